Background: an optimization exercise with open tools, aiming at small area, a short achievable clock period and few clock cycles. Do not read the settings as production practice. Where RTL was checked, it was by simulation tests only, not by an equivalence proof against the original. The runs stand in the order in which they began. Some may have run side by side, so a run need not build on the results above it, and the first need not be the original design. Some runs may be left out. An edit can pass the tests and still lose a function that they never use. Only the layout flow was run in run 2; the RTL was not checked for function there. Power is estimated from default activity; no workload was simulated.

### design/flow/run.sh
#!/bin/bash
# synth_recipe.tcl (not shown) runs the flow's synth.tcl, then flattens the netlist and writes it again
# the make line also repeats each setting of config.mk as NAME=value (left out here)
make -C /OpenROAD-flow-scripts/flow DESIGN_CONFIG=/design/flow/config.mk WORK_HOME=/design/flow/orfs CLKGATE_MAP_FILE= SYNTH_SCRIPT=/design/flow/synth_recipe.tcl finish
### design/flow/constraint.sdc
create_clock -name core_clock -period 17.0 [get_ports {clk_i}]
set_input_delay 3.4000 -clock core_clock [delete_from_list [all_inputs] [get_ports {clk_i}]]
set_output_delay 3.4000 -clock core_clock [all_outputs]
set_load 0.01 [all_outputs]
### design/flow/config.mk
export PLATFORM = sky130hd
export DESIGN_NAME = core_ahb
export DESIGN_NICKNAME = core_ahb
export VERILOG_FILES = /design/flow/design.v
export SDC_FILE = /design/flow/constraint.sdc
export NUM_CORES = 8
export LEC_CHECK = 0
export CAP_MARGIN = 20
export CORE_MARGIN = 2
export CORE_UTILIZATION = 40
export SLEW_MARGIN = 20
### design/flow/design.v
module core_ahb #(
    parameter DATA_WIDTH = 32
)(
    input clk_i,
    input reset_i,
    input   [DATA_WIDTH-1:0]    hrdata_i,
    output  reg [DATA_WIDTH-1:0]    hwdata_o,
    input                       hready_i,
    input                       hresp_i,
    output  reg [DATA_WIDTH-1:0]    haddr_o,
    output  reg                     hwrite_o,
    output                          htrans_o
);
reg                      instr_ready;
reg  [DATA_WIDTH-1:0]    instr_rdata;
wire    [DATA_WIDTH-1:0]    instr_addr;
wire                        instr_req;
reg                      data_ready;
reg   [DATA_WIDTH-1:0]    data_rdata;
wire    [DATA_WIDTH-1:0]    data_wdata; 
wire    [DATA_WIDTH-1:0]    data_addr;
wire                        data_req;
wire                        data_write;    
logic							  icache_req_pending;
logic icache_ready;
logic [DATA_WIDTH-1:0] icache_rdata;
logic cache_hit;
logic icache_req;
enum logic [2:0] {IDLE, I_ADDR, I_DATA, D_ADDR, D_DATA} arbiterThisState, arbiterNextState;
assign htrans_o = (arbiterThisState == I_ADDR) || (arbiterThisState == D_ADDR);
Svarog1_Core core(
.clk_i(clk_i),
.reset_i(reset_i),
.instr_ready_i(icache_ready),
.instr_rdata_i(icache_rdata),
.instr_addr_o(instr_addr),
.instr_req_o(instr_req),
.data_ready_i(data_ready),
.data_rdata_i(data_rdata),
.data_wdata_o(data_wdata),
.data_addr_o(data_addr),
.data_req_o(data_req),
.data_write_o(data_write)   
);
ICACHE # (
    .DATA_WIDTH(DATA_WIDTH),
    .CACHE_SIZE_BITS(5)  
    ) I1 (
    .clk_i(clk_i),
    .reset_i(reset_i),
    .core_addr_i(instr_addr),
    .core_req_i(instr_req),
    .core_ready_o(icache_ready),
    .core_rdata_o(icache_rdata),
    .cache_req_o(icache_req),
    .hrdata_i(hrdata_i),
    .hready_i(hready_i && (arbiterThisState == I_DATA))
);
always_comb begin : arbiterStateLogic
    unique case(arbiterThisState)
        IDLE : begin
            if(data_req  ) arbiterNextState = D_ADDR;
            else if((icache_req  )  ) arbiterNextState = I_ADDR;
            else arbiterNextState = IDLE;
        end
        I_ADDR : begin
            arbiterNextState = I_DATA;
        end
        I_DATA : begin  
            arbiterNextState = hready_i ? (data_req ? D_ADDR : IDLE) : I_DATA;
        end
        D_ADDR : begin
            arbiterNextState = D_DATA;
        end
        D_DATA : begin  
            arbiterNextState = hready_i ? (icache_req ? I_ADDR : IDLE) : D_DATA;
        end
		default arbiterNextState = IDLE;
    endcase
end
always_ff @(posedge clk_i or negedge reset_i) begin : arbiterStateFSM
    if(!reset_i) begin
        arbiterThisState <= IDLE;
    end
    else begin
        arbiterThisState <= arbiterNextState;
    end
end
always_comb begin : arbiterBusLogic
    unique case (arbiterThisState)
        IDLE : begin
            hwdata_o = 32'h0;
            haddr_o = 32'hFFFFFFFF;
            hwrite_o = 1'b0;
            instr_rdata = 32'h0;
            instr_ready = 1'b0;
            data_rdata = 32'h0;
            data_ready = 1'h0;
        end 
        I_ADDR : begin
            hwdata_o = 32'h0;
            haddr_o = instr_addr;
            hwrite_o = 1'b0;
            instr_rdata = 32'h0;
            instr_ready = 1'b0;
            data_rdata = 32'h0;
            data_ready = 1'h0;
        end
        I_DATA : begin
            hwdata_o = 32'h0;
            haddr_o = instr_addr;
            hwrite_o = 1'b0;
            instr_rdata = hrdata_i;
            instr_ready = hready_i;
            data_rdata = 32'h0;
            data_ready = 1'h0;         
        end
        D_ADDR : begin
            hwdata_o = 32'h0;
            haddr_o = data_addr;
            hwrite_o = data_write;
            instr_rdata = 32'h0;
            instr_ready = 1'b0;
            data_rdata = 32'h0;
            data_ready = 1'h0;
        end
        D_DATA : begin
            hwdata_o = data_write ? data_wdata : 32'h0;
            haddr_o = data_addr;
            hwrite_o = data_write;
            instr_rdata = 32'h0;
            instr_ready = 1'b0;
            data_rdata = hrdata_i;
            data_ready = hready_i;  
        end
		default : begin
            hwdata_o = 32'h0;
            haddr_o = 32'h0;
            hwrite_o = 1'b0;
            instr_rdata = 32'h0;
            instr_ready = 1'b0;
            data_rdata = 32'h0;
            data_ready = 1'h0;			
		end
    endcase
end
endmodule
module Svarog1_Core #(
parameter DATA_WIDTH=32,
parameter REGISTERS_NUMBER=32
)(
input clk_i,
input reset_i,
input                   instr_ready_i,
input  [DATA_WIDTH-1:0] instr_rdata_i,
output [DATA_WIDTH-1:0] instr_addr_o,
output                  instr_req_o,
input                   data_ready_i,
input  [DATA_WIDTH-1:0] data_rdata_i,
output reg [DATA_WIDTH-1:0] data_wdata_o,
output [DATA_WIDTH-1:0] data_addr_o,
output                  data_req_o,
output                  data_write_o
);
wire pc_branch_en;
wire [DATA_WIDTH-1:0] pc_instr_addr;
wire [DATA_WIDTH-1:0] pc_branch_addr;
wire rf_write_en;
wire [4:0] rf_write_addr;
wire [4:0] rf_read_1_addr;
wire [4:0] rf_read_2_addr;
wire [DATA_WIDTH-1:0] rf_write_data;
wire [DATA_WIDTH-1:0] rf_read_1_data;
wire [DATA_WIDTH-1:0] rf_read_2_data;
wire [DATA_WIDTH-1:0] alu_A;
wire [DATA_WIDTH-1:0] alu_B;
wire [9:0] alu_op_sel;
wire [DATA_WIDTH-1:0] alu_res;
wire alu_zero;
wire alu_neg;
wire alu_ovf;
wire alu_carry;
wire dec_br_sel;
wire [DATA_WIDTH-1:0] dec_imm_branch_addr;
wire [DATA_WIDTH-1:0] branch_link_addr;
wire [2:0] ls_extend;
wire [DATA_WIDTH-1:0] dec_a_imm;
wire [DATA_WIDTH-1:0] dec_b_imm;
wire dec_a_sel;
wire dec_b_sel;
wire dec_rf_wr_sel;
wire [DATA_WIDTH-1:0] dec_fetch_addr;
wire [DATA_WIDTH-1:0] branch_imm_with_offset;
wire data_wr_en;
wire data_rd_en;
reg [DATA_WIDTH-1:0] data_rdata_extended;
pc Program_Counter(
.clk_i(clk_i),
.reset_i(reset_i),
.pc_en_i(instr_ready_i),
.branch_en_i(pc_branch_en),
.branch_addr_i(pc_branch_addr),
.instr_addr_o(pc_instr_addr)
);
registers Register_File(
.clk_i(clk_i),
.reset_i(reset_i),
.write_en_i(rf_write_en),
.write_addr_i(rf_write_addr),
.read_1_addr_i(rf_read_1_addr),
.read_2_addr_i(rf_read_2_addr),
.write_data_i(rf_write_data),
.read_1_data_o(rf_read_1_data),
.read_2_data_o(rf_read_2_data)
);
alu ALU(
.clk_i(clk_i),
.reset_i(reset_i),
.A_i(alu_A),
.B_i(alu_B),
.Op_Sel_i(alu_op_sel),
.Res_o(alu_res),
.zero_o(alu_zero),
.carry_o(alu_carry),
.neg_o(alu_neg),
.ovf_o(alu_ovf)
);
newDecoder Decoder(
.clk_i(clk_i),
.reset_i(reset_i),
.imem_data_i(instr_rdata_i),
.imem_ready_i(instr_ready_i),
.instr_fetched_addr_o(dec_fetch_addr),
.instr_fetch_en_o(instr_req_o),
.flag_carry_i(alu_carry),
.flag_neg_i(alu_neg),
.flag_zero_i(alu_zero),
.flag_ovf_i(alu_ovf),
.br_sel_o(dec_br_sel),
.pc_addr_i(pc_instr_addr),
.pc_br_en_o(pc_branch_en),
.alu_b_imm_o(dec_b_imm),
.alu_a_sel_o(dec_a_sel),
.alu_b_sel_o(dec_b_sel),
.alu_op_sel_o(alu_op_sel),
.ls_data_extend_o(ls_extend),
.rf_wr_sel_o(dec_rf_wr_sel),
.rf_wr_en_o(rf_write_en),
.rf_rd_a_addr_o(rf_read_1_addr),
.rf_rd_b_addr_o(rf_read_2_addr),
.rf_wr_addr_o(rf_write_addr),
.dmem_ready_i(data_ready_i),
.dmem_wr_en_o(data_wr_en),
.dmem_rd_en_o(data_rd_en)	
);
Mux_2_to_1 Mux_A(
.data0_i(rf_read_1_data),
.data1_i(dec_fetch_addr),
.select_i(dec_a_sel),
.data_o(alu_A)
);
Mux_2_to_1 Mux_B(
.data0_i(rf_read_2_data),
.data1_i(dec_b_imm),
.select_i(dec_b_sel),
.data_o(alu_B)
);
Mux_4_to_1 Mux_Writeback(
.data0_i(alu_res),
.data1_i(data_rdata_extended),
.data2_i(branch_link_addr),
.data3_i(0),
.select_i({pc_branch_en, dec_rf_wr_sel}),
.data_o(rf_write_data)
);
Mux_2_to_1 Mux_Branch(
.data0_i(alu_res),
.data1_i(branch_imm_with_offset),
.select_i(dec_br_sel),
.data_o(pc_branch_addr)
);
always_comb begin : lsExtend
        unique case(ls_extend)
                3'b000 : begin  
                  data_wdata_o = { {24{rf_read_2_data[7]}},rf_read_2_data[7:0]};  
                  data_rdata_extended = { {24{data_rdata_i[7]}} ,data_rdata_i[7:0]};
                end
                3'b001 : begin  
                  data_wdata_o = { {16{rf_read_2_data[15]}}, rf_read_2_data[15:0]};
                  data_rdata_extended = { {16{data_rdata_i[15]}}, data_rdata_i[15:0]};        
                end
                3'b010 : begin  
                  data_wdata_o = rf_read_2_data[31:0];
                  data_rdata_extended = data_rdata_i[31:0];
                end
                3'b100 : begin  
                  data_wdata_o = { {24{1'b0}} , rf_read_2_data[7:0]};
                  data_rdata_extended = { {24{1'b0}}, data_rdata_i[7:0]};
                end 
                3'b101 : begin  
                  data_wdata_o = { {16{1'b0}}, rf_read_2_data[15:0]};
                  data_rdata_extended = {{16{1'b0}}, data_rdata_i[15:0]};
                end
                default : begin
                  data_wdata_o = rf_read_2_data[31:0];
                  data_rdata_extended = data_rdata_i[31:0];                        
                end
        endcase
end
assign dec_imm_branch_addr = dec_b_imm;
assign branch_imm_with_offset = dec_imm_branch_addr + dec_fetch_addr;
assign branch_link_addr = dec_fetch_addr + 4;  
assign instr_addr_o = pc_instr_addr;
assign data_write_o = (!data_rd_en && data_wr_en); 
assign data_req_o = data_rd_en || data_wr_en; 
assign data_addr_o = alu_res;
endmodule
module ICACHE #(
    parameter DATA_WIDTH = 32,
    parameter CACHE_SIZE_BITS = 4,
    parameter CACHE_LENGTH = 2 ** CACHE_SIZE_BITS,
    parameter TAG_SIZE_BITS = DATA_WIDTH - CACHE_SIZE_BITS - 2,  
    parameter BYTE_OFFSET = 2
)(
    input                       clk_i,
    input                       reset_i,
    input   [DATA_WIDTH-1:0]    core_addr_i,
    input                       core_req_i,
    output                      core_ready_o,
    output  [DATA_WIDTH-1:0]    core_rdata_o,
    output reg                  cache_hit_o,
    output reg                  cache_req_o, 
    input   [DATA_WIDTH-1:0]        hrdata_i,
    input                       hready_i,
    input                       hresp_i
);
logic                   valid_bit [0:CACHE_LENGTH-1];
logic [TAG_SIZE_BITS-1:0] cache_tag [0:CACHE_LENGTH-1];
logic [TAG_SIZE_BITS-1:0] req_tag;
logic [DATA_WIDTH-1:0]  cache_data [0:CACHE_LENGTH-1];
logic [CACHE_SIZE_BITS-1:0] cache_index;
logic cache_is_hit;
logic cache_is_miss; 
logic tag_match;
logic sram_ready;
logic sram_wr_en;
integer cnt;
enum {CACHE_IDLE, CACHE_COMPARE, CACHE_WB, CACHE_ALLOCATE} cacheThisState, cacheNextState;
assign cache_index = core_addr_i[(CACHE_SIZE_BITS+BYTE_OFFSET-1):(BYTE_OFFSET)];  
assign cache_hit_o = cache_is_hit;
assign req_tag = core_addr_i[(DATA_WIDTH-1):(CACHE_SIZE_BITS+BYTE_OFFSET)];
assign tag_match = (cache_tag[cache_index] == req_tag);
assign cache_is_hit = (tag_match && valid_bit[cache_index] && (cacheThisState == CACHE_COMPARE));  
assign cache_is_miss = ((!tag_match || !(valid_bit[cache_index])) && (cacheThisState == CACHE_COMPARE));
assign sram_ready = (cacheThisState == CACHE_COMPARE);  
assign sram_wr_en = (cacheThisState == CACHE_ALLOCATE);
assign core_rdata_o = cache_data[cache_index];
assign core_ready_o = cache_is_hit;
assign cache_req_o = (cacheThisState == CACHE_ALLOCATE);
always_ff @(posedge clk_i or negedge reset_i) begin : dataAllocate
    if(~reset_i) begin
        for(cnt=0; cnt<2 ** CACHE_SIZE_BITS; cnt++) begin
        cache_data[cnt] <= 32'h00000000;
        cache_tag[cnt] <= 22'b0;
        valid_bit[cnt] <= 1'b0;
    end
    end
    else if(sram_wr_en && hready_i) begin
        cache_data[cache_index] <= hrdata_i;
        cache_tag[cache_index] <= req_tag;
        valid_bit[cache_index] <= 1'b1;
    end
end
always_comb begin : cacheStateLogic
    unique case(cacheThisState)
        CACHE_IDLE : cacheNextState = core_req_i ? CACHE_COMPARE : CACHE_IDLE;
        CACHE_COMPARE : begin   
            cacheNextState = sram_ready ? (cache_is_hit ?  CACHE_IDLE : CACHE_ALLOCATE) : CACHE_COMPARE;
        end
        CACHE_ALLOCATE : cacheNextState = hready_i ? CACHE_COMPARE : CACHE_ALLOCATE;
        default : cacheNextState = CACHE_IDLE;
    endcase
end
always_ff @(posedge clk_i or negedge reset_i) begin : cacheStateFSM
    if(!reset_i) cacheThisState <= CACHE_IDLE; 
    else cacheThisState <= cacheNextState;
end
endmodule
module newDecoder #(
    parameter DATA_WIDTH = 32
)(
    input                       clk_i,
    input                       reset_i,
    input   [DATA_WIDTH-1:0]    imem_data_i,
    input                       imem_ready_i,
    output reg [DATA_WIDTH-1:0] instr_fetched_addr_o,
    output reg                  instr_fetch_en_o,
    input                       flag_carry_i,
    input                       flag_neg_i,
    input                       flag_zero_i,
    input                       flag_ovf_i,
    output reg                  br_sel_o, 
    input      [DATA_WIDTH-1:0] pc_addr_i,
    output reg                  pc_br_en_o,
    output reg [DATA_WIDTH-1:0] alu_b_imm_o,
    output reg                  alu_a_sel_o,
    output reg                  alu_b_sel_o,
    output reg [9:0]            alu_op_sel_o,
    output reg [2:0]            ls_data_extend_o,
    output reg                  rf_wr_sel_o,
    output reg                  rf_wr_en_o,
    output reg [4:0]            rf_rd_a_addr_o,
    output reg [4:0]            rf_rd_b_addr_o,
    output reg [4:0]            rf_wr_addr_o,
    input                       dmem_ready_i,
    output reg                  dmem_wr_en_o,
    output reg                  dmem_rd_en_o    
);
enum {ARG_REGFILE, ARG_IMM_PC} alu_arg_select;
enum {WB_ALU_PC, WB_DMEM} wb_select;
enum {PC_ALU, PC_IMM} pc_br_select;
enum {DEC_FETCH, DEC_EXEC, DEC_DMEM} decThisState, decNextState;
localparam I_LUI    =   7'b0110111;
localparam I_AUIPC  =   7'b0010111;
localparam I_JAL    =   7'b1101111;
localparam I_JALR   =   7'b1100111;
localparam I_BR     =   7'b1100011;
localparam I_LD     =   7'b0000011;
localparam I_ST     =   7'b0100011;
localparam I_IMM    =   7'b0010011;
localparam I_REG    =   7'b0110011;
localparam I_FENCE  =   7'b0001111;
localparam I_ECABR  =   7'b1110011; 
localparam BR_TYPE_BEQ  =   3'b000;
localparam BR_TYPE_BNE  =   3'b001;
localparam BR_TYPE_BLT  =   3'b100;
localparam BR_TYPE_BLTU =   3'b110;
localparam BR_TYPE_BGE  =   3'b101;
localparam BR_TYPE_BGEU =   3'b111;
localparam LD_TYPE_LB   =   3'b000;
localparam LD_TYPE_LH   =   3'b001;
localparam LD_TYPE_LW   =   3'b010;
localparam LD_TYPE_LD   =   3'b011;
localparam LD_TYPE_LBU  =   3'b100;
localparam LD_TYPE_LHU  =   3'b101;
localparam LD_TYPE_LWU  =   3'b110;
localparam ST_TYPE_SB   =   3'b000;
localparam ST_TYPE_SH   =   3'b001;
localparam ST_TYPE_SW   =   3'b010;
localparam ST_TYPE_SD   =   3'b011;
logic [DATA_WIDTH-1:0]  instr_fetch_reg;
logic [DATA_WIDTH-1:0]  instr_current_addr;
logic                   instr_is_dmem_access;
logic                   instr_is_jump;
logic                   instr_dmem_nrw;
logic                   br_addr_done;
assign instr_fetched_addr_o = instr_current_addr;
always_comb begin : dataPathLogic
    unique case(instr_fetch_reg[6:0])
            I_LUI : begin
                alu_b_imm_o = {instr_fetch_reg[31:12], 12'h000};
                alu_a_sel_o = ARG_REGFILE;
                alu_b_sel_o = ARG_IMM_PC;
                alu_op_sel_o = 10'b0;
                rf_rd_a_addr_o = 5'b0;  
                rf_rd_b_addr_o = 5'b0;  
                rf_wr_addr_o = instr_fetch_reg[11:7];
                rf_wr_sel_o = WB_ALU_PC;
                br_sel_o = PC_ALU;
                instr_is_jump = 1'b0;
                instr_is_dmem_access = 1'b0;
                instr_dmem_nrw = 1'b0;
                ls_data_extend_o = 3'b000;
            end
            I_AUIPC : begin
                alu_b_imm_o = {instr_fetch_reg[31:12], 12'h000};
                alu_a_sel_o = ARG_IMM_PC;
                alu_b_sel_o = ARG_IMM_PC;
                alu_op_sel_o = 10'b0;
                rf_rd_a_addr_o = 5'b0;  
                rf_rd_b_addr_o = 5'b0;  
                rf_wr_addr_o = instr_fetch_reg[11:7];
                rf_wr_sel_o = WB_ALU_PC;
                br_sel_o = PC_ALU;
                instr_is_jump = 1'b0;
                instr_is_dmem_access = 1'b0;
                instr_dmem_nrw = 1'b0;
                ls_data_extend_o = 3'b000;
            end
            I_JAL : begin
                alu_b_imm_o = { {11{instr_fetch_reg[31]}}, instr_fetch_reg[31], instr_fetch_reg[19:12], instr_fetch_reg[20], instr_fetch_reg[30:21], 1'b0};
                alu_a_sel_o = ARG_IMM_PC; 
                alu_b_sel_o = ARG_IMM_PC;
                alu_op_sel_o = 10'b0000000000;  
                rf_rd_a_addr_o = 5'b0;  
                rf_rd_b_addr_o = 5'b0;  
                rf_wr_addr_o = instr_fetch_reg[11:7];
                rf_wr_sel_o = WB_ALU_PC;  
                br_sel_o = PC_ALU;   
                instr_is_jump = 1'b1;
                instr_is_dmem_access = 1'b0;
                instr_dmem_nrw = 1'b0;
                ls_data_extend_o = 3'b000;
            end
            I_JALR : begin
                alu_b_imm_o = { {20{instr_fetch_reg[31]}}, instr_fetch_reg[31:20]};
                alu_a_sel_o = ARG_REGFILE;
                alu_b_sel_o = ARG_IMM_PC;
                alu_op_sel_o = 10'b0000000000;  
                rf_rd_a_addr_o = instr_fetch_reg[19:15]; 
                rf_rd_b_addr_o = 5'b0;  
                rf_wr_addr_o = instr_fetch_reg[11:7];
                rf_wr_sel_o = WB_ALU_PC;  
                br_sel_o = PC_ALU;  
                instr_is_jump = 1'b1;
                instr_is_dmem_access = 1'b0;    
                instr_dmem_nrw = 1'b0;
                ls_data_extend_o = 3'b000;
            end
            I_BR : begin
                alu_b_imm_o = { {19{instr_fetch_reg[31]}}, instr_fetch_reg[31],instr_fetch_reg[7], instr_fetch_reg[30:25], instr_fetch_reg[11:8], 1'b0};
                alu_a_sel_o = ARG_REGFILE;
                alu_b_sel_o = ARG_REGFILE;
                rf_rd_a_addr_o = instr_fetch_reg[19:15];
                rf_rd_b_addr_o = instr_fetch_reg[24:20];
                rf_wr_addr_o = 5'b0;
                rf_wr_sel_o = WB_ALU_PC; 
                br_sel_o = PC_IMM;  
                instr_is_dmem_access = 1'b0; 
                instr_dmem_nrw = 1'b0;
                ls_data_extend_o = 3'b000;
                unique case(instr_fetch_reg[14:12])
                    BR_TYPE_BEQ : begin
                        alu_op_sel_o = 10'b0100000000;  
                        instr_is_jump = flag_zero_i;
                    end
                    BR_TYPE_BNE : begin
                        alu_op_sel_o = 10'b0100000000;  
                        instr_is_jump = !flag_zero_i;
                    end 
                    BR_TYPE_BLT : begin
                        alu_op_sel_o = 10'b0000000010;  
                        instr_is_jump = !flag_zero_i;
                    end 
                    BR_TYPE_BLTU : begin 
                        alu_op_sel_o = 10'b0000000011;  
                        instr_is_jump = !flag_zero_i;
                    end
                    BR_TYPE_BGE : begin
                        alu_op_sel_o = 10'b0000000010;  
                        instr_is_jump = flag_zero_i;
                    end 
                    BR_TYPE_BGEU : begin 
                        alu_op_sel_o = 10'b0000000011;  
                        instr_is_jump = flag_zero_i;
                    end
                    default : begin
                        alu_op_sel_o = 10'b0100000000;
                        instr_is_jump = 1'b0;
                    end
                endcase
            end
            I_LD : begin
                alu_b_imm_o = { {20{instr_fetch_reg[31]}}, instr_fetch_reg[31:20]};
                alu_a_sel_o = ARG_REGFILE;
                alu_b_sel_o = ARG_IMM_PC;
                alu_op_sel_o = 10'b0000000000;  
                rf_rd_a_addr_o = instr_fetch_reg[19:15]; 
                rf_rd_b_addr_o = 5'b0;  
                rf_wr_addr_o = instr_fetch_reg[11:7];
                rf_wr_sel_o = WB_DMEM;
                br_sel_o = PC_ALU;
                instr_is_jump = 1'b0;
                instr_is_dmem_access = 1'b1;
                instr_dmem_nrw = 1'b0;
                ls_data_extend_o = instr_fetch_reg[14:12];  
            end
            I_ST : begin
                alu_b_imm_o = { {20{instr_fetch_reg[31]}}, instr_fetch_reg[31:25], instr_fetch_reg[11:7]};
                alu_a_sel_o = ARG_REGFILE;
                alu_b_sel_o = ARG_IMM_PC;           
                alu_op_sel_o = 10'b0000000000;  
                rf_rd_a_addr_o = instr_fetch_reg[19:15]; 
                rf_rd_b_addr_o = instr_fetch_reg[24:20];
                rf_wr_addr_o = 5'b00000;
                rf_wr_sel_o = WB_ALU_PC;
                br_sel_o = PC_ALU;
                instr_is_jump = 1'b0;
                instr_is_dmem_access = 1'b1;
                instr_dmem_nrw = 1'b1;
                ls_data_extend_o = instr_fetch_reg[14:12];  
            end
            I_IMM : begin
                alu_b_imm_o = { {20{instr_fetch_reg[31]}}, instr_fetch_reg[31:20]};
                alu_a_sel_o = ARG_REGFILE;
                alu_b_sel_o = ARG_IMM_PC;
                alu_op_sel_o = (instr_fetch_reg[14:12] == 3'b101) ? {1'b0, instr_fetch_reg[30], 5'b0, instr_fetch_reg[14:12]} : {7'b0, instr_fetch_reg[14:12]};  
                rf_rd_a_addr_o = instr_fetch_reg[19:15]; 
                rf_rd_b_addr_o = 5'b0;  
                rf_wr_addr_o = instr_fetch_reg[11:7];
                rf_wr_sel_o = WB_ALU_PC;
                br_sel_o = PC_ALU;
                instr_is_jump = 1'b0;
                instr_is_dmem_access = 1'b0;
                instr_dmem_nrw = 1'b0;
                ls_data_extend_o = 3'b000;   
            end
            I_REG : begin
                alu_b_imm_o = 32'b0;
                alu_a_sel_o = ARG_REGFILE;
                alu_b_sel_o = ARG_REGFILE;
                alu_op_sel_o = {instr_fetch_reg[31:25], instr_fetch_reg[14:12]};
                rf_rd_a_addr_o = instr_fetch_reg[19:15]; 
                rf_rd_b_addr_o = instr_fetch_reg[24:20];  
                rf_wr_addr_o = instr_fetch_reg[11:7];
                rf_wr_sel_o = WB_ALU_PC;
                br_sel_o = PC_ALU;
                instr_is_jump = 1'b0;
                instr_is_dmem_access = 1'b0;
                instr_dmem_nrw = 1'b0;
                ls_data_extend_o = 3'b000;                 
            end
            I_FENCE : begin
                alu_b_imm_o = 32'b0;
                alu_a_sel_o = ARG_REGFILE;
                alu_b_sel_o = ARG_REGFILE;
                alu_op_sel_o = 0;
                rf_rd_a_addr_o = 0; 
                rf_rd_b_addr_o = 0; 
                rf_wr_addr_o = 0;
                rf_wr_sel_o = WB_ALU_PC;
                br_sel_o = PC_ALU;
                instr_is_jump = 1'b0;
                instr_is_dmem_access = 1'b0;   
                instr_dmem_nrw = 1'b0;
                ls_data_extend_o = 3'b000;
            end
            I_ECABR : begin
                alu_b_imm_o = 32'b0;
                alu_a_sel_o = ARG_REGFILE;
                alu_b_sel_o = ARG_REGFILE;
                alu_op_sel_o = 0;
                rf_rd_a_addr_o = 0; 
                rf_rd_b_addr_o = 0;  
                rf_wr_addr_o = 0;
                rf_wr_sel_o = WB_ALU_PC;
                br_sel_o = PC_ALU;
                instr_is_jump = 1'b0;
                instr_is_dmem_access = 1'b0;              
                instr_dmem_nrw = 1'b0;
                ls_data_extend_o = 3'b000;
            end
            default : begin
                alu_b_imm_o = 32'b0;
                alu_a_sel_o = ARG_REGFILE;
                alu_b_sel_o = ARG_REGFILE;
                alu_op_sel_o = 0;
                rf_rd_a_addr_o = 0; 
                rf_rd_b_addr_o = 0;  
                rf_wr_addr_o = 0;
                rf_wr_sel_o = WB_ALU_PC;
                br_sel_o = PC_ALU;
                instr_is_jump = 1'b0;
                instr_is_dmem_access = 1'b0;              
                instr_dmem_nrw = 1'b0;
                ls_data_extend_o = 3'b000;
            end
    endcase
end
always_comb begin : stateLogic
        unique case(decThisState)
            DEC_FETCH   :   begin
                decNextState = imem_ready_i ? DEC_EXEC : DEC_FETCH;
                instr_fetch_en_o = 1'b0; ;  
                rf_wr_en_o = 1'b0;
                pc_br_en_o = 1'b0;
                dmem_wr_en_o = 1'b0;
                dmem_rd_en_o = 1'b0;
            end
            DEC_EXEC    :   begin
                decNextState = instr_is_dmem_access ? DEC_DMEM : (instr_is_jump ? (br_addr_done ? DEC_FETCH : DEC_EXEC) : DEC_FETCH);  
                instr_fetch_en_o = instr_is_jump ? br_addr_done : ~instr_is_dmem_access;  
                rf_wr_en_o = ~instr_is_dmem_access & ~br_addr_done;  
                pc_br_en_o = instr_is_jump & ~br_addr_done;  
                dmem_wr_en_o = (instr_dmem_nrw & instr_is_dmem_access);
                dmem_rd_en_o = (~instr_dmem_nrw & instr_is_dmem_access);
            end
            DEC_DMEM    :   begin
                decNextState = dmem_ready_i ? DEC_FETCH : DEC_DMEM;
                instr_fetch_en_o =   dmem_ready_i;  
                rf_wr_en_o = ~instr_dmem_nrw & dmem_ready_i;  
                pc_br_en_o = 1'b0;
                dmem_wr_en_o = instr_dmem_nrw;
                dmem_rd_en_o = ~instr_dmem_nrw;
            end
            default     :   begin
                decNextState = DEC_FETCH;
                instr_fetch_en_o = 1'b1;
                rf_wr_en_o = 1'b0;
                pc_br_en_o = 1'b0;
                dmem_wr_en_o = 1'b0;
                dmem_rd_en_o = 1'b0;
            end
        endcase
end
always_ff @(posedge clk_i or negedge reset_i) begin : stateFSM
    if(!reset_i)    decThisState <= DEC_EXEC;
    else            decThisState <= decNextState;
end
always_ff @( posedge clk_i or negedge reset_i ) begin : isAddrDone
    if(~reset_i) br_addr_done <= 1'b0;
    else if((decThisState == DEC_EXEC) && instr_is_jump) br_addr_done <= 1'b1;
    else br_addr_done <= 1'b0;
end
always_ff @(posedge clk_i or negedge reset_i) begin : instrFetch
    if(!reset_i) begin
        instr_fetch_reg <= 32'h0;
        instr_current_addr <= 32'h0;
    end
    else if((decThisState == DEC_FETCH) && imem_ready_i) begin
        instr_fetch_reg <= imem_data_i;
        instr_current_addr <= pc_addr_i;
    end
end
endmodule
module alu #(
parameter DATA_WIDTH=32,
parameter ADDR_BUS_WIDTH=5,
parameter OP_WIDTH=10
)(
input clk_i,
input reset_i,
input [DATA_WIDTH-1:0] A_i,
input [DATA_WIDTH-1:0] B_i,
input [OP_WIDTH-1:0] Op_Sel_i,
output reg [DATA_WIDTH-1:0] Res_o,
output reg zero_o,
output reg carry_o,
output reg neg_o,
output reg ovf_o
);
always_comb
begin
	case(Op_Sel_i)
		10'b0000000000: {carry_o, Res_o} = A_i + B_i;  
		10'b0100000000: {carry_o, Res_o} = A_i - B_i;  
		10'b0000000001: {carry_o, Res_o} = A_i << B_i[4:0];  
		10'b0000000010:  
			begin
				if($signed(A_i) < $signed(B_i)) {carry_o, Res_o} = {1'b0, 32'h00000001};
				else {carry_o, Res_o} = {1'b0, 32'h0};
			end 
		10'b0000000011:  
			begin
				if(A_i < B_i) {carry_o, Res_o} = {1'b0, 32'h00000001};
				else {carry_o, Res_o} = {1'b0, 32'h0};
			end
		10'b0000000100: {carry_o, Res_o} = A_i ^ B_i;  
		10'b0000000101: {carry_o, Res_o} = A_i >> B_i[4:0]; 
		10'b0100000101: {carry_o, Res_o} = {1'b0, $signed(A_i) >>> B_i[4:0]};  
		10'b0000000110: {carry_o, Res_o} = A_i | B_i;  
		10'b0000000111: {carry_o, Res_o} = A_i & B_i;  
		default: 		{carry_o, Res_o} = {1'b0, 32'h0};
	endcase
end
	assign zero_o = ~(|Res_o);
	assign ovf_o = ({carry_o, Res_o[31]} == 2'b01);
	assign neg_o = Res_o[31];
endmodule
module pc #(
parameter DATA_WIDTH=32,
parameter RESET_VECTOR = 32'h00000000
)
(
input	clk_i,
input	reset_i,
input pc_en_i,
input	branch_en_i,			 
input	[31:0]	branch_addr_i,
output reg [31:0] instr_addr_o
);
always_ff @(posedge clk_i or negedge reset_i)
begin
	if(~reset_i)
	begin
		instr_addr_o <= RESET_VECTOR;
	end
	else if(branch_en_i == 1'b1) instr_addr_o <= branch_addr_i;
	else if(pc_en_i == 1'b1) instr_addr_o <= instr_addr_o + 4;
	else instr_addr_o <= instr_addr_o;
end
endmodule
module registers
#(
parameter DATA_WIDTH=32,
parameter REGISTERS_NUMBER=32,
parameter ADDR_BUS_WIDTH=5
)
(
input clk_i,
input reset_i,
input write_en_i,
input [ADDR_BUS_WIDTH-1:0] write_addr_i,
input [ADDR_BUS_WIDTH-1:0] read_1_addr_i,
input [ADDR_BUS_WIDTH-1:0] read_2_addr_i,
input [DATA_WIDTH-1:0] write_data_i,
output [DATA_WIDTH-1:0] read_1_data_o,
output [DATA_WIDTH-1:0] read_2_data_o
);
wire write_en_int;
reg [DATA_WIDTH-1:0] GPRx[REGISTERS_NUMBER-1:0];
assign read_1_data_o = (read_1_addr_i == 5'b00000) ? 32'h00000000 : GPRx[read_1_addr_i];
assign read_2_data_o = (read_2_addr_i == 5'b00000) ? 32'h00000000 : GPRx[read_2_addr_i];
assign write_en_int = (write_addr_i == 5'b00000) ? 1'b0 : write_en_i;
always_ff @(posedge clk_i or negedge reset_i)
begin
 if(!reset_i)
 begin
    GPRx[1] <= 32'h00000000;
    GPRx[2] <= 32'h00000000;
    GPRx[3] <= 32'h00000000;
    GPRx[4] <= 32'h00000000;
    GPRx[5] <= 32'h00000000;
    GPRx[6] <= 32'h00000000;
    GPRx[7] <= 32'h00000000;
    GPRx[8] <= 32'h00000000;
    GPRx[9] <= 32'h00000000;
    GPRx[10] <= 32'h00000000;
    GPRx[11] <= 32'h00000000;
    GPRx[12] <= 32'h00000000;
    GPRx[13] <= 32'h00000000;
    GPRx[14] <= 32'h00000000;
    GPRx[15] <= 32'h00000000;
    GPRx[16] <= 32'h00000000;
    GPRx[17] <= 32'h00000000;
    GPRx[18] <= 32'h00000000;
    GPRx[19] <= 32'h00000000;
    GPRx[20] <= 32'h00000000;
    GPRx[21] <= 32'h00000000;
    GPRx[22] <= 32'h00000000;
    GPRx[23] <= 32'h00000000;
    GPRx[24] <= 32'h00000000;
    GPRx[25] <= 32'h00000000;
    GPRx[26] <= 32'h00000000;
    GPRx[27] <= 32'h00000000;
    GPRx[28] <= 32'h00000000;
    GPRx[29] <= 32'h00000000;
    GPRx[30] <= 32'h00000000;
    GPRx[31] <= 32'h00000000;
end
 else if(write_en_int)
	begin
			GPRx[write_addr_i] <= write_data_i;
	end
end
endmodule
module Mux_2_to_1 #(
parameter DATA_WIDTH=32
)(
input [DATA_WIDTH-1:0] data0_i,
input [DATA_WIDTH-1:0] data1_i,
input select_i,
output reg [DATA_WIDTH-1:0] data_o
);
always @(*)
begin
	case(select_i)
		2'b00: data_o  = data0_i;
		2'b01: data_o  = data1_i;
	endcase
end
endmodule
module Mux_4_to_1 #(
parameter DATA_WIDTH=32
)(
input [DATA_WIDTH-1:0] data0_i,
input [DATA_WIDTH-1:0] data1_i,
input [DATA_WIDTH-1:0] data2_i,
input [DATA_WIDTH-1:0] data3_i,
input [1:0] select_i,
output reg [DATA_WIDTH-1:0] data_o
);
always_comb
begin
	case(select_i)
		2'b00: data_o  = data0_i;
		2'b01: data_o  = data1_i;
		2'b10: data_o  = data2_i;
		2'b11: data_o = data3_i;
	endcase
end
endmodule
==> results.cfg, run 1 <==
[run_status]
status = finished clean

[die]
die_w_um = 625
core_mm2 = 0.383
die_h_um = 625
initial_core_util_pct = 40.3
std_cell_rows = 227
die-area_mm2 = 0.390
num_io_pins = 102

[logic_synthesis]
netlist_area_mm2 = 0.154
synth_top_family_by_area = compound AO/OA/AOI/OAI gates
yosys.area_share.adder_pct = 1.18
syn_inst = 14500
ys_ff_latch = 2952
yosysWarnings = 19
synth_top_flop_cell = dfrtp_1
syn_area_per_cell_um2 = 10.6
synth_simple_gate_area_share_pct = 10.0
seq_area_frac_synth_pct = 47.9
synth.mux.area_fraction_pct = 17.2
synth_xor_area_share_pct = 0.699
async_flop_share_pct = 100
synth_compound_area_share_pct = 18.5
ys_types = 120
synth_edf_count = 0

[placement]
place_congestion = 1.12
port-buffer-count = 100
post_dp_cell_area_mm2 = 0.162
hpwl_um = 506000

[timing]
worst_slew_pin_slew_ns = 1.43
rsz0062_at_grt = no
max-slew-margin-rel_pct = 4.23
final.setup.tns_ns = 0
fin_crit_sh_pct = 89.9
min_period_ns = 15.29
finalHoldViolCount = 0
fmax_mhz = 65.4
slew_violations = 0
setup_viol = 0
skew_ns = 0.0750

[clock_network]
clockRootBuffer = clkbuf_16
ctsHoldBuffers = 0
clk_path_buf_depth = 4
cts_tree = built
cts_buffers = 318
cts.sinks = 2952
clk_pin_slew_ns = 0.06
htreeDepth = 5
post_cts_buffers = 0
clock_latency_ns = 1.02
ctsResizeCount = 0

[detailed_routing]
routed_via_density = 7.24
wirelength_um = 804000
vias = 142000
drtPass1Iterations = 14
drc = 0
dr.first_iter.drc_count = 23300
wire_per_inst_um = 41.0
ant_nets = 0

[setup_path]
crit_arrival_ns = 11.89
crit_type = reg2out
endpoint_kind = primary output
worstPathRequired_ns = 13.60
startpoint_type = flip-flop
worstPathMaxFanout = 18

[cells_and_area]
nNetsFinal = 14300
stdcell_area_mm2 = 0.174
regMostFlops = I1.cache_data
drive_above_1_share_pct = 24.7
area_growth_pct = 12.7
largest_reg_flops = 1024
num-fill-cells = 35900

[job]
drv_cap = 0

[power_and_ir_drop]
power_leakage_uw = 0.0755
ir_drop_mv = 0.116
p_total_uw = 18100
powerDensity_mw_per_mm2 = 104

[global_route]
grt_pass1_vias = 131000
grt_pass1_wl_um = 1100000
globalRouteTotalUtil_pct = 40.1
antenna_found_initial = 89
grt_max_degree = 178
overflow = 0

[worst_hold_path]
min_path_type = reg2reg
-- metrics by stage --
stage	utilization, %	hold WS (ns)	cells	setup slack, ns
2_1_floorplan	-	0.433	14500	7.11
3_3_place_gp	42.3	0.447	18900	3.59
3_5_place_dp	42.3	0.451	18900	3.52
4_1_cts	45.2	0.465	19400	2.50
5_1_grt	45.3	0.476	19500	1.93
6_report	45.4	0.463	19600	1.71
-- logic make-up (layout without fill, tap and decap cells) --
family          after synthesis  count (layout)
flops                      2952            2952
fa+ha+maj                   144             144
compound gates             3925            3925
mux                        2395            2395
buf+inv                    1634            1528
xor+xnor                    123             123
other cells                   0             143
simple gates               3348            3348
-- power breakdown --
group	total (µW)	internal [µW]	switching [µW]
combinational	3320	671	2650
sequential	7330	7110	222
clock	7480	4330	3150
-- path summary, 6_finish.rpt --
kind / startpoint / cells past startpoint / to / slack, ns
max in group asynchronous: reset_i / 4 / I1.cache_tag[31][4] / 11.41
setup reg to reg: core.Decoder.instr_fetch_reg[2] / 33 / core.Register_File.GPRx[23][12] / 3.97
min in group asynchronous: reset_i / 1 / core.Register_File.GPRx[26][8] / 2.41
setup / recovery: core.Decoder.instr_fetch_reg[2] / 24 / haddr_o[30] / 1.71
hold / removal: I1.valid_bit[20] / 1 / I1.valid_bit[20] / 0.46
hold reg to reg: I1.valid_bit[20] / 1 / I1.valid_bit[20] / 0.46
-- final cells by class --
cell class                 count  area [µm²]  area share (%)
antenna                      143         358           0.206
clock buffer                 462        9400            5.41
clock inverter               115        1630           0.939
inverter                     168         637           0.367
multi-input combinational   9935       75200            43.3
sequential                  2952       73900            42.6
tap                         5038        6300            3.63
timing repair buffer         783        6280            3.62
-- layout by cell type, fill, tap and decap left out, types with 51 or more instances in the layout --
cell / count
a221oi_1: 316
o31ai_1: 602
nand2_1: 1334
xnor2_1: 107
clkbuf_16: 322
a211oi_1: 58
and3_1: 58
a32oi_1: 54
nor2_4: 55
nand3_1: 238
ha_1: 139
inv_1: 157
nor3_1: 157
o21ai_0: 464
o211ai_1: 56
mux2i_1: 482
clkdlybuf4s50_1: 95
a21o_1: 51
clkbuf_8: 82
clkbuf_1: 58
o22ai_1: 146
a31oi_1: 373
a22o_1: 278
dfrtp_1: 2940
a22oi_1: 548
diode_2: 143
a222oi_1: 120
buf_4: 668
nand4_1: 243
nor2_1: 713
mux2_2: 1902
a21oi_1: 359
-- routing by layer --
| metal | routed length, µm | global-route usage [%] | share of wire, % | vias up |
|---|---|---|---|---|
| met5 | 1650 | 2.69 | 0.20 | - |
| met4 | 78500 | 29.9 | 9.8 | 64 |
| met3 | 113000 | 17.2 | 14 | 4100 |
| met2 | 323000 | 55.6 | 40 | 12400 |
| met1 | 288000 | 49.0 | 36 | 71200 |
| li1 | - | - | - | 54100 |
-- critical path, stage by stage, from the launching register on --
cell	delay [ns]
dfrtp_1	0.56
nand4bb_2	0.84
buf_4	0.53
nor2_1	0.29
nand3_1	0.23
nor2_4	0.96
buf_4	0.60
a22oi_1	0.22
nand4_1	0.15
a2111oi_0	0.09
a21oi_1	0.90
nand2_1	0.27
nand2_1	0.41
ha_1	0.36
or4_1	0.66
o31ai_1	0.64
o41ai_1	0.26
o31ai_1	0.43
a21oi_1	0.18
a21bo_2	0.22
a221o_1	0.34
a211o_1	0.43
a221oi_1	0.34
o21ai_0	0.37
clkdlybuf4s50_1	0.60
-- cells in the mapped netlist (240+ instances only) --
cell type,n,share of area [%]
dfrtp_1,2951,48
mux2_2,1902,14
nand2_1,1368,3.3
clkbuf_1,965,2.4
nor2_1,803,2.0
o31ai_1,602,2.9
a22oi_1,548,2.7
mux2i_1,482,3.1
o21ai_0,466,1.5
a21oi_1,381,1.2
a31oi_1,378,1.5
a221oi_1,320,1.8
a22o_1,278,1.6
buf_2,260,0.84
nand4_1,243,0.99
nand3_1,240,0.78
Testbench counts, summed over its fixed seeds: cycles 276,941.
==> run 2: changes to the inputs <==
==> design/flow/design.v (replaced) <==
module core_ahb #(
    parameter DATA_WIDTH = 32
)(
    input                       clk_i,
    input                       reset_i,
    input   [DATA_WIDTH-1:0]    hrdata_i,
    output  [DATA_WIDTH-1:0]    hwdata_o,
    input                       hready_i,
    input                       hresp_i,
    output  [DATA_WIDTH-1:0]    haddr_o,
    output                      hwrite_o,
    output                      htrans_o
);
localparam SETS = 16;
localparam IW   = 4;             
localparam TW   = 7;             
reg         b_addr;              
reg         b_data;              
reg         k_fetch;             
reg         k_load;              
reg  [29:0] ha;                  
reg         hw;
reg  [31:0] hwd;
assign htrans_o = b_addr;
assign haddr_o  = {ha, 2'b00};
assign hwrite_o = hw;
assign hwdata_o = hwd;
wire b_end    = b_data & hready_i;
wire bus_free = ~b_addr & (~b_data | hready_i);
reg  [29:0] fpc;                 
reg         ff_pend;             
reg  [31:2] ir;                  
reg  [29:0] ipc;                 
reg         iv;                  
reg         ld_pend;             
reg  [31:0] rf [1:31];
reg  [31:1] rfv;                 
reg         cv0 [0:SETS-1];
reg         cv1 [0:SETS-1];
reg  [TW:0] ct0 [0:SETS-1];      
reg  [TW:0] ct1 [0:SETS-1];
reg  [29:0] cd0 [0:SETS-1];
reg  [29:0] cd1 [0:SETS-1];
reg  [18:0] rg0, rg1;            
reg         rgv0, rgv1;
reg         cur_rid;             
reg         fw;                  
reg         frid;                
reg  [15:0] lfsr;
wire [4:0] op   = ir[6:2];
wire [2:0] f3   = ir[14:12];
wire [4:0] rd   = ir[11:7];
wire [4:0] rs1  = ir[19:15];
wire [4:0] rs2  = ir[24:20];
wire is_ctrl  = op[4];                           
wire is_jal   = op[4] & op[1];
wire is_jalr  = op[4] & ~op[1] & op[0];
wire is_br    = op[4] & ~op[0];
wire is_u     = ~op[4] & op[0];                  
wire is_lui   = is_u & op[3];
wire is_mem   = ~op[4] & ~op[2] & ~op[0];
wire is_st    = is_mem & op[3];
wire is_ld    = is_mem & ~op[3];
wire is_op    = ~op[4] & op[2] & ~op[0];         
wire is_reg   = is_op & op[3];
wire [31:0] imm_i = {{20{ir[31]}}, ir[31:20]};
wire [31:0] imm_s = {{20{ir[31]}}, ir[31:25], ir[11:7]};
wire [31:0] imm_u = {ir[31:12], 12'h000};
wire [29:0] imm_b = {{19{ir[31]}}, ir[31], ir[7], ir[30:25], ir[11:9]};
wire [29:0] imm_j = {{11{ir[31]}}, ir[31], ir[19:12], ir[20], ir[30:22]};
wire [31:0] rfvz = {rfv, 1'b0};
wire [31:0] r1 = rfvz[rs1] ? rf[rs1] : 32'h0;
wire [31:0] r2 = rfvz[rs2] ? rf[rs2] : 32'h0;
wire [31:0] opb = (is_reg | is_br) ? r2 : (is_st ? imm_s : imm_i);
wire [2:0]  fn  = is_op ? f3 : 3'b000;
wire        sub = is_br | (is_op & (f3 == 3'b010 || f3 == 3'b011)) | (is_reg & ir[30] & f3 == 3'b000);
wire [32:0] sum = {1'b0, r1} + {1'b0, opb ^ {32{sub}}} + {32'h0, sub};
wire        ltu = ~sum[32];
wire        lt  = (r1[31] ^ opb[31]) ? r1[31] : sum[31];
wire [31:0] x   = r1 ^ opb;
wire        eq  = ~|x;
wire [4:0]  sh  = opb[4:0];
wire        sleft = ~f3[2];
wire [31:0] sh_in;
wire [31:0] sh_out;
wire [32:0] sh_ext = {ir[30] & ~sleft & r1[31], sh_in};
wire [32:0] sh_r   = $signed(sh_ext) >>> sh;
genvar gk;
generate for (gk = 0; gk < 32; gk = gk + 1) begin : g_rev
    assign sh_in[gk]  = sleft ? r1[31-gk] : r1[gk];
    assign sh_out[gk] = sleft ? sh_r[31-gk] : sh_r[gk];
end endgenerate
reg [31:0] alu;
always @* begin
    case (fn)
        3'b000: alu = sum[31:0];
        3'b001: alu = sh_out;
        3'b010: alu = {31'h0, lt};
        3'b011: alu = {31'h0, ltu};
        3'b100: alu = x;
        3'b101: alu = sh_out;
        3'b110: alu = r1 | opb;
        default: alu = r1 & opb;
    endcase
end
wire taken = f3[2] ? ((f3[1] ? ltu : lt) ^ f3[0]) : (eq ^ f3[0]);
wire [29:0] tgt = ipc + (is_jal ? imm_j : (is_br ? imm_b : imm_u[31:2]));
wire redirect = iv & (is_jal | is_jalr | (is_br & taken));
wire [29:0] redirect_pc = is_jalr ? sum[31:2] : tgt;
reg [31:0] ld_data;
always @* begin
    case (f3)
        3'b000: ld_data = {{24{hrdata_i[7]}}, hrdata_i[7:0]};
        3'b001: ld_data = {{16{hrdata_i[15]}}, hrdata_i[15:0]};
        3'b100: ld_data = {24'h0, hrdata_i[7:0]};
        3'b101: ld_data = {16'h0, hrdata_i[15:0]};
        default: ld_data = hrdata_i;
    endcase
end
reg [31:0] st_data;
always @* begin
    case (f3[1:0])
        2'b00: st_data = {{24{r2[7]}}, r2[7:0]};
        2'b01: st_data = {{16{r2[15]}}, r2[15:0]};
        default: st_data = r2;
    endcase
end
wire dreq    = iv & is_mem & ~ld_pend;
wire ld_done = iv & is_ld & ld_pend & b_end;
wire e_done  = iv & (~is_mem | (is_st & bus_free) | ld_done);
wire        wb_en   = (iv & ~is_mem & ~is_br) | ld_done;
wire [31:0] wb_data = ld_done ? ld_data :
                      (is_jal | is_jalr) ? {fpc, 2'b00} :
                      is_u ? (is_lui ? imm_u : {tgt, 2'b00}) : alu;
always @(posedge clk_i) begin
    if (wb_en && rd != 5'd0) rf[rd] <= wb_data;
end
always @(posedge clk_i or negedge reset_i) begin
    if (!reset_i) rfv <= 31'h0;
    else if (wb_en && rd != 5'd0) rfv[rd] <= 1'b1;
end
wire [29:0] fpc1 = fpc + 30'd1;
wire [29:0] la   = ff_pend ? fpc1 : fpc;
wire [IW-1:0] lidx = la[IW-1:0];
wire [TW-1:0] ltag = la[IW+TW-1:IW];
wire [18:0]   lreg = la[29:11];
wire rm0  = rgv0 & (rg0 == lreg);
wire rm1  = rgv1 & (rg1 == lreg);
wire rhit = rm0 | rm1;
wire lrid = rm1;
wire hw0  = cv0[lidx] & (ct0[lidx] == {lrid, ltag});
wire hw1  = cv1[lidx] & (ct1[lidx] == {lrid, ltag});
wire hit  = rhit & (hw0 | hw1);
wire [29:0] hdata = hw0 ? cd0[lidx] : cd1[lidx];
wire ir_free    = ~iv | e_done;
wire f_ret      = b_end & k_fetch;                       
wire deliver_c  = ~ff_pend & hit & ir_free & ~redirect;
wire deliver_b  = ff_pend & f_ret & ir_free & ~redirect;
wire deliver    = deliver_c | deliver_b;
wire ctrl_block = iv & is_ctrl;
wire ireq_d = ~ff_pend & rhit & ~hit & ~ctrl_block;
wire ireq_p = deliver_b & ~hrdata_i[6] & rhit & ~hit;
wire ireq   = ireq_d | ireq_p;
wire issue_d = bus_free & dreq;
wire issue_i = bus_free & ~dreq & ireq;
wire iway   = ~cv0[lidx] ? 1'b0 : (~cv1[lidx] ? 1'b1 : lfsr[0]);
wire fetch_busy = (b_addr | b_data) & k_fetch;
wire ralloc = ~ff_pend & ~rhit & ~ctrl_block & ~fetch_busy & ~redirect;
wire rvict  = ~rgv0 ? 1'b0 : (~rgv1 ? 1'b1 : ~cur_rid);
always @(posedge clk_i or negedge reset_i) begin
    if (!reset_i) begin
        b_addr  <= 1'b0;
        b_data  <= 1'b0;
        k_fetch <= 1'b0;
        k_load  <= 1'b0;
        hw      <= 1'b0;
        fpc     <= 30'h0;
        ff_pend <= 1'b0;
        iv      <= 1'b0;
        ld_pend <= 1'b0;
        rgv0    <= 1'b0;
        rgv1    <= 1'b0;
        cur_rid <= 1'b0;
        lfsr    <= 16'h1;
    end else begin
        lfsr <= {lfsr[14:0], lfsr[15] ^ lfsr[13] ^ lfsr[12] ^ lfsr[10]};
        b_addr <= issue_d | issue_i;
        b_data <= b_addr | (b_data & ~hready_i);
        if (issue_d | issue_i) begin
            k_fetch <= issue_i;
            k_load  <= issue_d & is_ld;
            hw      <= issue_d & is_st;
        end
        if (issue_d & is_ld) ld_pend <= 1'b1;
        else if (ld_done) ld_pend <= 1'b0;
        if (redirect) iv <= 1'b0;
        else if (deliver) iv <= 1'b1;
        else if (e_done) iv <= 1'b0;
        if (redirect) fpc <= redirect_pc;
        else if (deliver) fpc <= fpc1;
        if (redirect) ff_pend <= 1'b0;
        else if (issue_i) ff_pend <= 1'b1;
        else if (f_ret) ff_pend <= 1'b0;
        if (deliver_c) cur_rid <= lrid;
        else if (deliver_b) cur_rid <= frid;
        if (ralloc) begin
            if (rvict) rgv1 <= 1'b1; else rgv0 <= 1'b1;
        end
    end
end
always @(posedge clk_i) begin
    if (issue_d | issue_i) ha <= issue_d ? sum[31:2] : la;
    if (issue_d & is_st) hwd <= st_data;
    if (issue_i) begin
        fw   <= iway;
        frid <= lrid;
    end
    if (deliver) begin
        ir  <= deliver_b ? hrdata_i[31:2] : hdata;
        ipc <= fpc;
    end
    if (ralloc) begin
        if (rvict) rg1 <= lreg; else rg0 <= lreg;
    end
end
integer s;
always @(posedge clk_i or negedge reset_i) begin
    if (!reset_i) begin
        for (s = 0; s < SETS; s = s + 1) begin
            cv0[s] <= 1'b0;
            cv1[s] <= 1'b0;
        end
    end else begin
        for (s = 0; s < SETS; s = s + 1) begin
            if (ralloc && ct0[s][TW] == rvict) cv0[s] <= 1'b0;
            if (ralloc && ct1[s][TW] == rvict) cv1[s] <= 1'b0;
        end
        if (f_ret) begin
            if (fw) cv1[ha[IW-1:0]] <= 1'b1; else cv0[ha[IW-1:0]] <= 1'b1;
        end
    end
end
always @(posedge clk_i) begin
    if (f_ret) begin
        if (fw) begin
            ct1[ha[IW-1:0]] <= {frid, ha[IW+TW-1:IW]};
            cd1[ha[IW-1:0]] <= hrdata_i[31:2];
        end else begin
            ct0[ha[IW-1:0]] <= {frid, ha[IW+TW-1:IW]};
            cd0[ha[IW-1:0]] <= hrdata_i[31:2];
        end
    end
end
endmodule
==> run 2 against run 1 <==
Utilization about the same. Global-route usage down 15 points. Sequential cell count down 453. Maximum frequency up 49%. Non-clock buffer count down 421. Cell count down 43%. Routed wire length down 53%. Still clean. Worst hold slack worse by 0.12 ns. Clock-buffer cell count down 134. Critical path type is now reg2reg. Sequential share of layout area up 14 points. Final area down 24%. Register-to-register slack better by 2.7 ns.
==> results.cfg, run 2 <==
[setup_path]
worstPathRequired_ns = 17.75
crit_arrival_ns = 11.04
endpoint_kind = flip-flop
worstPathMaxFanout = 92
startpoint_type = flip-flop
crit_type = reg2reg

[timing]
worst_slew_pin_slew_ns = 1.26
fin_crit_sh_pct = 60.6
post-route-worst-setup-slack_ns = 6.70
min_period_ns = 10.30
final.setup.tns_ns = 0
rsz0062_at_grt = no
max-slew-margin-rel_pct = 15.4
setup_viol = 0
finalHoldViolCount = 0
skew_ns = 0.0825
fmax_mhz = 97.1
slew_violations = 0

[global_route]
grt_pass1_vias = 68900
grt_max_degree = 100
gr-usage-met3_pct = 3.75
overflow = 0
grt_pass1_wl_um = 527000
met1_usage_pct = 34.1
globalRouteTotalUtil_pct = 25.2
use_met2_pct = 40.9
top_usage_layer = met2
antenna_found_initial = 16

[logic_synthesis]
yosysMostFrequentCell = edfxtp_1
syn_area_per_cell_um2 = 17.0
synth_common_cells = edfxtp_1 (2,370), mux4_2 (878), nor2_1 (406)
syn_inst = 6843
ys_types = 100
synth_top_flop_cell = edfxtp_1
yosysWarnings = 3
yosysTopAreaCell = edfxtp_1
synth.top_cell.area_share_pct = 61.1
ys_ff_latch = 2499
async_flop_share_pct = 4.76
seq_area_frac_synth_pct = 63.9
synth_edf_count = 2370
netlist_top_cells_area = edfxtp_1 (61%), mux4_2 (17%), mux2i_1 (2.6%)
netlist_area_mm2 = 0.116

[die]
core_mm2 = 0.290
die_w_um = 543
num_io_pins = 102
std_cell_rows = 198
die-area_mm2 = 0.295
die_h_um = 543
initial_core_util_pct = 40.1

[cells_and_area]
drive_above_1_share_pct = 24.2
nNetsFinal = 7194
final_common_cell = edfxtp_1
area_growth_pct = 13.1
final_cell_mix = edfxtp_1 (2,370), mux4_2 (878), nor2_1 (337), mux2i_1 (306), a21oi_1 (286)
largest_reg_flops = 992
regMostFlops = rf

[clock_network]
clk_path_buf_depth = 4
ctsResizeCount = 0
clockRootBuffer = clkbuf_16
cts.sinks = 2499
cts_buffers = 273
clock_latency_ns = 0.87
post_cts_buffers = 0
htreeDepth = 5
clk_pin_slew_ns = 0.06
cts_tree = built
ctsHoldBuffers = 0

[detailed_routing]
wirelength_um = 378000
vias = 68900
ant_nets = 0
routed_via_density = 6.20
drc = 0
dr.first_iter.drc_count = 8542
drtPass1Iterations = 5
wire_per_inst_um = 34.0

[placement]
hpwl_um = 232000
dp_slack_ns = 6.78
place_congestion = 0.997
port-buffer-count = 98

[worst_hold_path]
min_path_type = reg2reg

[run_status]
status = finished clean

[job]
drv_cap = 0
run 2: cell count changes after synthesis, sizes merged, moves of 396 or more:
cell    previous run  this run
o31ai            604        11
nand2           1371       239
clkbuf           965       245
edfxtp             0      2370
mux2            1903        70
mux4               4       881
dfrtp           2951       118
a22oi            548        73
nor2             805       409
run 2: final cells by class:
type | count | area (µm²)
inverters | 123 | 462
fillers | 25100 | 159000
repair buffers | 362 | 3030
diodes | 6 | 15.0
flip-flops and latches | 2499 | 74400
well taps | 3900 | 4880
clock inverters | 135 | 1240
clock buffers | 328 | 7170
multi-input cells | 3760 | 40400
run 2: critical path, cell delays in order (launching register included):
cell and delay [ns]:
dfxtp_4 0.90, buf_12 0.60, buf_4 0.84, mux4_2 0.60
mux4_2 0.47, mux2i_1 0.58, nor2_1 0.19, a21oi_2 0.18
buf_4 0.39, xnor2_1 0.12, ha_1 0.38, a21o_1 0.20
a221o_1 0.38, a21oi_1 0.27, o21ai_0 0.19, a41o_1 0.31
o21ai_0 0.18, buf_4 0.19, o21ai_0 0.13, or2_2 0.31
a41o_1 0.28, nand2_2 0.07, buf_4 0.51, and2_4 0.53
buf_4 0.61, mux2_2 0.41
run 2: through the flow:
step	cell area [µm²]	std cells	utilization (%)	hold WS [ns]
final	132000	11100	45.3	0.348
after global routing	132000	11100	45.3	0.341
after CTS	132000	11100	45.3	0.346
after detailed placement	123000	10600	42.4	0.341
after global placement	123000	10600	42.4	0.337
after floorplan	116000	6844	-	0.331
run 2: worst paths after layout:
path / start / end / slack, ns / cells past startpoint
worst min-delay path: lfsr[4] / lfsr[5] / 0.35 / 0
max in group asynchronous: reset_i / fpc[23] / 12.98 / 2
worst min register to register: lfsr[4] / lfsr[5] / 0.35 / 0
worst max register to register: flip-flop / flip-flop / 6.70 / 25
min in group asynchronous: reset_i / cv1[14] / 2.60 / 1
worst max-delay path: flip-flop / flip-flop / 6.70 / 25
run 2: per-layer routing:
metal | wire length, µm | up-vias
li1 | - | 28300
met1 | 152000 | 36700
met2 | 181000 | 3141
met3 | 27000 | 733
met4 | 17700 | 8
met5 | 57 | -
run 2: cell families (layout without fill, tap and decap cells):
kind of cell | after synthesis | in the layout | synth area share (%)
flops | 2499 | 2499 | 63.9
mux | 1258 | 1258 | 20.4
simple gates | 1065 | 1065 | 4.29
compound gates | 1059 | 1059 | 6.02
buf+inv | 585 | 948 | 2.11
xor+xnor | 237 | 237 | 1.81
fa+ha+maj | 139 | 139 | 1.51
other cells | 1 | 8 | 0.00322
Power of run 2 is not shown: the default activity estimate is doubtful for this run.
==> run 3: changes to the inputs <==
==> design/flow/design.v (replaced) <==
module core_ahb #(
    parameter DATA_WIDTH = 32
)(
    input                       clk_i,
    input                       reset_i,
    input   [DATA_WIDTH-1:0]    hrdata_i,
    output  [DATA_WIDTH-1:0]    hwdata_o,
    input                       hready_i,
    input                       hresp_i,
    output  [DATA_WIDTH-1:0]    haddr_o,
    output                      hwrite_o,
    output                      htrans_o
);
localparam SETS = 16;
localparam IW   = 4;             
localparam TW   = 7;             
reg         b_addr;              
reg         b_data;              
reg         k_fetch;             
reg         k_load;              
reg  [29:0] ha;                  
reg         hw;
reg  [31:0] hwd;
assign htrans_o = b_addr;
assign haddr_o  = {ha, 2'b00};
assign hwrite_o = hw;
assign hwdata_o = hwd;
wire b_end    = b_data & hready_i;
wire b_idle   = ~b_addr & ~b_data;
wire bus_free = ~b_addr & (~b_data | hready_i);
reg         rsp_fetch;           
reg         rsp_load;            
reg  [31:0] rsp_d;
reg  [IW+TW-1:0] rsp_a;
reg         rsp_way, rsp_rid;
reg         dq_v;
reg  [29:0] dq_a;
reg         dq_w;
reg  [31:0] dq_d;
reg  [29:0] fpc;                 
reg         fl_v;                
reg         fl_off;
reg  [31:2] ir;                  
reg  [29:0] ipc;                 
reg         iv;                  
reg  [31:1] oh1, oh2;            
reg         ld_pend;             
reg  [4:0]  ld_rd;               
reg  [2:0]  ld_f3;               
reg         clr;                 
reg  [4:0]  clr_n;
reg  [31:0] rf [1:31];
reg         cv0 [0:SETS-1];
reg         cv1 [0:SETS-1];
reg  [TW:0] ct0 [0:SETS-1];      
reg  [TW:0] ct1 [0:SETS-1];
reg  [29:0] cd0 [0:SETS-1];
reg  [29:0] cd1 [0:SETS-1];
reg  [18:0] rg0, rg1;            
reg         rgv0, rgv1;
reg         cur_rid;             
reg         fw;                  
reg         frid;                
reg  [15:0] lfsr;
wire [4:0] op   = ir[6:2];
wire [2:0] f3   = ir[14:12];
wire [4:0] rd   = ir[11:7];
wire [4:0] rs1  = ir[19:15];
wire [4:0] rs2  = ir[24:20];
wire is_ctrl  = op[4];                           
wire is_jal   = op[4] & op[1];
wire is_jalr  = op[4] & ~op[1] & op[0];
wire is_br    = op[4] & ~op[0];
wire is_u     = ~op[4] & op[0];                  
wire is_lui   = is_u & op[3];
wire is_mem   = ~op[4] & ~op[2] & ~op[0];
wire is_st    = is_mem & op[3];
wire is_ld    = is_mem & ~op[3];
wire is_op    = ~op[4] & op[2] & ~op[0];         
wire is_reg   = is_op & op[3];
wire [31:0] imm_i = {{20{ir[31]}}, ir[31:20]};
wire [31:0] imm_s = {{20{ir[31]}}, ir[31:25], ir[11:7]};
wire [31:0] imm_u = {ir[31:12], 12'h000};
wire [29:0] imm_b = {{19{ir[31]}}, ir[31], ir[7], ir[30:25], ir[11:9]};
wire [29:0] imm_j = {{11{ir[31]}}, ir[31], ir[19:12], ir[20], ir[30:22]};
reg  [31:0] r1, r2;
integer q;
always @* begin
    r1 = 32'h0;
    r2 = 32'h0;
    for (q = 1; q < 32; q = q + 1) begin
        r1 = r1 | ({32{oh1[q]}} & rf[q]);
        r2 = r2 | ({32{oh2[q]}} & rf[q]);
    end
end
wire [31:0] opb = (is_reg | is_br) ? r2 : (is_st ? imm_s : imm_i);
wire [2:0]  fn  = is_op ? f3 : 3'b000;
wire        sub = is_reg & ir[30] & (f3 == 3'b000);
wire [31:0] sum;
wire        cout;
ks_add #(.W(32), .L(5)) u_add (.a(r1), .b(opb ^ {32{sub}}), .ci(sub), .s(sum), .co(cout));
wire [31:0] x   = r1 ^ opb;
wire        eq  = ~|x;
wire        lt30;
cmp_lt #(.W(31)) u_cmp (.a(r1[30:0]), .b(opb[30:0]), .lt(lt30));
wire        ltu = (~r1[31] & opb[31]) | (~x[31] & lt30);
wire        lt  = (r1[31] & ~opb[31]) | (~x[31] & lt30);
wire [4:0]  sh  = opb[4:0];
wire        sleft = ~f3[2];
wire [31:0] sh_in;
wire [31:0] sh_out;
wire [32:0] sh_ext = {ir[30] & ~sleft & r1[31], sh_in};
wire [32:0] sh_r   = $signed(sh_ext) >>> sh;
genvar gk;
generate for (gk = 0; gk < 32; gk = gk + 1) begin : g_rev
    assign sh_in[gk]  = sleft ? r1[31-gk] : r1[gk];
    assign sh_out[gk] = sleft ? sh_r[31-gk] : sh_r[gk];
end endgenerate
reg [31:0] alu;
always @* begin
    case (fn)
        3'b000: alu = sum;
        3'b001: alu = sh_out;
        3'b010: alu = {31'h0, lt};
        3'b011: alu = {31'h0, ltu};
        3'b100: alu = x;
        3'b101: alu = sh_out;
        3'b110: alu = r1 | opb;
        default: alu = r1 & opb;
    endcase
end
wire taken = f3[2] ? ((f3[1] ? ltu : lt) ^ f3[0]) : (eq ^ f3[0]);
wire [29:0] tgt;
wire        tgt_co;
ks_add #(.W(30), .L(5)) u_tgt (.a(ipc), .b(is_jal ? imm_j : (is_br ? imm_b : imm_u[31:2])), .ci(1'b0), .s(tgt), .co(tgt_co));
reg [31:0] ld_data;
always @* begin
    case (ld_f3)
        3'b000: ld_data = {{24{rsp_d[7]}}, rsp_d[7:0]};
        3'b001: ld_data = {{16{rsp_d[15]}}, rsp_d[15:0]};
        3'b100: ld_data = {24'h0, rsp_d[7:0]};
        3'b101: ld_data = {16'h0, rsp_d[15:0]};
        default: ld_data = rsp_d;
    endcase
end
reg [31:0] st_data;
always @* begin
    case (f3[1:0])
        2'b00: st_data = {{24{r2[7]}}, r2[7:0]};
        2'b01: st_data = {{16{r2[15]}}, r2[15:0]};
        default: st_data = r2;
    endcase
end
wire uses1   = ~is_u & ~is_jal;
wire uses2   = is_reg | is_br | is_st;
wire writes  = ~is_br & ~is_st;
wire ld_hz   = ld_pend & (((ld_rd != 5'd0) & ((uses1 & rs1 == ld_rd) | (uses2 & rs2 == ld_rd) | (writes & rd == ld_rd))) |
                          is_ld | (writes & rsp_load));
wire e_go    = iv & ~clr & ~ld_hz & (~is_mem | ~dq_v);   
wire e_mem   = e_go & is_mem;
wire e_direct = e_mem & b_idle;                          
wire redirect = e_go & (is_jal | is_jalr | (is_br & taken));
wire [29:0] redirect_pc = is_jalr ? sum[31:2] : tgt;
wire        e_wb    = e_go & writes & ~is_ld;
wire [4:0]  wb_rd   = rsp_load ? ld_rd : (clr ? clr_n : rd);
wire [31:0] wb_data = rsp_load ? ld_data :
                      clr ? 32'h0 :
                      (is_jal | is_jalr) ? {fpc, 2'b00} :
                      is_u ? (is_lui ? imm_u : {tgt, 2'b00}) : alu;
wire        wb_en   = (rsp_load | clr | e_wb) & (wb_rd != 5'd0);
always @(posedge clk_i) begin
    if (wb_en) rf[wb_rd] <= wb_data;
end
wire          waitf = fl_v & ~fl_off;                    
wire [29:0]   fpc1  = fpc + 30'd1;
wire [29:0]   la    = waitf ? fpc1 : fpc;
wire [IW-1:0] lidx  = la[IW-1:0];
wire [TW-1:0] ltag  = la[IW+TW-1:IW];
wire [18:0]   lreg  = la[29:11];
wire rm0  = rgv0 & (rg0 == lreg);
wire rm1  = rgv1 & (rg1 == lreg);
wire rhit = rm0 | rm1;
wire lrid = rm1;
wire hw0  = cv0[lidx] & (ct0[lidx] == {lrid, ltag});
wire hw1  = cv1[lidx] & (ct1[lidx] == {lrid, ltag});
wire hit  = rhit & (hw0 | hw1);
wire [29:0] hdata = hw0 ? cd0[lidx] : cd1[lidx];
wire ir_free    = ~iv | e_go;
wire f_end      = b_end & k_fetch;                       
wire deliver_b  = f_end & waitf & ir_free;               
wire deliver_c  = ~waitf & hit & ir_free;
wire deliver    = deliver_c | deliver_b;
wire [31:2] nxt_ir = deliver_b ? hrdata_i[31:2] : hdata;
wire ctrl_block = iv & is_ctrl;
wire ireq_d  = ~fl_v & ~rsp_fetch & rhit & ~hit & ~ctrl_block;
wire ireq_p  = f_end & waitf & ~hrdata_i[6] & rhit & ~hit;
wire dq_issue = bus_free & dq_v;
wire issue_i  = bus_free & ~dq_v & ~e_direct & (ireq_d | ireq_p);
wire iway    = ~cv0[lidx] ? 1'b0 : (~cv1[lidx] ? 1'b1 : lfsr[0]);
wire fetch_busy = ((b_addr | b_data) & k_fetch) | rsp_fetch;
wire ralloc = ~fl_v & ~rhit & ~ctrl_block & ~fetch_busy;
wire rvict  = ~rgv0 ? 1'b0 : (~rgv1 ? 1'b1 : ~cur_rid);
always @(posedge clk_i or negedge reset_i) begin
    if (!reset_i) begin
        b_addr    <= 1'b0;
        b_data    <= 1'b0;
        k_fetch   <= 1'b0;
        k_load    <= 1'b0;
        hw        <= 1'b0;
        rsp_fetch <= 1'b0;
        rsp_load  <= 1'b0;
        dq_v      <= 1'b0;
        fpc       <= 30'h0;
        fl_v      <= 1'b0;
        fl_off    <= 1'b0;
        iv        <= 1'b0;
        ld_pend   <= 1'b0;
        clr       <= 1'b1;
        clr_n     <= 5'd1;
        rgv0      <= 1'b0;
        rgv1      <= 1'b0;
        cur_rid   <= 1'b0;
        lfsr      <= 16'h1;
    end else begin
        lfsr <= {lfsr[14:0], lfsr[15] ^ lfsr[13] ^ lfsr[12] ^ lfsr[10]};
        if (clr) begin
            clr_n <= clr_n + 5'd1;
            if (clr_n == 5'd31) clr <= 1'b0;
        end
        b_addr <= e_direct | dq_issue | issue_i;
        b_data <= b_addr | (b_data & ~hready_i);
        if (e_direct) begin
            k_fetch <= 1'b0;
            k_load  <= is_ld;
            hw      <= is_st;
        end else if (dq_issue) begin
            k_fetch <= 1'b0;
            k_load  <= ~dq_w;
            hw      <= dq_w;
        end else if (issue_i) begin
            k_fetch <= 1'b1;
            k_load  <= 1'b0;
            hw      <= 1'b0;
        end
        rsp_fetch <= f_end;
        rsp_load  <= b_end & k_load;
        if (e_mem & ~e_direct) dq_v <= 1'b1;
        else if (dq_issue) dq_v <= 1'b0;
        if (e_mem & is_ld) ld_pend <= 1'b1;
        else if (rsp_load) ld_pend <= 1'b0;
        if (redirect) iv <= 1'b0;
        else if (deliver) iv <= 1'b1;
        else if (e_go) iv <= 1'b0;
        if (redirect) fpc <= redirect_pc;
        else if (deliver) fpc <= fpc1;
        if (redirect) fl_v <= 1'b0;
        else if (issue_i) fl_v <= 1'b1;
        else if (f_end) fl_v <= 1'b0;
        if (issue_i) fl_off <= ireq_p & ~deliver_b;
        else if (deliver) fl_off <= 1'b0;
        if (deliver_c) cur_rid <= lrid;
        else if (deliver_b) cur_rid <= frid;
        if (ralloc) begin
            if (rvict) rgv1 <= 1'b1; else rgv0 <= 1'b1;
        end
    end
end
always @(posedge clk_i) begin
    rsp_d   <= hrdata_i;
    rsp_a   <= ha[IW+TW-1:0];
    rsp_way <= fw;
    rsp_rid <= frid;
    if (e_direct) begin
        ha  <= sum[31:2];
        hwd <= st_data;
    end else if (dq_issue) begin
        ha  <= dq_a;
        hwd <= dq_d;
    end else if (issue_i) begin
        ha  <= la;
    end
    if (e_mem & ~e_direct) begin
        dq_a <= sum[31:2];
        dq_w <= is_st;
        dq_d <= st_data;
    end
    if (e_mem & is_ld) begin
        ld_rd <= rd;
        ld_f3 <= f3;
    end
    if (issue_i) begin
        fw   <= iway;
        frid <= lrid;
    end
    if (deliver) begin
        ir  <= nxt_ir;
        ipc <= fpc;
        for (q = 1; q < 32; q = q + 1) begin
            oh1[q] <= (nxt_ir[19:15] == q);
            oh2[q] <= (nxt_ir[24:20] == q);
        end
    end
    if (ralloc) begin
        if (rvict) rg1 <= lreg; else rg0 <= lreg;
    end
end
integer s;
always @(posedge clk_i or negedge reset_i) begin
    if (!reset_i) begin
        for (s = 0; s < SETS; s = s + 1) begin
            cv0[s] <= 1'b0;
            cv1[s] <= 1'b0;
        end
    end else begin
        for (s = 0; s < SETS; s = s + 1) begin
            if (ralloc && ct0[s][TW] == rvict) cv0[s] <= 1'b0;
            if (ralloc && ct1[s][TW] == rvict) cv1[s] <= 1'b0;
        end
        if (rsp_fetch) begin
            if (rsp_way) cv1[rsp_a[IW-1:0]] <= 1'b1; else cv0[rsp_a[IW-1:0]] <= 1'b1;
        end
    end
end
always @(posedge clk_i) begin
    if (rsp_fetch) begin
        if (rsp_way) begin
            ct1[rsp_a[IW-1:0]] <= {rsp_rid, rsp_a[IW+TW-1:IW]};
            cd1[rsp_a[IW-1:0]] <= rsp_d[31:2];
        end else begin
            ct0[rsp_a[IW-1:0]] <= {rsp_rid, rsp_a[IW+TW-1:IW]};
            cd0[rsp_a[IW-1:0]] <= rsp_d[31:2];
        end
    end
end
endmodule
module cmp_lt #(
    parameter W = 31
)(
    input  [W-1:0] a,
    input  [W-1:0] b,
    output         lt
);
wire [31:0] l0 = {{(32-W){1'b0}}, ~a & b};
wire [31:0] e0 = {{(32-W){1'b1}}, ~(a ^ b)};
wire [15:0] l1, e1;
wire [7:0]  l2, e2;
wire [3:0]  l3, e3;
wire [1:0]  l4, e4;
genvar i;
generate
    for (i = 0; i < 16; i = i + 1) begin : t1
        assign l1[i] = l0[2*i+1] | (e0[2*i+1] & l0[2*i]);
        assign e1[i] = e0[2*i+1] & e0[2*i];
    end
    for (i = 0; i < 8; i = i + 1) begin : t2
        assign l2[i] = l1[2*i+1] | (e1[2*i+1] & l1[2*i]);
        assign e2[i] = e1[2*i+1] & e1[2*i];
    end
    for (i = 0; i < 4; i = i + 1) begin : t3
        assign l3[i] = l2[2*i+1] | (e2[2*i+1] & l2[2*i]);
        assign e3[i] = e2[2*i+1] & e2[2*i];
    end
    for (i = 0; i < 2; i = i + 1) begin : t4
        assign l4[i] = l3[2*i+1] | (e3[2*i+1] & l3[2*i]);
        assign e4[i] = e3[2*i+1] & e3[2*i];
    end
endgenerate
assign lt = l4[1] | (e4[1] & l4[0]);
endmodule
module ks_add #(
    parameter W = 32,
    parameter L = 5                  
)(
    input  [W-1:0] a,
    input  [W-1:0] b,
    input          ci,
    output [W-1:0] s,
    output         co
);
wire [W-1:0] g [0:L];
wire [W-1:0] p [0:L];
assign g[0] = (a & b) | {{(W-1){1'b0}}, ci & (a[0] ^ b[0])};
assign p[0] = a ^ b;
genvar i, j;
generate
    for (i = 0; i < L; i = i + 1) begin : lv
        for (j = 0; j < W; j = j + 1) begin : bt
            if (j >= (1 << i)) begin : c
                assign g[i+1][j] = g[i][j] | (p[i][j] & g[i][j-(1<<i)]);
                assign p[i+1][j] = p[i][j] & p[i][j-(1<<i)];
            end else begin : n
                assign g[i+1][j] = g[i][j];
                assign p[i+1][j] = p[i][j];
            end
        end
    end
endgenerate
assign s  = p[0] ^ {g[L][W-2:0], ci};
assign co = g[L][W-1];
endmodule
==> design/flow/flow/run.sh (new file) <==
#!/bin/bash
# Own layout flow: the standard flow (standard.sh) run in stages.
#  - ports are buffered with buf_4 cells (the default picks a slow delay buffer)
#  - no setup repair at floorplan, where clocks are still ideal
#  - setup repair at CTS and global route aims at MARGIN ns of slack, so the
#    tools keep shortening the critical paths well below the 17 ns period
# Each step's output goes to a log file of its own here; ORFS's own logs are
# under orfs/logs.
set -e
MARGIN=11.0
export BUFFER_PORTS_ARGS="-buffer_cell sky130_fd_sc_hd__buf_4"
SETUP_SLACK_MARGIN=0 bash standard.sh synth > run_synth.log 2>&1
SETUP_SLACK_MARGIN=0 bash standard.sh floorplan > run_floorplan.log 2>&1
SETUP_SLACK_MARGIN=0 bash standard.sh place > run_place.log 2>&1
SETUP_SLACK_MARGIN=$MARGIN bash standard.sh cts > run_cts.log 2>&1
SETUP_SLACK_MARGIN=$MARGIN bash standard.sh finish > run_finish.log 2>&1
==> design/flow/standard.sh (new file) <==
#!/bin/bash
# synth_recipe.tcl (not shown) runs the flow's synth.tcl, then flattens the netlist and writes it again
# the make line also repeats each setting of config.mk as NAME=value (left out here)
make -C /OpenROAD-flow-scripts/flow DESIGN_CONFIG=/design/flow/config.mk WORK_HOME=/design/flow/orfs CLKGATE_MAP_FILE= SYNTH_SCRIPT=/design/flow/synth_recipe.tcl "${@:-finish}"
removed: design/flow/run.sh
==> run 3 against run 2 <==
Now fails the layout checks on capacitance limit, slew limit. First-iteration DRC count grew 110%. Highest routed layer unchanged. Largest cell class unchanged. Via count increased by 31%. Setup slack improved by 4.2 ns. Critical path depth shrank 2. Final area grew 5.9%. Utilization grew 2.1 points. Maximum frequency is 68% higher. Worst hold slack got worse by 0.0040 ns.
==> results.cfg, run 3 <==
[logic_synthesis]
yosysTopAreaCell = edfxtp_1
netlist_top_cells_area = edfxtp_1 (64%), a22oi_1 (4.7%), nand2_1 (4.2%)
synth_compound_area_share_pct = 12.8
syn_area_per_cell_um2 = 13.2
async_flop_share_pct = 3.74
yosys.area_share.adder_pct = 1.72
ys_ff_latch = 2647
synth_xor_area_share_pct = 1.80
ys_types = 102
yosysWarnings = 5
yosysMostFrequentCell = edfxtp_1
synth_common_cells = edfxtp_1 (2,503), nand2_1 (1,308), a22oi_1 (748)
synth_top_family_by_area = compound AO/OA/AOI/OAI gates
synth_simple_gate_area_share_pct = 10.6
synth_top_flop_cell = edfxtp_1
synth_edf_count = 2503
syn_inst = 8986
seq_area_frac_synth_pct = 66.4
synth.mux.area_fraction_pct = 4.08
synth.top_cell.area_share_pct = 63.5
netlist_area_mm2 = 0.118

[global_route]
overflow = 0
grt_pass1_vias = 84400
grt_pass1_wl_um = 668000
globalRouteTotalUtil_pct = 31.6
antenna_found_initial = 34
grt_max_degree = 188

[worst_hold_path]
min_path_cells = 0
hold_end = lfsr[8]
hp-start = lfsr[7]
min_path_type = reg2reg

[placement]
hpwl_um = 257000
place_congestion = 1.00
post_dp_cell_area_mm2 = 0.124
port-buffer-count = 98
dpl.cell_count = 12600

[die]
num_io_pins = 102
core_mm2 = 0.294
die_h_um = 548
initial_core_util_pct = 40.2
die_w_um = 548
std_cell_rows = 199
die-area_mm2 = 0.300

[power_and_ir_drop]
ir_drop_mv = 0.0883
power_leakage_uw = 0.0480
powerDensity_mw_per_mm2 = 116

[cells_and_area]
regMostFlops = rf
stdcell_area_mm2 = 0.139
nNetsFinal = 9467
final_common_cell = edfxtp_1
final_util_pct = 47.4
largest_reg_flops = 992
area_growth_pct = 17.8
final_cell_mix = edfxtp_1 (2,503), nand2_1 (1,292), a22oi_1 (746), nand3_1 (451), buf_4 (440)
drive_above_1_share_pct = 16.3
num-fill-cells = 25400
fin_cells = 13400

[detailed_routing]
drtPass1Iterations = 13
wire_per_inst_um = 36.8
routed_via_density = 6.74
vias = 90600
wirelength_um = 495000
dr.first_iter.drc_count = 17700
ant_nets = 0
drc = 0

[setup_path]
reg2regPathDepth = 23
crit_type = reg2reg
crit_chain = buf_4 > buf_4 > a222oi_1 > nand3_1 > or4_4 > o21a_1 > xor2_1 > ha_2 > o21ai_2 > nand2b_1 > a31oi_4 > o221ai_4 > a2111o_1 > o21ai_4 > o21ai_4 > o41ai_4 > o21ai_2 > xnor2_2 > buf_4 > a221oi_4 > o31ai_4 > buf_12 > buf_12
r2r-start = oh2[6]
path_common_cell = buf_4
crit_slowest_cell = or4_4
crit_path_start = oh2[6]
worstPathMaxFanout = 19
endpoint_kind = flip-flop
reg2reg_to = rf[31][30]
r2r_setup_slack_ns = 10.87
worstPathRequired_ns = 17.65
startpoint_type = flip-flop
max_stage_delay_ns = 0.65
crit_arrival_ns = 6.78

[clock_network]
clk_pin_slew_ns = 0.06
cts_tree = built
cts.sinks = 2647
cts_buffers = 286
clk_path_buf_depth = 4
htreeDepth = 5
clockRootBuffer = clkbuf_16
ctsHoldBuffers = 0
clock_latency_ns = 0.94

[timing]
worst_slew_pin_slew_ns = 1.80
final.setup.tns_ns = 0
setup_viol = 0
fmax_mhz = 163
holdWs_ns = 0.344
slew_violations = 3
fin_crit_sh_pct = 36.1
finalHoldViolCount = 0
rsz0062_at_grt = yes
min_period_ns = 6.13
skew_ns = 0.100
max-slew-margin-rel_pct = -20.0

[run_status]
status = finished with violations
so.violations = capacitance limit, slew limit

[job]
drv_cap = 1
run 3: changes by cell type after synthesis, moves of 83 or more:
cell / previous run / this run
and3_1: 30 / 158
o21ai_0: 187 / 276
a311oi_1: 10 / 128
nand2_1: 239 / 1308
nand3_1: 97 / 455
a31oi_1: 22 / 140
a22o_1: 11 / 103
a22oi_1: 73 / 748
nand4_1: 44 / 129
a21oi_1: 291 / 208
edfxtp_1: 2370 / 2503
a221oi_1: 28 / 122
clkbuf_1: 245 / 452
mux4_2: 878 / 73
run 3: final cells by class:
| type | instances | area [µm²] | share of cell area [%] |
|---|---|---|---|
| diodes | 28 | 70.1 | 0.0503 |
| clock buffers | 354 | 7540 | 5.41 |
| clock inverters | 156 | 1550 | 1.11 |
| inverters | 138 | 546 | 0.391 |
| multi-input cells | 5576 | 39100 | 28.1 |
| flip-flops and latches | 2647 | 78600 | 56.4 |
| well taps | 3919 | 4900 | 3.52 |
| repair buffers | 620 | 7050 | 5.06 |
| repair inverters | 1 | 8.76 | 0.00628 |
run 3: power by group:
part           switching, µW  internal (µW)
clock                   2690           3480
sequential              90.6           7190
combinational           1850            893
run 3: repair_timing:
item / 4_1_cts / 5_1_grt
endpoints found under the hold margin: 0 / 0
pin swaps: 67 / 78
setup buffers: 128 / 55
resized for setup: 380 / 142
cloned: 50 / 19
endpoints found under the setup margin: 1311 / 1060
run 3: worst max-delay path by stage:
stage	end	slack, ns	depth (start not counted)
2_1_floorplan	ipc[0]	9.77	7
3_3_place_gp	rf[18][24]	8.63	20
3_5_place_dp	rf[5][25]	8.64	22
4_1_cts	rf[6][29]	10.95	23
5_1_grt	rf[21][29]	10.77	27
6_report	rf[31][30]	10.87	23
run 3: kinds of logic (layout without fill, tap and decap cells):
| family | count (synthesis) | in the layout |
|---|---|---|
| adder cells (fa/ha/maj) | 161 | 161 |
| buffers and inverters | 780 | 1269 |
| AO/OA/AOI/OAI | 2105 | 2116 |
| other | 1 | 30 |
| XOR/XNOR | 240 | 240 |
| AND/OR/NAND/NOR | 2679 | 2684 |
| flip-flops | 2647 | 2647 |
| multiplexers | 373 | 373 |
run 3: per-stage QoR:
step	total power [µW]	setup slack, ns
after global routing	16700	10.77
after CTS	16100	10.95
after detailed placement	9940	8.64
after global placement	9920	8.63
after floorplan	9120	9.77
final	16200	10.87
run 3: critical path, delay by kind of cell (launching register included):
kind	cells	cell delay, ns
simple gates	3	0.93
compound gates	12	2.80
buf+inv	5	0.93
xor+xnor	2	0.30
flops	1	0.43
fa+ha+maj	1	0.40
run 3: metal layers:
metal	part of all wire [%]	GRT usage, %	routed length [µm]	vias to the layer above
met3	14	10.9	70900	2186
met1	35	40.3	175000	44700
li1	-	-	-	35700
met2	42	45.8	207000	7925
met5	0.018	0	89	-
met4	8.5	20.3	42100	12
Testbench counts for the RTL of run 3, summed over its fixed seeds: cycles 124,547.
==> run 4: changes to the inputs <==
--- a/design/flow/design.v
+++ b/design/flow/design.v
@@ -38,6 +38,11 @@
 reg         dq_w;
 reg  [31:0] dq_d;
 reg  [29:0] fpc;                 
+reg         redir_q;             
+reg  [29:0] rtgt;
+reg         w_v;                 
+reg  [4:0]  w_rd;
+reg  [31:0] w_d;
 reg         fl_v;                
 reg         fl_off;
 reg  [31:2] ir;                  
@@ -83,16 +88,20 @@
 wire [31:0] imm_u = {ir[31:12], 12'h000};
 wire [29:0] imm_b = {{19{ir[31]}}, ir[31], ir[7], ir[30:25], ir[11:9]};
 wire [29:0] imm_j = {{11{ir[31]}}, ir[31], ir[19:12], ir[20], ir[30:22]};
-reg  [31:0] r1, r2;
+reg  [31:0] rf1, rf2;
 integer q;
 always @* begin
-    r1 = 32'h0;
-    r2 = 32'h0;
+    rf1 = 32'h0;
+    rf2 = 32'h0;
     for (q = 1; q < 32; q = q + 1) begin
-        r1 = r1 | ({32{oh1[q]}} & rf[q]);
-        r2 = r2 | ({32{oh2[q]}} & rf[q]);
+        rf1 = rf1 | ({32{oh1[q]}} & rf[q]);
+        rf2 = rf2 | ({32{oh2[q]}} & rf[q]);
     end
 end
+wire        byp1 = w_v & (w_rd == rs1);
+wire        byp2 = w_v & (w_rd == rs2);
+wire [31:0] r1 = byp1 ? w_d : rf1;
+wire [31:0] r2 = byp2 ? w_d : rf2;
 wire [31:0] opb = (is_reg | is_br) ? r2 : (is_st ? imm_s : imm_i);
 wire [2:0]  fn  = is_op ? f3 : 3'b000;
 wire        sub = is_reg & ir[30] & (f3 == 3'b000);
@@ -161,19 +170,26 @@
 wire e_direct = e_mem & b_idle;                          
 wire redirect = e_go & (is_jal | is_jalr | (is_br & taken));
 wire [29:0] redirect_pc = is_jalr ? sum[31:2] : tgt;
-wire        e_wb    = e_go & writes & ~is_ld;
-wire [4:0]  wb_rd   = rsp_load ? ld_rd : (clr ? clr_n : rd);
-wire [31:0] wb_data = rsp_load ? ld_data :
-                      clr ? 32'h0 :
-                      (is_jal | is_jalr) ? {fpc, 2'b00} :
+wire        e_wb    = e_go & writes & ~is_ld & (rd != 5'd0);
+wire [31:0] e_res   = (is_jal | is_jalr) ? {fpc, 2'b00} :
                       is_u ? (is_lui ? imm_u : {tgt, 2'b00}) : alu;
-wire        wb_en   = (rsp_load | clr | e_wb) & (wb_rd != 5'd0);
+wire        ld_wr   = rsp_load & (ld_rd != 5'd0);
+wire        w_wr    = w_v & ~rsp_load & ~clr;
+wire [4:0]  wb_rd   = rsp_load ? ld_rd : (clr ? clr_n : w_rd);
+wire [31:0] wb_data = rsp_load ? ld_data : (clr ? 32'h0 : w_d);
+wire        wb_en   = ld_wr | clr | w_wr;
 always @(posedge clk_i) begin
     if (wb_en) rf[wb_rd] <= wb_data;
+    if (e_wb) begin
+        w_rd <= rd;
+        w_d  <= e_res;
+    end
+    rtgt <= redirect_pc;
 end
 wire          waitf = fl_v & ~fl_off;                    
-wire [29:0]   fpc1  = fpc + 30'd1;
-wire [29:0]   la    = waitf ? fpc1 : fpc;
+wire [29:0]   fa    = redir_q ? rtgt : fpc;              
+wire [29:0]   fpc1  = fa + 30'd1;
+wire [29:0]   la    = waitf ? fpc1 : fa;
 wire [IW-1:0] lidx  = la[IW-1:0];
 wire [TW-1:0] ltag  = la[IW+TW-1:IW];
 wire [18:0]   lreg  = la[29:11];
@@ -181,9 +197,9 @@
 wire rm1  = rgv1 & (rg1 == lreg);
 wire rhit = rm0 | rm1;
 wire lrid = rm1;
-wire hw0  = cv0[lidx] & (ct0[lidx] == {lrid, ltag});
-wire hw1  = cv1[lidx] & (ct1[lidx] == {lrid, ltag});
-wire hit  = rhit & (hw0 | hw1);
+wire hw0  = cv0[lidx] & (ct0[lidx][TW-1:0] == ltag) & (ct0[lidx][TW] ? rm1 : rm0);
+wire hw1  = cv1[lidx] & (ct1[lidx][TW-1:0] == ltag) & (ct1[lidx][TW] ? rm1 : rm0);
+wire hit  = hw0 | hw1;
 wire [29:0] hdata = hw0 ? cd0[lidx] : cd1[lidx];
 wire ir_free    = ~iv | e_go;
 wire f_end      = b_end & k_fetch;                       
@@ -211,6 +227,8 @@
         rsp_load  <= 1'b0;
         dq_v      <= 1'b0;
         fpc       <= 30'h0;
+        redir_q   <= 1'b0;
+        w_v       <= 1'b0;
         fl_v      <= 1'b0;
         fl_off    <= 1'b0;
         iv        <= 1'b0;
@@ -251,8 +269,11 @@
         if (redirect) iv <= 1'b0;
         else if (deliver) iv <= 1'b1;
         else if (e_go) iv <= 1'b0;
-        if (redirect) fpc <= redirect_pc;
-        else if (deliver) fpc <= fpc1;
+        redir_q <= redirect;
+        if (deliver) fpc <= fpc1;
+        else if (redir_q) fpc <= fa;
+        if (e_wb) w_v <= 1'b1;
+        else if (w_wr) w_v <= 1'b0;
         if (redirect) fl_v <= 1'b0;
         else if (issue_i) fl_v <= 1'b1;
         else if (f_end) fl_v <= 1'b0;
@@ -294,7 +315,7 @@
     end
     if (deliver) begin
         ir  <= nxt_ir;
-        ipc <= fpc;
+        ipc <= fa;
         for (q = 1; q < 32; q = q + 1) begin
             oh1[q] <= (nxt_ir[19:15] == q);
             oh2[q] <= (nxt_ir[24:20] == q);
==> design/flow/flow/run.sh (replaced) <==
#!/bin/bash
# Own layout flow: the standard flow (standard.sh), run step by step.
#  - synthesis: the standard script, but adders are left to ABC as plain gates
#    (ADDER_MAP_FILE empty) instead of being mapped onto full/half-adder cells
#  - ports are buffered with buf_4 cells (the default picks a slow delay buffer)
#  - clock tree: clkbuf_8/clkbuf_4 below a clkbuf_16 root, no dummy loads
#  - no setup repair at floorplan and placement, where clocks are still ideal
#  - setup repair at CTS and global route aims at MARGIN ns of slack, so the
#    tools keep shortening the critical paths well below the 17 ns period
#  - after global route, max slew / capacitance are repaired once more
#    (flow/post_grt.tcl)
# Each step's output goes to a log file of its own here; ORFS's own logs are
# under orfs/logs.
set -e
MARGIN=12
export BUFFER_PORTS_ARGS="-buffer_cell sky130_fd_sc_hd__buf_4"
export CTS_ARGS="-sink_clustering_enable -repair_clock_nets -dont_use_dummy_load -buf_list {sky130_fd_sc_hd__clkbuf_8 sky130_fd_sc_hd__clkbuf_4} -root_buf sky130_fd_sc_hd__clkbuf_16"
export POST_GLOBAL_ROUTE_TCL="$PWD/flow/post_grt.tcl"
ADDER_MAP_FILE= SETUP_SLACK_MARGIN=0 bash standard.sh synth > run_synth.log 2>&1
SETUP_SLACK_MARGIN=0 bash standard.sh floorplan > run_floorplan.log 2>&1
SETUP_SLACK_MARGIN=0 bash standard.sh place > run_place.log 2>&1
SETUP_SLACK_MARGIN=$MARGIN bash standard.sh cts > run_cts.log 2>&1
SETUP_SLACK_MARGIN=$MARGIN bash standard.sh grt > run_grt.log 2>&1
SETUP_SLACK_MARGIN=$MARGIN bash standard.sh finish > run_finish.log 2>&1
==> design/flow/flow/post_grt.tcl (new file) <==
# Runs at the end of global route (POST_GLOBAL_ROUTE_TCL): timing repair may
# have cloned or moved gates after the electrical repair ran, so fix max
# slew / capacitance once more, then update the routing guides.
global_route -start_incremental
repair_design_helper
detailed_placement
global_route -end_incremental
estimate_parasitics -global_routing
report_check_types -max_slew -max_capacitance -max_count 5
write_guides $::env(RESULTS_DIR)/route.guide
==> design/flow/config.mk (replaced) <==
export PLATFORM = sky130hd
export DESIGN_NAME = core_ahb
export DESIGN_NICKNAME = core_ahb
export VERILOG_FILES = /design/flow/design.v
export SDC_FILE = /design/flow/constraint.sdc
export NUM_CORES = 8
export LEC_CHECK = 0
export CAP_MARGIN = 30
export CORE_MARGIN = 2
export CORE_UTILIZATION = 55
export SLEW_MARGIN = 30
==> run 4 against run 3 <==
The run now finishes clean. Sequential power up 4.1%. Worst hold slack worse by 0.012 ns. Critical path type unchanged. Maximum frequency up 14%. Via count rose by 9.3%. Sequential share of layout area shrank 0.95 points. Register-to-register slack better by 0.77 ns. Final area grew 4.0%. Non-clock buffer count up 383. Clock skew rose by 0.0055 ns.
==> results.cfg, run 4 <==
[global_route]
globalRouteTotalUtil_pct = 45.7
grt_pass1_wl_um = 710000
overflow = 0
grt_pass1_vias = 90800
antenna_found_initial = 31
grt_max_degree = 77

[logic_synthesis]
synth_edf_count = 2540
synth_top_flop_cell = edfxtp_1
yosysTopAreaCell = edfxtp_1
netlist_top_cells_area = edfxtp_1 (63%), a22oi_1 (4.1%), nand2_1 (3.6%)
netlist_area_mm2 = 0.121
seq_area_frac_synth_pct = 66.6
async_flop_share_pct = 3.72
ys_ff_latch = 2716
yosysWarnings = 5
synth_common_cells = edfxtp_1 (2,540), nand2_1 (1,155), a22oi_1 (652)
synth.top_cell.area_share_pct = 63.2
yosysMostFrequentCell = edfxtp_1
syn_area_per_cell_um2 = 12.9
syn_inst = 9367
ys_types = 118

[cells_and_area]
regMostFlops = rf
final_common_cell = edfxtp_1
drive_above_1_share_pct = 23.2
area_growth_pct = 20.1
nNetsFinal = 10200
largest_reg_flops = 992
final_cell_mix = edfxtp_1 (2,540), nand2_1 (1,133), buf_4 (647), a22oi_1 (644), a21oi_1 (468)
multi_input_area_mm2 = 0.0425
regArea_mm2 = 0.0803
num-fill-cells = 15900

[power_and_ir_drop]
p_total_uw = 17800
net-switching-power_uw = 5950
clkPwrFrac_pct = 27.7
power_leakage_uw = 0.0493
p_int_uw = 11800
powerDensity_mw_per_mm2 = 123
power_switching_share_pct = 33.5
ir_drop_mv = 0.149
combPwrFrac_pct = 29.6
seqPwrFrac_pct = 42.7

[setup_path]
reg2regPathDepth = 22
path_common_cell = buf_6
worstPathMaxFanout = 7
r2r-start = redir_q
crit_slowest_cell = or4_4
reg2reg_to = oh1[8]
crit_chain = buf_12 > buf_16 > nand3b_4 > a22oi_2 > buf_6 > nand3b_4 > buf_6 > nor4b_4 > xnor2_2 > xor2_1 > or4_4 > nor4_4 > buf_6 > nand2_4 > a21oi_4 > buf_12 > buf_16 > mux2i_1 > mux2_4 > or2_4 > or2_4 > nor2_1
crit_arrival_ns = 6.12
max_stage_delay_ns = 0.60
r2r_setup_slack_ns = 11.64
startpoint_type = flip-flop
worstPathRequired_ns = 17.76
endpoint_kind = flip-flop
crit_type = reg2reg

[job]
drv_cap = 0

[worst_hold_path]
min_path_type = reg2reg
hp-start = ha[2]
hold_end = rsp_a[2]
min_path_cells = 0

[clock_network]
clock_latency_ns = 0.92
cts_buffers = 446
clk_pin_slew_ns = 0.06
ctsHoldBuffers = 0
post_cts_buffers = 249
clk_path_buf_depth = 4
cts.sinks = 2716
ctsResizeCount = 829
htreeDepth = 5
cts_tree = built
clockRootBuffer = clkbuf_16

[placement]
port-buffer-count = 98
hpwl_um = 280000
place_congestion = 0.990

[detailed_routing]
drtPass1Iterations = 14
wirelength_um = 535000
drc = 0
ant_nets = 0
dr.first_iter.drc_count = 20000
wire_per_inst_um = 41.1
routed_via_density = 7.61
vias = 99000

[timing]
slew_violations = 0
setup_viol = 0
skew_ns = 0.106
final.setup.tns_ns = 0
min_period_ns = 5.36
worst_slew_pin_slew_ns = 1.19
finalHoldViolCount = 0
fin_crit_sh_pct = 31.5
fmax_mhz = 187
max-slew-margin-rel_pct = 20.5

[die]
die_w_um = 472
initial_core_util_pct = 55.4
std_cell_rows = 171
die-area_mm2 = 0.223
die_h_um = 472
core_mm2 = 0.218
num_io_pins = 102

[run_status]
status = finished clean
run 4: cell types whose count changed in the layout (fill, tap and decap cells not counted), sizes merged, moves of 155 or more:
cell / change
a21oi: +319
a221oi: +261
buf: +370
ha: -159
nand2: -155
nand3: -255
nor2: +166
run 4: worst max-delay path, delay by kind of cell (launching register included):
family                 cells  cell delay [ns]
buffers and inverters      7             1.26
AO/OA/AOI/OAI              2             0.36
multiplexers               2             0.44
flip-flops                 1             0.49
AND/OR/NAND/NOR            9             2.24
XOR/XNOR                   2             0.32
run 4: cell families (layout without fill, tap and decap cells):
family                     after synthesis  in the layout  synth area share [%]
AOI/OAI and AO/OA                     2803           2804                  16.6
DFF                                   2716           2716                  66.6
other                                    1             19               0.00311
buffers and inverters                  785           1552                  2.54
adders and majority gates               37             37                 0.307
xor gates and xnor gates               319            319                  2.43
and+or+nand+nor                       2494           2499                  9.43
muxes                                  212            213                  2.13
run 4: layer usage:
metal	GRT usage, %	vias up	wire length [µm]
met5	0.952	-	602
met4	29.2	34	45200
met3	17.7	2545	85200
met2	64.4	9462	221000
met1	59.0	48700	183000
li1	-	38300	-
run 4: area by class of cell:
class / instances / area share (%)
antenna: 17 / 0.0294
tap: 2854 / 2.46
inverter: 100 / 0.301
timing repair inverter: 3 / 0.0199
timing repair buffer: 1003 / 7.97
sequential: 2716 / 55.4
clock buffer: 446 / 4.49
multi-input combinational: 5874 / 29.3
run 4: how the worst max path moves through the flow:
stage / end / from
floorplan: fpc[17] / hready_i
global placement: oh2[29] / redir_q
detailed placement: oh2[25] / redir_q
CTS: oh1[16] / redir_q
finish: oh1[8] / redir_q
run 4: metrics by stage:
step           utilization, %  setup slack, ns  area [µm²]  hold slack, ns  std cells
6_report                 66.6            11.64      145000           0.332      13000
4_1_cts                  64.3            11.65      140000           0.346      12700
3_5_place_dp             57.9             9.01      126000           0.335      12000
3_3_place_gp             57.8             9.11      126000           0.332      12000
2_1_floorplan               -            10.36      121000           0.323       9368
run 4: power groups by stage:
stage	logic (µW)	clock network [µW]	registers, µW
final	5260	4920	7580
after CTS	4940	4900	7580
after detailed placement	4160	0	7710
after global placement	4130	0	7710
after floorplan	2720	0	7680
Testbench counts for the RTL of run 4, summed over its fixed seeds: cycles 124,547.
==> run 5: changes to the inputs <==
--- a/design/flow/design.v
+++ b/design/flow/design.v
@@ -19,10 +19,11 @@
 reg         k_fetch;             
 reg         k_load;              
 reg  [29:0] ha;                  
+reg  [1:0]  hb;                  
 reg         hw;
 reg  [31:0] hwd;
 assign htrans_o = b_addr;
-assign haddr_o  = {ha, 2'b00};
+assign haddr_o  = {ha, hb};
 assign hwrite_o = hw;
 assign hwdata_o = hwd;
 wire b_end    = b_data & hready_i;
@@ -35,6 +36,7 @@
 reg         rsp_way, rsp_rid;
 reg         dq_v;
 reg  [29:0] dq_a;
+reg  [1:0]  dq_b;
 reg         dq_w;
 reg  [31:0] dq_d;
 reg  [29:0] fpc;                 
@@ -293,15 +295,19 @@
     rsp_rid <= frid;
     if (e_direct) begin
         ha  <= sum[31:2];
+        hb  <= sum[1:0];
         hwd <= st_data;
     end else if (dq_issue) begin
         ha  <= dq_a;
+        hb  <= dq_b;
         hwd <= dq_d;
     end else if (issue_i) begin
         ha  <= la;
+        hb  <= 2'b00;
     end
     if (e_mem & ~e_direct) begin
         dq_a <= sum[31:2];
+        dq_b <= sum[1:0];
         dq_w <= is_st;
         dq_d <= st_data;
     end
--- a/design/flow/config.mk
+++ b/design/flow/config.mk
@@ -7,5 +7,5 @@
 export LEC_CHECK = 0
 export CAP_MARGIN = 30
 export CORE_MARGIN = 2
-export CORE_UTILIZATION = 55
+export CORE_UTILIZATION = 45
 export SLEW_MARGIN = 30
==> run 5 against run 4 <==
Sequential share of layout area rose by 0.71 points. Critical endpoint is now oh1[12]. Cell count rose by 5.2%. Clock-buffer cell count fell by 6. Sequential cell count rose by 4. Combinational power rose by 25%. Utilization fell by 13 points. Power rose by 8.6%. First-iteration DRC count fell by 2.0%. Non-clock buffer count fell by 107.
==> results.cfg, run 5 <==
[run_status]
status = finished clean

[logic_synthesis]
async_flop_share_pct = 3.71
synth_common_cells = edfxtp_1 (2,544), nand2_1 (1,184), a22oi_1 (774)
syn_inst = 9429
netlist_top_cells_area = edfxtp_1 (63%), a22oi_1 (4.8%), nand2_1 (3.7%)
synth_edf_count = 2544
ys_types = 108
ys_ff_latch = 2720
yosysMostFrequentCell = edfxtp_1
yosysTopAreaCell = edfxtp_1
synth.top_cell.area_share_pct = 63.3
seq_area_frac_synth_pct = 66.6
syn_area_per_cell_um2 = 12.8
netlist_area_mm2 = 0.121
synth_top_flop_cell = edfxtp_1
yosysWarnings = 5

[power_and_ir_drop]
net-switching-power_uw = 6930
p_total_uw = 19300
p_int_uw = 12400
power_leakage_uw = 0.0482
clkPwrFrac_pct = 25.2
ir_drop_mv = 0.185
power_switching_share_pct = 35.9
combPwrFrac_pct = 34.1
powerDensity_mw_per_mm2 = 135
seqPwrFrac_pct = 40.6

[placement]
post_dp_cell_area_mm2 = 0.127
port-buffer-count = 100
hpwl_um = 290000
place_congestion = 0.980

[detailed_routing]
drc = 0
wirelength_um = 539000
dr.first_iter.drc_count = 19600
drtPass1Iterations = 12
routed_via_density = 7.14
ant_nets = 0
vias = 97700
wire_per_inst_um = 39.4

[timing]
max-slew-margin-rel_pct = 17.2
setup_viol = 0
fin_crit_sh_pct = 34.0
worst_slew_pin_slew_ns = 1.23
skew_ns = 0.121
final.setup.tns_ns = 0
slew_violations = 0
holdWs_ns = 0.331
finalHoldViolCount = 0
fmax_mhz = 173
min_period_ns = 5.79

[die]
core_mm2 = 0.267
die_h_um = 522
die_w_um = 522
num_io_pins = 102
die-area_mm2 = 0.272
initial_core_util_pct = 45.1
std_cell_rows = 190

[clock_network]
clock_latency_ns = 1.03
clockRootBuffer = clkbuf_16
post_cts_buffers = 205
clk_pin_slew_ns = 0.06
cts_buffers = 440
htreeDepth = 5
ctsHoldBuffers = 0
cts.sinks = 2720
cts_tree = built
ctsResizeCount = 735
clk_path_buf_depth = 4

[cells_and_area]
multi_input_area_mm2 = 0.0418
num-fill-cells = 22200
drive_above_1_share_pct = 20.9
regMostFlops = rf
area_growth_pct = 18.8
regArea_mm2 = 0.0805
stdcell_area_mm2 = 0.143
final_cell_mix = edfxtp_1 (2,544), nand2_1 (1,159), a22oi_1 (770), buf_4 (621), a21oi_1 (496)
final_common_cell = edfxtp_1
largest_reg_flops = 992
nNetsFinal = 10100
final_util_pct = 53.6

[worst_hold_path]
min_path_type = reg2reg
min_path_cells = 0

[setup_path]
path_common_cell = buf_12
crit_slowest_cell = or4_4
crit_type = reg2reg
crit_chain = buf_12 > mux2i_2 > buf_6 > inv_8 > nand2_2 > or4_4 > buf_12 > nor4_4 > xnor3_1 > or4_4 > nand4bb_4 > or3_4 > a211oi_4 > buf_12 > buf_16 > a211oi_1 > a31oi_2 > o221ai_2 > buf_6 > o21a_4 > nand3b_4 > nor2_4
reg2regPathDepth = 22
max_stage_delay_ns = 0.56
worstPathMaxFanout = 11
startpoint_type = flip-flop
endpoint_kind = flip-flop
worstPathRequired_ns = 17.82
crit_arrival_ns = 6.61

[global_route]
grt_max_degree = 136
globalRouteTotalUtil_pct = 37.9
grt_pass1_vias = 91700
grt_pass1_wl_um = 722000
antenna_found_initial = 28
overflow = 0

[job]
drv_cap = 0
==> run 5: cell families (layout without fill, tap and decap cells) <==
family | count (synthesis) | after routing | synth area share (%)
mux | 233 | 233 | 2.05
fa+ha+maj | 37 | 37 | 0.307
flops | 2720 | 2720 | 66.6
compound gates | 2802 | 2804 | 16.4
other cells | 0 | 26 | 0
xor+xnor | 318 | 318 | 2.62
buf+inv | 779 | 1449 | 2.50
simple gates | 2540 | 2549 | 9.52
==> run 5: final cells by class <==
class	instances	share of cell area (%)
Timing Repair inverter	4	0.0402
Timing Repair Buffer	896	6.70
Inverter	109	0.323
Tap cell	3552	3.10
Clock buffer	440	4.48
Sequential cell	2720	56.1
Multi-Input combinational cell	5941	29.2
Antenna cell	26	0.0454
==> run 5: per-stage QoR <==
step                      setup slack, ns  instances
after floorplan                     10.17       9429
after global placement               9.28      12800
after detailed placement             9.29      12800
after CTS                           11.33      13500
final                               11.21      13700
==> run 5: path summary, 6_finish.rpt <==
path,from,endpoint,slack (ns)
worst max-delay path,redir_q,oh1[12],11.21
worst min-delay path,lfsr[6],lfsr[7],0.33
worst max register to register,redir_q,oh1[12],11.21
worst min register to register,lfsr[6],lfsr[7],0.33
max in group asynchronous,reset_i,rsp_load,13.41
min in group asynchronous,reset_i,fpc[27],2.42
==> run 5: critical path: cells and delay by family (launching register included) <==
kind	cells	cell delay (ns)
simple gates	8	2.53
buf+inv	7	1.18
compound gates	5	0.91
flops	1	0.50
xor+xnor	1	0.31
mux	1	0.15
==> run 5: power groups by stage <==
stage	Clock (µW)	Combinational [µW]	Sequential, µW
floorplan	0	3290	7890
global placement	0	5150	7970
detailed placement	0	5200	7970
CTS	4880	5980	7830
finish	4870	6590	7840
==> run 5: layer usage <==
layer	share of wire [%]	GRT usage [%]	vias to the layer above
li1	-	-	38200
met1	35	48.7	48100
met2	42	54.5	8994
met3	15	13.4	2345
met4	8.2	24.0	16
met5	0.036	0	-
Testbench counts for the RTL of run 5, summed over its fixed seeds: cycles 124,547.
==> run 6: changes to the inputs <==
--- a/design/flow/design.v
+++ b/design/flow/design.v
@@ -41,6 +41,7 @@
 reg  [31:0] dq_d;
 reg  [29:0] fpc;                 
 reg         redir_q;             
+reg  [29:0] lseq;                
 reg  [29:0] rtgt;
 reg         w_v;                 
 reg  [4:0]  w_rd;
@@ -191,7 +192,8 @@
 wire          waitf = fl_v & ~fl_off;                    
 wire [29:0]   fa    = redir_q ? rtgt : fpc;              
 wire [29:0]   fpc1  = fa + 30'd1;
-wire [29:0]   la    = waitf ? fpc1 : fa;
+wire [29:0]   fpc2  = fa + 30'd2;
+wire [29:0]   la    = redir_q ? rtgt : lseq;
 wire [IW-1:0] lidx  = la[IW-1:0];
 wire [TW-1:0] ltag  = la[IW+TW-1:IW];
 wire [18:0]   lreg  = la[29:11];
@@ -202,19 +204,37 @@
 wire hw0  = cv0[lidx] & (ct0[lidx][TW-1:0] == ltag) & (ct0[lidx][TW] ? rm1 : rm0);
 wire hw1  = cv1[lidx] & (ct1[lidx][TW-1:0] == ltag) & (ct1[lidx][TW] ? rm1 : rm0);
 wire hit  = hw0 | hw1;
-wire [29:0] hdata = hw0 ? cd0[lidx] : cd1[lidx];
+wire [29:0] hd0 = cd0[lidx];
+wire [29:0] hd1 = cd1[lidx];
+wire [29:0] hdata = hw0 ? hd0 : hd1;
 wire ir_free    = ~iv | e_go;
 wire f_end      = b_end & k_fetch;                       
 wire deliver_b  = f_end & waitf & ir_free;               
 wire deliver_c  = ~waitf & hit & ir_free;
 wire deliver    = deliver_c | deliver_b;
-wire [31:2] nxt_ir = deliver_b ? hrdata_i[31:2] : hdata;
+wire [31:2] nxt_ir = waitf ? hrdata_i[31:2] : hdata;
+reg  [31:1] d0a, d0b, d1a, d1b, dba, dbb;
+integer z;
+always @* begin
+    for (z = 1; z < 32; z = z + 1) begin
+        d0a[z] = (hd0[17:13] == z);
+        d0b[z] = (hd0[22:18] == z);
+        d1a[z] = (hd1[17:13] == z);
+        d1b[z] = (hd1[22:18] == z);
+        dba[z] = (hrdata_i[19:15] == z);
+        dbb[z] = (hrdata_i[24:20] == z);
+    end
+end
+wire [31:1] nxt_oh1 = waitf ? dba : (hw0 ? d0a : d1a);
+wire [31:1] nxt_oh2 = waitf ? dbb : (hw0 ? d0b : d1b);
 wire ctrl_block = iv & is_ctrl;
 wire ireq_d  = ~fl_v & ~rsp_fetch & rhit & ~hit & ~ctrl_block;
 wire ireq_p  = f_end & waitf & ~hrdata_i[6] & rhit & ~hit;
 wire dq_issue = bus_free & dq_v;
 wire issue_i  = bus_free & ~dq_v & ~e_direct & (ireq_d | ireq_p);
 wire iway    = ~cv0[lidx] ? 1'b0 : (~cv1[lidx] ? 1'b1 : lfsr[0]);
+wire waitf_n = issue_i ? (~ireq_p | deliver_b) : (~f_end & fl_v & (~fl_off | deliver));
+wire [29:0] lseq_n = waitf_n ? (deliver ? fpc2 : fpc1) : (deliver ? fpc1 : fa);
 wire fetch_busy = ((b_addr | b_data) & k_fetch) | rsp_fetch;
 wire ralloc = ~fl_v & ~rhit & ~ctrl_block & ~fetch_busy;
 wire rvict  = ~rgv0 ? 1'b0 : (~rgv1 ? 1'b1 : ~cur_rid);
@@ -230,6 +250,7 @@
         dq_v      <= 1'b0;
         fpc       <= 30'h0;
         redir_q   <= 1'b0;
+        lseq      <= 30'h0;
         w_v       <= 1'b0;
         fl_v      <= 1'b0;
         fl_off    <= 1'b0;
@@ -272,6 +293,7 @@
         else if (deliver) iv <= 1'b1;
         else if (e_go) iv <= 1'b0;
         redir_q <= redirect;
+        lseq    <= lseq_n;
         if (deliver) fpc <= fpc1;
         else if (redir_q) fpc <= fa;
         if (e_wb) w_v <= 1'b1;
@@ -319,13 +341,11 @@
         fw   <= iway;
         frid <= lrid;
     end
-    if (deliver) begin
+    if (ir_free) begin
         ir  <= nxt_ir;
         ipc <= fa;
-        for (q = 1; q < 32; q = q + 1) begin
-            oh1[q] <= (nxt_ir[19:15] == q);
-            oh2[q] <= (nxt_ir[24:20] == q);
-        end
+        oh1 <= nxt_oh1;
+        oh2 <= nxt_oh2;
     end
     if (ralloc) begin
         if (rvict) rg1 <= lreg; else rg0 <= lreg;
==> run 6 against run 5 <==
Die area rose by 1.6%. Clock skew rose by 0.018 ns. First-iteration DRC count fell by 1.9%. Routed wire length fell by 2.4%. Critical path depth did not move. Largest cell class unchanged. Register-to-register slack improved by 0.24 ns. Largest power group is now combinational cells. Sequential share of layout area rose by 0.27 points. Cell count rose by 2.4%. Clock power barely moved. Sequential power rose by 9.6%. Via count rose by 1.3%. Utilization fell by 0.47 points.
==> results.cfg, run 6 <==
[setup_path]
worstPathRequired_ns = 17.66
worstPathMaxFanout = 20
r2r-start = oh2[25]
reg2regPathDepth = 22
endpoint_kind = flip-flop
startpoint_type = flip-flop
crit_end = w_d[25]
crit_arrival_ns = 6.21
crit_type = reg2reg
reg2reg_to = w_d[25]
r2r_setup_slack_ns = 11.45
crit_path_start = oh2[25]

[global_route]
grt_pass1_wl_um = 704000
grt_max_degree = 109
grt_pass1_vias = 91300
globalRouteTotalUtil_pct = 36.0
overflow = 0
antenna_found_initial = 29

[clock_network]
cts.sinks = 2750
cts_tree = built
ctsHoldBuffers = 0
post_cts_buffers = 179
htreeDepth = 5
cts_buffers = 442
clk_pin_slew_ns = 0.06
clock_latency_ns = 1.04
clockRootBuffer = clkbuf_16
ctsResizeCount = 633
clk_path_buf_depth = 4

[logic_synthesis]
synth_edf_count = 2544
ys_types = 109
yosysMostFrequentCell = edfxtp_1
netlist_area_mm2 = 0.123
syn_area_per_cell_um2 = 12.4
synth_common_cells = edfxtp_1 (2,544), nand2_1 (1,538), nand3_1 (693)
yosysTopAreaCell = edfxtp_1
ys_ff_latch = 2750
syn_inst = 9881
yosysWarnings = 5
async_flop_share_pct = 4.76
netlist_top_cells_area = edfxtp_1 (62%), nand2_1 (4.7%), a22oi_1 (3.5%)
seq_area_frac_synth_pct = 66.2
synth_top_flop_cell = edfxtp_1
synth.top_cell.area_share_pct = 62.3

[cells_and_area]
stdcell_area_mm2 = 0.144
drive_above_1_share_pct = 19.3
num-fill-cells = 22700
final_cell_mix = edfxtp_1 (2,544), nand2_1 (1,519), nand3_1 (685), a22oi_1 (568), buf_4 (537)
regArea_mm2 = 0.0812
multi_input_area_mm2 = 0.0424
area_growth_pct = 17.4
regMostFlops = rf
final_common_cell = edfxtp_1
largest_reg_flops = 992
nNetsFinal = 10500

[timing]
fin_crit_sh_pct = 32.6
max-slew-margin-rel_pct = 21.8
setup_viol = 0
final.setup.tns_ns = 0
finalHoldViolCount = 0
skew_ns = 0.139
holdWs_ns = 0.326
worst_slew_pin_slew_ns = 1.17
min_period_ns = 5.55
fmax_mhz = 180
slew_violations = 0
post-route-worst-setup-slack_ns = 11.45

[power_and_ir_drop]
power_leakage_uw = 0.0489
p_total_uw = 30500
powerDensity_mw_per_mm2 = 212
ir_drop_mv = 0.167

[die]
std_cell_rows = 191
core_mm2 = 0.271
num_io_pins = 102
die-area_mm2 = 0.277
die_w_um = 526
die_h_um = 526
initial_core_util_pct = 45.2

[detailed_routing]
drc = 0
dr.first_iter.drc_count = 19200
wire_per_inst_um = 37.6
wirelength_um = 527000
ant_nets = 0
vias = 99000
routed_via_density = 7.06
drtPass1Iterations = 13

[placement]
post_dp_cell_area_mm2 = 0.128
port-buffer-count = 100
place_congestion = 0.996
dp_slack_ns = 9.35
hpwl_um = 273000

[worst_hold_path]
min_path_type = reg2reg

[job]
drv_cap = 0

[run_status]
status = finished clean
[run 6: cell types whose count changed after synthesis, moves of 45 or more]
cell,previous run,this run
buf_2,27,161
and3_1,37,102
o21ai_0,332,287
a22o_1,77,179
a311oi_1,17,148
nand2_1,1184,1538
a221oi_1,300,190
clkbuf_1,527,454
nand3_1,228,693
a22oi_1,774,577
a21oi_1,544,344
[run 6: worst max-delay path, cell delays in order, from the launching register on]
cell,delay [ns]
edfxtp_1,0.41
buf_12,0.23
buf_12,0.22
a22o_1,0.22
a221oi_2,0.27
and4_4,0.38
nand4_1,0.34
nand2_2,0.26
buf_4,0.18
xnor2_2,0.09
or3_1,0.41
o21ai_2,0.22
a21oi_4,0.10
o211ai_4,0.27
a211oi_4,0.15
buf_4,0.16
buf_6,0.12
buf_6,0.11
o21ai_4,0.17
a21oi_2,0.10
xor2_2,0.18
a2111oi_4,0.37
o22ai_4,0.18
[run 6: worst min-delay path by stage]
stage	slack (ns)	end	cells after the start	from
floorplan	0.32	rsp_way	0	fw
global placement	0.34	lfsr[2]	0	lfsr[1]
detailed placement	0.34	lfsr[6]	0	lfsr[5]
CTS	0.30	lfsr[15]	0	lfsr[14]
finish	0.33	lfsr[15]	0	lfsr[14]
[run 6: metal layers]
| layer | up-vias | global-route usage (%) | routed length [µm] |
|---|---|---|---|
| met5 | - | 0.571 | 528 |
| met4 | 26 | 22.8 | 44300 |
| met3 | 2475 | 13.2 | 80800 |
| met2 | 8929 | 50.6 | 214000 |
| met1 | 48500 | 46.8 | 187000 |
| li1 | 39000 | - | - |
[run 6: logic make-up after synthesis]
group	count (synthesis)	synth area share, %
adders and majority gates	44	0.362
buffers and inverters	826	2.73
xor gates and xnor gates	335	2.42
muxes	242	2.15
DFF	2750	66.2
and+or+nand+nor	3336	12.3
AOI/OAI and AO/OA	2348	13.9
[run 6: final cells by class]
class	count	share of cell area, %
antenna	34	0.0591
clock buffer	442	4.48
inverter	112	0.296
multi-input combinational	6318	29.5
sequential	2750	56.4
tap	3570	3.10
timing repair buffer	794	6.19
[run 6: through the flow]
stage               instances  utilization, %
floorplan                9881               -
global placement        13200            47.3
detailed placement      13200            47.4
CTS                     13800            51.9
finish                  14000            53.1
[run 6: where the power goes]
part / switching, µW / total (µW) / internal [µW]
sequential: 397 / 8590 / 8200
combinational: 11000 / 17000 / 5970
clock: 2450 / 4900 / 2460
total: 13900 / 30500 / 16600
Testbench counts for the RTL of run 6, summed over its fixed seeds: cycles 124,547.
==> run 7: changes to the inputs <==
--- a/design/flow/design.v
+++ b/design/flow/design.v
@@ -52,6 +52,7 @@
 reg  [29:0] ipc;                 
 reg         iv;                  
 reg  [31:1] oh1, oh2;            
+reg         bq1, bq2;            
 reg         ld_pend;             
 reg  [4:0]  ld_rd;               
 reg  [2:0]  ld_f3;               
@@ -101,10 +102,8 @@
         rf2 = rf2 | ({32{oh2[q]}} & rf[q]);
     end
 end
-wire        byp1 = w_v & (w_rd == rs1);
-wire        byp2 = w_v & (w_rd == rs2);
-wire [31:0] r1 = byp1 ? w_d : rf1;
-wire [31:0] r2 = byp2 ? w_d : rf2;
+wire [31:0] r1 = rf1 | ({32{bq1}} & w_d);
+wire [31:0] r2 = rf2 | ({32{bq2}} & w_d);
 wire [31:0] opb = (is_reg | is_br) ? r2 : (is_st ? imm_s : imm_i);
 wire [2:0]  fn  = is_op ? f3 : 3'b000;
 wire        sub = is_reg & ir[30] & (f3 == 3'b000);
@@ -128,19 +127,16 @@
     assign sh_in[gk]  = sleft ? r1[31-gk] : r1[gk];
     assign sh_out[gk] = sleft ? sh_r[31-gk] : sh_r[gk];
 end endgenerate
-reg [31:0] alu;
-always @* begin
-    case (fn)
-        3'b000: alu = sum;
-        3'b001: alu = sh_out;
-        3'b010: alu = {31'h0, lt};
-        3'b011: alu = {31'h0, ltu};
-        3'b100: alu = x;
-        3'b101: alu = sh_out;
-        3'b110: alu = r1 | opb;
-        default: alu = r1 & opb;
-    endcase
-end
+wire s_link  = is_jal | is_jalr;
+wire s_lui   = is_lui;
+wire s_auipc = is_u & ~is_lui;
+wire s_sum   = ~is_u & ~s_link & (~is_op | (f3 == 3'b000));
+wire s_sh    = is_op & (f3[1:0] == 2'b01);
+wire s_slt   = is_op & (f3 == 3'b010);
+wire s_sltu  = is_op & (f3 == 3'b011);
+wire s_xor   = is_op & (f3 == 3'b100);
+wire s_or    = is_op & (f3 == 3'b110);
+wire s_and   = is_op & (f3 == 3'b111);
 wire taken = f3[2] ? ((f3[1] ? ltu : lt) ^ f3[0]) : (eq ^ f3[0]);
 wire [29:0] tgt;
 wire        tgt_co;
@@ -174,8 +170,15 @@
 wire redirect = e_go & (is_jal | is_jalr | (is_br & taken));
 wire [29:0] redirect_pc = is_jalr ? sum[31:2] : tgt;
 wire        e_wb    = e_go & writes & ~is_ld & (rd != 5'd0);
-wire [31:0] e_res   = (is_jal | is_jalr) ? {fpc, 2'b00} :
-                      is_u ? (is_lui ? imm_u : {tgt, 2'b00}) : alu;
+wire [31:0] e_res   = ({32{s_sum}}   & sum) |
+                      ({32{s_sh}}    & sh_out) |
+                      ({32{s_xor}}   & x) |
+                      ({32{s_or}}    & (r1 | opb)) |
+                      ({32{s_and}}   & (r1 & opb)) |
+                      {31'h0, (s_slt & lt) | (s_sltu & ltu)} |
+                      ({32{s_link}}  & {fpc, 2'b00}) |
+                      ({32{s_lui}}   & imm_u) |
+                      ({32{s_auipc}} & {tgt, 2'b00});
 wire        ld_wr   = rsp_load & (ld_rd != 5'd0);
 wire        w_wr    = w_v & ~rsp_load & ~clr;
 wire [4:0]  wb_rd   = rsp_load ? ld_rd : (clr ? clr_n : w_rd);
@@ -227,6 +230,15 @@
 end
 wire [31:1] nxt_oh1 = waitf ? dba : (hw0 ? d0a : d1a);
 wire [31:1] nxt_oh2 = waitf ? dbb : (hw0 ? d0b : d1b);
+wire        w_v_n  = e_wb | (w_v & ~w_wr);
+wire [4:0]  w_rd_n = e_wb ? rd : w_rd;
+wire        ldp_n  = (e_mem & is_ld) | (ld_pend & ~rsp_load);
+wire [4:0]  ldrd_n = (e_mem & is_ld) ? rd : ld_rd;
+function automatic bq_of(input [4:0] r);
+    bq_of = w_v_n & (r == w_rd_n) & ~(ldp_n & (r == ldrd_n));
+endfunction
+wire        nbq1 = waitf ? bq_of(hrdata_i[19:15]) : (hw0 ? bq_of(hd0[17:13]) : bq_of(hd1[17:13]));
+wire        nbq2 = waitf ? bq_of(hrdata_i[24:20]) : (hw0 ? bq_of(hd0[22:18]) : bq_of(hd1[22:18]));
 wire ctrl_block = iv & is_ctrl;
 wire ireq_d  = ~fl_v & ~rsp_fetch & rhit & ~hit & ~ctrl_block;
 wire ireq_p  = f_end & waitf & ~hrdata_i[6] & rhit & ~hit;
@@ -238,6 +250,13 @@
 wire fetch_busy = ((b_addr | b_data) & k_fetch) | rsp_fetch;
 wire ralloc = ~fl_v & ~rhit & ~ctrl_block & ~fetch_busy;
 wire rvict  = ~rgv0 ? 1'b0 : (~rgv1 ? 1'b1 : ~cur_rid);
+wire        s_e  = e_direct;
+wire        s_q  = ~e_direct & dq_issue;
+wire        s_i  = ~e_direct & ~dq_issue & issue_i;
+wire        s_h  = ~(e_direct | dq_issue | issue_i);
+wire [29:0] ha_n  = ({30{s_e}} & sum[31:2]) | ({30{s_q}} & dq_a) | ({30{s_i}} & la) | ({30{s_h}} & ha);
+wire [1:0]  hb_n  = ({2{s_e}} & sum[1:0]) | ({2{s_q}} & dq_b) | ({2{s_h}} & hb);
+wire [31:0] hwd_n = ({32{s_e}} & st_data) | ({32{s_q}} & dq_d) | ({32{s_i | s_h}} & hwd);
 always @(posedge clk_i or negedge reset_i) begin
     if (!reset_i) begin
         b_addr    <= 1'b0;
@@ -315,18 +334,9 @@
     rsp_a   <= ha[IW+TW-1:0];
     rsp_way <= fw;
     rsp_rid <= frid;
-    if (e_direct) begin
-        ha  <= sum[31:2];
-        hb  <= sum[1:0];
-        hwd <= st_data;
-    end else if (dq_issue) begin
-        ha  <= dq_a;
-        hb  <= dq_b;
-        hwd <= dq_d;
-    end else if (issue_i) begin
-        ha  <= la;
-        hb  <= 2'b00;
-    end
+    ha  <= ha_n;
+    hb  <= hb_n;
+    hwd <= hwd_n;
     if (e_mem & ~e_direct) begin
         dq_a <= sum[31:2];
         dq_b <= sum[1:0];
@@ -344,8 +354,10 @@
     if (ir_free) begin
         ir  <= nxt_ir;
         ipc <= fa;
-        oh1 <= nxt_oh1;
-        oh2 <= nxt_oh2;
+        oh1 <= nxt_oh1 & {31{~nbq1}};
+        oh2 <= nxt_oh2 & {31{~nbq2}};
+        bq1 <= nbq1;
+        bq2 <= nbq2;
     end
     if (ralloc) begin
         if (rvict) rg1 <= lreg; else rg0 <= lreg;
==> run 7 against run 6 <==
Still clean on timing, DRC and antenna. Utilization shrank 1.1 points. Clock skew shrank 0.047 ns. Combinational power shrank 3%. Worst hold slack gained 0.021 ns. Global-route usage shrank 1.1 points. Critical endpoint is now w_d[19]. Largest cell class unchanged. Largest power group unchanged.
==> results.cfg, run 7 <==
[clock_network]
clk_path_buf_depth = 4
ctsResizeCount = 321
cts_tree = built
clock_latency_ns = 0.93
cts_buffers = 440
clockRootBuffer = clkbuf_16
ctsHoldBuffers = 0
htreeDepth = 5
clk_pin_slew_ns = 0.06
cts.sinks = 2752
post_cts_buffers = 85

[detailed_routing]
wirelength_um = 500000
ant_nets = 0
wire_per_inst_um = 38.1
dr.first_iter.drc_count = 18900
routed_via_density = 7.07
drtPass1Iterations = 13
vias = 92800
drc = 0

[setup_path]
worstPathRequired_ns = 17.63
path_common_cell = buf_12
crit_chain = buf_12 > buf_4 > buf_12 > buf_16 > a22oi_2 > nand4_1 > or4_4 > o211ai_1 > buf_4 > a21oi_1 > o32ai_2 > o21ai_1 > a211oi_2 > o31ai_4 > buf_12 > a221o_2 > nand3_2 > o2111ai_4 > xnor2_4 > a221o_2
startpoint_type = flip-flop
crit_type = reg2reg
max_stage_delay_ns = 0.59
worstPathMaxFanout = 9
endpoint_kind = flip-flop
crit_arrival_ns = 5.71
crit_slowest_cell = or4_4

[worst_hold_path]
min_path_type = reg2reg

[logic_synthesis]
yosysMostFrequentCell = edfxtp_1
netlist_top_cells_area = edfxtp_1 (61%), a22oi_1 (6.4%), dfrtp_1 (2.6%)
syn_area_per_cell_um2 = 13.4
ys_ff_latch = 2752
syn_inst = 9095
async_flop_share_pct = 4.76
seq_area_frac_synth_pct = 66.3
synth_top_flop_cell = edfxtp_1
yosysTopAreaCell = edfxtp_1
ys_types = 118
synth_common_cells = edfxtp_1 (2,472), a22oi_1 (1,039), nand2_1 (694)
synth.top_cell.area_share_pct = 61.1
synth_edf_count = 2472
netlist_area_mm2 = 0.121
yosysWarnings = 5

[timing]
skew_ns = 0.0916
final.setup.tns_ns = 0
finalHoldViolCount = 0
worst_slew_pin_slew_ns = 1.21
fin_crit_sh_pct = 29.9
post-route-worst-setup-slack_ns = 11.91
min_period_ns = 5.09
holdWs_ns = 0.347
fmax_mhz = 197
slew_violations = 0
max-slew-margin-rel_pct = 18.5
setup_viol = 0

[cells_and_area]
area_growth_pct = 14.9
nNetsFinal = 9599
largest_reg_flops = 992
fin_cells = 13100
regMostFlops = rf
final_common_cell = edfxtp_1
drive_above_1_share_pct = 18.1
stdcell_area_mm2 = 0.140
num-fill-cells = 22400
final_cell_mix = edfxtp_1 (2,472), a22oi_1 (1,002), nand2_1 (691), buf_4 (489), clkbuf_8 (409)

[power_and_ir_drop]
seqPwrFrac_pct = 29.6
clkPwrFrac_pct = 16.1
power_switching_share_pct = 46.4
ir_drop_mv = 0.224
combPwrFrac_pct = 54.3
p_int_uw = 16300
powerDensity_mw_per_mm2 = 218
net-switching-power_uw = 14100
power_leakage_uw = 0.0457

[die]
die-area_mm2 = 0.274
core_mm2 = 0.268
die_h_um = 524
std_cell_rows = 190
die_w_um = 524
num_io_pins = 102
initial_core_util_pct = 45.3

[global_route]
globalRouteTotalUtil_pct = 34.9
overflow = 0
grt_max_degree = 168
grt_pass1_vias = 86500
grt_pass1_wl_um = 671000
antenna_found_initial = 34

[run_status]
status = finished clean

[placement]
hpwl_um = 273000
dpl.cell_count = 12400
place_congestion = 0.982
dp_slack_ns = 9.90
port-buffer-count = 100
post_dp_cell_area_mm2 = 0.127

[job]
drv_cap = 0
-- run 7: layer usage --
layer / wire length, µm / vias to the layer above / GRT usage, %
met5: 983 / - / 0.606
met4: 38200 / 44 / 20.3
met3: 75000 / 2121 / 12.6
met2: 208000 / 8261 / 50.4
met1: 177000 / 45600 / 45.1
li1: - / 36800 / -
-- run 7: critical path: cells and delay by family, from the launching register on --
family	cells	cell delay, ns
AOI/OAI and AO/OA	10	2.42
and+or+nand+nor	3	0.83
xor gates and xnor gates	1	0.19
buffers and inverters	6	0.91
DFF	1	0.43
-- run 7: per-stage QoR --
stage	power, µW	utilization, %
floorplan	17200	-
global placement	22700	47.3
detailed placement	22800	47.4
CTS	28600	50.8
finish	30400	52.0
-- run 7: path summary, 6_finish.rpt --
path | cells after the start | end | slack, ns | from
setup reg to reg | 20 | w_d[19] | 11.91 | oh2[16]
hold reg to reg | 0 | lfsr[7] | 0.35 | lfsr[6]
min in group asynchronous | 1 | fpc[24] | 2.56 | reset_i
setup / recovery | 20 | w_d[19] | 11.91 | oh2[16]
hold / removal | 0 | lfsr[7] | 0.35 | lfsr[6]
max in group asynchronous | 2 | cv0[10] | 13.02 | reset_i
-- run 7: power by group through the flow --
stage               logic (µW)  clock network, µW  registers (µW)
floorplan                 8430                  0            8740
global placement         13600                  0            9060
CTS                      14700               4900            8960
finish                   16500               4890            9000
detailed placement       13700                  0            9070
-- run 7: cell type report --
class / count / area, µm² / area share [%]
Sequential cell: 2752 / 80600 / 57.7
Antenna cell: 20 / 50.0 / 0.0359
Inverter: 150 / 573 / 0.411
Clock buffer: 440 / 6430 / 4.61
Multi-Input combinational cell: 5527 / 40000 / 28.7
Tap cell: 3552 / 4440 / 3.19
Timing Repair Buffer: 692 / 7490 / 5.37
-- run 7: cell families after synthesis --
kind of cell | synth area share (%)
xor+xnor | 2.66
simple gates | 8.77
compound gates | 15.6
flops | 66.3
mux | 3.41
fa+ha+maj | 0.390
buf+inv | 2.91
Testbench counts for the RTL of run 7, summed over its fixed seeds: cycles 124,547.
==> run 8: changes to the inputs <==
--- a/design/flow/flow/run.sh
+++ b/design/flow/flow/run.sh
@@ -3,7 +3,7 @@
 #  - synthesis: the standard script, but adders are left to ABC as plain gates
 #    (ADDER_MAP_FILE empty) instead of being mapped onto full/half-adder cells
 #  - ports are buffered with buf_4 cells (the default picks a slow delay buffer)
-#  - clock tree: clkbuf_8/clkbuf_4 below a clkbuf_16 root, no dummy loads
+#  - clock tree: clkbuf_16 buffers, clusters of up to 22 sinks within 70 um, no dummy loads
 #  - no setup repair at floorplan and placement, where clocks are still ideal
 #  - setup repair at CTS and global route aims at MARGIN ns of slack, so the
 #    tools keep shortening the critical paths well below the 17 ns period
@@ -14,7 +14,7 @@
 set -e
 MARGIN=12
 export BUFFER_PORTS_ARGS="-buffer_cell sky130_fd_sc_hd__buf_4"
-export CTS_ARGS="-sink_clustering_enable -repair_clock_nets -dont_use_dummy_load -buf_list {sky130_fd_sc_hd__clkbuf_8 sky130_fd_sc_hd__clkbuf_4} -root_buf sky130_fd_sc_hd__clkbuf_16"
+export CTS_ARGS="-sink_clustering_enable -repair_clock_nets -dont_use_dummy_load -buf_list {sky130_fd_sc_hd__clkbuf_16} -root_buf sky130_fd_sc_hd__clkbuf_16 -sink_clustering_size 22 -sink_clustering_max_diameter 70"
 export POST_GLOBAL_ROUTE_TCL="$PWD/flow/post_grt.tcl"
 ADDER_MAP_FILE= SETUP_SLACK_MARGIN=0 bash standard.sh synth > run_synth.log 2>&1
 SETUP_SLACK_MARGIN=0 bash standard.sh floorplan > run_floorplan.log 2>&1
==> run 8 against run 7 <==
Clock power fell by about 20%. Still clean. Final area fell by 1.7%. Routed wire length fell by 0.93%. Sequential share of layout area rose by 0.99 points. Cell count fell by 2.2%.
==> results.cfg, run 8 <==
[logic_synthesis]
async_flop_share_pct = 4.76
yosysMostFrequentCell = edfxtp_1
netlist_area_mm2 = 0.121
synth_common_cells = edfxtp_1 (2,472), a22oi_1 (1,039), nand2_1 (694)
netlist_top_cells_area = edfxtp_1 (61%), a22oi_1 (6.4%), dfrtp_1 (2.6%)
seq_area_frac_synth_pct = 66.3
syn_area_per_cell_um2 = 13.4
synth_top_flop_cell = edfxtp_1
synth_edf_count = 2472
yosysTopAreaCell = edfxtp_1
ys_types = 118
syn_inst = 9095
ys_ff_latch = 2752
yosysWarnings = 5
synth.top_cell.area_share_pct = 61.1

[global_route]
grt_pass1_wl_um = 665000
grt_max_degree = 168
globalRouteTotalUtil_pct = 34.7
antenna_found_initial = 30
grt_pass1_vias = 84300
overflow = 0

[setup_path]
reg2regPathDepth = 17
worstPathRequired_ns = 17.60
r2r-start = oh1[18]
crit_type = reg2reg
startpoint_type = flip-flop
reg2reg_to = w_d[19]
crit_arrival_ns = 5.77
endpoint_kind = flip-flop
worstPathMaxFanout = 32
r2r_setup_slack_ns = 11.83

[die]
die_w_um = 524
initial_core_util_pct = 45.3
die_h_um = 524
core_mm2 = 0.268
die-area_mm2 = 0.274
std_cell_rows = 190
num_io_pins = 102

[detailed_routing]
drc = 0
wirelength_um = 495000
wire_per_inst_um = 38.6
ant_nets = 0
routed_via_density = 7.12
vias = 91400
dr.first_iter.drc_count = 18500
drtPass1Iterations = 11

[clock_network]
clk_path_buf_depth = 4
cts_buffers = 167
ctsHoldBuffers = 0
clock_latency_ns = 0.93
clockRootBuffer = clkbuf_16
ctsResizeCount = 329
clk_pin_slew_ns = 0.09
htreeDepth = 4
post_cts_buffers = 80
cts_tree = built
cts.sinks = 2752

[cells_and_area]
area_growth_pct = 12.9
final_cell_mix = edfxtp_1 (2,472), a22oi_1 (1,005), nand2_1 (691), buf_4 (472), o21ai_0 (330)
largest_reg_flops = 992
final_common_cell = edfxtp_1
drive_above_1_share_pct = 15.5
regMostFlops = rf
stdcell_area_mm2 = 0.137
nNetsFinal = 9306

[worst_hold_path]
min_path_type = reg2reg
hold_end = lfsr[7]
hp-start = lfsr[6]
min_path_cells = 0

[timing]
worst_slew_pin_slew_ns = 1.20
finalHoldViolCount = 0
setup_viol = 0
post-route-worst-setup-slack_ns = 11.83
max-slew-margin-rel_pct = 19.7
min_period_ns = 5.17
fin_crit_sh_pct = 30.4
slew_violations = 0
fmax_mhz = 193
final.setup.tns_ns = 0
skew_ns = 0.112

[power_and_ir_drop]
power_leakage_uw = 0.0443
powerDensity_mw_per_mm2 = 215
ir_drop_mv = 0.245
p_total_uw = 29500

[placement]
hpwl_um = 273000
post_dp_cell_area_mm2 = 0.127
port-buffer-count = 100
place_congestion = 0.982
dp_slack_ns = 9.90

[run_status]
status = finished clean

[job]
drv_cap = 0
## run 8: cell counts after synthesis
Identical to the previous run, type by type.
## run 8: layout make-up
cell class | instances | area, µm²
clock buffers | 167 | 4180
inverters | 150 | 571
diodes | 18 | 45.0
repair buffers | 672 | 7320
fillers | 22500 | 131000
flip-flops and latches | 2752 | 80600
well taps | 3552 | 4440
multi-input cells | 5527 | 40000
## run 8: report_power, final
group	switching, µW	internal [µW]	total [µW]
registers	660	8310	8970
logic	11000	5560	16600
clock network	2170	1750	3910
## run 8: per-layer routing
| metal | global-route usage (%) | share of wire (%) | up-vias |
|---|---|---|---|
| met5 | 0.416 | 0.10 | - |
| met4 | 19.6 | 7.6 | 27 |
| met3 | 12.3 | 15 | 1983 |
| met2 | 50.3 | 42 | 7912 |
| met1 | 45.1 | 36 | 45300 |
| li1 | - | - | 36300 |
## run 8: worst max path at each step
| stage | slack (ns) | end | start |
|---|---|---|---|
| 2_1_floorplan | 11.38 | lseq[28] | hready_i |
| 3_3_place_gp | 9.94 | lseq[13] | hready_i |
| 3_5_place_dp | 9.90 | lseq[21] | hready_i |
| 4_1_cts | 11.82 | w_d[26] | oh2[17] |
| 6_report | 11.83 | w_d[19] | oh1[18] |
## run 8: cells by family after synthesis
logic type	after synthesis	synth area share, %
muxes	322	3.41
xor gates and xnor gates	368	2.66
AOI/OAI and AO/OA	2679	15.6
buffers and inverters	820	2.91
adders and majority gates	47	0.390
DFF	2752	66.3
and+or+nand+nor	2107	8.77
## run 8: worst max-delay path: stages (launching register included)
cell and delay [ns]:
edfxtp_1 0.37, buf_4 0.44, a22oi_1 0.35, nand4_1 0.25, or4_4 0.60, o211ai_1 0.19, o21ai_0 0.17, o32ai_2 0.18
buf_4 0.17, nor3_1 0.05, a211oi_2 0.35, o31ai_4 0.13, buf_12 0.16, a221o_2 0.41, nand3_2 0.11, o2111ai_4 0.16
xnor2_4 0.18, a221o_2 0.57
## run 8: metrics by stage
stage | utilization [%] | instances | hold WS, ns
after global placement | 47.3 | 12400 | 0.334
final | 51.1 | 12800 | 0.328
after CTS | 49.9 | 12700 | 0.335
after floorplan | - | 9095 | 0.323
after detailed placement | 47.4 | 12400 | 0.337
==> run 9: changes to the inputs <==
--- a/design/flow/design.v
+++ b/design/flow/design.v
@@ -163,7 +163,7 @@
 wire uses2   = is_reg | is_br | is_st;
 wire writes  = ~is_br & ~is_st;
 wire ld_hz   = ld_pend & (((ld_rd != 5'd0) & ((uses1 & rs1 == ld_rd) | (uses2 & rs2 == ld_rd) | (writes & rd == ld_rd))) |
-                          is_ld | (writes & rsp_load));
+                          is_ld | (writes & rsp_load & w_v));
 wire e_go    = iv & ~clr & ~ld_hz & (~is_mem | ~dq_v);   
 wire e_mem   = e_go & is_mem;
 wire e_direct = e_mem & b_idle;                          
--- a/design/flow/config.mk
+++ b/design/flow/config.mk
@@ -7,5 +7,5 @@
 export LEC_CHECK = 0
 export CAP_MARGIN = 30
 export CORE_MARGIN = 2
-export CORE_UTILIZATION = 45
+export CORE_UTILIZATION = 50
 export SLEW_MARGIN = 30
==> run 9 against run 8 <==
Area after synthesis is 1.1% lower. Power fell by 5.8%. Via count fell by 3.1%. Setup slack better by 0.0062 ns. Clock power is essentially flat. Final area is 0.43% lower. Die area down 11%. Largest power group unchanged. Highest routed layer unchanged.
==> results.cfg, run 9 <==
[setup_path]
r2r_setup_slack_ns = 11.84
crit_path_start = oh1[9]
path_depth = 17
max_stage_delay_ns = 0.49
worst-path-buf-inv = 3
crit_end = w_d[31]
worstPathMaxFanout = 32
crit_type = reg2reg
worstPathRequired_ns = 17.48
crit_family = compound AO/OA/AOI/OAI gates
reg2regPathDepth = 17
r2r-start = oh1[9]
crit_arrival_ns = 5.65
reg2reg_to = w_d[31]
crit_slowest_cell = a221o_1
crit_chain = buf_8 > a22oi_1 > nand4_1 > nor4_2 > buf_4 > buf_4 > o21ai_0 > a21oi_1 > a21oi_2 > a221oi_4 > nand3_2 > a211oi_4 > and2b_2 > o21ai_4 > a221oi_4 > xnor2_2 > a221o_1
endpoint_kind = flip-flop
startpoint_type = flip-flop

[clock_network]
post_cts_buffers = 132
clockRootBuffer = clkbuf_16
ctsHoldBuffers = 0
clock_latency_ns = 0.87
cts.sinks = 2752
clk_path_buf_depth = 3
htreeDepth = 4
cts_tree = built
cts_buffers = 167
ctsResizeCount = 407
clk_pin_slew_ns = 0.08

[logic_synthesis]
yosysMostFrequentCell = edfxtp_1
synth_top_flop_cell = edfxtp_1
yosysTopAreaCell = edfxtp_1
syn_inst = 8563
syn_area_per_cell_um2 = 14.0
yosysWarnings = 5
seq_area_frac_synth_pct = 67.0
ys_types = 107
ys_ff_latch = 2752
netlist_top_cells_area = edfxtp_1 (62%), a22oi_1 (7.3%), mux4_2 (4.7%)
async_flop_share_pct = 4.76
synth_common_cells = edfxtp_1 (2,472), a22oi_1 (1,167), nand2_1 (508)
synth.top_cell.area_share_pct = 61.8
synth_edf_count = 2472
netlist_area_mm2 = 0.120

[global_route]
antenna_found_initial = 30
grt_max_degree = 75
overflow = 0
globalRouteTotalUtil_pct = 39.0
grt_pass1_wl_um = 662000
grt_pass1_vias = 82900

[timing]
setup_viol = 0
final.setup.tns_ns = 0
finalHoldViolCount = 0
fmax_mhz = 194
fin_crit_sh_pct = 30.4
worst_slew_pin_slew_ns = 1.16
skew_ns = 0.127
max-slew-margin-rel_pct = 22.9
min_period_ns = 5.16
slew_violations = 0

[die]
core_mm2 = 0.239
die_w_um = 494
num_io_pins = 102
die-area_mm2 = 0.244
std_cell_rows = 179
die_h_um = 494
initial_core_util_pct = 50.4

[placement]
port-buffer-count = 100
hpwl_um = 277000
place_congestion = 0.997

[cells_and_area]
final_util_pct = 57.3
nNetsFinal = 8880
regMostFlops = rf
largest_reg_flops = 992
final_cell_mix = edfxtp_1 (2,472), a22oi_1 (1,141), buf_4 (504), nand2_1 (503), nor2_1 (371)
num-fill-cells = 19000
final_common_cell = edfxtp_1
drive_above_1_share_pct = 18.6
area_growth_pct = 13.6

[detailed_routing]
routed_via_density = 7.37
dr.first_iter.drc_count = 17800
drtPass1Iterations = 13
wirelength_um = 493000
wire_per_inst_um = 41.0
ant_nets = 0
vias = 88600
drc = 0

[job]
drv_cap = 0

[worst_hold_path]
min_path_type = reg2reg

[run_status]
status = finished clean

[power_and_ir_drop]
ir_drop_mv = 0.145
power_leakage_uw = 0.0442
powerDensity_mw_per_mm2 = 203
==> run 9: cell types whose count changed in the layout (fill, tap and decap cells not counted), sizes merged, moves of 103 or more <==
cell,previous run,this run
a211oi,222,24
nand2,694,508
and2,210,27
mux4,67,249
a311oi,167,4
a22oi,1040,1168
nor2,332,453
nand3,125,228
==> run 9: final cells by class <==
class | count | area [µm²] | area share [%]
clock buffer | 167 | 4180 | 3.06
antenna | 21 | 52.6 | 0.0385
tap | 3167 | 3960 | 2.90
sequential | 2752 | 80500 | 59.0
inverter | 168 | 653 | 0.478
timing repair buffer | 692 | 7300 | 5.35
multi-input combinational | 5063 | 39900 | 29.2
==> run 9: metal layers <==
layer / up-vias / share of wire, % / track usage (%)
li1: 34600 / - / -
met1: 44400 / 34 / 49.6
met2: 7520 / 43 / 58.0
met3: 1996 / 14 / 13.0
met4: 28 / 8.1 / 23.8
met5: - / 0.079 / 0.0783
==> run 9: through the flow <==
step	hold WS (ns)	instance area, µm²	power, µW	std cells	setup WS [ns]
3_3_place_gp	0.329	126000	21300	11600	9.86
3_5_place_dp	0.335	126000	21500	11600	9.84
2_1_floorplan	0.323	120000	16400	8563	11.30
4_1_cts	0.340	134000	26400	11900	11.92
6_report	0.339	137000	27800	12000	11.84
==> run 9: worst reg2reg max path: cells and delay by family, from the launching register on <==
kind                   cells  cell delay, ns
AO/OA/AOI/OAI              9            2.48
AND/OR/NAND/NOR            4            1.05
buffers and inverters      3            0.72
flip-flops                 1            0.40
XOR/XNOR                   1            0.16
==> run 9: how the worst min path moves through the flow <==
| stage | start | to | slack, ns | cells past startpoint |
|---|---|---|---|---|
| 2_1_floorplan | fw | rsp_way | 0.32 | 0 |
| 4_1_cts | lfsr[6] | lfsr[7] | 0.34 | 0 |
| 6_report | lfsr[6] | lfsr[7] | 0.34 | 0 |
| 3_5_place_dp | fw | rsp_way | 0.33 | 0 |
| 3_3_place_gp | fw | rsp_way | 0.33 | 0 |
==> run 9: kinds of logic (layout without fill, tap and decap cells) <==
kind of cell | after synthesis | count (layout) | share of synthesized area, %
simple gates | 1837 | 1839 | 7.45
mux | 419 | 426 | 6.14
xor+xnor | 372 | 372 | 2.71
buf+inv | 760 | 1027 | 2.53
other cells | 0 | 21 | 0
compound gates | 2370 | 2372 | 13.7
flops | 2752 | 2752 | 67.0
fa+ha+maj | 53 | 54 | 0.442
==> run 9: report_power, final <==
group | switching (µW) | internal [µW] | leakage [µW]
logic | 9550 | 5060 | 0.0167
registers | 791 | 8470 | 0.0254
clock network | 2140 | 1740 | 0.00206
Testbench counts for the RTL of run 9, summed over its fixed seeds: cycles 124,293.
==> run 10: changes to the inputs <==
--- a/design/flow/design.v
+++ b/design/flow/design.v
@@ -104,7 +104,7 @@
 end
 wire [31:0] r1 = rf1 | ({32{bq1}} & w_d);
 wire [31:0] r2 = rf2 | ({32{bq2}} & w_d);
-wire [31:0] opb = (is_reg | is_br) ? r2 : (is_st ? imm_s : imm_i);
+wire [31:0] opb = (is_reg | is_br) ? r2 : imm_i;
 wire [2:0]  fn  = is_op ? f3 : 3'b000;
 wire        sub = is_reg & ir[30] & (f3 == 3'b000);
 wire [31:0] sum;
@@ -168,7 +168,10 @@
 wire e_mem   = e_go & is_mem;
 wire e_direct = e_mem & b_idle;                          
 wire redirect = e_go & (is_jal | is_jalr | (is_br & taken));
-wire [29:0] redirect_pc = is_jalr ? sum[31:2] : tgt;
+wire [31:0] agu;
+wire        agu_co;
+ks_add #(.W(32), .L(5)) u_agu (.a(r1), .b(is_st ? imm_s : imm_i), .ci(1'b0), .s(agu), .co(agu_co));
+wire [29:0] redirect_pc = is_jalr ? agu[31:2] : tgt;
 wire        e_wb    = e_go & writes & ~is_ld & (rd != 5'd0);
 wire [31:0] e_res   = ({32{s_sum}}   & sum) |
                       ({32{s_sh}}    & sh_out) |
@@ -254,8 +257,8 @@
 wire        s_q  = ~e_direct & dq_issue;
 wire        s_i  = ~e_direct & ~dq_issue & issue_i;
 wire        s_h  = ~(e_direct | dq_issue | issue_i);
-wire [29:0] ha_n  = ({30{s_e}} & sum[31:2]) | ({30{s_q}} & dq_a) | ({30{s_i}} & la) | ({30{s_h}} & ha);
-wire [1:0]  hb_n  = ({2{s_e}} & sum[1:0]) | ({2{s_q}} & dq_b) | ({2{s_h}} & hb);
+wire [29:0] ha_n  = ({30{s_e}} & agu[31:2]) | ({30{s_q}} & dq_a) | ({30{s_i}} & la) | ({30{s_h}} & ha);
+wire [1:0]  hb_n  = ({2{s_e}} & agu[1:0]) | ({2{s_q}} & dq_b) | ({2{s_h}} & hb);
 wire [31:0] hwd_n = ({32{s_e}} & st_data) | ({32{s_q}} & dq_d) | ({32{s_i | s_h}} & hwd);
 always @(posedge clk_i or negedge reset_i) begin
     if (!reset_i) begin
@@ -338,8 +341,8 @@
     hb  <= hb_n;
     hwd <= hwd_n;
     if (e_mem & ~e_direct) begin
-        dq_a <= sum[31:2];
-        dq_b <= sum[1:0];
+        dq_a <= agu[31:2];
+        dq_b <= agu[1:0];
         dq_w <= is_st;
         dq_d <= st_data;
     end
==> run 10 against run 9 <==
Clock power barely moved. First-iteration DRC count is 4.4% higher. Sequential power is 3.7% lower. Combinational power rose by 19%. Largest power group unchanged. Still clean on timing, DRC and antenna. Worst hold slack better by 0.0090 ns. Global-route usage rose by 0.94 points. Register-to-register slack improved by 0.05 ns. Setup slack improved by 0.053 ns. Area after synthesis increased by 2.6%. Critical path depth fell by 1. Routed wire length is 5.4% higher. Clock-buffer cell count up 1.
==> results.cfg, run 10 <==
[cells_and_area]
final_cell_mix = edfxtp_1 (2,472), nand2_1 (1,232), a22oi_1 (1,040), buf_4 (440), a21oi_1 (399)
area_growth_pct = 12.2
regMostFlops = rf
nNetsFinal = 9945
final_common_cell = edfxtp_1
fin_cells = 13100
largest_reg_flops = 992
drive_above_1_share_pct = 14.4

[timing]
final.setup.tns_ns = 0
fmax_mhz = 196
skew_ns = 0.144
max-slew-margin-rel_pct = 20.9
worst_slew_pin_slew_ns = 1.19
fin_crit_sh_pct = 30.1
finalHoldViolCount = 0
setup_viol = 0
min_period_ns = 5.11
slew_violations = 0

[die]
std_cell_rows = 182
num_io_pins = 102
die_h_um = 501
die_w_um = 501
die-area_mm2 = 0.251
initial_core_util_pct = 50.2
core_mm2 = 0.245

[logic_synthesis]
synth_edf_count = 2472
ys_types = 101
yosysMostFrequentCell = edfxtp_1
syn_area_per_cell_um2 = 12.6
yosysTopAreaCell = edfxtp_1
netlist_area_mm2 = 0.123
synth_top_flop_cell = edfxtp_1
syn_inst = 9807
ys_ff_latch = 2752
synth_xor_area_share_pct = 3.06
synth_compound_area_share_pct = 14.0
netlist_top_cells_area = edfxtp_1 (60%), a22oi_1 (6.4%), nand2_1 (3.8%)
async_flop_share_pct = 4.76
synth_common_cells = edfxtp_1 (2,472), nand2_1 (1,238), a22oi_1 (1,055)
synth.top_cell.area_share_pct = 60.2
yosys.area_share.adder_pct = 0.431
synth.mux.area_fraction_pct = 2.95
synth_simple_gate_area_share_pct = 11.4
seq_area_frac_synth_pct = 65.3
yosysWarnings = 5
synth_top_family_by_area = compound AO/OA/AOI/OAI gates

[power_and_ir_drop]
powerDensity_mw_per_mm2 = 219
power_leakage_uw = 0.0458
ir_drop_mv = 0.164

[clock_network]
clockRootBuffer = clkbuf_16
ctsResizeCount = 348
cts.sinks = 2752
cts_tree = built
ctsHoldBuffers = 0
clk_path_buf_depth = 3
cts_buffers = 168
htreeDepth = 4
clock_latency_ns = 0.89
post_cts_buffers = 73
clk_pin_slew_ns = 0.09

[placement]
hpwl_um = 294000
port-buffer-count = 100
dpl.cell_count = 12800
place_congestion = 0.986

[setup_path]
endpoint_kind = flip-flop
crit_type = reg2reg
worstPathMaxFanout = 25
r2r_setup_slack_ns = 11.89
worstPathRequired_ns = 17.60
startpoint_type = flip-flop
crit_arrival_ns = 5.71

[detailed_routing]
drtPass1Iterations = 21
dr.first_iter.drc_count = 18600
wirelength_um = 520000
wire_per_inst_um = 39.6
vias = 95700
drc = 0
routed_via_density = 7.28
ant_nets = 0

[global_route]
globalRouteTotalUtil_pct = 39.9
grt_max_degree = 144
grt_pass1_wl_um = 702000
overflow = 0
antenna_found_initial = 40
grt_pass1_vias = 88300

[worst_hold_path]
min_path_type = reg2reg

[run_status]
status = finished clean

[job]
drv_cap = 0
-- run 10: cell count changes after synthesis, moves of 30 or more --
cell      delta
mux4_2     -195
clkbuf_1    +79
and3_1      +99
nand3_1    +165
nand2_1    +730
xnor2_1     +47
nor3_1      +54
mux2i_1     +58
a311oi_1   +161
a21oi_1     +38
o21ai_0     -30
a22oi_1    -112
-- run 10: kinds of logic after synthesis --
kind of cell,Yosys count
AOI/OAI and AO/OA,2444
xor gates and xnor gates,430
adders and majority gates,53
buffers and inverters,872
DFF,2752
muxes,289
and+or+nand+nor,2967
-- run 10: layout make-up --
class                   instances  area, µm²
fillers                     19900     107000
flip-flops and latches       2752      80600
multi-input cells            6196      42200
repair buffers                629       6670
clock buffers                 168       4200
well taps                    3220       4030
inverters                     162        634
diodes                         18       45.0
-- run 10: critical path, cell delays in order, from the launching register on --
cell      delay [ns]
edfxtp_1        0.45
buf_8           0.23
a22oi_2         0.26
nand4_1         0.19
nor4_4          0.34
buf_6           0.25
inv_8           0.08
o21ai_4         0.26
buf_4           0.18
buf_16          0.17
mux4_2          0.54
mux4_2          0.47
nor2_1          0.21
o21ai_0         0.16
o21ai_0         0.31
a21oi_1         0.27
o221ai_1        0.39
-- run 10: per-stage QoR --
step | util [%] | hold slack [ns] | area, µm² | power (µW) | worst slack (ns)
2_1_floorplan | - | 0.323 | 123000 | 17500 | 11.74
3_3_place_gp | 52.4 | 0.334 | 129000 | 23600 | 9.42
3_5_place_dp | 52.5 | 0.331 | 129000 | 23800 | 9.38
4_1_cts | 55.3 | 0.352 | 136000 | 28600 | 11.94
6_report | 56.3 | 0.348 | 138000 | 30200 | 11.89
-- run 10: final timing paths --
| check | from | to | cells past startpoint |
|---|---|---|---|
| worst max-delay path | oh2[3] | w_d[7] | 16 |
| worst min-delay path | lfsr[8] | lfsr[9] | 0 |
| worst max register to register | oh2[3] | w_d[7] | 16 |
| worst min register to register | lfsr[8] | lfsr[9] | 0 |
| max in group asynchronous | reset_i | b_addr | 2 |
| min in group asynchronous | reset_i | lseq[18] | 1 |
-- run 10: report_power, final --
part	internal, µW	total (µW)	switching [µW]
combinational	5680	17400	11700
clock	1750	3900	2160
sequential	8250	8920	672
-- run 10: metal layers --
metal / up-vias / track usage, % / share of wire (%) / wire, µm
met5: - / 0.386 / 0.062 / 320
met4: 30 / 22.7 / 7.6 / 39400
met3: 1977 / 12.8 / 14 / 73500
met2: 7940 / 58.1 / 42 / 220000
met1: 47500 / 52.8 / 36 / 187000
li1: 38200 / - / - / -
Testbench counts for the RTL of run 10, summed over its fixed seeds: cycles 124,293.

separate check: timing with driven ports:
No port has a modelled driver above. Below, the same layouts with a new extraction and two added sets of constraints.
Step 1 assumes that a clkbuf_16 drives the clock port and a buf_2 every other input.
Step 2 adds t to the input delays and takes it off the output delays; t is the mean of the earliest and latest rising clock arrival at the registers after step 1. Input paths then give back, and output paths get back, about the clock's delay inside the block.
Three values: ideal ports, drivers, drivers and shift; two values: the first two.
| run | t (ns) | setup slack, ns | hold WS [ns] | latest minus earliest clock arrival (ns) | worst register clock-pin slew, ns |
|---|---|---|---|---|---|
| run 1 | 1.092 | 1.711 / 1.598 / 2.691 | 0.463 / 0.463 / 0.463 | 0.075 / 0.075 | 0.08 / 0.08 |
| run 2 | 0.930 | 6.705 / 6.705 / 6.705 | 0.348 / 0.348 / 0.348 | 0.082 / 0.083 | 0.07 / 0.07 |
| run 3 | 0.985 | 10.869 / 10.869 / 10.869 | 0.344 / 0.344 / 0.344 | 0.112 / 0.112 | 0.07 / 0.07 |
| run 4 | 0.980 | 11.643 / 11.643 / 11.085 | 0.332 / 0.332 / 0.332 | 0.106 / 0.105 | 0.07 / 0.07 |
| run 5 | 1.079 | 11.213 / 11.213 / 11.213 | 0.331 / 0.331 / 0.331 | 0.121 / 0.121 | 0.07 / 0.07 |
| run 6 | 1.069 | 11.450 / 11.410 / 11.139 | 0.326 / 0.326 / 0.326 | 0.141 / 0.142 | 0.07 / 0.07 |
| run 7 | 0.975 | 11.915 / 11.905 / 11.189 | 0.347 / 0.347 / 0.347 | 0.091 / 0.091 | 0.07 / 0.07 |
| run 8 | 0.984 | 11.832 / 11.832 / 11.210 | 0.328 / 0.328 / 0.328 | 0.112 / 0.113 | 0.10 / 0.10 |
| run 9 | 0.913 | 11.838 / 11.838 / 11.096 | 0.339 / 0.339 / 0.339 | 0.131 / 0.131 | 0.09 / 0.09 |
| run 10 | 0.917 | 11.891 / 11.891 / 11.263 | 0.348 / 0.348 / 0.348 | 0.144 / 0.143 | 0.10 / 0.10 |
For run 9, which loses most, drivers alone change the setup slack by 0.000 ns; drivers and shift together by -0.742 ns.
